Source: an optimization exercise on an open RTL-to-GDS flow (aim: small area and a short achievable clock period). Production flows keep margins and buffers that such runs may drop. The RTL was checked by simulation tests, not by an equivalence proof against the original design. Runs are listed by start time; runs that overlapped did not see each other's results, and the first one shown may already differ from the original design. Not every run is shown, and edits may drop behaviour that the tests do not exercise. Power figures rest on the tool's default switching activity, not on a simulated workload.

<file path="flow/config.mk">
export PLATFORM = sky130hd
export DESIGN_NAME = harvos_mpu_pair
export DESIGN_NICKNAME = harvos_mpu_pair
export VERILOG_FILES = /design/flow/design.v
export SDC_FILE = /design/flow/constraint.sdc
export NUM_CORES = 4
export LEC_CHECK = 0
export CAP_MARGIN = 20
export CORE_MARGIN = 2
export CORE_UTILIZATION = 40
export PLACE_DENSITY = 0.6
export SETUP_SLACK_MARGIN = 0.25
export SLEW_MARGIN = 20
</file>
<file path="flow/constraint.sdc">
create_clock -name core_clock -period 7.0 [get_ports {clk}]
set_input_delay 1.4000 -clock core_clock [delete_from_list [all_inputs] [get_ports {clk}]]
set_output_delay 1.4000 -clock core_clock [all_outputs]
set_load 0.01 [all_outputs]
</file>
<file path="flow/design.v">
module mpu #(
  parameter integer NREG = 8
) (
  input  wire                          clk,
  input  wire                          rst_n,
  input  wire [31:0]                   smpuctl_q,  
  input  wire                          prog_en,
  input  wire [$clog2(NREG)-1:0]       prog_idx,
  input  wire                          prog_valid,
  input  wire [31:0]                   prog_base,
  input  wire [31:0]                   prog_limit,     
  input  wire                          prog_allow_r,
  input  wire                          prog_allow_w,
  input  wire                          prog_allow_x,
  input  wire                          prog_user_ok,   
  input  wire                          prog_is_ispace,
  input  wire [1:0]                    acc_type,    
  input  wire [1:0]                    cur_priv,    
  input  wire [31:0]                   phys_addr,
  output reg                           allow,
  output reg                           is_ispace_region
);
  localparam [1:0] ACC_FETCH = 2'b00, ACC_LOAD = 2'b01, ACC_STORE = 2'b10;
  localparam [1:0] PRIV_U = 2'b00;
  integer i;
  reg regs_valid[NREG];
  reg [31:0] regs_base[NREG];
  reg [31:0] regs_limit[NREG];
  reg regs_allow_r[NREG];
  reg regs_allow_w[NREG];
  reg regs_allow_x[NREG];
  reg regs_user_ok[NREG];
  reg regs_is_ispace[NREG];
  reg lock_q;
  always @(posedge clk or negedge rst_n) begin
    if (!rst_n) lock_q <= 1'b0; else lock_q <= lock_q | smpuctl_q[0];
  end
  always @(posedge clk or negedge rst_n) begin
    if (!rst_n) begin
      for (i = 0; i < NREG; i++) begin
        regs_valid[i] <= '0; regs_base[i] <= '0; regs_limit[i] <= '0; regs_allow_r[i] <= '0; regs_allow_w[i] <= '0; regs_allow_x[i] <= '0; regs_user_ok[i] <= '0; regs_is_ispace[i] <= '0;
      end
    end else begin
      if (prog_en && !lock_q) begin
        regs_valid[prog_idx] <= prog_valid; regs_base[prog_idx] <= prog_base; regs_limit[prog_idx] <= prog_limit; regs_allow_r[prog_idx] <= prog_allow_r; regs_allow_w[prog_idx] <= prog_allow_w; regs_allow_x[prog_idx] <= prog_allow_x; regs_user_ok[prog_idx] <= prog_user_ok; regs_is_ispace[prog_idx] <= prog_is_ispace;
      end
    end
  end
  reg hit;
  reg allow_r, allow_w, allow_x, user_ok;
  reg region_is_ispace;
  always @* begin
    hit = 1'b0;
    allow_r = 1'b0; allow_w = 1'b0; allow_x = 1'b0; user_ok = 1'b0;
    region_is_ispace = 1'b0;
    for (i = 0; i < NREG; i++) begin
      if (regs_valid[i] && phys_addr >= regs_base[i] && phys_addr <= regs_limit[i]) begin
        hit = 1'b1;
        allow_r = regs_allow_r[i];
        allow_w = regs_allow_w[i];
        allow_x = regs_allow_x[i];
        user_ok = regs_user_ok[i];
        region_is_ispace = regs_is_ispace[i];
      end
    end
    allow = 1'b0;
    is_ispace_region = region_is_ispace;
    if (hit) begin
      case (acc_type)
        ACC_FETCH: allow = allow_x;
        ACC_LOAD:  allow = allow_r;
        ACC_STORE: allow = allow_w;
        default:   allow = 1'b0;
      endcase
      if (cur_priv == PRIV_U && !user_ok) allow = 1'b0;
    end
  end
endmodule
module harvos_mpu_pair (
  input  wire        clk,
  input  wire        rst_n,
  input  wire        smpuctl_lock,
  input  wire        mpu_prog_en,
  input  wire [2:0]  mpu_prog_idx,
  input  wire [31:0] mpu_prog_base,
  input  wire [31:0] mpu_prog_limit,
  input  wire [2:0]  mpu_prog_perm,       
  input  wire        mpu_prog_user_ok,
  input  wire        mpu_prog_is_ispace,
  input  wire [1:0]  cur_priv,
  input  wire [31:0] if_paddr,
  output wire        if_allow,
  output wire        if_is_ispace,
  input  wire [31:0] d_paddr,
  input  wire        d_is_store,
  output wire        d_allow,
  output wire        d_is_ispace
);
  localparam [1:0] ACC_FETCH = 2'b00, ACC_LOAD = 2'b01, ACC_STORE = 2'b10;
  wire [31:0] smpuctl_q = {31'h0, smpuctl_lock};
  mpu #(.NREG(8)) u_mpu_if (
    .clk(clk), .rst_n(rst_n),
    .smpuctl_q      (smpuctl_q),
    .prog_en        (mpu_prog_en),
    .prog_idx       (mpu_prog_idx),
    .prog_valid     (mpu_prog_en),
    .prog_base      (mpu_prog_base),
    .prog_limit     (mpu_prog_limit),
    .prog_allow_r   (mpu_prog_perm[0]),
    .prog_allow_w   (mpu_prog_perm[1]),
    .prog_allow_x   (mpu_prog_perm[2]),
    .prog_user_ok   (mpu_prog_user_ok),
    .prog_is_ispace (mpu_prog_is_ispace),
    .acc_type       (ACC_FETCH),
    .cur_priv       (cur_priv),
    .phys_addr      (if_paddr),
    .allow          (if_allow),
    .is_ispace_region(if_is_ispace)
  );
  mpu #(.NREG(8)) u_mpu_d (
    .clk(clk), .rst_n(rst_n),
    .smpuctl_q      (smpuctl_q),
    .prog_en        (mpu_prog_en),
    .prog_idx       (mpu_prog_idx),
    .prog_valid     (mpu_prog_en),
    .prog_base      (mpu_prog_base),
    .prog_limit     (mpu_prog_limit),
    .prog_allow_r   (mpu_prog_perm[0]),
    .prog_allow_w   (mpu_prog_perm[1]),
    .prog_allow_x   (mpu_prog_perm[2]),
    .prog_user_ok   (mpu_prog_user_ok),
    .prog_is_ispace (mpu_prog_is_ispace),
    .acc_type       (d_is_store ? ACC_STORE : ACC_LOAD),
    .cur_priv       (cur_priv),
    .phys_addr      (d_paddr),
    .allow          (d_allow),
    .is_ispace_region(d_is_ispace)
  );
endmodule
</file>
<file path="flow/run.sh">
#!/bin/bash
# synth_recipe.tcl (not shown) runs the flow's synth.tcl, then flattens the netlist and writes it again
# the make line also repeats each setting of config.mk as NAME=value (left out here)
make -C /OpenROAD-flow-scripts/flow DESIGN_CONFIG=/design/flow/config.mk WORK_HOME=/design/flow/orfs CLKGATE_MAP_FILE= SYNTH_SCRIPT=/design/flow/synth_recipe.tcl finish
</file>
==> results of run 1 <==
==> final cells by class <==
class	count	area, um2	area share (%)
multi-input cells	4259	34100	44.7
flip-flops and latches	1098	27500	36.1
repair buffers	412	4170	5.47
inverters	1033	3880	5.09
clock buffers	186	3600	4.73
well taps	2175	2720	3.57
clock inverters	29	259	0.340
diodes	7	17.5	0.0230
==> per-layer routing <==
layer / part of all wire, % / vias to the layer above / wire (um) / GRT usage (%)
met2: 46 / 1262 / 91300 / 38.5
met3: 5.7 / 317 / 11400 / 3.36
li1: - / 23500 / - / -
met1: 46 / 24700 / 91100 / 33.2
met4: 3.0 / 8 / 5990 / 6.73
met5: 0.024 / - / 48 / 0
==> power by group through the flow <==
stage,Combinational (mW),Clock (mW),Sequential (mW)
after floorplan,1.20,0,6.83
after global placement,2.20,0,6.85
after detailed placement,2.27,0,6.86
after CTS,2.32,6.46,6.75
after global routing,2.61,6.72,6.78
final,2.32,6.35,6.75
==> registers in the layout (all words and copies together) (netlist names) <==
signal	count
u_mpu_if.regs_user_ok	8
u_mpu_if.lock_q	1
u_mpu_d.regs_allow_r	8
u_mpu_d.regs_valid	8
u_mpu_if.regs_allow_x	8
u_mpu_d.regs_base	256
u_mpu_if.regs_limit	256
u_mpu_if.regs_base	256
u_mpu_d.regs_user_ok	8
u_mpu_d.regs_limit	256
u_mpu_d.regs_is_ispace	8
u_mpu_if.regs_is_ispace	8
u_mpu_if.regs_valid	8
u_mpu_d.lock_q	1
u_mpu_d.regs_allow_w	8
==> cells by family after synthesis <==
| family | after synthesis |
|---|---|
| fa+ha+maj | 1024 |
| simple gates | 1242 |
| buf+inv | 1271 |
| mux | 587 |
| compound gates | 1406 |
| flops | 1098 |
==> cells in the final DEF, fill, tap and decap left out, types with 141 or more instances in the layout <==
| cell | count |
|---|---|
| dfrtp_1 | 1098 |
| buf_4 | 204 |
| a21o_1 | 141 |
| mux2_2 | 585 |
| ha_1 | 1023 |
| a21oi_1 | 289 |
| nand4_1 | 165 |
| o21ai_0 | 678 |
| inv_1 | 1031 |
| nand2_1 | 629 |
==> worst paths after layout <==
check	from	end	slack [ns]	cells past startpoint
max in group asynchronous	rst_n	u_mpu_d.regs_limit[3][3]	4.80	3
setup / recovery	if_paddr[7]	if_is_ispace	0.21	16
hold / removal	u_mpu_if.regs_valid[4]	u_mpu_if.regs_valid[4]	0.48	1
hold reg to reg	u_mpu_if.regs_valid[4]	u_mpu_if.regs_valid[4]	0.48	1
min in group asynchronous	rst_n	u_mpu_d.regs_base[0][7]	0.66	1
setup reg to reg	u_mpu_if.lock_q	u_mpu_if.regs_limit[6][0]	4.42	4
==> stage by stage <==
step,utilization (%),worst slack (ns)
2_1_floorplan,-,1.51
3_3_place_gp,44.0,-0.585
3_5_place_dp,44.0,-0.582
4_1_cts,46.6,0.231
5_1_grt,46.7,0.00902
6_report,46.7,0.205
==> cell usage after synthesis (10+ instances only) <==
cell type  instances  area (um2)
a31oi_1           13        81.3
nand2_1          635        2380
o21a_1            42         315
a2111oi_0         20         175
nand2b_1          51         319
o22ai_1           11        68.8
and4_1            14         123
or2_2             19         119
nor3_1            38         190
mux2_2           585        6590
a211o_1           21         184
o31ai_1           13        97.6
o211ai_1          31         233
nor2_1           123         462
nand3_1           67         335
a221o_1           10         100
buf_1             59         221
nand4_1          165        1030
a21o_1           141        1060
o2111ai_1         10        87.6
ha_1            1024       12800
inv_1           1033        3880
clkbuf_1         179         672
a221oi_1          20         175
nor4_1            21         131
dfrtp_1         1098       27500
o21ai_0          679        3400
a21oi_1          292        1460
nor2b_1           50         313
a211oi_1          51         383
and3_1            14        87.6
==> repair_timing <==
action / in CTS / in global routing
setup endpoints to repair: 4 / 4
resized for setup: 81 / 20
setup buffers: 8 / 2
pin swaps: 13 / 12
==> results_dict.tcl, run 1 <==
set metrics [dict create \
    finalNonFillerCells 9199 \
    timing.final.crit_period_ns 6.79 \
    combPwrFrac_pct 15.1 \
    cp.arrival_ns 5.39 \
    synth-simple-area-share_pct 8.91 \
    hold_path_class "flop to flop" \
    p_switching_mw 4.25 \
    num_io_pins 147 \
    synth_area_mm2 0.0658 \
    grt.total_usage_pct 23.8 \
    cts_root_buffer "clkbuf_16" \
    layout-drive-gt1-share_pct 16.2 \
    grt_start_max_net_pins 149 \
    run_status "no timing/DRC/antenna violations" \
    chipWidth_um 410 \
    clk_latency_ns 0.75 \
    slowest_delay_ns 0.55 \
    path_buf_inv 6 \
    hold_buffers 0 \
    ir_worst_vdd_mv 0.219 \
    crit_path_end_kind "output pin" \
    syn_nets 7795 \
    synth_cells 6628 \
    synth-edff-count 0 \
    synthArstFlopShare_pct 100 \
    drc 0 \
    synth_mux_area_share_pct 10.0 \
    path_cells "clkdlybuf4s50_1 > buf_12 > buf_6 > ha_1 > o21ai_0 > a2111oi_2 > o21ai_0 > o211ai_1 > a211oi_2 > o22ai_2 > a21boi_2 > inv_1 > o211a_1 > o31ai_2 > buf_4 > clkdlybuf4s50_1" \
    syn_area_per_cell_um2 9.93 \
    synth_compound_area_share_pct 12.6 \
    worstSetupStartpointType "input pin" \
    nFillCells 15200 \
    gp_congestion 0.903 \
    power_frac_seq_pct 43.8 \
    start_util_pct 40.3 \
    cp.required_ns 5.60 \
    stdcell_area_mm2 0.0762 \
    yosysWarnings 9 \
    dp_cells 8967 \
    power_mw 15.4 \
    die_h_um 410 \
    dpl.hpwl_mm 138 \
    cts_buffer_depth 3 \
    critical_path_class "input pin to output pin" \
    cp_slowest_cell "clkdlybuf4s50_1" \
    final.setup.tns_ns 0 \
    ys_ff_latch 1098 \
    grt_pass1_vias 50200 \
    slew_headroom_pct 25.1 \
    netSwitchingFraction_pct 27.5 \
    cts-htree-levels 3 \
    num_rows 148 \
    finalCritPeriodShare_pct 97.1 \
    ant_nets 0 \
    synth_fa_ha_area_share_pct 19.5 \
    p_int_mw 11.2 \
    setup_viol 0 \
    tightest_slew_ns 1.12 \
    io_buffer_count 146 \
    ys_seq_area_share_pct 41.7 \
    crit_family "compound AO/OA/AOI/OAI gates" \
    p_leak_nw 37.7 \
    fin_nets 8091 \
    synth_top_family_by_area "adder cells" \
    avgViaCountPerCell 5.41 \
    cts.sinks 1098 \
    cts_tree "yes" \
    synth_cell_type_count 72 \
    first_iter_violations 3775 \
    finalHoldViolCount 0 \
    worst-path-max-fanout 12 \
    first_pass_iters 5 \
    clk_pin_slew_ns 0.06 \
    p_per_area_mw_per_mm2 202 \
    fmax_mhz 147 \
    maxCapViolations 0 \
    hold_slack_ns 0.479 \
    rsz0062_at_grt "true" \
    wl_per_cell_um 21.7 \
    vias 49800 \
    wirelength_mm 200 \
    fin_worst_skew_ns 0.0160 \
    clock_power_share_pct 41.2 \
    grt_antenna_before_repair 30 \
    place_area_mm2 0.0718 \
    synthXorXnorAreaFrac_pct 0 \
    die_area_mm2 0.168 \
    synth_flop_cell "dfrtp_1" \
    area_growth_pct 15.7 \
    grt_overflow 0 \
    core_mm2 0.163 \
    grt_pass1_wl_mm 306 \
    drv_slew 0 \
    cts_buffers 120 \
]
==> run 2, diff against run 1 <==
==> flow/design.v (replaced) <==
module mpu #(
  parameter integer NREG = 8
) (
  input  wire                    clk,
  input  wire                    rst_n,
  input  wire                    lock_in,
  input  wire                    prog_en,
  input  wire [$clog2(NREG)-1:0] prog_idx,
  input  wire [31:0]             prog_base,
  input  wire [31:0]             prog_limit,     
  input  wire [2:0]              prog_perm,      
  input  wire                    prog_user_ok,
  input  wire                    prog_is_ispace,
  input  wire [1:0]              cur_priv,       
  input  wire [31:0]             if_addr,
  output wire                    if_allow,
  output wire                    if_is_ispace,
  input  wire [31:0]             d_addr,
  input  wire                    d_is_store,
  output wire                    d_allow,
  output wire                    d_is_ispace
);
  function automatic ge32(input [31:0] a, input [31:0] b);
    reg c;
    integer k;
    begin
      c = 1'b1;
      for (k = 0; k < 32; k = k + 1)
        c = (a[k] & ~b[k]) | (a[k] & c) | (~b[k] & c);
      ge32 = c;
    end
  endfunction
  reg            lock_q;
  reg [NREG-1:0] valid;
  reg [31:0]     base  [NREG];
  reg [31:0]     limit [NREG];
  reg [NREG-1:0] perm_r, perm_w, perm_x, user_ok, is_ispace;
  wire wr = prog_en && !lock_q;
  always @(posedge clk or negedge rst_n) begin
    if (!rst_n) lock_q <= 1'b0; else lock_q <= lock_q | lock_in;
  end
  always @(posedge clk or negedge rst_n) begin
    if (!rst_n) valid <= '0;
    else if (wr) valid[prog_idx] <= 1'b1;
  end
  always @(posedge clk) begin
    if (wr) begin
      base[prog_idx]      <= prog_base;
      limit[prog_idx]     <= prog_limit;
      perm_r[prog_idx]    <= prog_perm[0];
      perm_w[prog_idx]    <= prog_perm[1];
      perm_x[prog_idx]    <= prog_perm[2];
      user_ok[prog_idx]   <= prog_user_ok;
      is_ispace[prog_idx] <= prog_is_ispace;
    end
  end
  wire sup = |cur_priv;
  reg [NREG-1:0] if_hit, d_hit;
  reg [NREG-1:0] if_ok, d_ok;
  integer i;
  always @* begin
    for (i = 0; i < NREG; i = i + 1) begin
      if_hit[i] = valid[i] && ge32(if_addr, base[i]) && ge32(limit[i], if_addr);
      d_hit[i]  = valid[i] && ge32(d_addr, base[i]) && ge32(limit[i], d_addr);
      if_ok[i]  = perm_x[i] && (sup || user_ok[i]);
      d_ok[i]   = (d_is_store ? perm_w[i] : perm_r[i]) && (sup || user_ok[i]);
    end
  end
  reg if_a, if_s, d_a, d_s;
  always @* begin
    if_a = 1'b0; if_s = 1'b0; d_a = 1'b0; d_s = 1'b0;
    for (i = 0; i < NREG; i = i + 1) begin
      if (if_hit[i]) begin if_a = if_ok[i]; if_s = is_ispace[i]; end
      if (d_hit[i])  begin d_a = d_ok[i];   d_s = is_ispace[i]; end
    end
  end
  assign if_allow     = if_a;
  assign if_is_ispace = if_s;
  assign d_allow      = d_a;
  assign d_is_ispace  = d_s;
endmodule
module harvos_mpu_pair (
  input  wire        clk,
  input  wire        rst_n,
  input  wire        smpuctl_lock,
  input  wire        mpu_prog_en,
  input  wire [2:0]  mpu_prog_idx,
  input  wire [31:0] mpu_prog_base,
  input  wire [31:0] mpu_prog_limit,
  input  wire [2:0]  mpu_prog_perm,       
  input  wire        mpu_prog_user_ok,
  input  wire        mpu_prog_is_ispace,
  input  wire [1:0]  cur_priv,
  input  wire [31:0] if_paddr,
  output wire        if_allow,
  output wire        if_is_ispace,
  input  wire [31:0] d_paddr,
  input  wire        d_is_store,
  output wire        d_allow,
  output wire        d_is_ispace
);
  mpu #(.NREG(8)) u_mpu (
    .clk            (clk),
    .rst_n          (rst_n),
    .lock_in        (smpuctl_lock),
    .prog_en        (mpu_prog_en),
    .prog_idx       (mpu_prog_idx),
    .prog_base      (mpu_prog_base),
    .prog_limit     (mpu_prog_limit),
    .prog_perm      (mpu_prog_perm),
    .prog_user_ok   (mpu_prog_user_ok),
    .prog_is_ispace (mpu_prog_is_ispace),
    .cur_priv       (cur_priv),
    .if_addr        (if_paddr),
    .if_allow       (if_allow),
    .if_is_ispace   (if_is_ispace),
    .d_addr         (d_paddr),
    .d_is_store     (d_is_store),
    .d_allow        (d_allow),
    .d_is_ispace    (d_is_ispace)
  );
endmodule
--- a/flow/config.mk
+++ b/flow/config.mk
@@ -5,6 +5,7 @@
 export SDC_FILE = /design/flow/constraint.sdc
 export NUM_CORES = 4
 export LEC_CHECK = 0
+export ABC_AREA = 1
 export CAP_MARGIN = 20
 export CORE_MARGIN = 2
 export CORE_UTILIZATION = 40
==> run 2 against run 1 <==
Net effect: critical endpoint is now d_allow; sequential power decreased by 45%; largest power group unchanged; synthesized cell count decreased by 31%; synthesized area decreased by 47%; combinational power decreased by 59%; clock power decreased by 44%; fmax increased by 4.8%; non-clock buffer count decreased by 80; sequential share of layout area increased by 5.1 points.
==> results_dict.tcl, run 2 <==
set metrics [dict create \
    grt_pass1_wl_mm 172 \
    first_pass_iters 6 \
    regArea_mm2 0.0168 \
    grt.total_usage_pct 24.9 \
    setup_slack_ns 0.516 \
    hold_depth 1 \
    crit_family "simple AND/OR/NAND/NOR gates" \
    finalCritPeriodShare_pct 92.6 \
    finalHoldViolCount 0 \
    syn_area_per_cell_um2 7.62 \
    cts-htree-levels 3 \
    cts_buffers 68 \
    drv_slew 0 \
    synth_flop_cell "edfxtp_1" \
    vias 31200 \
    wl_per_cell_um 19.2 \
    stdcell_area_mm2 0.0408 \
    r2r-start "u_mpu.lock_q" \
    dpl.hpwl_mm 83.2 \
    top_regs "u_mpu.base x256, u_mpu.limit x256" \
    worst-path-max-fanout 6 \
    chipWidth_um 298 \
    slew_headroom_pct 34.9 \
    final_core_util_pct 47.7 \
    crit_path_end_kind "output pin" \
    setup_viol 0 \
    cp_slowest_cell "clkdlybuf4s50_1" \
    reg2reg_to "u_mpu.limit[5][21]" \
    run_status "no timing/DRC/antenna violations" \
    p_leak_nw 20.0 \
    clk_latency_ns 0.61 \
    synth_top_area_cell "edfxtp_1" \
    fmax_mhz 154 \
    tightest_slew_ns 0.974 \
    fin_nets 4904 \
    die_h_um 298 \
    critical_path_class "input pin to output pin" \
    worstSetupStartpointType "input pin" \
    maxCapViolations 0 \
    start_util_pct 40.5 \
    grt_antenna_before_repair 7 \
    place_area_mm2 0.0381 \
    wirelength_mm 114 \
    synth_top_area_share_pct 47.9 \
    p_int_mw 6.10 \
    final.setup.tns_ns 0 \
    synth-edff-count 552 \
    nFillCells 8241 \
    ys_seq_area_share_pct 48.5 \
    yosysWarnings 1 \
    holdPathEnd "u_mpu.lock_q" \
    power_frac_seq_pct 44.8 \
    area_growth_pct 17.8 \
    path_buf_inv 5 \
    gp_congestion 0.907 \
    rsz0062_at_grt "false" \
    p_per_area_mw_per_mm2 202 \
    clk_pin_slew_ns 0.06 \
    grt_overflow 0 \
    reg2reg_slack_ns 3.55 \
    cts.sinks 561 \
    hold_path_class "flop to flop" \
    power_mw 8.23 \
    cts_tree "yes" \
    ant_nets 0 \
    clock_power_share_pct 43.5 \
    yosys-top-cells-count "1416 x inv_1, 1105 x nand2_1, 939 x o22ai_1, 552 x edfxtp_1, 142 x clkbuf_1" \
    hold_slack_ns 0.465 \
    cts_root_buffer "clkbuf_16" \
    dp_slack_ns -0.288 \
    io_buffer_count 146 \
    hold_buffers 0 \
    min_from "u_mpu.lock_q" \
    multi_input_area_mm2 0.0119 \
    timing.final.crit_period_ns 6.48 \
    first_iter_violations 3487 \
    netSwitchingFraction_pct 25.9 \
    synth_most_common_cell "inv_1" \
    grt_start_max_net_pins 65 \
    syn_nets 4692 \
    ir_worst_vdd_mv 0.196 \
    synth.area.top_cells "edfxtp_1 48%, o22ai_1 17%, inv_1 15%" \
    worst_path_most_repeated_cell "nand2_1" \
    slowest_delay_ns 0.64 \
    reg2regPathDepth 7 \
    final_cell_mix "1415 x inv_1, 1026 x nand2_1, 932 x o22ai_1" \
    synthArstFlopShare_pct 1.60 \
    cts_buffer_depth 3 \
    finalNonFillerCells 5955 \
    core_mm2 0.0855 \
    avgViaCountPerCell 5.23 \
    cp.arrival_ns 5.08 \
    die_area_mm2 0.0890 \
    num_rows 107 \
    combPwrFrac_pct 11.7 \
    drc 0 \
    synth_area_mm2 0.0346 \
    grt_pass1_vias 28900 \
    dp_cells 5825 \
    layout-drive-gt1-share_pct 10.2 \
    synth_cells 4546 \
    ys_ff_latch 561 \
    final_common_cell "inv_1" \
    cp.required_ns 5.60 \
    num_io_pins 147 \
    p_switching_mw 2.13 \
    synth_cell_type_count 33 \
    fin_worst_skew_ns 0.0233 \
]
run 2: cells by family (layout without fill, tap and decap cells):
family	after synthesis	after routing	synth area share, %
buffers and inverters	1664	1928	18.4
AND/OR/NAND/NOR	1272	1272	14.0
AO/OA/AOI/OAI	1042	1042	18.8
flip-flops	561	561	48.5
multiplexers	4	4	0.130
adder cells (fa/ha/maj)	3	3	0.108
other	0	1	0
run 2: power groups by stage:
stage | Sequential, mW | Combinational [mW] | Clock, mW
global placement | 3.76 | 0.914 | 0
CTS | 3.69 | 0.928 | 3.62
finish | 3.69 | 0.961 | 3.58
floorplan | 3.76 | 0.521 | 0
global route | 3.69 | 1.05 | 3.75
detailed placement | 3.76 | 0.919 | 0
run 2: worst max-delay path by stage:
| stage | startpoint | to | slack, ns | depth (start not counted) |
|---|---|---|---|---|
| 2_1_floorplan | mpu_prog_en | u_mpu.base[0][0] | 1.12 | 4 |
| 3_3_place_gp | if_paddr[1] | if_allow | -0.27 | 41 |
| 3_5_place_dp | d_paddr[2] | d_allow | -0.29 | 38 |
| 4_1_cts | d_paddr[1] | d_is_ispace | 0.25 | 44 |
| 5_1_grt | if_paddr[1] | if_allow | 0.20 | 41 |
| 6_report | d_paddr[10] | d_allow | 0.52 | 38 |
run 2: final cells by class:
cell class / instances / share of cell area, %
diodes: 1 / 0.00613
clock buffers: 78 / 4.36
clock inverters: 44 / 1.06
inverters: 1473 / 13.6
multi-input cells: 2321 / 29.1
flip-flops and latches: 561 / 41.2
well taps: 1144 / 3.51
repair buffers: 332 / 7.17
repair inverters: 1 / 0.0184
run 2: worst reg2reg max path, delay by kind of cell, from the launching register on:
kind	cells	cell delay [ns]
DFF	1	0.37
and+or+nand+nor	3	1.48
buffers and inverters	4	1.23
run 2: per-layer routing:
| metal | vias to the layer above | wire [um] | track usage [%] |
|---|---|---|---|
| met1 | 14400 | 52900 | 37.3 |
| met2 | 1426 | 47600 | 35.8 |
| met5 | - | 31 | 0 |
| met3 | 155 | 11200 | 5.53 |
| li1 | 15200 | - | - |
| met4 | 6 | 2410 | 6.64 |
run 2: timing repair:
item                       4_1_cts  5_1_grt
gates cloned                     0        1
resized for setup               57      120
setup endpoints to repair        4        4
pin swaps                       28       93
setup buffers                    4        2
==> run 3, diff against run 2 <==
--- a/flow/design.v
+++ b/flow/design.v
@@ -21,13 +21,17 @@
   output wire                    d_is_ispace
 );
   function automatic ge32(input [31:0] a, input [31:0] b);
-    reg c;
-    integer k;
+    reg [31:0] gt, ge;
+    integer w, k;
     begin
-      c = 1'b1;
-      for (k = 0; k < 32; k = k + 1)
-        c = (a[k] & ~b[k]) | (a[k] & c) | (~b[k] & c);
-      ge32 = c;
+      gt = a & ~b;
+      ge = a | ~b;
+      for (w = 1; w < 32; w = w * 2)
+        for (k = 0; k < 32; k = k + 2 * w) begin
+          ge[k] = gt[k + w] | (ge[k + w] & ge[k]);
+          gt[k] = gt[k + w] | (ge[k + w] & gt[k]);
+        end
+      ge32 = ge[0];
     end
   endfunction
   reg            lock_q;
--- a/flow/config.mk
+++ b/flow/config.mk
@@ -10,5 +10,5 @@
 export CORE_MARGIN = 2
 export CORE_UTILIZATION = 40
 export PLACE_DENSITY = 0.6
-export SETUP_SLACK_MARGIN = 0.25
+export SETUP_SLACK_MARGIN = 2.0
 export SLEW_MARGIN = 20
==> run 3 against run 2 <==
Net effect: still clean on timing, DRC and antenna; synthesized cell count increased by 22%; combinational power rose by 66%; clock power increased by 5%; fmax is 28% higher; critical path type unchanged; largest power group is now clock.
==> results_dict.tcl, run 3 <==
set metrics [dict create \
    run_status "no timing/DRC/antenna violations" \
    dp_slack_ns 0.667 \
    chipWidth_um 317 \
    dp_cells 6864 \
    synth_cells 5540 \
    finalHoldViolCount 0 \
    layout-drive-gt1-share_pct 17.4 \
    first_iter_violations 4468 \
    synth_most_common_cell "nand2_1" \
    start_util_pct 40.4 \
    die_h_um 317 \
    cts_buffer_depth 3 \
    core_mm2 0.0969 \
    syn_area_per_cell_um2 7.06 \
    vias 41000 \
    synth_cell_type_count 54 \
    ant_nets 0 \
    fmax_mhz 197 \
    ys_ff_latch 561 \
    grt_start_max_net_pins 65 \
    top_regs "u_mpu.base x256, u_mpu.limit x256" \
    cts-htree-levels 3 \
    syn_nets 5687 \
    wl_per_cell_um 21.7 \
    rsz0062_at_grt "true" \
    drv_slew 0 \
    maxCapViolations 0 \
    hold_buffers 0 \
    synth_flop_cell "edfxtp_1" \
    synthArstFlopShare_pct 1.60 \
    hold_path_class "flop to flop" \
    ir_worst_vdd_mv 0.190 \
    synth.area.top_cells "edfxtp_1 42%, nand2_1 18%, o21ai_0 6.1%" \
    hold_depth 1 \
    worst-path-max-fanout 4 \
    cts.sinks 561 \
    finalNonFillerCells 7223 \
    critical_path_class "input pin to output pin" \
    fin_worst_skew_ns 0.0255 \
    tightest_slew_ns 0.934 \
    reg2regPathDepth 7 \
    die_area_mm2 0.100 \
    cts_tree "yes" \
    drc 0 \
    grt_pass1_vias 37000 \
    area_growth_pct 26.3 \
    final_cell_mix "1719 x nand2_1, 561 x inv_1, 552 x edfxtp_1" \
    power_mw 9.04 \
    synth_area_mm2 0.0391 \
    cp.required_ns 5.60 \
    final_common_cell "nand2_1" \
    reg2reg_slack_ns 3.43 \
    stdcell_area_mm2 0.0494 \
    holdPathEnd "u_mpu.lock_q" \
    fin_nets 6034 \
    timing.final.crit_period_ns 5.07 \
    cts_buffers 73 \
    nFillCells 9175 \
    yosysWarnings 1 \
    p_per_area_mw_per_mm2 183 \
    grt_pass1_wl_mm 223 \
    place_area_mm2 0.0418 \
    clk_latency_ns 0.66 \
    gp_congestion 0.964 \
    slew_headroom_pct 37.6 \
    reg2reg_to "u_mpu.limit[7][20]" \
    crit_path_end_kind "output pin" \
    final_core_util_pct 51.0 \
    setup_viol 0 \
    min_from "u_mpu.lock_q" \
    r2r-start "u_mpu.lock_q" \
    avgViaCountPerCell 5.68 \
    setup_slack_ns 1.93 \
    first_pass_iters 7 \
    finalCritPeriodShare_pct 72.4 \
    ys_seq_area_share_pct 43.0 \
    cts_root_buffer "clkbuf_16" \
    num_io_pins 147 \
    yosys-top-cells-count "1909 x nand2_1, 581 x inv_1, 574 x nor2_1, 552 x edfxtp_1, 476 x o21ai_0" \
    worstSetupStartpointType "input pin" \
    clk_pin_slew_ns 0.05 \
    p_leak_nw 21.5 \
    grt_antenna_before_repair 3 \
    io_buffer_count 146 \
    num_rows 114 \
    final.setup.tns_ns 0 \
    grt_overflow 0 \
    cp.arrival_ns 3.67 \
    hold_slack_ns 0.467 \
    synth-edff-count 552 \
    grt.total_usage_pct 30.0 \
    synth_top_area_cell "edfxtp_1" \
    wirelength_mm 157 \
    synth_top_area_share_pct 42.4 \
    dpl.hpwl_mm 102 \
]
[run 3: final cells by class]
class	instances	area (um2)	area share [%]
Multi-Input combinational cell	4134	20500	41.6
Sequential cell	561	16800	34.0
Timing Repair Buffer	451	5240	10.6
Inverter	647	2790	5.64
Clock buffer	98	2000	4.05
Tap cell	1276	1600	3.23
Clock inverter	34	324	0.656
Timing Repair inverter	19	108	0.218
Antenna cell	3	7.51	0.0152
[run 3: what timing repair did]
action                     4_1_cts  5_1_grt
buffers inserted               141       30
resized for setup              829      472
setup endpoints to repair        4        4
cloned                          38       13
pin swaps                       88      146
[run 3: cells by family after synthesis]
group	share of synthesized area, %
buffers and inverters	9.33
AO/OA/AOI/OAI	19.1
adder cells (fa/ha/maj)	0.179
AND/OR/NAND/NOR	28.3
flip-flops	43.0
multiplexers	0.0576
[run 3: worst max path at each step]
stage | end | from
after detailed placement | if_is_ispace | if_paddr[12]
after floorplan | u_mpu.base[0][0] | mpu_prog_en
after CTS | if_is_ispace | if_paddr[3]
after global placement | if_is_ispace | if_paddr[12]
after global routing | d_allow | d_paddr[17]
final | if_is_ispace | if_paddr[10]
[run 3: per-layer routing]
metal  share of wire (%)  GRT usage (%)  vias to the layer above  routed length (um)
li1                    -              -                    19300                   -
met1                  39           37.8                    19300               60900
met2                  46           49.5                     2008               72800
met3                 8.2           3.57                      418               12800
met4                 6.6           18.2                        0               10300
met5                   0              0                        -                   0
[run 3: power by group]
| part | internal (mW) | switching, mW |
|---|---|---|
| clock | 2.20 | 1.55 |
| sequential | 3.69 | 0.00292 |
| combinational | 0.584 | 1.02 |
[run 3: worst max-delay path: stages]
cell        delay (ns)
buf_6             0.09
clkinvlp_4        0.19
buf_6             0.18
o22ai_2           0.10
nand2_1           0.10
nand2_1           0.06
nand3_1           0.08
nand2_1           0.07
nand3_1           0.07
nand2_1           0.07
nand4_1           0.32
a21oi_2           0.31
nor2_4            0.09
buf_4             0.14
a21oi_2           0.16
a21oi_4           0.09
buf_6             0.12
==> run 4, diff against run 3 <==
--- a/flow/config.mk
+++ b/flow/config.mk
@@ -10,5 +10,5 @@
 export CORE_MARGIN = 2
 export CORE_UTILIZATION = 40
 export PLACE_DENSITY = 0.6
-export SETUP_SLACK_MARGIN = 2.0
+export SETUP_SLACK_MARGIN = 0.25
 export SLEW_MARGIN = 20
==> run 4 against run 3 <==
Net effect: still clean on timing, DRC and antenna; worst hold slack better by 0.00076 ns; synthesized area unchanged; utilization is 5.4 points lower; synthesized cell count stayed put; clock skew about the same; clock-buffer cell count did not move; combinational power fell by 24%; final cell count decreased by 3.1%; wire length is 8.4% lower; global-route usage is 1.9 points lower; sequential share of layout area up 4.0 points; critical path type unchanged.
==> results_dict.tcl, run 4 <==
set metrics [dict create \
    run_status "no timing/DRC/antenna violations" \
    cts_buffers 73 \
    num_rows 114 \
    ys_ff_latch 561 \
    clk_pin_slew_ns 0.05 \
    synth_cells 5540 \
    grt_overflow 0 \
    path_buf_inv 3 \
    start_util_pct 40.4 \
    ctsResizeCount 0 \
    synth_most_common_cell "nand2_1" \
    maxCapViolations 0 \
    synth-edff-count 552 \
    cts-htree-levels 3 \
    area_growth_pct 13.0 \
    final.setup.tns_ns 0 \
    cts.sinks 561 \
    core_mm2 0.0969 \
    hold_buffers 0 \
    cts_buffer_depth 3 \
    grt.total_usage_pct 28.1 \
    fin_nets 5812 \
    io_buffer_count 146 \
    timing.final.crit_period_ns 6.38 \
    ir_worst_vdd_mv 0.183 \
    die_area_mm2 0.100 \
    yosys-top-cells-count "1909 x nand2_1, 581 x inv_1, 574 x nor2_1, 552 x edfxtp_1, 476 x o21ai_0" \
    clk_latency_ns 0.65 \
    first_iter_violations 3858 \
    gp_congestion 0.964 \
    cp_slowest_cell "clkdlybuf4s50_1" \
    slew_headroom_pct 38.4 \
    num_io_pins 147 \
    cp.arrival_ns 4.98 \
    tightest_slew_ns 0.922 \
    hold_path_class "flop to flop" \
    worst-path-max-fanout 14 \
    worst_path_most_repeated_cell "nand2_1" \
    crit_family "buffers and inverters" \
    synth.area.top_cells "edfxtp_1 42%, nand2_1 18%, o21ai_0 6.1%" \
    fin_worst_skew_ns 0.0259 \
    ant_nets 0 \
    final_common_cell "nand2_1" \
    p_leak_nw 19.5 \
    syn_area_per_cell_um2 7.06 \
    path_cells "clkdlybuf4s50_1 > inv_2 > o22ai_1 > o21ai_1 > nand2_1 > nand2_1 > nand2_1 > nand3_1 > nand2_1 > nand4_1 > a21oi_1 > nor2_2 > a21oi_1 > nand2_1 > a21oi_2 > clkdlybuf4s50_1" \
    die_h_um 317 \
    synth_cell_type_count 54 \
    final_cell_mix "1909 x nand2_1, 581 x inv_1, 566 x nor2_1" \
    fmax_mhz 157 \
    syn_nets 5687 \
    crit_path_end_kind "output pin" \
    nFillCells 9596 \
    ys_seq_area_share_pct 43.0 \
    dpl.hpwl_mm 102 \
    grt_pass1_wl_mm 209 \
    worstSetupStartpointType "input pin" \
    avgViaCountPerCell 5.55 \
    slowest_delay_ns 0.89 \
    drc 0 \
    synth_area_mm2 0.0391 \
    synthArstFlopShare_pct 1.60 \
    wirelength_mm 144 \
    wl_per_cell_um 20.5 \
    rsz0062_at_grt "false" \
    critical_path_class "input pin to output pin" \
    finalHoldViolCount 0 \
    yosysWarnings 1 \
    p_per_area_mw_per_mm2 196 \
    synth_flop_cell "edfxtp_1" \
    synth_top_area_cell "edfxtp_1" \
    cp.required_ns 5.60 \
    first_pass_iters 6 \
    grt_start_max_net_pins 65 \
    vias 38900 \
    setup_viol 0 \
    chipWidth_um 317 \
    synth_top_area_share_pct 42.4 \
    post-cts-setup-buffer-count 0 \
    layout-drive-gt1-share_pct 5.33 \
    grt_antenna_before_repair 3 \
    drv_slew 0 \
    place_area_mm2 0.0418 \
    cts_root_buffer "clkbuf_16" \
    top_regs "u_mpu.base x256, u_mpu.limit x256" \
    finalCritPeriodShare_pct 91.2 \
    cts_tree "yes" \
    stdcell_area_mm2 0.0442 \
    grt_pass1_vias 35100 \
]
## run 4: worst register-to-register path: stages (launching register included)
cell	delay (ns)
dfrtp_1	0.37
inv_1	0.05
nand2_1	0.30
inv_1	0.78
nand2_1	0.44
nor2_4	0.16
buf_4	0.46
buf_4	0.59
## run 4: metal layers
metal  GRT usage [%]  vias up  wire length [um]
li1                -    18900                 -
met1            34.8    18000             57200
met2            47.0     1641             67700
met3            3.46      332              9830
met4            16.6        0              8920
met5               0        -                 0
## run 4: cells by family after synthesis
group / share of synthesized area [%]
AND/OR/NAND/NOR: 28.3
AO/OA/AOI/OAI: 19.1
buffers and inverters: 9.33
flip-flops: 43.0
adder cells (fa/ha/maj): 0.179
multiplexers: 0.0576
## run 4: final cells by class
| type | instances | area, um2 | area share (%) |
|---|---|---|---|
| multi-input combinational | 4134 | 18700 | 42.4 |
| sequential | 561 | 16800 | 38.0 |
| inverter | 647 | 2440 | 5.53 |
| timing repair buffer | 248 | 2280 | 5.17 |
| clock buffer | 98 | 2000 | 4.53 |
| tap | 1276 | 1600 | 3.61 |
| clock inverter | 34 | 324 | 0.733 |
| antenna | 3 | 7.51 | 0.0170 |
## run 4: per-stage QoR
step                      hold WS [ns]  utilization [%]  setup WS (ns)  cells  power [mW]
final                            0.468             45.6          0.619   7001        8.64
after global routing             0.486             45.6          0.305   7001        8.92
after CTS                        0.466             45.6          0.651   6996        8.69
after detailed placement         0.454             43.2          0.667   6864        4.96
after global placement           0.451             43.2          0.677   6864        4.95
after floorplan                  0.440                -           1.13   5540        4.47
## run 4: path summary, 6_finish.rpt
check | depth (start not counted) | start | slack, ns | endpoint
max | 16 | if_paddr[12] | 0.62 | if_is_ispace
max in group asynchronous | 1 | rst_n | 5.45 | u_mpu.valid[6]
min | 1 | u_mpu.lock_q | 0.47 | u_mpu.lock_q
min in group asynchronous | 1 | rst_n | 1.14 | u_mpu.valid[7]
min reg2reg | 1 | u_mpu.lock_q | 0.47 | u_mpu.lock_q
max reg2reg | 7 | u_mpu.lock_q | 3.43 | u_mpu.limit[7][20]
## run 4: where the power goes
| group | internal (mW) | total, mW | switching [mW] |
|---|---|---|---|
| Clock | 2.20 | 3.73 | 1.53 |
| Combinational | 0.369 | 1.22 | 0.851 |
| Sequential | 3.69 | 3.69 | 0.00219 |
==> run 5, diff against run 4 <==
--- a/flow/design.v
+++ b/flow/design.v
@@ -21,17 +21,18 @@
   output wire                    d_is_ispace
 );
   function automatic ge32(input [31:0] a, input [31:0] b);
-    reg [31:0] gt, ge;
+    reg [31:0] gt, pp;
     integer w, k;
     begin
       gt = a & ~b;
-      ge = a | ~b;
+      pp = a | ~b;
+      gt[0] = pp[0];
       for (w = 1; w < 32; w = w * 2)
         for (k = 0; k < 32; k = k + 2 * w) begin
-          ge[k] = gt[k + w] | (ge[k + w] & ge[k]);
-          gt[k] = gt[k + w] | (ge[k + w] & gt[k]);
+          gt[k] = gt[k + w] | (pp[k + w] & gt[k]);
+          pp[k] = pp[k + w] & pp[k];
         end
-      ge32 = ge[0];
+      ge32 = gt[0];
     end
   endfunction
   reg            lock_q;
@@ -70,18 +71,28 @@
       d_ok[i]   = (d_is_store ? perm_w[i] : perm_r[i]) && (sup || user_ok[i]);
     end
   end
-  reg if_a, if_s, d_a, d_s;
-  always @* begin
-    if_a = 1'b0; if_s = 1'b0; d_a = 1'b0; d_s = 1'b0;
-    for (i = 0; i < NREG; i = i + 1) begin
-      if (if_hit[i]) begin if_a = if_ok[i]; if_s = is_ispace[i]; end
-      if (d_hit[i])  begin d_a = d_ok[i];   d_s = is_ispace[i]; end
+  function automatic [1:0] pick8(input [7:0] hit, input [7:0] v);
+    reg [7:0] h, x;
+    integer w, k;
+    begin
+      h = hit;
+      x = hit & v;
+      for (w = 1; w < 8; w = w * 2)
+        for (k = 0; k < 8; k = k + 2 * w) begin
+          x[k] = x[k + w] | (~h[k + w] & x[k]);
+          h[k] = h[k + w] | h[k];
+        end
+      pick8 = {h[0], x[0]};
     end
-  end
-  assign if_allow     = if_a;
-  assign if_is_ispace = if_s;
-  assign d_allow      = d_a;
-  assign d_is_ispace  = d_s;
+  endfunction
+  wire [1:0] if_a = pick8(if_hit, if_ok);
+  wire [1:0] if_s = pick8(if_hit, is_ispace);
+  wire [1:0] d_a  = pick8(d_hit, d_ok);
+  wire [1:0] d_s  = pick8(d_hit, is_ispace);
+  assign if_allow     = if_a[0];
+  assign if_is_ispace = if_s[0];
+  assign d_allow      = d_a[0];
+  assign d_is_ispace  = d_s[0];
 endmodule
 module harvos_mpu_pair (
   input  wire        clk,
--- a/flow/config.mk
+++ b/flow/config.mk
@@ -10,5 +10,5 @@
 export CORE_MARGIN = 2
 export CORE_UTILIZATION = 40
 export PLACE_DENSITY = 0.6
-export SETUP_SLACK_MARGIN = 0.25
+export SETUP_SLACK_MARGIN = 2.5
 export SLEW_MARGIN = 20
==> run 5 against run 4 <==
Net effect: sequential share of layout area down 1.1 points; fmax rose by 31%; clock power decreased by 6.4%; wire length grew 1.5%; non-clock buffer count up 196; register-to-register slack better by 0.51 ns; first-iteration DRC count grew 12%; clock skew up 0.0022 ns; largest cell class unchanged; highest routed layer is now met5.
==> results_dict.tcl, run 5 <==
set metrics [dict create \
    cts-htree-levels 3 \
    p_int_mw 6.16 \
    yosys-top-cells-count "1528 x nand2_1, 647 x nor2_1, 579 x inv_1, 552 x edfxtp_1, 444 x o21ai_0" \
    start_util_pct 40.2 \
    wirelength_mm 146 \
    ant_nets 0 \
    worst-path-max-fanout 5 \
    netSwitchingFraction_pct 27.4 \
    ys_ff_latch 561 \
    synth_top_area_share_pct 46.1 \
    grt_overflow 0 \
    cts_buffers 69 \
    multi_input_area_mm2 0.0178 \
    first_iter_violations 4312 \
    maxCapViolations 0 \
    top_regs "u_mpu.base x256, u_mpu.limit x256" \
    power_frac_seq_pct 43.6 \
    synthArstFlopShare_pct 1.60 \
    layout-drive-gt1-share_pct 19.7 \
    first_pass_iters 6 \
    die_area_mm2 0.0924 \
    grt.total_usage_pct 30.7 \
    reg2reg_slack_ns 3.94 \
    p_switching_mw 2.32 \
    fin_worst_skew_ns 0.0281 \
    slew_headroom_pct 21.7 \
    finalHoldViolCount 0 \
    clk_latency_ns 0.62 \
    drv_slew 0 \
    tightest_slew_ns 1.17 \
    rsz0062_at_grt "true" \
    synth_most_common_cell "nand2_1" \
    cts_root_buffer "clkbuf_16" \
    wl_per_cell_um 22.4 \
    cp.required_ns 5.60 \
    p_per_area_mw_per_mm2 186 \
    syn_nets 5079 \
    grt_antenna_before_repair 5 \
    ir_worst_vdd_mv 0.189 \
    yosysWarnings 1 \
    clk_pin_slew_ns 0.05 \
    grt_start_max_net_pins 57 \
    final_cell_mix "1331 x nand2_1, 558 x nor2_1, 552 x edfxtp_1" \
    regArea_mm2 0.0168 \
    grt_pass1_wl_mm 213 \
    hold_buffers 0 \
    dp_cells 6171 \
    syn_area_per_cell_um2 7.30 \
    num_io_pins 147 \
    clock_power_share_pct 41.1 \
    core_mm2 0.0896 \
    die_h_um 304 \
    final.setup.tns_ns 0 \
    area_growth_pct 26.4 \
    power_mw 8.48 \
    synth_cell_type_count 42 \
    combPwrFrac_pct 15.3 \
    finalCritPeriodShare_pct 69.4 \
    io_buffer_count 146 \
    avgViaCountPerCell 5.68 \
    cts_buffer_depth 3 \
    vias 37000 \
    final_common_cell "nand2_1" \
    synth.area.top_cells "edfxtp_1 46%, nand2_1 16%, nor2_1 6.7%" \
    cts_tree "yes" \
    cts.sinks 561 \
    grt_pass1_vias 33900 \
    num_rows 110 \
    synth_flop_cell "edfxtp_1" \
    drc 0 \
    synth_area_mm2 0.0360 \
    synth_cells 4932 \
    setup_viol 0 \
    worstSetupStartpointType "input pin" \
    gp_congestion 1.00 \
    timing.final.crit_period_ns 4.86 \
    fmax_mhz 206 \
    cp.arrival_ns 3.46 \
    nFillCells 8525 \
    critical_path_class "input pin to output pin" \
    synth_top_area_cell "edfxtp_1" \
    hold_path_class "flop to flop" \
    run_status "no timing/DRC/antenna violations" \
    finalNonFillerCells 6515 \
    crit_path_end_kind "output pin" \
    dpl.hpwl_mm 99.6 \
    p_leak_nw 19.2 \
    fin_nets 5431 \
    ys_seq_area_share_pct 46.7 \
    chipWidth_um 304 \
    synth-edff-count 552 \
]
==> run 5: changes by cell type after synthesis, moves of 48 or more <==
cell     before   now
nor2_1      574   647
a31oi_1     167    79
nand3_1     196   313
a21oi_1     267   219
nor3_1       87    23
nand2_1    1909  1528
==> run 5: final timing paths <==
check / startpoint / endpoint / cells after the start
max: if_paddr[5] / if_is_ispace / 20
min reg2reg: u_mpu.lock_q / u_mpu.lock_q / 1
min in group asynchronous: rst_n / u_mpu.valid[3] / 1
max in group asynchronous: rst_n / u_mpu.valid[6] / 1
min: u_mpu.lock_q / u_mpu.lock_q / 1
max reg2reg: u_mpu.lock_q / u_mpu.limit[0][22] / 6
==> run 5: layout make-up <==
class	count	area share, %
inverter	621	5.74
multi-input combinational	3570	39.2
clock inverter	37	0.668
tap	1176	3.23
timing repair inverter	17	0.275
clock buffer	87	4.04
sequential	561	36.9
antenna	2	0.0110
timing repair buffer	444	9.90
==> run 5: power groups by stage <==
stage,logic (mW),registers [mW],clock network (mW)
after floorplan,0.542,3.76,0
after global routing,1.37,3.69,3.65
after detailed placement,0.968,3.76,0
after CTS,1.22,3.69,3.53
final,1.30,3.69,3.49
after global placement,0.962,3.76,0
==> run 5: logic make-up after synthesis <==
kind of cell               after synthesis  synth area share, %
and+or+nand+nor                       2604                 29.2
AOI/OAI and AO/OA                      960                 14.5
DFF                                    561                 46.7
buffers and inverters                  801                 9.49
muxes                                    2               0.0626
adders and majority gates                4                0.139
==> run 5: timing repair <==
action	4_1_cts	5_1_grt
cloned	30	1
endpoints found under the hold margin	0	0
setup buffers	163	24
pin swaps	234	112
endpoints found under the setup margin	4	26
gates resized for setup	1057	153
==> run 5: per-layer routing <==
metal	share of wire (%)	vias to the layer above	track usage (%)	wire length, um
met5	0.12	-	0	176
met1	40	17500	41.0	58000
li1	-	17100	-	-
met3	10	368	5.72	15000
met2	45	2027	48.8	65900
met4	4.7	10	13.4	6850
==> run 5: worst max-delay path, cell delays in order <==
cell and delay (ns):
buf_8 0.08, clkinvlp_4 0.19, buf_4 0.20, nand2_1 0.05, nand3_1 0.16, a21oi_2 0.16
nand2_1 0.07, nand2_1 0.15, nand2_1 0.09, nand2_2 0.10, nand2_1 0.07, nand2_2 0.08
nand3_2 0.09, nand2_4 0.11, inv_2 0.04, nand3_1 0.07, nand2_1 0.06, inv_2 0.07
nand2_4 0.09, buf_6 0.13
==> run 5: stage by stage <==
step	hold WS [ns]	setup WS, ns	instance area [um2]	util (%)
floorplan	0.440	2.10	36000	-
global placement	0.492	0.627	38600	43.1
detailed placement	0.480	0.662	38600	43.1
CTS	0.491	2.21	44800	50.0
global route	0.547	2.06	45500	50.8
finish	0.506	2.14	45500	50.8
==> run 6, diff against run 5 <==
--- a/flow/config.mk
+++ b/flow/config.mk
@@ -10,5 +10,5 @@
 export CORE_MARGIN = 2
 export CORE_UTILIZATION = 40
 export PLACE_DENSITY = 0.6
-export SETUP_SLACK_MARGIN = 2.5
+export SETUP_SLACK_MARGIN = 1.5
 export SLEW_MARGIN = 20
==> run 6 against run 5 <==
Net effect: first-iteration DRC count grew 2.1%; critical path depth is 5 lower; clock power rose by 2%; non-clock buffer count is 153 lower; total power down 1.7%; clock skew fell by 0.015 ns; cell area down 7.5%; critical endpoint is now d_is_ispace; final cell count fell by 2.6%; wire length shrank 4.3%; die area unchanged; synthesized area unchanged.
==> results_dict.tcl, run 6 <==
set metrics [dict create \
    dp_slack_ns 0.650 \
    gp_congestion 0.972 \
    reg2reg_to "u_mpu.base[7][21]" \
    cts_buffers 68 \
    holdPathEnd "u_mpu.lock_q" \
    regArea_mm2 0.0168 \
    cts_tree "yes" \
    p_switching_mw 2.24 \
    ys_seq_area_share_pct 46.7 \
    final_cell_mix "1492 x nand2_1, 613 x nor2_1, 558 x inv_1" \
    synth_cell_type_count 42 \
    fin_nets 5266 \
    synth_top_area_cell "edfxtp_1" \
    clk_pin_slew_ns 0.06 \
    cts_root_buffer "clkbuf_16" \
    core_mm2 0.0896 \
    wirelength_mm 140 \
    min_from "u_mpu.lock_q" \
    multi_input_area_mm2 0.0163 \
    crit_path_end_kind "output pin" \
    critical_path_class "input pin to output pin" \
    p_per_area_mw_per_mm2 198 \
    grt_pass1_wl_mm 203 \
    synth.area.top_cells "edfxtp_1 46%, nand2_1 16%, nor2_1 6.7%" \
    hold_buffers 0 \
    cp.arrival_ns 4.03 \
    syn_nets 5079 \
    synth_cells 4932 \
    synth-edff-count 552 \
    ir_worst_vdd_mv 0.171 \
    combPwrFrac_pct 12.8 \
    reg2reg_slack_ns 3.65 \
    ant_nets 0 \
    dpl.hpwl_mm 99.9 \
    setup_viol 0 \
    layout-drive-gt1-share_pct 9.33 \
    drv_slew 0 \
    io_buffer_count 146 \
    p_int_mw 6.10 \
    yosysWarnings 1 \
    grt_antenna_before_repair 3 \
    first_iter_violations 4403 \
    finalCritPeriodShare_pct 77.5 \
    hold_depth 1 \
    netSwitchingFraction_pct 26.8 \
    run_status "no timing/DRC/antenna violations" \
    yosys-top-cells-count "1528 x nand2_1, 647 x nor2_1, 579 x inv_1, 552 x edfxtp_1, 444 x o21ai_0" \
    chipWidth_um 304 \
    r2r-start "u_mpu.lock_q" \
    fin_worst_skew_ns 0.0131 \
    setup_slack_ns 1.57 \
    die_area_mm2 0.0924 \
    synth_top_area_share_pct 46.1 \
    grt.total_usage_pct 29.5 \
    cts_buffer_depth 3 \
    finalHoldViolCount 0 \
    area_growth_pct 16.9 \
    final_common_cell "nand2_1" \
    hold_path_class "flop to flop" \
    tightest_slew_ns 0.946 \
    num_rows 110 \
    grt_overflow 0 \
    wl_per_cell_um 22.0 \
    slew_headroom_pct 36.8 \
    clock_power_share_pct 42.9 \
    first_pass_iters 6 \
    synthArstFlopShare_pct 1.60 \
    grt_start_max_net_pins 57 \
    p_leak_nw 18.0 \
    cts-htree-levels 3 \
    cp.required_ns 5.60 \
    grt_pass1_vias 32200 \
    power_frac_seq_pct 44.3 \
    worstSetupStartpointType "input pin" \
    synth_flop_cell "edfxtp_1" \
    vias 35600 \
    synth_most_common_cell "nand2_1" \
    top_regs "u_mpu.base x256, u_mpu.limit x256" \
    clk_latency_ns 0.64 \
    final.setup.tns_ns 0 \
    cts.sinks 561 \
    ys_ff_latch 561 \
    fmax_mhz 184 \
    drc 0 \
    worst-path-max-fanout 14 \
    maxCapViolations 0 \
    reg2regPathDepth 6 \
    start_util_pct 40.2 \
    avgViaCountPerCell 5.62 \
    synth_area_mm2 0.0360 \
    power_mw 8.34 \
    nFillCells 8763 \
    syn_area_per_cell_um2 7.30 \
    die_h_um 304 \
    num_io_pins 147 \
    rsz0062_at_grt "true" \
    timing.final.crit_period_ns 5.43 \
]
run 6: cell counts after synthesis:
Identical to the previous run, type by type.
run 6: critical path: stages:
cell and delay, ns:
clkdlybuf4s50_1 0.55, inv_4 0.12, buf_4 0.18, o211ai_1 0.24
nor2_1 0.10, nor2_2 0.24, nand2_1 0.16, a21oi_1 0.15
nand2_1 0.11, nand3_1 0.09, nand2_1 0.06, nor2_1 0.14
nand2_1 0.09, nand2_2 0.11, dlygate4sd2_1 0.28
run 6: power groups by stage:
stage,sequential [mW],combinational [mW],clock [mW]
global placement,3.76,0.967,0
detailed placement,3.76,0.972,0
CTS,3.69,1.01,3.62
floorplan,3.76,0.542,0
global route,3.69,1.15,3.74
finish,3.69,1.07,3.57
run 6: cells by family after synthesis:
logic type,share of synthesized area [%]
AO/OA/AOI/OAI,14.5
adder cells (fa/ha/maj),0.139
buffers and inverters,9.49
flip-flops,46.7
multiplexers,0.0626
AND/OR/NAND/NOR,29.2
run 6: metrics by stage:
stage / hold slack, ns / instances / instance area (um2) / utilization, %
after floorplan: 0.440 / 4932 / 36000 / -
after global placement: 0.455 / 6167 / 38700 / 43.2
after CTS: 0.476 / 6328 / 41500 / 46.3
after detailed placement: 0.462 / 6167 / 38700 / 43.2
after global routing: 0.481 / 6343 / 42100 / 46.9
final: 0.474 / 6345 / 42100 / 46.9
run 6: per-layer routing:
layer	share of wire, %	global-route usage (%)
met5	0.014	0
met4	4.5	12.7
met3	10	4.95
met2	45	46.3
met1	41	40.2
run 6: worst max path at each step:
stage	start	endpoint	slack (ns)	cells after the start
3_3_place_gp	if_paddr[14]	if_is_ispace	0.69	18
6_report	d_paddr[22]	d_is_ispace	1.57	15
2_1_floorplan	mpu_prog_en	u_mpu.base[0][0]	1.12	4
4_1_cts	if_paddr[13]	if_allow	1.46	20
3_5_place_dp	if_paddr[14]	if_allow	0.65	18
5_1_grt	d_paddr[20]	d_is_ispace	1.39	15
run 6: what timing repair did:
action                                  in CTS  in global routing
pin swaps                                    9                 26
setup buffers                               37                 14
endpoints found under the setup margin       4                  4
gates cloned                                 6                  1
gates resized for setup                    124                198
run 6: layout make-up:
cell class              instances  area share [%]
flip-flops and latches        561            39.9
well taps                    1176            3.50
clock inverters                32           0.833
repair buffers                291            6.67
multi-input cells            3570            38.6
repair inverters                6           0.107
inverters                     621            5.94
diodes                          2          0.0119
clock buffers                  86            4.36
==> run 7, diff against run 6 <==
--- a/flow/config.mk
+++ b/flow/config.mk
@@ -9,6 +9,9 @@
 export CAP_MARGIN = 20
 export CORE_MARGIN = 2
 export CORE_UTILIZATION = 40
+export CTS_BUF_LIST = sky130_fd_sc_hd__clkbuf_2 sky130_fd_sc_hd__clkbuf_4 sky130_fd_sc_hd__clkbuf_8
+export CTS_CLUSTER_DIAMETER = 60
+export CTS_CLUSTER_SIZE = 30
 export PLACE_DENSITY = 0.6
-export SETUP_SLACK_MARGIN = 1.5
+export SETUP_SLACK_MARGIN = 2.5
 export SLEW_MARGIN = 20
==> run 7 against run 6 <==
Net effect: still clean; via count is 3.9% higher; register-to-register slack gained 0.28 ns; synthesized cell count unchanged; fmax increased by 12%; wire length is 4.8% higher; clock-buffer cell count is 22 lower; sequential power about the same; final cell count is 2.7% higher; clock skew up 0.021 ns; worst hold slack better by 0.038 ns; synthesized area unchanged; critical path type unchanged; largest cell class is now multi-input gates; largest power group unchanged.
==> results_dict.tcl, run 7 <==
set metrics [dict create \
    reg2reg_slack_ns 3.93 \
    grt_pass1_vias 33700 \
    start_util_pct 40.2 \
    cts_root_buffer "clkbuf_8" \
    io_buffer_count 146 \
    cts_buffers 60 \
    fin_worst_skew_ns 0.0338 \
    synth_most_common_cell "nand2_1" \
    grt.total_usage_pct 30.5 \
    synth-edff-count 552 \
    critical_path_class "input pin to output pin" \
    hold_buffers 0 \
    worst_path_most_repeated_cell "nand2_2" \
    first_iter_violations 4334 \
    slowest_delay_ns 0.20 \
    cts.sinks 561 \
    die_area_mm2 0.0924 \
    dpl.hpwl_mm 99.6 \
    synth_cell_type_count 42 \
    hold_depth 1 \
    grt_start_max_net_pins 57 \
    cts_tree "yes" \
    run_status "no timing/DRC/antenna violations" \
    top_regs "u_mpu.base x256, u_mpu.limit x256" \
    yosys-top-cells-count "1528 x nand2_1, 647 x nor2_1, 579 x inv_1, 552 x edfxtp_1, 444 x o21ai_0" \
    synthArstFlopShare_pct 1.60 \
    tightest_slew_ns 1.16 \
    final.setup.tns_ns 0 \
    core_mm2 0.0896 \
    cp.required_ns 5.60 \
    synth_top_area_cell "edfxtp_1" \
    rsz0062_at_grt "true" \
    synth_cells 4932 \
    synth.area.top_cells "edfxtp_1 46%, nand2_1 16%, nor2_1 6.7%" \
    final_common_cell "nand2_1" \
    avgViaCountPerCell 5.68 \
    die_h_um 304 \
    area_growth_pct 25.8 \
    p_per_area_mw_per_mm2 170 \
    ys_seq_area_share_pct 46.7 \
    reg2regPathDepth 6 \
    vias 37000 \
    finalCritPeriodShare_pct 69.3 \
    power_mw 7.69 \
    cp.arrival_ns 3.45 \
    cts_buffer_depth 3 \
    holdPathEnd "u_mpu.lock_q" \
    maxCapViolations 0 \
    yosysWarnings 1 \
    worst-path-max-fanout 5 \
    hold_path_class "flop to flop" \
    cp_slowest_cell "buf_12" \
    first_pass_iters 6 \
    nFillCells 8524 \
    ir_worst_vdd_mv 0.190 \
    wirelength_mm 146 \
    fmax_mhz 206 \
    timing.final.crit_period_ns 4.85 \
    r2r-start "u_mpu.lock_q" \
    synth_area_mm2 0.0360 \
    p_leak_nw 19.0 \
    grt_pass1_wl_mm 212 \
    gp_congestion 1.00 \
    slew_headroom_pct 22.2 \
    num_rows 110 \
    min_from "u_mpu.lock_q" \
    drv_slew 0 \
    drc 0 \
    num_io_pins 147 \
    worstSetupStartpointType "input pin" \
    clk_pin_slew_ns 0.12 \
    grt_overflow 0 \
    setup_slack_ns 2.15 \
    ant_nets 0 \
    synth_top_area_share_pct 46.1 \
    reg2reg_to "u_mpu.base[6][22]" \
    syn_area_per_cell_um2 7.30 \
    layout-drive-gt1-share_pct 21.7 \
    ys_ff_latch 561 \
    wl_per_cell_um 22.5 \
    path_cells "buf_4 > clkinvlp_4 > buf_12 > nand2_2 > nand3_2 > nor2_1 > nor2_2 > nand2_4 > nand2_1 > nand2_2 > nand2_2 > nand2_4 > nand3_4 > inv_2 > nor2_1 > nor2_1 > nand2_1 > inv_1 > nand2_2 > buf_6" \
    cts-htree-levels 2 \
    final_cell_mix "1297 x nand2_1, 552 x edfxtp_1, 547 x inv_1" \
    synth_flop_cell "edfxtp_1" \
    fin_nets 5430 \
    grt_antenna_before_repair 5 \
    dp_slack_ns 0.662 \
    setup_viol 0 \
    syn_nets 5079 \
    finalHoldViolCount 0 \
    crit_path_end_kind "output pin" \
    clk_latency_ns 0.78 \
    chipWidth_um 304 \
]
==> run 7: cell types whose count changed in the layout (fill, tap and decap cells not counted), moves of 58 or more <==
cell / before / now
nand2_1: 1492 / 1297
nand2_2: 37 / 194
buf_4: 107 / 203
o21ai_0: 419 / 329
nor2_1: 613 / 544
clkbuf_16: 70 / 3
a21oi_1: 200 / 136
clkbuf_8: 2 / 61
nor2_2: 26 / 84
==> run 7: per-layer routing <==
metal,global-route usage [%],vias up,part of all wire (%),wire length (um)
li1,-,17100,-,-
met1,40.7,17600,40,58700
met2,48.5,1964,45,66200
met3,5.70,377,9.9,14500
met4,13.0,6,4.8,7010
met5,0,-,0.023,34
==> run 7: where the power goes <==
part | total [mW] | switching, mW | internal, mW
Combinational | 1.32 | 0.852 | 0.468
Sequential | 3.69 | 0.00405 | 3.68
Clock | 2.69 | 1.60 | 1.09
Total | 7.69 | 2.45 | 5.24
==> run 7: cell type report <==
cell class,count,area (um2),share of cell area (%)
Antenna cell,3,7.51,0.0166
Sequential cell,561,16800,37.1
Timing Repair Buffer,451,4550,10.0
Multi-Input combinational cell,3570,18200,40.1
Tap cell,1176,1470,3.25
Clock buffer,64,862,1.90
Clock inverter,50,642,1.42
Inverter,621,2640,5.82
Timing Repair inverter,18,129,0.285
==> run 7: cell families after synthesis <==
| kind of cell | share of synthesized area [%] |
|---|---|
| AO/OA/AOI/OAI | 14.5 |
| AND/OR/NAND/NOR | 29.2 |
| flip-flops | 46.7 |
| adder cells (fa/ha/maj) | 0.139 |
| multiplexers | 0.0626 |
| buffers and inverters | 9.49 |
==> run 7: how the worst max path moves through the flow <==
stage	slack (ns)	end	cells past startpoint	startpoint
after CTS	2.22	d_allow	17	d_paddr[11]
after global placement	0.63	d_is_ispace	14	d_paddr[26]
after floorplan	2.10	u_mpu.base[2][0]	4	mpu_prog_en
after detailed placement	0.66	d_allow	17	d_paddr[26]
after global routing	2.10	if_is_ispace	20	if_paddr[5]
final	2.15	d_is_ispace	20	d_paddr[7]
==> run 7: stage by stage <==
| step | hold slack [ns] | instances | util, % | instance area (um2) |
|---|---|---|---|---|
| 6_report | 0.513 | 6514 | 50.5 | 45300 |
| 4_1_cts | 0.509 | 6479 | 49.3 | 44100 |
| 3_3_place_gp | 0.492 | 6171 | 43.1 | 38600 |
| 3_5_place_dp | 0.480 | 6171 | 43.1 | 38600 |
| 2_1_floorplan | 0.440 | 4932 | - | 36000 |
| 5_1_grt | 0.565 | 6513 | 50.5 | 45300 |
==> run 7: timing repair <==
item	4_1_cts	5_1_grt
gates cloned	29	4
setup buffers	165	28
endpoints found under the hold margin	0	0
setup endpoints to repair	4	17
pin swaps	240	199
gates resized for setup	1063	295
==> run 7: critical path, delay by kind of cell <==
family                 cells  cell delay, ns
buffers and inverters      6            0.77
AND/OR/NAND/NOR           14            1.28
==> run 8, diff against run 7 <==
==> flow/flow/run.sh (new file) <==
#!/bin/bash
# Own layout flow: the standard layout, with the port buffers that
# global placement inserts made plain buf_2 cells (the resizer may upsize
# them later) instead of the delay-cell buffers ORFS picks by default.
set -euo pipefail
bash standard.sh synth > synth.log 2>&1
bash standard.sh finish "BUFFER_PORTS_ARGS=-buffer_cell sky130_fd_sc_hd__buf_2" > layout.log 2>&1
==> flow/standard.sh (new file) <==
#!/bin/bash
# synth_recipe.tcl (not shown) runs the flow's synth.tcl, then flattens the netlist and writes it again
# the make line also repeats each setting of config.mk as NAME=value (left out here)
make -C /OpenROAD-flow-scripts/flow DESIGN_CONFIG=/design/flow/config.mk WORK_HOME=/design/flow/orfs CLKGATE_MAP_FILE= SYNTH_SCRIPT=/design/flow/synth_recipe.tcl "${@:-finish}"
--- a/flow/config.mk
+++ b/flow/config.mk
@@ -9,9 +9,9 @@
 export CAP_MARGIN = 20
 export CORE_MARGIN = 2
 export CORE_UTILIZATION = 40
-export CTS_BUF_LIST = sky130_fd_sc_hd__clkbuf_2 sky130_fd_sc_hd__clkbuf_4 sky130_fd_sc_hd__clkbuf_8
-export CTS_CLUSTER_DIAMETER = 60
-export CTS_CLUSTER_SIZE = 30
+export CTS_BUF_LIST = sky130_fd_sc_hd__clkbuf_4 sky130_fd_sc_hd__clkbuf_8
+export CTS_CLUSTER_DIAMETER = 50
+export CTS_CLUSTER_SIZE = 20
 export PLACE_DENSITY = 0.6
 export SETUP_SLACK_MARGIN = 2.5
 export SLEW_MARGIN = 20
removed: flow/run.sh
==> run 8 against run 7 <==
Net effect: sequential cell count stayed put; clock-buffer cell count is 17 higher; synthesized area stayed put.
==> results_dict.tcl, run 8 <==
set metrics [dict create \
    cts_root_buffer "clkbuf_8" \
    crit_path_end_kind "output pin" \
    clk_latency_ns 0.74 \
    cp.required_ns 5.60 \
    die_area_mm2 0.0924 \
    grt_overflow 0 \
    syn_area_per_cell_um2 7.30 \
    avgViaCountPerCell 5.60 \
    p_per_area_mw_per_mm2 182 \
    final_core_util_pct 47.0 \
    final_cell_mix "1427 x nand2_1, 584 x nor2_1, 553 x inv_1" \
    io_buffer_count 146 \
    wl_per_cell_um 22.0 \
    path_cells "buf_12 > clkinvlp_4 > buf_4 > clkbuf_16 > o21ai_0 > nor2_1 > nand2_1 > nand2_1 > nand2_2 > nand2_1 > nand2_2 > nand4_1 > nand2_1 > nand3_1 > nand2_1 > inv_1 > nand2_2 > buf_6" \
    core_mm2 0.0896 \
    ant_nets 0 \
    final.setup.tns_ns 0 \
    synth_area_mm2 0.0360 \
    ys_seq_area_share_pct 46.7 \
    finalHoldViolCount 0 \
    run_status "no timing/DRC/antenna violations" \
    clk_pin_slew_ns 0.10 \
    synth_cells 4932 \
    syn_nets 5079 \
    setup_slack_ns 2.12 \
    vias 35600 \
    grt_start_max_net_pins 45 \
    p_leak_nw 17.8 \
    worstSetupStartpointType "input pin" \
    yosys-top-cells-count "1528 x nand2_1, 647 x nor2_1, 579 x inv_1, 552 x edfxtp_1, 444 x o21ai_0" \
    synth_top_area_share_pct 46.1 \
    ys_ff_latch 561 \
    grt_pass1_vias 32400 \
    top_regs "u_mpu.base x256, u_mpu.limit x256" \
    cp_slowest_cell "o21ai_0" \
    synth_flop_cell "edfxtp_1" \
    timing.final.crit_period_ns 4.88 \
    maxCapViolations 0 \
    die_h_um 304 \
    first_pass_iters 6 \
    dp_slack_ns 1.31 \
    drv_slew 0 \
    fin_worst_skew_ns 0.0481 \
    cts_buffers 75 \
    chipWidth_um 304 \
    yosysWarnings 1 \
    drc 0 \
    slew_headroom_pct 29.9 \
    cts.sinks 561 \
    gp_congestion 0.998 \
    num_io_pins 147 \
    tightest_slew_ns 1.05 \
    synth_top_area_cell "edfxtp_1" \
    fin_nets 5253 \
    layout-drive-gt1-share_pct 15.2 \
    first_iter_violations 4092 \
    dp_cells 6091 \
    power_mw 7.66 \
    final_common_cell "nand2_1" \
    critical_path_class "input pin to output pin" \
    finalNonFillerCells 6348 \
    start_util_pct 40.2 \
    hold_path_class "flop to flop" \
    grt_antenna_before_repair 12 \
    cp.arrival_ns 3.48 \
    cts_buffer_depth 3 \
    finalCritPeriodShare_pct 69.8 \
    area_growth_pct 17.1 \
    synth_cell_type_count 42 \
    grt.total_usage_pct 29.3 \
    hold_slack_ns 0.509 \
    slowest_delay_ns 0.19 \
    grt_pass1_wl_mm 202 \
    setup_viol 0 \
    worst_path_most_repeated_cell "nand2_1" \
    synth.area.top_cells "edfxtp_1 46%, nand2_1 16%, nor2_1 6.7%" \
    synthArstFlopShare_pct 1.60 \
    dpl.hpwl_mm 97.2 \
    worst-path-max-fanout 16 \
    num_rows 110 \
    wirelength_mm 139 \
    ir_worst_vdd_mv 0.187 \
    synth-edff-count 552 \
    stdcell_area_mm2 0.0421 \
    nFillCells 8861 \
    rsz0062_at_grt "true" \
    cts_tree "yes" \
    fmax_mhz 205 \
    synth_most_common_cell "nand2_1" \
    cts-htree-levels 3 \
    place_area_mm2 0.0373 \
]
[run 8: worst max-delay path, delay by kind of cell]
kind	cells	cell delay (ns)
AOI/OAI and AO/OA	1	0.19
and+or+nand+nor	11	1.16
buffers and inverters	6	0.71
[run 8: logic make-up after synthesis]
kind of cell             Yosys count  synth area share [%]
AO/OA/AOI/OAI                    960                  14.5
AND/OR/NAND/NOR                 2604                  29.2
flip-flops                       561                  46.7
multiplexers                       2                0.0626
adder cells (fa/ha/maj)            4                 0.139
buffers and inverters            801                  9.49
[run 8: path summary, 6_finish.rpt]
kind	startpoint	cells after the start	slack (ns)	endpoint
worst max-delay path	d_paddr[7]	18	2.12	d_allow
worst min-delay path	u_mpu.lock_q	1	0.51	u_mpu.lock_q
worst max register to register	u_mpu.lock_q	6	4.02	u_mpu.base[7][22]
worst min register to register	u_mpu.lock_q	1	0.51	u_mpu.lock_q
max in group asynchronous	rst_n	1	6.20	u_mpu.valid[2]
min in group asynchronous	rst_n	1	0.53	u_mpu.valid[0]
[run 8: per-layer routing]
layer	share of wire [%]	vias up	track usage [%]
met3	10	302	6.19
li1	-	16700	-
met1	40	16700	39.0
met5	0.062	-	0
met2	45	1819	46.5
met4	4.0	16	11.8
[run 8: power breakdown]
part           switching, mW  total [mW]  internal (mW)
clock network           1.57        2.87           1.30
registers            0.00379        3.69           3.68
logic                  0.760        1.11          0.346
[run 8: cell type report]
| class | count | area (um2) | area share, % |
|---|---|---|---|
| multi-input combinational | 3570 | 16900 | 40.0 |
| sequential | 561 | 16800 | 39.9 |
| antenna | 5 | 12.5 | 0.0297 |
| inverter | 621 | 2650 | 6.29 |
| tap | 1176 | 1470 | 3.49 |
| timing repair buffer | 263 | 2550 | 6.06 |
| clock inverter | 57 | 606 | 1.44 |
| clock buffer | 81 | 1080 | 2.57 |
| timing repair inverter | 14 | 98.8 | 0.235 |
[run 8: what timing repair did]
action | in CTS | in global routing
cloned | 18 | 1
resized for setup | 543 | 122
setup buffers | 90 | 5
hold buffers | 0 | 0
pin swaps | 84 | 36
setup endpoints to repair | 4 | 4
==> run 9, diff against run 8 <==
==> flow/run.sh (new file) <==
#!/bin/bash
# synth_recipe.tcl (not shown) runs the flow's synth.tcl, then flattens the netlist and writes it again
# the make line also repeats each setting of config.mk as NAME=value (left out here)
make -C /OpenROAD-flow-scripts/flow DESIGN_CONFIG=/design/flow/config.mk WORK_HOME=/design/flow/orfs CLKGATE_MAP_FILE= SYNTH_SCRIPT=/design/flow/synth_recipe.tcl finish
--- a/flow/config.mk
+++ b/flow/config.mk
@@ -8,10 +8,10 @@
 export ABC_AREA = 1
 export CAP_MARGIN = 20
 export CORE_MARGIN = 2
-export CORE_UTILIZATION = 40
+export CORE_UTILIZATION = 60
 export CTS_BUF_LIST = sky130_fd_sc_hd__clkbuf_4 sky130_fd_sc_hd__clkbuf_8
 export CTS_CLUSTER_DIAMETER = 50
 export CTS_CLUSTER_SIZE = 20
-export PLACE_DENSITY = 0.6
+export PLACE_DENSITY = 0.75
 export SETUP_SLACK_MARGIN = 2.5
 export SLEW_MARGIN = 20
removed: flow/flow/run.sh
removed: flow/standard.sh
==> run 9 against run 8 <==
Net effect: fmax increased by 1.9%; worst setup slack improved by 0.091 ns; synthesized area unchanged; die area decreased by 33%; clock power about the same; final cell count decreased by 3.9%; utilization increased by 29 points; sequential cell count unchanged; critical path type unchanged.
==> results_dict.tcl, run 9 <==
set metrics [dict create \
    run_status "no timing/DRC/antenna violations" \
    vias 38100 \
    synth_area_mm2 0.0360 \
    grt_pass1_wl_mm 203 \
    yosys-top-cells-count "1528 x nand2_1, 647 x nor2_1, 579 x inv_1, 552 x edfxtp_1, 444 x o21ai_0" \
    cp.required_ns 5.60 \
    syn_nets 5079 \
    core_mm2 0.0591 \
    path_cells "buf_4 > inv_6 > buf_6 > o21ai_1 > inv_1 > nand3_1 > nand2_1 > nand2_1 > nand2_2 > a21oi_4 > nand2_2 > nand3_2 > nand2_2 > nor2_2 > nand2_1 > nand2_2 > buf_6" \
    combPwrFrac_pct 16.7 \
    area_growth_pct 25.1 \
    dp_slack_ns 0.741 \
    drv_slew 0 \
    hold_path_class "flop to flop" \
    setup_viol 0 \
    io_buffer_count 146 \
    drc 0 \
    avgViaCountPerCell 6.25 \
    final_common_cell "nand2_1" \
    yosysWarnings 1 \
    cp_slowest_cell "a21oi_4" \
    num_rows 89 \
    final.setup.tns_ns 0 \
    grt_pass1_vias 33600 \
    final_cell_mix "1349 x nand2_1, 552 x edfxtp_1, 548 x inv_1" \
    tightest_slew_ns 0.922 \
    place_area_mm2 0.0381 \
    synth.area.top_cells "edfxtp_1 46%, nand2_1 16%, nor2_1 6.7%" \
    die_h_um 249 \
    first_pass_iters 13 \
    slew_headroom_pct 38.4 \
    wl_per_cell_um 23.0 \
    crit_path_end_kind "output pin" \
    p_per_area_mw_per_mm2 175 \
    finalCritPeriodShare_pct 68.5 \
    path_buf_inv 5 \
    clk_latency_ns 0.74 \
    gp_congestion 1.05 \
    finalHoldViolCount 0 \
    grt.total_usage_pct 43.5 \
    synth_flop_cell "edfxtp_1" \
    cts-htree-levels 3 \
    synthArstFlopShare_pct 1.60 \
    layout-drive-gt1-share_pct 21.9 \
    ys_seq_area_share_pct 46.7 \
    synth_top_area_share_pct 46.1 \
    fin_nets 5418 \
    num_io_pins 147 \
    p_switching_mw 2.45 \
    rsz0062_at_grt "true" \
    ys_ff_latch 561 \
    timing.final.crit_period_ns 4.79 \
    worstSetupStartpointType "input pin" \
    ir_worst_vdd_mv 0.201 \
    p_leak_nw 19.0 \
    maxCapViolations 0 \
    dpl.hpwl_mm 90.9 \
    hold_buffers 0 \
    power_frac_seq_pct 46.8 \
    cts_tree "yes" \
    start_util_pct 60.9 \
    critical_path_class "input pin to output pin" \
    top_regs "u_mpu.base x256, u_mpu.limit x256" \
    p_int_mw 5.43 \
    slowest_delay_ns 0.25 \
    grt_overflow 0 \
    netSwitchingFraction_pct 31.1 \
    ant_nets 0 \
    grt_start_max_net_pins 65 \
    wirelength_mm 141 \
    cts_root_buffer "clkbuf_8" \
    stdcell_area_mm2 0.0450 \
    cts_buffer_depth 3 \
    cp.arrival_ns 3.39 \
    clock_power_share_pct 36.5 \
    clk_pin_slew_ns 0.09 \
    synth_cells 4932 \
    worst-path-max-fanout 15 \
    synth-edff-count 552 \
    fin_worst_skew_ns 0.0363 \
    cts.sinks 561 \
    fmax_mhz 209 \
    synth_most_common_cell "nand2_1" \
    worst_path_most_repeated_cell "nand2_2" \
    die_area_mm2 0.0620 \
    crit_family "simple AND/OR/NAND/NOR gates" \
    first_iter_violations 6886 \
    grt_antenna_before_repair 2 \
    cts_buffers 71 \
    setup_slack_ns 2.21 \
    synth_top_area_cell "edfxtp_1" \
    synth_cell_type_count 42 \
    syn_area_per_cell_um2 7.30 \
    chipWidth_um 249 \
]
[run 9: cell counts after synthesis]
No cell type changed its count.
[run 9: repair_timing]
action | 4_1_cts | 5_1_grt
endpoints found under the setup margin | 4 | 17
pin swaps | 228 | 171
cloned | 42 | 3
buffers inserted | 143 | 23
gates resized for setup | 1130 | 324
[run 9: power groups by stage]
stage | logic (mW) | clock network, mW | registers [mW]
after floorplan | 0.542 | 0 | 3.76
after global placement | 0.930 | 0 | 3.76
after detailed placement | 0.938 | 0 | 3.76
after CTS | 1.19 | 2.86 | 3.69
after global routing | 1.37 | 2.99 | 3.69
final | 1.32 | 2.88 | 3.69
[run 9: layout make-up]
type,instances,area (um2)
antenna,3,7.51
clock buffer,73,998
clock inverter,56,669
fill,4299,14100
inverter,621,2620
multi-input combinational,3570,18500
sequential,561,16800
tap,773,967
timing repair buffer,419,4320
timing repair inverter,27,181
[run 9: metal layers]
layer	GRT usage, %	vias to the layer above	part of all wire, %
met5	0	-	0.0092
met4	19.4	2	5.4
li1	-	17100	-
met3	12.8	565	16
met1	60.2	17300	36
met2	63.6	3175	42
[run 9: kinds of logic after synthesis]
family,after synthesis,share of synthesized area (%)
AOI/OAI and AO/OA,960,14.5
DFF,561,46.7
and+or+nand+nor,2604,29.2
buffers and inverters,801,9.49
muxes,2,0.0626
adders and majority gates,4,0.139
[run 9: path summary, 6_finish.rpt]
check | from | endpoint | slack [ns] | depth (start not counted)
worst max-delay path | d_paddr[18] | d_is_ispace | 2.21 | 17
worst min-delay path | u_mpu.lock_q | u_mpu.lock_q | 0.48 | 1
worst max register to register | u_mpu.lock_q | u_mpu.limit[5][17] | 4.18 | 6
worst min register to register | u_mpu.lock_q | u_mpu.lock_q | 0.48 | 1
max in group asynchronous | rst_n | u_mpu.lock_q | 5.66 | 1
min in group asynchronous | rst_n | u_mpu.valid[6] | 0.98 | 1
[run 9: worst reg2reg max path, stage by stage (launching register included)]
cell	delay, ns
dfrtp_1	0.38
inv_1	0.05
nand2_1	0.25
inv_1	0.19
nand2_1	0.24
nor2_4	0.71
buf_4	0.60
[run 9: stage by stage]
stage / instances / power, mW / hold WS [ns] / util (%)
2_1_floorplan: 4932 / 4.30 / 0.440 / -
5_1_grt: 6100 / 8.05 / 0.495 / 76.2
3_3_place_gp: 5759 / 4.69 / 0.457 / 64.5
4_1_cts: 6073 / 7.73 / 0.481 / 74.1
6_report: 6103 / 7.88 / 0.478 / 76.2
3_5_place_dp: 5759 / 4.70 / 0.463 / 64.5
==> run 10, diff against run 9 <==
==> flow/flow/run.sh (new file) <==
#!/bin/bash
# Own layout flow: the standard synthesis and layout, with
#  - the port buffers that global placement inserts made plain buf_2 cells
#    (the resizer may upsize them later) instead of ORFS's default pick, a
#    delay cell;
#  - the delay cells and low-power clock inverters kept out of placement,
#    resizing and timing repair, so the resizer uses ordinary buffers and
#    inverters.
set -euo pipefail
bash standard.sh synth > synth.log 2>&1
DU=$(make -s -C "$FLOW_HOME" DESIGN_CONFIG="$PWD/config.mk" WORK_HOME="$PWD/orfs" print-DONT_USE_CELLS | sed 's/^DONT_USE_CELLS: *//')
for c in clkdlybuf4s15_1 clkdlybuf4s15_2 clkdlybuf4s18_1 clkdlybuf4s18_2 clkdlybuf4s25_1 \
         clkdlybuf4s25_2 clkdlybuf4s50_1 clkdlybuf4s50_2 clkinvlp_2 clkinvlp_4 dlygate4sd1_1 \
         dlygate4sd2_1 dlygate4sd3_1 dlymetal6s2s_1 dlymetal6s4s_1 dlymetal6s6s_1; do
  DU="$DU sky130_fd_sc_hd__$c"
done
echo "DONT_USE_CELLS=$DU" > dont_use.log
bash standard.sh finish "BUFFER_PORTS_ARGS=-buffer_cell sky130_fd_sc_hd__buf_2" "DONT_USE_CELLS=$DU" > layout.log 2>&1
==> flow/standard.sh (new file) <==
#!/bin/bash
# synth_recipe.tcl (not shown) runs the flow's synth.tcl, then flattens the netlist and writes it again
# the make line also repeats each setting of config.mk as NAME=value (left out here)
make -C /OpenROAD-flow-scripts/flow DESIGN_CONFIG=/design/flow/config.mk WORK_HOME=/design/flow/orfs CLKGATE_MAP_FILE= SYNTH_SCRIPT=/design/flow/synth_recipe.tcl "${@:-finish}"
--- a/flow/config.mk
+++ b/flow/config.mk
@@ -8,10 +8,10 @@
 export ABC_AREA = 1
 export CAP_MARGIN = 20
 export CORE_MARGIN = 2
-export CORE_UTILIZATION = 60
+export CORE_UTILIZATION = 40
 export CTS_BUF_LIST = sky130_fd_sc_hd__clkbuf_4 sky130_fd_sc_hd__clkbuf_8
 export CTS_CLUSTER_DIAMETER = 50
 export CTS_CLUSTER_SIZE = 20
-export PLACE_DENSITY = 0.75
+export PLACE_DENSITY = 0.6
 export SETUP_SLACK_MARGIN = 2.5
 export SLEW_MARGIN = 20
removed: flow/run.sh
==> run 10 against run 9 <==
Net effect: total power rose by 3.4%; fmax rose by 1.9%; via count fell by 4.7%; critical path depth fell by 1; synthesized area did not move; utilization fell by 26 points; synthesized cell count did not move; first-iteration DRC count fell by 40%; sequential power barely moved.
==> results_dict.tcl, run 10 <==
set metrics [dict create \
    first_pass_iters 6 \
    cp_slowest_cell "a21oi_2" \
    synthArstFlopShare_pct 1.60 \
    power_frac_seq_pct 45.3 \
    grt.total_usage_pct 29.5 \
    worst-path-max-fanout 10 \
    cts-htree-levels 3 \
    first_iter_violations 4106 \
    area_growth_pct 24.5 \
    synth_area_mm2 0.0360 \
    final_core_util_pct 50.0 \
    multi_input_area_mm2 0.0185 \
    cts_buffers 85 \
    slew_headroom_pct 37.4 \
    ant_nets 0 \
    final.setup.tns_ns 0 \
    start_util_pct 40.2 \
    die_h_um 304 \
    final_cell_mix "1329 x nand2_1, 552 x edfxtp_1, 545 x inv_1" \
    synth-edff-count 552 \
    synth_flop_cell "edfxtp_1" \
    core_mm2 0.0896 \
    vias 36300 \
    grt_antenna_before_repair 7 \
    fin_nets 5335 \
    p_switching_mw 2.52 \
    setup_viol 0 \
    p_int_mw 5.62 \
    combPwrFrac_pct 15.1 \
    reg2regPathDepth 6 \
    num_rows 110 \
    gp_congestion 0.996 \
    rsz0062_at_grt "true" \
    finalCritPeriodShare_pct 67.2 \
    nFillCells 8541 \
    yosys-top-cells-count "1528 x nand2_1, 647 x nor2_1, 579 x inv_1, 552 x edfxtp_1, 444 x o21ai_0" \
    synth_cells 4932 \
    syn_area_per_cell_um2 7.30 \
    regArea_mm2 0.0168 \
    chipWidth_um 304 \
    grt_overflow 0 \
    drc 0 \
    reg2reg_slack_ns 3.88 \
    synth_top_area_cell "edfxtp_1" \
    clock_power_share_pct 39.6 \
    ir_worst_vdd_mv 0.151 \
    r2r-start "u_mpu.lock_q" \
    synth.area.top_cells "edfxtp_1 46%, nand2_1 16%, nor2_1 6.7%" \
    slowest_delay_ns 0.35 \
    worst_path_most_repeated_cell "nand2_1" \
    layout-drive-gt1-share_pct 21.2 \
    timing.final.crit_period_ns 4.70 \
    num_io_pins 147 \
    p_per_area_mw_per_mm2 182 \
    cp.required_ns 5.60 \
    grt_pass1_vias 32800 \
    fin_worst_skew_ns 0.0462 \
    yosysWarnings 1 \
    cts_root_buffer "clkbuf_8" \
    cts_tree "yes" \
    ys_seq_area_share_pct 46.7 \
    maxCapViolations 0 \
    path_cells "buf_16 > buf_6 > nand2_1 > o211ai_1 > a21oi_2 > nand2_1 > nand2_1 > a21oi_2 > nand2_1 > nand4_1 > nand2_1 > nand2_1 > nand2_1 > nand2_2 > nand2_4 > buf_6" \
    run_status "no timing/DRC/antenna violations" \
    ys_ff_latch 561 \
    synth_cell_type_count 42 \
    hold_path_class "input pin to async pin" \
    hold_buffers 0 \
    drv_slew 0 \
    top_regs "u_mpu.base x256, u_mpu.limit x256" \
    finalHoldViolCount 0 \
    final_common_cell "nand2_1" \
    synth_top_area_share_pct 46.1 \
    p_leak_nw 18.8 \
    dpl.hpwl_mm 96.8 \
    wirelength_mm 142 \
    wl_per_cell_um 22.1 \
    critical_path_class "input pin to output pin" \
    tightest_slew_ns 0.940 \
    grt_pass1_wl_mm 205 \
    grt_start_max_net_pins 65 \
    avgViaCountPerCell 5.64 \
    cp.arrival_ns 3.30 \
    io_buffer_count 146 \
    netSwitchingFraction_pct 31.0 \
    clk_pin_slew_ns 0.09 \
    syn_nets 5079 \
    die_area_mm2 0.0924 \
    worstSetupStartpointType "input pin" \
    fmax_mhz 213 \
    cts.sinks 561 \
    clk_latency_ns 0.74 \
    crit_path_end_kind "output pin" \
    reg2reg_to "u_mpu.base[0][22]" \
    synth_most_common_cell "nand2_1" \
    cts_buffer_depth 3 \
]
## run 10: metal layers
layer	vias up	track usage, %	part of all wire, %
met5	-	0	0.037
met4	8	12.1	4.4
met3	332	5.55	9.9
met2	1806	47.0	45
met1	17200	39.7	40
li1	17000	-	-
## run 10: how the worst max path moves through the flow
stage	endpoint	cells after the start	startpoint
2_1_floorplan	u_mpu.base[2][0]	4	mpu_prog_en
3_3_place_gp	d_is_ispace	16	d_paddr[29]
3_5_place_dp	if_allow	16	if_paddr[28]
4_1_cts	if_allow	19	if_paddr[31]
5_1_grt	d_allow	18	d_paddr[18]
6_report	if_is_ispace	16	if_paddr[21]
## run 10: cells by family (layout without fill, tap and decap cells)
logic type | count (synthesis) | after routing | synth area share [%]
simple gates | 2604 | 2604 | 29.2
compound gates | 960 | 960 | 14.5
buf+inv | 801 | 1129 | 9.49
flops | 561 | 561 | 46.7
fa+ha+maj | 4 | 4 | 0.139
mux | 2 | 2 | 0.0626
other cells | 0 | 3 | 0
## run 10: area by class of cell
cell class | count | share of cell area, %
antenna | 3 | 0.0168
sequential | 561 | 37.5
tap | 1176 | 3.28
inverter | 621 | 6.67
multi-input combinational | 3570 | 41.2
clock buffer | 87 | 2.64
clock inverter | 72 | 1.78
timing repair inverter | 15 | 0.282
timing repair buffer | 334 | 6.62
## run 10: critical path, delay by kind of cell
kind	cells	cell delay [ns]
simple gates	10	0.95
buf+inv	3	0.37
compound gates	3	0.59
## run 10: what timing repair did
action | 4_1_cts | 5_1_grt
pin swaps | 187 | 222
gates cloned | 10 | 9
resized for setup | 962 | 421
setup buffers | 124 | 45
setup endpoints to repair | 4 | 4
## run 10: power by group through the flow
stage	sequential, mW	combinational, mW	clock (mW)
global placement	3.76	0.877	0
global route	3.69	1.31	3.41
detailed placement	3.76	0.883	0
CTS	3.69	1.11	3.27
floorplan	3.76	0.542	0
finish	3.69	1.23	3.23
## run 10: through the flow
step                      worst slack (ns)  hold slack [ns]  cells  area (um2)  total power, mW
after floorplan                       2.10            0.440   4932       36000             4.30
after global placement                1.34            0.464   6089       37300             4.64
after detailed placement              1.40            0.479   6089       37300             4.64
after CTS                             2.40            0.426   6382       43100             8.07
after global routing                  2.24            0.464   6439       44800             8.40
final                                 2.30            0.465   6439       44800             8.14
==> run 11, diff against run 10 <==
--- a/flow/design.v
+++ b/flow/design.v
@@ -20,19 +20,23 @@
   output wire                    d_allow,
   output wire                    d_is_ispace
 );
+  localparam integer RIP = 10;
   function automatic ge32(input [31:0] a, input [31:0] b);
     reg [31:0] gt, pp;
+    reg c;
     integer w, k;
     begin
       gt = a & ~b;
       pp = a | ~b;
-      gt[0] = pp[0];
-      for (w = 1; w < 32; w = w * 2)
-        for (k = 0; k < 32; k = k + 2 * w) begin
+      c = pp[0];
+      for (k = 1; k < RIP; k = k + 1)
+        c = gt[k] | (pp[k] & c);
+      for (w = 1; w < 32 - RIP; w = w * 2)
+        for (k = RIP; k + w < 32; k = k + 2 * w) begin
           gt[k] = gt[k + w] | (pp[k + w] & gt[k]);
           pp[k] = pp[k + w] & pp[k];
         end
-      ge32 = gt[0];
+      ge32 = gt[RIP] | (pp[RIP] & c);
     end
   endfunction
   reg            lock_q;
==> run 11 against run 10 <==
Net effect: utilization shrank 1.4 points; register-to-register slack got worse by 0.61 ns; die area fell by 2.8%; highest routed layer unchanged; cell area decreased by 5.9%; final cell count is 8.3% lower; via count fell by 4.5%; worst hold slack improved by 0.0083 ns; worst setup slack got worse by 0.31 ns; clock skew fell by 0.0034 ns; sequential share of layout area is 2.3 points higher.
==> results_dict.tcl, run 11 <==
set metrics [dict create \
    final_cell_mix "1092 x nand2_1, 593 x inv_1, 552 x edfxtp_1" \
    synth_flop_cell "edfxtp_1" \
    cp.required_ns 5.60 \
    stdcell_area_mm2 0.0422 \
    synth-edff-count 552 \
    layout-drive-gt1-share_pct 18.0 \
    grt_overflow 0 \
    clock_power_share_pct 39.9 \
    syn_area_per_cell_um2 7.93 \
    power_frac_seq_pct 46.0 \
    avgViaCountPerCell 5.87 \
    power_mw 8.01 \
    top_regs "u_mpu.base x256, u_mpu.limit x256" \
    critical_path_class "input pin to output pin" \
    vias 34700 \
    cp_slowest_cell "a21oi_1" \
    synth_area_mm2 0.0350 \
    synthArstFlopShare_pct 1.60 \
    synth_most_common_cell "nand2_1" \
    cts_buffer_depth 3 \
    final_common_cell "nand2_1" \
    path_cells "buf_16 > buf_1 > o21ai_0 > inv_1 > nand3_1 > o211ai_1 > a21oi_1 > nand2_1 > a21oi_2 > nand2_2 > nand3_1 > nand2_1 > nor2_4 > nand2_2 > nand2_4 > buf_6" \
    combPwrFrac_pct 14.1 \
    nFillCells 8294 \
    fmax_mhz 200 \
    area_growth_pct 20.6 \
    finalCritPeriodShare_pct 71.6 \
    synth_top_area_share_pct 47.4 \
    synth.area.top_cells "edfxtp_1 47%, nand2_1 12%, inv_1 6.6%" \
    p_per_area_mw_per_mm2 190 \
    cp.arrival_ns 3.61 \
    core_mm2 0.0868 \
    grt_start_max_net_pins 49 \
    chipWidth_um 300 \
    p_switching_mw 2.45 \
    cts.sinks 561 \
    grt_antenna_before_repair 14 \
    netSwitchingFraction_pct 30.6 \
    grt_pass1_wl_mm 206 \
    fin_worst_skew_ns 0.0429 \
    timing.final.crit_period_ns 5.01 \
    finalNonFillerCells 5907 \
    die_h_um 300 \
    clk_pin_slew_ns 0.07 \
    dp_cells 5573 \
    first_iter_violations 5330 \
    setup_viol 0 \
    tightest_slew_ns 1.07 \
    worstSetupStartpointType "input pin" \
    die_area_mm2 0.0898 \
    place_area_mm2 0.0364 \
    cts_tree "yes" \
    final.setup.tns_ns 0 \
    p_leak_nw 17.3 \
    synth_cell_type_count 51 \
    cts-htree-levels 3 \
    synth_cells 4411 \
    ant_nets 0 \
    grt.total_usage_pct 31.2 \
    yosysWarnings 1 \
    cts_root_buffer "clkbuf_8" \
    num_rows 108 \
    grt_pass1_vias 31500 \
    run_status "no timing/DRC/antenna violations" \
    gp_congestion 1.02 \
    syn_nets 4558 \
    num_io_pins 147 \
    slew_headroom_pct 28.6 \
    finalHoldViolCount 0 \
    hold_path_class "flop to flop" \
    worst-path-max-fanout 7 \
    ys_ff_latch 561 \
    start_util_pct 40.3 \
    yosys-top-cells-count "1147 x nand2_1, 611 x inv_1, 552 x edfxtp_1, 373 x nand3_1, 321 x o21ai_0" \
    maxCapViolations 0 \
    ir_worst_vdd_mv 0.183 \
    crit_path_end_kind "output pin" \
    drc 0 \
    first_pass_iters 6 \
    wirelength_mm 143 \
    wl_per_cell_um 24.2 \
    drv_slew 0 \
    io_buffer_count 146 \
    clk_latency_ns 0.77 \
    ys_seq_area_share_pct 48.0 \
    synth_top_area_cell "edfxtp_1" \
    hold_buffers 0 \
    fin_nets 4818 \
    p_int_mw 5.56 \
    slowest_delay_ns 0.36 \
    dpl.hpwl_mm 101 \
    rsz0062_at_grt "true" \
    hold_slack_ns 0.473 \
    cts_buffers 85 \
]
-- run 11: cell type report --
cell class	count	area, um2	share of cell area (%)
Antenna cell	9	22.5	0.0534
Clock buffer	94	1260	2.99
Clock inverter	65	716	1.70
Inverter	661	2890	6.85
Multi-Input combinational cell	3018	16300	38.6
Sequential cell	561	16800	39.8
Tap cell	1155	1450	3.43
Timing Repair Buffer	339	2730	6.48
Timing Repair inverter	5	38.8	0.0920
-- run 11: cells by family (layout without fill, tap and decap cells) --
family                   count (synthesis)  after routing  share of synthesized area, %
AO/OA/AOI/OAI                          965            965                          16.5
adder cells (fa/ha/maj)                  4              4                         0.143
buffers and inverters                  832           1164                          10.1
flip-flops                             561            561                          48.0
multiplexers                             2              2                        0.0644
other                                    0              9                             0
AND/OR/NAND/NOR                       2047           2047                          25.1
-- run 11: what timing repair did --
action / in CTS / in global routing
endpoints found under the setup margin: 4 / 4
gates cloned: 8 / 0
buffers inserted: 129 / 29
resized for setup: 640 / 133
pin swaps: 144 / 86
-- run 11: worst paths after layout --
check                           slack, ns                to  cells after the start         start
worst max register to register       3.27  u_mpu.base[5][5]                      6  u_mpu.lock_q
max in group asynchronous            6.24    u_mpu.valid[0]                      1         rst_n
worst max-delay path                 1.99           d_allow                     16   d_paddr[24]
worst min register to register       0.47      u_mpu.lock_q                      1  u_mpu.lock_q
worst min-delay path                 0.47      u_mpu.lock_q                      1  u_mpu.lock_q
min in group asynchronous            0.50    u_mpu.valid[5]                      1         rst_n
-- run 11: power groups by stage --
stage / Combinational (mW) / Clock (mW) / Sequential, mW
5_1_grt: 1.20 / 3.38 / 3.68
3_5_place_dp: 0.884 / 0 / 3.76
4_1_cts: 1.06 / 3.23 / 3.68
6_report: 1.13 / 3.20 / 3.68
3_3_place_gp: 0.879 / 0 / 3.76
2_1_floorplan: 0.526 / 0 / 3.76
-- run 11: through the flow --
step	setup slack, ns	util [%]
6_report	1.99	48.6
5_1_grt	1.86	48.6
4_1_cts	2.10	47.9
3_5_place_dp	0.812	42.0
3_3_place_gp	0.731	41.9
2_1_floorplan	2.11	-
-- run 11: worst max-delay path: cells and delay by family --
kind	cells	cell delay (ns)
and+or+nand+nor	8	0.84
buffers and inverters	4	0.43
AOI/OAI and AO/OA	4	0.94
-- run 11: per-layer routing --
layer / wire [um] / vias up / track usage [%]
li1: - / 15800 / -
met1: 57600 / 16500 / 43.5
met2: 61900 / 2050 / 46.5
met3: 17000 / 325 / 6.97
met4: 6680 / 8 / 13.7
met5: 50 / - / 0
==> run 12, diff against run 11 <==
--- a/flow/design.v
+++ b/flow/design.v
@@ -20,23 +20,19 @@
   output wire                    d_allow,
   output wire                    d_is_ispace
 );
-  localparam integer RIP = 10;
   function automatic ge32(input [31:0] a, input [31:0] b);
     reg [31:0] gt, pp;
-    reg c;
     integer w, k;
     begin
       gt = a & ~b;
       pp = a | ~b;
-      c = pp[0];
-      for (k = 1; k < RIP; k = k + 1)
-        c = gt[k] | (pp[k] & c);
-      for (w = 1; w < 32 - RIP; w = w * 2)
-        for (k = RIP; k + w < 32; k = k + 2 * w) begin
+      gt[0] = pp[0];
+      for (w = 1; w < 32; w = w * 2)
+        for (k = 0; k < 32; k = k + 2 * w) begin
           gt[k] = gt[k + w] | (pp[k + w] & gt[k]);
           pp[k] = pp[k + w] & pp[k];
         end
-      ge32 = gt[RIP] | (pp[RIP] & c);
+      ge32 = gt[0];
     end
   endfunction
   reg            lock_q;
==> flow/flow/run.sh (replaced) <==
#!/bin/bash
# Own layout flow: the standard layout, with the port buffers that
# global placement inserts made plain buf_2 cells (the resizer may upsize
# them later) instead of the delay-cell buffers ORFS picks by default.
set -euo pipefail
bash standard.sh synth > synth.log 2>&1
bash standard.sh finish "BUFFER_PORTS_ARGS=-buffer_cell sky130_fd_sc_hd__buf_2" > layout.log 2>&1
--- a/flow/config.mk
+++ b/flow/config.mk
@@ -13,5 +13,5 @@
 export CTS_CLUSTER_DIAMETER = 50
 export CTS_CLUSTER_SIZE = 20
 export PLACE_DENSITY = 0.6
-export SETUP_SLACK_MARGIN = 2.5
+export SETUP_SLACK_MARGIN = 2.0
 export SLEW_MARGIN = 20
==> run 12 against run 11 <==
Net effect: still clean on timing, DRC and antenna; sequential share of layout area rose by 1.1 points; sequential cell count did not move; final cell count rose by 7.0%; sequential power barely moved; worst hold slack improved by 0.0041 ns; synthesized cell count rose by 12%; register-to-register slack improved by 0.42 ns; critical endpoint is now if_is_ispace.
==> results_dict.tcl, run 12 <==
set metrics [dict create \
    synth_top_area_share_pct 46.1 \
    top_regs "u_mpu.base x256, u_mpu.limit x256" \
    drv_slew 0 \
    r2r-start "u_mpu.lock_q" \
    hold_buffers 0 \
    fin_worst_skew_ns 0.0402 \
    final.setup.tns_ns 0 \
    clk_latency_ns 0.75 \
    cp.required_ns 5.60 \
    first_pass_iters 8 \
    synth_top_family_by_area "simple AND/OR/NAND/NOR gates" \
    wirelength_mm 137 \
    syn_area_per_cell_um2 7.30 \
    nFillCells 8814 \
    p_int_mw 5.42 \
    maxCapViolations 0 \
    die_area_mm2 0.0924 \
    timing.final.crit_period_ns 4.98 \
    crit_path_end "if_is_ispace" \
    cp.arrival_ns 3.58 \
    grt_pass1_vias 31400 \
    wl_per_cell_um 21.7 \
    synthArstFlopShare_pct 1.60 \
    ys_seq_area_share_pct 46.7 \
    synth.area.top_cells "edfxtp_1 46%, nand2_1 16%, nor2_1 6.7%" \
    avgViaCountPerCell 5.58 \
    synth-edff-count 552 \
    p_per_area_mw_per_mm2 191 \
    ir_worst_vdd_mv 0.141 \
    finalCritPeriodShare_pct 71.1 \
    cp_num_cells 14 \
    num_io_pins 147 \
    crit_family "buffers and inverters" \
    cts_root_buffer "clkbuf_8" \
    slew_headroom_pct 23.3 \
    grt_pass1_wl_mm 198 \
    yosys-top-cells-count "1528 x nand2_1, 647 x nor2_1, 579 x inv_1, 552 x edfxtp_1, 444 x o21ai_0" \
    core_mm2 0.0896 \
    clk_pin_slew_ns 0.10 \
    synth_compound_area_share_pct 14.5 \
    rsz0062_at_grt "true" \
    die_h_um 304 \
    crit_path_end_kind "output pin" \
    synth_area_mm2 0.0360 \
    p_leak_nw 17.5 \
    synth_cells 4932 \
    cts_buffer_depth 3 \
    grt.total_usage_pct 28.7 \
    netSwitchingFraction_pct 30.7 \
    clock_power_share_pct 39.9 \
    gp_congestion 1.01 \
    drc 0 \
    p_switching_mw 2.40 \
    first_iter_violations 4024 \
    grt_start_max_net_pins 49 \
    dpl.hpwl_mm 96.5 \
    synth_fa_ha_area_share_pct 0.139 \
    reg2reg_to "u_mpu.base[6][21]" \
    start_util_pct 40.2 \
    synth_top_area_cell "edfxtp_1" \
    cts-htree-levels 3 \
    combPwrFrac_pct 13.0 \
    tightest_slew_ns 1.15 \
    cts.sinks 561 \
    fin_nets 5222 \
    final_common_cell "nand2_1" \
    synth_cell_type_count 42 \
    syn_nets 5079 \
    io_buffer_count 146 \
    setup_viol 0 \
    final_cell_mix "1488 x nand2_1, 605 x nor2_1, 554 x inv_1" \
    fmax_mhz 201 \
    vias 35200 \
    synth_most_common_cell "nand2_1" \
    power_frac_seq_pct 47.1 \
    layout-drive-gt1-share_pct 12.3 \
    ant_nets 0 \
    worst-path-max-fanout 14 \
    num_rows 110 \
    synth_mux_area_share_pct 0.0626 \
    yosysWarnings 1 \
    run_status "no timing/DRC/antenna violations" \
    power_mw 7.83 \
    reg2regPathDepth 7 \
    cp_slowest_cell "o21ai_0" \
    chipWidth_um 304 \
    synth_flop_cell "edfxtp_1" \
    setup_slack_ns 2.02 \
    finalHoldViolCount 0 \
    reg2reg_slack_ns 3.69 \
    place_area_mm2 0.0373 \
    grt_overflow 0 \
    area_growth_pct 14.1 \
    worst_path_most_repeated_cell "nand2_1" \
    grt_antenna_before_repair 9 \
    worstSetupStartpointType "input pin" \
    synthXorXnorAreaFrac_pct 0 \
    cts_buffers 79 \
    critical_path_class "input pin to output pin" \
    slowest_delay_ns 0.30 \
    dp_slack_ns 1.32 \
    path_buf_inv 5 \
    cts_tree "yes" \
    ys_ff_latch 561 \
    path_cells "buf_4 > clkinvlp_4 > buf_12 > o21ai_0 > nor3b_4 > buf_4 > a21oi_2 > nand2_1 > nand3_2 > nand2_1 > nor2_2 > nand2_1 > nand2_4 > buf_2" \
    hold_path_class "input pin to async pin" \
    startpoint "if_paddr[24]" \
    stdcell_area_mm2 0.0411 \
    synth-simple-area-share_pct 29.2 \
]
[run 12: cell count changes after synthesis, sizes merged, moves of 40 or more]
cell    before   now
nand2     1151  1531
a21oi      128   219
nand3      375   318
a211oi      49     6
a31oi       31    79
o21ai      366   470
o22ai      263   156
nor3        65    25
nor2       314   650
[run 12: power groups by stage]
stage	registers (mW)	clock network (mW)	logic [mW]
floorplan	3.76	0	0.542
global placement	3.76	0	0.873
detailed placement	3.76	0	0.881
CTS	3.68	3.16	0.952
global route	3.68	3.30	1.10
finish	3.68	3.12	1.02
[run 12: worst register-to-register path, stage by stage, from the launching register on]
cell     delay [ns]
dfrtp_1        0.38
inv_1          0.05
nand2_1        0.19
inv_1          0.47
nand2_1        0.39
nor2_4         0.15
buf_4          0.48
buf_4          0.73
[run 12: repair_timing]
| action | in CTS | in global routing |
|---|---|---|
| cloned | 14 | 2 |
| pin swaps | 11 | 35 |
| setup buffers | 53 | 13 |
| gates resized for setup | 199 | 204 |
| endpoints found under the setup margin | 4 | 4 |
[run 12: layer usage]
layer	up-vias	part of all wire [%]	track usage, %
li1	16700	-	-
met1	16400	41	38.8
met2	1791	45	45.4
met3	321	10	5.91
met4	12	4.2	11.0
met5	-	0.052	0
[run 12: how the worst min path moves through the flow]
| stage | endpoint | cells past startpoint |
|---|---|---|
| 6_report | u_mpu.valid[4] | 1 |
| 5_1_grt | u_mpu.valid[7] | 1 |
| 4_1_cts | u_mpu.valid[6] | 1 |
| 3_5_place_dp | u_mpu.lock_q | 1 |
| 3_3_place_gp | u_mpu.lock_q | 1 |
| 2_1_floorplan | u_mpu.lock_q | 1 |
[run 12: kinds of logic (layout without fill, tap and decap cells)]
logic type,Yosys count,count (layout)
adder cells (fa/ha/maj),4,4
buffers and inverters,801,1010
AND/OR/NAND/NOR,2604,2604
multiplexers,2,2
other,0,3
flip-flops,561,561
AO/OA/AOI/OAI,960,960
[run 12: per-stage QoR]
step	util, %	hold slack (ns)	std cells
after floorplan	-	0.440	4932
after global placement	41.7	0.454	6088
after detailed placement	41.7	0.461	6088
after CTS	45.0	0.453	6302
after global routing	45.8	0.461	6320
final	45.8	0.477	6320
[run 12: cell type report]
| cell class | instances | area [um2] | share of cell area (%) |
|---|---|---|---|
| Sequential cell | 561 | 16800 | 40.9 |
| Multi-Input combinational cell | 3570 | 16400 | 39.9 |
| Inverter | 621 | 2570 | 6.27 |
| Timing Repair Buffer | 227 | 1830 | 4.45 |
| Tap cell | 1176 | 1470 | 3.58 |
| Clock buffer | 82 | 1120 | 2.72 |
| Clock inverter | 65 | 774 | 1.89 |
| Timing Repair inverter | 15 | 110 | 0.268 |
| Antenna cell | 3 | 7.51 | 0.0183 |
==> run 13, diff against run 12 <==
--- a/flow/design.v
+++ b/flow/design.v
@@ -20,19 +20,23 @@
   output wire                    d_allow,
   output wire                    d_is_ispace
 );
+  localparam integer RIP = 10;
   function automatic ge32(input [31:0] a, input [31:0] b);
     reg [31:0] gt, pp;
+    reg c;
     integer w, k;
     begin
       gt = a & ~b;
       pp = a | ~b;
-      gt[0] = pp[0];
-      for (w = 1; w < 32; w = w * 2)
-        for (k = 0; k < 32; k = k + 2 * w) begin
+      c = pp[0];
+      for (k = 1; k < RIP; k = k + 1)
+        c = gt[k] | (pp[k] & c);
+      for (w = 1; w < 32 - RIP; w = w * 2)
+        for (k = RIP; k + w < 32; k = k + 2 * w) begin
           gt[k] = gt[k + w] | (pp[k + w] & gt[k]);
           pp[k] = pp[k + w] & pp[k];
         end
-      ge32 = gt[0];
+      ge32 = gt[RIP] | (pp[RIP] & c);
     end
   endfunction
   reg            lock_q;
--- a/flow/config.mk
+++ b/flow/config.mk
@@ -13,5 +13,5 @@
 export CTS_CLUSTER_DIAMETER = 50
 export CTS_CLUSTER_SIZE = 20
 export PLACE_DENSITY = 0.6
-export SETUP_SLACK_MARGIN = 2.0
+export SETUP_SLACK_MARGIN = 2.5
 export SLEW_MARGIN = 20
==> run 13 against run 12 <==
Net effect: sequential power barely moved; critical path depth rose by 2; global-route usage rose by 2.2 points; highest routed layer unchanged; cell area rose by 1.1%; fmax fell by 4.0%; combinational power rose by 9.8%; utilization rose by 2.0 points; via count fell by 1.7%; register-to-register slack got worse by 0.38 ns; synthesized cell count fell by 11%.
==> results_dict.tcl, run 13 <==
set metrics [dict create \
    die_h_um 300 \
    final_common_cell "nand2_1" \
    min_from "u_mpu.lock_q" \
    avgViaCountPerCell 5.89 \
    grt_pass1_vias 30800 \
    grt_start_max_net_pins 42 \
    grt_pass1_wl_mm 204 \
    drc 0 \
    syn_nets 4558 \
    syn_area_per_cell_um2 7.93 \
    clk_latency_ns 0.75 \
    p_switching_mw 2.35 \
    yosysWarnings 1 \
    rsz0062_at_grt "true" \
    wirelength_mm 143 \
    synth_area_mm2 0.0350 \
    setup_viol 0 \
    cts-htree-levels 3 \
    synth.area.top_cells "edfxtp_1 47%, nand2_1 12%, inv_1 6.6%" \
    power_mw 7.80 \
    critical_path_class "input pin to output pin" \
    timing.final.crit_period_ns 5.18 \
    final_cell_mix "1114 x nand2_1, 594 x inv_1, 552 x edfxtp_1" \
    combPwrFrac_pct 14.4 \
    hold_buffers 0 \
    p_leak_nw 17.1 \
    cts_buffers 78 \
    finalCritPeriodShare_pct 74.0 \
    layout-drive-gt1-share_pct 17.1 \
    power_frac_seq_pct 47.2 \
    slew_headroom_pct 24.1 \
    wl_per_cell_um 24.4 \
    synth_cell_type_count 51 \
    yosys-top-cells-count "1147 x nand2_1, 611 x inv_1, 552 x edfxtp_1, 373 x nand3_1, 321 x o21ai_0" \
    worstSetupStartpointType "input pin" \
    die_area_mm2 0.0898 \
    ys_seq_area_share_pct 48.0 \
    crit_path_end_kind "output pin" \
    cp.arrival_ns 3.78 \
    grt_overflow 0 \
    chipWidth_um 300 \
    first_iter_violations 4626 \
    fin_worst_skew_ns 0.0313 \
    finalHoldViolCount 0 \
    fmax_mhz 193 \
    synth_top_area_cell "edfxtp_1" \
    top_regs "u_mpu.base x256, u_mpu.limit x256" \
    cts_tree "yes" \
    cts_root_buffer "clkbuf_8" \
    startpoint "if_paddr[16]" \
    run_status "no timing/DRC/antenna violations" \
    core_mm2 0.0868 \
    maxCapViolations 0 \
    p_int_mw 5.44 \
    ant_nets 0 \
    cp.required_ns 5.60 \
    cts_buffer_depth 3 \
    first_pass_iters 6 \
    p_per_area_mw_per_mm2 188 \
    num_io_pins 147 \
    vias 34600 \
    worst-path-max-fanout 17 \
    io_buffer_count 146 \
    ys_ff_latch 561 \
    clock_power_share_pct 38.4 \
    final_core_util_pct 47.9 \
    ir_worst_vdd_mv 0.168 \
    cts.sinks 561 \
    synth-edff-count 552 \
    drv_slew 0 \
    grt_antenna_before_repair 15 \
    netSwitchingFraction_pct 30.2 \
    clk_pin_slew_ns 0.09 \
    tightest_slew_ns 1.14 \
    area_growth_pct 18.8 \
    grt.total_usage_pct 30.9 \
    synthArstFlopShare_pct 1.60 \
    synth_most_common_cell "nand2_1" \
    hold_slack_ns 0.494 \
    synth_flop_cell "edfxtp_1" \
    hold_path_class "flop to flop" \
    gp_congestion 1.01 \
    fin_nets 4800 \
    final.setup.tns_ns 0 \
    start_util_pct 40.3 \
    dpl.hpwl_mm 101 \
    num_rows 108 \
    synth_top_area_share_pct 47.4 \
    synth_cells 4411 \
    r2r-start "u_mpu.lock_q" \
]
-- run 13: cell count changes after synthesis, moves of 26 or more --
cell	before	now
nand4_1	23	49
inv_1	579	611
a21oi_1	219	127
nand2_1	1528	1147
nand3_1	313	373
nor2_1	647	310
o211ai_1	18	56
o22ai_1	156	263
o21ai_0	444	321
a31oi_1	79	31
buf_2	108	77
o221ai_1	0	28
nor3_1	23	59
a211oi_1	6	40
-- run 13: critical path, stage by stage --
cell and delay (ns):
buf_4 0.19, inv_4 0.20, o21ai_1 0.09, nor2_1 0.46, o21ai_1 0.15, nand3_1 0.25
nand2_1 0.08, nand2_1 0.06, a21oi_1 0.08, nand2_1 0.11, nand3_2 0.10, nand2_2 0.12
nor2_1 0.05, a21oi_1 0.15, nand2_2 0.12, buf_6 0.14
-- run 13: cell families (layout without fill, tap and decap cells) --
family / Yosys count / count (layout) / synth area share (%)
flops: 561 / 561 / 48.0
simple gates: 2047 / 2047 / 25.1
mux: 2 / 2 / 0.0644
fa+ha+maj: 4 / 4 / 0.143
other cells: 0 / 10 / 0
compound gates: 965 / 965 / 16.5
buf+inv: 832 / 1137 / 10.1
-- run 13: per-layer routing --
layer / wire [um] / up-vias / share of wire [%] / global-route usage (%)
li1: - / 15700 / - / -
met1: 58300 / 16400 / 41 / 43.9
met2: 61700 / 2148 / 43 / 46.0
met3: 16900 / 329 / 12 / 6.29
met4: 6300 / 10 / 4.4 / 12.5
met5: 64 / - / 0.045 / 0
-- run 13: stage by stage --
step	area, um2	cells	worst slack (ns)
after detailed placement	36500	5575	0.641
after CTS	40800	5837	1.91
final	41500	5881	1.82
after floorplan	35000	4411	2.11
after global placement	36400	5574	0.571
after global routing	41500	5875	1.81
-- run 13: final timing paths --
kind | endpoint | slack (ns) | cells past startpoint
hold reg to reg | u_mpu.lock_q | 0.49 | 1
setup reg to reg | u_mpu.base[7][11] | 3.31 | 7
max in group asynchronous | u_mpu.valid[6] | 6.23 | 1
hold / removal | u_mpu.lock_q | 0.49 | 1
min in group asynchronous | u_mpu.valid[7] | 0.52 | 1
setup / recovery | if_is_ispace | 1.82 | 16
-- run 13: final cells by class --
type / count / area (um2)
Antenna cell: 10 / 25.0
Clock buffer: 82 / 1120
Clock inverter: 61 / 704
Fill cell: 8308 / 45200
Inverter: 661 / 2780
Multi-Input combinational cell: 3018 / 15800
Sequential cell: 561 / 16800
Tap cell: 1155 / 1450
Timing Repair Buffer: 320 / 2750
Timing Repair inverter: 13 / 91.3
-- run 13: timing repair --
item / in CTS / in global routing
pin swaps: 94 / 66
endpoints found under the hold margin: 0 / 0
gates cloned: 11 / 4
endpoints found under the setup margin: 4 / 4
setup buffers: 108 / 30
gates resized for setup: 417 / 129
-- run 13: power groups by stage --
| stage | Sequential [mW] | Clock, mW | Combinational, mW |
|---|---|---|---|
| after global placement | 3.76 | 0 | 0.883 |
| after detailed placement | 3.76 | 0 | 0.888 |
| after CTS | 3.68 | 3.04 | 1.04 |
| after global routing | 3.68 | 3.17 | 1.18 |
| final | 3.68 | 2.99 | 1.12 |
| after floorplan | 3.76 | 0 | 0.526 |
==> run 14, diff against run 13 <==
--- a/flow/design.v
+++ b/flow/design.v
@@ -20,23 +20,19 @@
   output wire                    d_allow,
   output wire                    d_is_ispace
 );
-  localparam integer RIP = 10;
   function automatic ge32(input [31:0] a, input [31:0] b);
     reg [31:0] gt, pp;
-    reg c;
     integer w, k;
     begin
       gt = a & ~b;
       pp = a | ~b;
-      c = pp[0];
-      for (k = 1; k < RIP; k = k + 1)
-        c = gt[k] | (pp[k] & c);
-      for (w = 1; w < 32 - RIP; w = w * 2)
-        for (k = RIP; k + w < 32; k = k + 2 * w) begin
+      gt[0] = pp[0];
+      for (w = 1; w < 32; w = w * 2)
+        for (k = 0; k < 32; k = k + 2 * w) begin
           gt[k] = gt[k + w] | (pp[k + w] & gt[k]);
           pp[k] = pp[k + w] & pp[k];
         end
-      ge32 = gt[RIP] | (pp[RIP] & c);
+      ge32 = gt[0];
     end
   endfunction
   reg            lock_q;
@@ -76,17 +72,15 @@
     end
   end
   function automatic [1:0] pick8(input [7:0] hit, input [7:0] v);
-    reg [7:0] h, x;
-    integer w, k;
+    reg x;
+    reg [7:0] above;
+    integer k;
     begin
-      h = hit;
-      x = hit & v;
-      for (w = 1; w < 8; w = w * 2)
-        for (k = 0; k < 8; k = k + 2 * w) begin
-          x[k] = x[k + w] | (~h[k + w] & x[k]);
-          h[k] = h[k + w] | h[k];
-        end
-      pick8 = {h[0], x[0]};
+      above[7] = 1'b0;
+      for (k = 6; k >= 0; k = k - 1) above[k] = above[k+1] | hit[k+1];
+      x = 1'b0;
+      for (k = 0; k < 8; k = k + 1) x = x | (hit[k] & v[k] & ~above[k]);
+      pick8 = {|hit, x};
     end
   endfunction
   wire [1:0] if_a = pick8(if_hit, if_ok);
--- a/flow/config.mk
+++ b/flow/config.mk
@@ -13,5 +13,5 @@
 export CTS_CLUSTER_DIAMETER = 50
 export CTS_CLUSTER_SIZE = 20
 export PLACE_DENSITY = 0.6
-export SETUP_SLACK_MARGIN = 2.5
+export SETUP_SLACK_MARGIN = 2.0
 export SLEW_MARGIN = 20
==> run 14 against run 13 <==
Net effect: still clean on timing, DRC and antenna; global-route usage shrank 3.0 points; synthesized area grew 1.9%; wire length decreased by 7.7%; sequential power hardly changed; clock-buffer cell count up 3; register-to-register slack is essentially flat; fmax rose by 4.9%; first-iteration DRC count is 10% lower; sequential cell count is the same; final cell count grew 3.1%; critical path type unchanged; critical endpoint is now d_allow; largest power group unchanged.
==> results_dict.tcl, run 14 <==
set metrics [dict create \
    run_status "no timing/DRC/antenna violations" \
    synth_area_mm2 0.0357 \
    timing.final.crit_period_ns 4.94 \
    fmax_mhz 202 \
    vias 34600 \
    synth-simple-area-share_pct 26.6 \
    synth_cell_type_count 50 \
    io_buffer_count 146 \
    synth_flop_cell "edfxtp_1" \
    cts_tree "yes" \
    cp.arrival_ns 3.54 \
    cts-htree-levels 3 \
    drv_slew 0 \
    hold_path_class "flop to flop" \
    cts_buffer_depth 3 \
    slew_headroom_pct 32.1 \
    clock_power_share_pct 39.1 \
    synth_top_family_by_area "simple AND/OR/NAND/NOR gates" \
    dpl.hpwl_mm 92.2 \
    power_frac_seq_pct 47.6 \
    die_area_mm2 0.0915 \
    p_int_mw 5.43 \
    gp_congestion 0.960 \
    worstSetupStartpointType "input pin" \
    dp_cells 5866 \
    finalNonFillerCells 6065 \
    chipWidth_um 303 \
    final_common_cell "nand2_1" \
    ant_nets 0 \
    rsz0062_at_grt "true" \
    first_pass_iters 6 \
    synth_mux_area_share_pct 0.0597 \
    cp.required_ns 5.60 \
    first_iter_violations 4161 \
    cts_root_buffer "clkbuf_8" \
    wl_per_cell_um 21.8 \
    finalHoldViolCount 0 \
    syn_area_per_cell_um2 7.57 \
    clk_latency_ns 0.72 \
    start_util_pct 40.3 \
    synth_cells 4710 \
    finalCritPeriodShare_pct 70.6 \
    crit_path_end_kind "output pin" \
    layout-drive-gt1-share_pct 13.0 \
    synthXorXnorAreaFrac_pct 0 \
    drc 0 \
    cts.sinks 561 \
    num_io_pins 147 \
    critical_path_class "input pin to output pin" \
    synth_compound_area_share_pct 16.5 \
    avgViaCountPerCell 5.71 \
    synth_most_common_cell "nand2_1" \
    p_leak_nw 16.9 \
    num_rows 109 \
    clk_pin_slew_ns 0.08 \
    grt_pass1_vias 30200 \
    die_h_um 303 \
    syn_nets 4857 \
    setup_viol 0 \
    synthArstFlopShare_pct 1.60 \
    core_mm2 0.0884 \
    synth.area.top_cells "edfxtp_1 46%, nand2_1 13%, inv_1 5.9%" \
    combPwrFrac_pct 13.2 \
    maxCapViolations 0 \
    yosys-top-cells-count "1261 x nand2_1, 560 x inv_1, 552 x edfxtp_1, 547 x nor2_1, 404 x o21ai_0" \
    nFillCells 8731 \
    area_growth_pct 14.9 \
    grt.total_usage_pct 27.9 \
    synth_top_area_share_pct 46.5 \
    synth-edff-count 552 \
    final_cell_mix "1213 x nand2_1, 552 x edfxtp_1, 548 x inv_1" \
    synth_top_area_cell "edfxtp_1" \
    ys_seq_area_share_pct 47.1 \
    grt_overflow 0 \
    tightest_slew_ns 1.02 \
    hold_slack_ns 0.479 \
    yosysWarnings 1 \
    worst-path-max-fanout 18 \
    wirelength_mm 132 \
    ys_ff_latch 561 \
    grt_start_max_net_pins 42 \
    synth_fa_ha_area_share_pct 0.140 \
    p_per_area_mw_per_mm2 189 \
    grt_pass1_wl_mm 191 \
    grt_antenna_before_repair 4 \
    top_regs "u_mpu.base x256, u_mpu.limit x256" \
    final.setup.tns_ns 0 \
    netSwitchingFraction_pct 29.9 \
    p_switching_mw 2.31 \
    power_mw 7.74 \
    fin_nets 4983 \
    fin_worst_skew_ns 0.0501 \
    ir_worst_vdd_mv 0.140 \
    cts_buffers 78 \
]
==> run 14: cell count changes in the layout (fill, tap and decap cells not counted), moves of 21 or more <==
| cell | previous run | this run |
|---|---|---|
| nand3_1 | 357 | 325 |
| o221ai_1 | 24 | 3 |
| nand2_1 | 1114 | 1213 |
| a31oi_1 | 30 | 70 |
| o21ai_0 | 269 | 379 |
| nor2_2 | 15 | 42 |
| buf_4 | 153 | 60 |
| inv_1 | 594 | 548 |
| o22ai_1 | 263 | 184 |
| nor2_1 | 287 | 501 |
| a21oi_1 | 96 | 184 |
==> run 14: cell families (layout without fill, tap and decap cells) <==
group / count (synthesis) / after routing
AND/OR/NAND/NOR: 2304 / 2304
flip-flops: 561 / 561
adder cells (fa/ha/maj): 4 / 4
multiplexers: 2 / 2
AO/OA/AOI/OAI: 1043 / 1043
other: 0 / 2
buffers and inverters: 796 / 984
==> run 14: final cells by class <==
cell class | instances | area [um2] | share of cell area, %
inverters | 622 | 2760 | 6.73
flip-flops and latches | 561 | 16800 | 41.0
clock buffers | 85 | 1150 | 2.81
repair buffers | 212 | 1910 | 4.65
diodes | 2 | 5.00 | 0.0122
multi-input cells | 3353 | 16100 | 39.4
repair inverters | 8 | 66.3 | 0.162
well taps | 1165 | 1460 | 3.56
clock inverters | 57 | 677 | 1.65
==> run 14: per-stage QoR <==
step	setup slack [ns]	area [um2]	utilization [%]
2_1_floorplan	1.12	35700	-
3_3_place_gp	1.50	37000	41.9
5_1_grt	1.95	41000	46.4
6_report	2.06	41000	46.4
3_5_place_dp	1.49	37000	41.9
4_1_cts	1.99	39700	44.9
==> run 14: power by group through the flow <==
stage	Clock, mW	Combinational (mW)	Sequential [mW]
after global routing	3.21	1.10	3.68
after CTS	3.08	0.926	3.68
after detailed placement	0	0.872	3.76
after global placement	0	0.867	3.76
final	3.03	1.03	3.68
after floorplan	0	0.535	3.76
==> run 14: critical path, cell delays in order <==
cell and delay, ns:
buf_6 0.17, inv_8 0.17, nor2_1 0.07, a211oi_1 0.27, nand2_1 0.28, nor4_2 0.35, nand2_1 0.14, nand2_1 0.09
nand3_1 0.15, nor2_1 0.13, nand3_1 0.07, nand3_1 0.10, buf_2 0.13
==> run 14: path summary, 6_finish.rpt <==
kind | to | start | slack (ns) | cells past startpoint
min | u_mpu.lock_q | u_mpu.lock_q | 0.48 | 1
max reg2reg | u_mpu.base[3][12] | u_mpu.lock_q | 3.32 | 7
min in group asynchronous | u_mpu.valid[2] | rst_n | 0.57 | 1
max | d_allow | d_paddr[25] | 2.06 | 13
max in group asynchronous | u_mpu.valid[3] | rst_n | 6.11 | 1
min reg2reg | u_mpu.lock_q | u_mpu.lock_q | 0.48 | 1
==> run 14: metal layers <==
metal | vias up | global-route usage (%) | wire [um]
met5 | - | 0 | 13
met4 | 2 | 9.91 | 4590
met2 | 1936 | 41.0 | 55800
met1 | 16200 | 41.4 | 57000
li1 | 16300 | - | -
met3 | 233 | 4.70 | 14800
==> run 14: timing repair <==
action	CTS	global route
pin swaps	7	67
resized for setup	200	312
setup endpoints to repair	4	4
cloned	3	7
hold buffers	0	0
setup buffers	29	15
==> run 15, diff against run 14 <==
--- a/flow/design.v
+++ b/flow/design.v
@@ -72,15 +72,17 @@
     end
   end
   function automatic [1:0] pick8(input [7:0] hit, input [7:0] v);
-    reg x;
-    reg [7:0] above;
-    integer k;
+    reg [7:0] h, x;
+    integer w, k;
     begin
-      above[7] = 1'b0;
-      for (k = 6; k >= 0; k = k - 1) above[k] = above[k+1] | hit[k+1];
-      x = 1'b0;
-      for (k = 0; k < 8; k = k + 1) x = x | (hit[k] & v[k] & ~above[k]);
-      pick8 = {|hit, x};
+      h = hit;
+      x = hit & v;
+      for (w = 1; w < 8; w = w * 2)
+        for (k = 0; k < 8; k = k + 2 * w) begin
+          x[k] = x[k + w] | (~h[k + w] & x[k]);
+          h[k] = h[k + w] | h[k];
+        end
+      pick8 = {h[0], x[0]};
     end
   endfunction
   wire [1:0] if_a = pick8(if_hit, if_ok);
--- a/flow/config.mk
+++ b/flow/config.mk
@@ -9,9 +9,9 @@
 export CAP_MARGIN = 20
 export CORE_MARGIN = 2
 export CORE_UTILIZATION = 40
-export CTS_BUF_LIST = sky130_fd_sc_hd__clkbuf_4 sky130_fd_sc_hd__clkbuf_8
+export CTS_BUF_LIST = sky130_fd_sc_hd__clkbuf_8
 export CTS_CLUSTER_DIAMETER = 50
-export CTS_CLUSTER_SIZE = 20
+export CTS_CLUSTER_SIZE = 24
 export PLACE_DENSITY = 0.6
 export SETUP_SLACK_MARGIN = 2.0
 export SLEW_MARGIN = 20
==> run 15 against run 14 <==
Net effect: still clean; worst hold slack worse by 0.0051 ns; sequential power about the same; combinational power is essentially flat; sequential share of layout area fell by 0.099 points; fmax down 0.74%; largest cell class unchanged.
==> results_dict.tcl, run 15 <==
set metrics [dict create \
    run_status "no timing/DRC/antenna violations" \
    p_per_area_mw_per_mm2 190 \
    synth-edff-count 552 \
    multi_input_area_mm2 0.0164 \
    cts_buffer_depth 3 \
    gp_congestion 1.01 \
    io_buffer_count 146 \
    area_growth_pct 14.1 \
    synth_cell_type_count 42 \
    drc 0 \
    reg2regPathDepth 7 \
    critical_path_class "input pin to output pin" \
    synthArstFlopShare_pct 1.60 \
    maxCapViolations 0 \
    layout-drive-gt1-share_pct 12.3 \
    synth.area.top_cells "edfxtp_1 46%, nand2_1 16%, nor2_1 6.7%" \
    reg2reg_slack_ns 3.69 \
    cts_buffers 79 \
    netSwitchingFraction_pct 30.7 \
    clk_pin_slew_ns 0.10 \
    cp.required_ns 5.60 \
    timing.final.crit_period_ns 4.98 \
    start_util_pct 40.2 \
    first_pass_iters 7 \
    wl_per_cell_um 21.7 \
    ant_nets 0 \
    synth_most_common_cell "nand2_1" \
    finalHoldViolCount 0 \
    num_rows 110 \
    slew_headroom_pct 23.3 \
    cts-htree-levels 3 \
    first_iter_violations 4025 \
    synth_top_area_share_pct 46.1 \
    yosys-top-cells-count "1528 x nand2_1, 647 x nor2_1, 579 x inv_1, 552 x edfxtp_1, 444 x o21ai_0" \
    p_int_mw 5.41 \
    reg2reg_to "u_mpu.base[6][21]" \
    r2r-start "u_mpu.lock_q" \
    p_switching_mw 2.40 \
    core_mm2 0.0896 \
    synth_flop_cell "edfxtp_1" \
    fmax_mhz 201 \
    clock_power_share_pct 39.8 \
    syn_area_per_cell_um2 7.30 \
    stdcell_area_mm2 0.0411 \
    top_regs "u_mpu.base x256, u_mpu.limit x256" \
    crit_path_end_kind "output pin" \
    cts_root_buffer "clkbuf_8" \
    final_common_cell "nand2_1" \
    avgViaCountPerCell 5.58 \
    finalCritPeriodShare_pct 71.1 \
    synth_cells 4932 \
    grt_pass1_wl_mm 198 \
    grt_overflow 0 \
    rsz0062_at_grt "true" \
    hold_buffers 0 \
    dpl.hpwl_mm 96.5 \
    setup_viol 0 \
    cp.arrival_ns 3.58 \
    ys_seq_area_share_pct 46.7 \
    finalNonFillerCells 6321 \
    wirelength_mm 137 \
    fin_worst_skew_ns 0.0394 \
    final.setup.tns_ns 0 \
    grt_pass1_vias 31400 \
    ys_ff_latch 561 \
    slowest_delay_ns 0.30 \
    die_h_um 304 \
    regArea_mm2 0.0168 \
    place_area_mm2 0.0373 \
    syn_nets 5079 \
    power_frac_seq_pct 47.1 \
    power_mw 7.81 \
    yosysWarnings 1 \
    worst_path_most_repeated_cell "nand2_1" \
    synth_area_mm2 0.0360 \
    final_cell_mix "1488 x nand2_1, 605 x nor2_1, 556 x inv_1" \
    grt_antenna_before_repair 9 \
    dp_cells 6088 \
    num_io_pins 147 \
    hold_path_class "input pin to async pin" \
    path_cells "buf_4 > clkinvlp_4 > buf_12 > o21ai_0 > nor3b_4 > buf_4 > a21oi_2 > nand2_1 > nand3_2 > nand2_1 > nor2_2 > nand2_1 > nand2_4 > buf_2" \
    clk_latency_ns 0.74 \
    vias 35300 \
    synth_top_area_cell "edfxtp_1" \
    p_leak_nw 17.5 \
    nFillCells 8813 \
    grt_start_max_net_pins 49 \
    chipWidth_um 304 \
    worst-path-max-fanout 14 \
    die_area_mm2 0.0924 \
    cts_tree "yes" \
    cts.sinks 561 \
    fin_nets 5222 \
    grt.total_usage_pct 28.7 \
    tightest_slew_ns 1.15 \
    drv_slew 0 \
    ir_worst_vdd_mv 0.141 \
    combPwrFrac_pct 13.1 \
    cp_slowest_cell "o21ai_0" \
    worstSetupStartpointType "input pin" \
]
-- run 15: changes by cell type after synthesis, sizes merged, moves of 8 or more --
| cell | delta |
|---|---|
| nand2 | +261 |
| nor2 | +94 |
| nand3 | -34 |
| o22ai | -29 |
| a211oi | -24 |
| o211ai | -21 |
| o2111ai | -17 |
| nor3 | -16 |
| a21oi | +15 |
| a31oi | +9 |
| nand4 | -8 |
-- run 15: worst max-delay path: cells and delay by family --
family	cells	cell delay [ns]
and+or+nand+nor	7	0.73
AOI/OAI and AO/OA	2	0.48
buffers and inverters	5	0.95
-- run 15: per-layer routing --
| metal | global-route usage (%) | vias to the layer above | routed length [um] | part of all wire (%) |
|---|---|---|---|---|
| met5 | 0 | - | 72 | 0.052 |
| met3 | 5.91 | 319 | 14100 | 10 |
| met1 | 38.8 | 16500 | 55800 | 41 |
| li1 | - | 16700 | - | - |
| met2 | 45.4 | 1796 | 61400 | 45 |
| met4 | 11.0 | 12 | 5810 | 4.2 |
-- run 15: kinds of logic (layout without fill, tap and decap cells) --
| kind of cell | Yosys count | count (layout) | share of synthesized area (%) |
|---|---|---|---|
| adders and majority gates | 4 | 4 | 0.139 |
| muxes | 2 | 2 | 0.0626 |
| buffers and inverters | 801 | 1010 | 9.49 |
| other | 0 | 4 | 0 |
| and+or+nand+nor | 2604 | 2604 | 29.2 |
| AOI/OAI and AO/OA | 960 | 960 | 14.5 |
| DFF | 561 | 561 | 46.7 |
-- run 15: area by class of cell --
class	count	share of cell area, %
Sequential cell	561	40.9
Multi-Input combinational cell	3570	39.9
Inverter	621	6.27
Timing Repair Buffer	227	4.45
Tap cell	1176	3.58
Clock buffer	80	2.68
Clock inverter	67	1.90
Timing Repair inverter	15	0.268
Antenna cell	4	0.0244
-- run 15: timing repair --
item / in CTS / in global routing
pin swaps: 11 / 35
setup endpoints to repair: 4 / 4
buffers inserted: 53 / 13
resized for setup: 199 / 204
cloned: 14 / 2
-- run 15: power groups by stage --
| stage | clock [mW] | combinational (mW) | sequential [mW] |
|---|---|---|---|
| after floorplan | 0 | 0.542 | 3.76 |
| after global placement | 0 | 0.873 | 3.76 |
| after detailed placement | 0 | 0.881 | 3.76 |
| after CTS | 3.15 | 0.952 | 3.68 |
| after global routing | 3.29 | 1.10 | 3.68 |
| final | 3.11 | 1.02 | 3.68 |
-- run 15: stage by stage --
step	hold WS, ns	setup slack, ns	util [%]
after floorplan	0.440	1.12	-
after CTS	0.453	1.98	45.0
after global placement	0.454	1.36	41.7
after detailed placement	0.461	1.32	41.7
after global routing	0.461	1.93	45.8
final	0.474	2.02	45.8
-- run 15: worst max-delay path by stage --
stage                       startpoint          endpoint  slack, ns
after floorplan            mpu_prog_en  u_mpu.base[0][0]       1.12
after global placement     d_paddr[29]           d_allow       1.36
after detailed placement   d_paddr[29]           d_allow       1.32
after CTS                  d_paddr[18]           d_allow       1.98
after global routing      if_paddr[24]          if_allow       1.93
final                     if_paddr[24]      if_is_ispace       2.02
==> run 16, diff against run 15 <==
--- a/flow/design.v
+++ b/flow/design.v
@@ -72,17 +72,15 @@
     end
   end
   function automatic [1:0] pick8(input [7:0] hit, input [7:0] v);
-    reg [7:0] h, x;
-    integer w, k;
+    reg x;
+    reg [7:0] above;
+    integer k;
     begin
-      h = hit;
-      x = hit & v;
-      for (w = 1; w < 8; w = w * 2)
-        for (k = 0; k < 8; k = k + 2 * w) begin
-          x[k] = x[k + w] | (~h[k + w] & x[k]);
-          h[k] = h[k + w] | h[k];
-        end
-      pick8 = {h[0], x[0]};
+      above[7] = 1'b0;
+      for (k = 6; k >= 0; k = k - 1) above[k] = above[k+1] | hit[k+1];
+      x = 1'b0;
+      for (k = 0; k < 8; k = k + 1) x = x | (hit[k] & v[k] & ~above[k]);
+      pick8 = {|hit, x};
     end
   endfunction
   wire [1:0] if_a = pick8(if_hit, if_ok);
==> flow/flow/run.sh (replaced) <==
#!/bin/bash
# Own layout flow: the standard synthesis and layout, with
#  - the port buffers that global placement inserts made plain buf_2 cells
#    (the resizer may upsize them later) instead of ORFS's default pick, a
#    delay cell;
#  - the resizer free to swap a cell for any equivalent cell, not only one
#    with the same footprint (MATCH_CELL_FOOTPRINT=0).
set -euo pipefail
bash standard.sh synth > synth.log 2>&1
bash standard.sh finish "BUFFER_PORTS_ARGS=-buffer_cell sky130_fd_sc_hd__buf_2" MATCH_CELL_FOOTPRINT=0 > layout.log 2>&1
--- a/flow/config.mk
+++ b/flow/config.mk
@@ -9,9 +9,9 @@
 export CAP_MARGIN = 20
 export CORE_MARGIN = 2
 export CORE_UTILIZATION = 40
-export CTS_BUF_LIST = sky130_fd_sc_hd__clkbuf_8
+export CTS_BUF_LIST = sky130_fd_sc_hd__clkbuf_4 sky130_fd_sc_hd__clkbuf_8
 export CTS_CLUSTER_DIAMETER = 50
-export CTS_CLUSTER_SIZE = 24
+export CTS_CLUSTER_SIZE = 20
 export PLACE_DENSITY = 0.6
 export SETUP_SLACK_MARGIN = 2.0
 export SLEW_MARGIN = 20
==> run 16 against run 15 <==
Net effect: combinational power about the same; via count down 1.7%; worst setup slack better by 0.014 ns; worst hold slack better by 0.0026 ns; sequential share of layout area about the same.
==> results_dict.tcl, run 16 <==
set metrics [dict create \
    cp.arrival_ns 3.56 \
    cp.required_ns 5.60 \
    fin_nets 4985 \
    drc 0 \
    clk_pin_slew_ns 0.08 \
    synth_area_mm2 0.0357 \
    combPwrFrac_pct 13.3 \
    yosysWarnings 1 \
    gp_congestion 0.960 \
    first_iter_violations 4158 \
    hold_path_class "flop to flop" \
    fmax_mhz 202 \
    path_buf_inv 3 \
    final_core_util_pct 46.5 \
    grt_start_max_net_pins 42 \
    first_pass_iters 6 \
    chipWidth_um 303 \
    cts_root_buffer "clkbuf_8" \
    tightest_slew_ns 1.03 \
    synth_top_area_cell "edfxtp_1" \
    nFillCells 8718 \
    cts_buffers 78 \
    ys_ff_latch 561 \
    syn_nets 4857 \
    synth_top_area_share_pct 46.5 \
    fin_worst_skew_ns 0.0437 \
    synth.area.top_cells "edfxtp_1 46%, nand2_1 13%, inv_1 5.9%" \
    p_int_mw 5.43 \
    vias 34700 \
    critical_path_class "input pin to output pin" \
    start_util_pct 40.3 \
    synth_cells 4710 \
    hold_buffers 0 \
    grt_pass1_vias 30200 \
    reg2regPathDepth 7 \
    finalCritPeriodShare_pct 70.9 \
    timing.final.crit_period_ns 4.96 \
    die_area_mm2 0.0915 \
    crit_family "simple AND/OR/NAND/NOR gates" \
    dp_slack_ns 1.49 \
    cts_tree "yes" \
    area_growth_pct 15.1 \
    slowest_delay_ns 0.45 \
    cp_num_cells 12 \
    run_status "no timing/DRC/antenna violations" \
    rsz0062_at_grt "true" \
    setup_slack_ns 2.04 \
    clock_power_share_pct 39.1 \
    ys_seq_area_share_pct 47.1 \
    ant_nets 0 \
    r2r-start "u_mpu.lock_q" \
    die_h_um 303 \
    finalHoldViolCount 0 \
    setup_viol 0 \
    hold_depth 1 \
    clk_latency_ns 0.71 \
    synth_flop_cell "edfxtp_1" \
    syn_area_per_cell_um2 7.57 \
    final_common_cell "nand2_1" \
    dpl.hpwl_mm 92.2 \
    ir_worst_vdd_mv 0.141 \
    wirelength_mm 132 \
    startpoint "d_paddr[28]" \
    num_io_pins 147 \
    p_switching_mw 2.31 \
    maxCapViolations 0 \
    synthArstFlopShare_pct 1.60 \
    final.setup.tns_ns 0 \
    grt.total_usage_pct 27.9 \
    power_mw 7.74 \
    top_regs "u_mpu.base x256, u_mpu.limit x256" \
    core_mm2 0.0884 \
    finalNonFillerCells 6068 \
    dp_cells 5866 \
    p_leak_nw 17.0 \
    layout-drive-gt1-share_pct 13.0 \
    grt_overflow 0 \
    cts-htree-levels 3 \
    p_per_area_mw_per_mm2 188 \
    wl_per_cell_um 21.8 \
    yosys-top-cells-count "1261 x nand2_1, 560 x inv_1, 552 x edfxtp_1, 547 x nor2_1, 404 x o21ai_0" \
    slew_headroom_pct 31.5 \
    path_cells "buf_6 > clkinv_8 > a211oi_1 > nand2_1 > nor2_1 > nand2_1 > nand2_1 > nand3_1 > nor2_1 > nand3_1 > nand3_1 > buf_2" \
    min_from "u_mpu.lock_q" \
    grt_pass1_wl_mm 191 \
    crit_path_end_kind "output pin" \
    io_buffer_count 146 \
    cp_slowest_cell "a211oi_1" \
    cts.sinks 561 \
    final_cell_mix "1209 x nand2_1, 552 x edfxtp_1, 548 x inv_1" \
    cts_buffer_depth 3 \
    synth_most_common_cell "nand2_1" \
    synth-edff-count 552 \
    netSwitchingFraction_pct 29.8 \
    worstSetupStartpointType "input pin" \
    power_frac_seq_pct 47.6 \
    avgViaCountPerCell 5.72 \
    synth_cell_type_count 50 \
    grt_antenna_before_repair 4 \
    num_rows 109 \
    drv_slew 0 \
    worst-path-max-fanout 18 \
]
==> run 16: changes by cell type after synthesis, sizes merged, moves of 7 or more <==
cell | previous run | this run
nand4 | 23 | 31
o22ai | 156 | 185
nand2 | 1531 | 1270
o21bai | 8 | 15
o2111ai | 0 | 17
a21oi | 219 | 204
nor2 | 650 | 556
clkbuf | 19 | 12
a211oi | 6 | 30
nor3 | 25 | 41
nand3 | 318 | 352
a31oi | 79 | 70
o211ai | 18 | 39
==> run 16: worst register-to-register path, stage by stage, from the launching register on <==
cell and delay [ns]:
dfrtp_1 0.38, inv_1 0.05, nand2_1 0.33, inv_1 0.71, nand2_1 0.43, nor2_4 0.70
buf_16 0.25, buf_4 0.43
==> run 16: final cells by class <==
type                    instances  area (um2)  share of cell area (%)
diodes                          3        7.51                  0.0183
clock buffers                  85        1150                    2.80
clock inverters                57         677                    1.65
inverters                     622        2820                    6.88
multi-input cells            3353       16100                    39.3
flip-flops and latches        561       16800                    40.9
well taps                    1165        1460                    3.55
repair buffers                214        1930                    4.71
repair inverters                8        66.3                   0.162
==> run 16: layer usage <==
metal	vias to the layer above	share of wire [%]	GRT usage (%)	routed length, um
li1	16300	-	-	-
met1	16100	43	41.4	56900
met2	2003	42	40.9	55900
met3	237	11	4.85	14900
met4	2	3.6	9.93	4810
met5	-	0.0091	0	12
==> run 16: cell families (layout without fill, tap and decap cells) <==
family / after synthesis / in the layout / synth area share (%)
AO/OA/AOI/OAI: 1043 / 1043 / 16.5
AND/OR/NAND/NOR: 2304 / 2304 / 26.6
flip-flops: 561 / 561 / 47.1
other: 0 / 3 / 0
multiplexers: 2 / 2 / 0.0597
buffers and inverters: 796 / 986 / 9.53
adder cells (fa/ha/maj): 4 / 4 / 0.140
==> run 16: what timing repair did <==
action	in CTS	in global routing
resized for setup	305	327
pin swaps	9	67
setup buffers	29	17
endpoints found under the hold margin	0	0
gates cloned	3	7
setup endpoints to repair	4	4
==> run 16: through the flow <==
step / hold WS [ns] / instance area, um2
6_report: 0.477 / 41100
5_1_grt: 0.498 / 41000
4_1_cts: 0.482 / 39800
3_5_place_dp: 0.464 / 37000
3_3_place_gp: 0.452 / 37000
2_1_floorplan: 0.440 / 35700
==> run 16: power by group through the flow <==
stage          sequential, mW  combinational [mW]  clock (mW)
2_1_floorplan            3.76               0.535           0
3_3_place_gp             3.76               0.867           0
3_5_place_dp             3.76               0.872           0
4_1_cts                  3.68               0.929        3.08
5_1_grt                  3.68                1.10        3.21
6_report                 3.68                1.03        3.02
==> run 16: path summary, 6_finish.rpt <==
check / to / slack (ns)
worst max-delay path: d_allow / 2.04
worst min-delay path: u_mpu.lock_q / 0.48
worst max register to register: u_mpu.base[3][12] / 3.30
worst min register to register: u_mpu.lock_q / 0.48
max in group asynchronous: u_mpu.valid[3] / 6.13
min in group asynchronous: u_mpu.valid[2] / 0.57
==> run 17, diff against run 16 <==
==> flow/flow/run.sh (replaced) <==
#!/bin/bash
# Own layout flow: the standard synthesis and layout, with
#  - the port buffers that global placement inserts made plain buf_2 cells
#    (the resizer may upsize them later) instead of ORFS's default pick, a
#    delay cell;
#  - power recovery after global routing (RECOVER_POWER), which downsizes
#    gates on paths with slack to spare.
set -euo pipefail
bash standard.sh synth > synth.log 2>&1
bash standard.sh finish "BUFFER_PORTS_ARGS=-buffer_cell sky130_fd_sc_hd__buf_2" RECOVER_POWER=100 > layout.log 2>&1
==> run 17 against run 16 <==
Net effect: the layout now fails its checks (max-capacitance violations, max-slew violations); final cell count barely moved; cell area fell by 0.74%; sequential power is essentially flat; clock-buffer cell count did not move; critical path depth fell by 5; worst setup slack got worse by 0.84 ns; highest routed layer unchanged.
==> results_dict.tcl, run 17 <==
set metrics [dict create \
    run_status "failed layout checks" \
    violations "max-capacitance violations, max-slew violations" \
    cts_root_buffer "clkbuf_8" \
    maxCapViolations 12 \
    top_regs "u_mpu.base x256, u_mpu.limit x256" \
    start_util_pct 40.3 \
    clk_pin_slew_ns 0.08 \
    cts-htree-levels 3 \
    rsz0062_at_grt "true" \
    synth_cells 4710 \
    synth_most_common_cell "nand2_1" \
    die_area_mm2 0.0915 \
    area_growth_pct 14.3 \
    p_leak_nw 16.7 \
    grt_overflow 0 \
    hold_buffers 0 \
    wl_per_cell_um 21.8 \
    gp_congestion 0.960 \
    crit_path_end_kind "flop" \
    final.setup.tns_ns 0 \
    avgViaCountPerCell 5.70 \
    holdPathEnd "u_mpu.lock_q" \
    wl_met1_mm 57.2 \
    cts_buffers 78 \
    dpl.hpwl_mm 92.2 \
    ys_ff_latch 561 \
    tightest_slew_ns 3.10 \
    layout-drive-gt1-share_pct 11.3 \
    synth_cell_type_count 50 \
    final_common_cell "nand2_1" \
    drc 0 \
    synth_top_area_share_pct 46.5 \
    dp_slack_ns 1.49 \
    syn_area_per_cell_um2 7.57 \
    wirelength_mm 132 \
    ir_worst_vdd_mv 0.140 \
    core_mm2 0.0884 \
    min_from "u_mpu.lock_q" \
    syn_nets 4857 \
    cts.sinks 561 \
    synth-edff-count 552 \
    slew_headroom_pct -107 \
    dr_wl_met2_mm 55.8 \
    routed.top_layer "met5" \
    cts_buffer_depth 3 \
    clk_latency_ns 0.72 \
    die_h_um 303 \
    num_rows 109 \
    grt_pass1_vias 30200 \
    p_per_area_mw_per_mm2 190 \
    cts_tree "yes" \
    io_buffer_count 146 \
    finalNonFillerCells 6064 \
    fmax_mhz 172 \
    synth_area_mm2 0.0357 \
    synth_top_area_cell "edfxtp_1" \
    yosys-top-cells-count "1261 x nand2_1, 560 x inv_1, 552 x edfxtp_1, 547 x nor2_1, 404 x o21ai_0" \
    reg2reg_to "u_mpu.limit[7][1]" \
    setup_slack_ns 1.20 \
    first_iter_violations 4145 \
    dp_cells 5866 \
    grt_start_max_net_pins 42 \
    wl_met3_mm 14.8 \
    finalCritPeriodShare_pct 82.9 \
    reg2reg_slack_ns 1.53 \
    reg2regPathDepth 7 \
    num_io_pins 147 \
    drv_slew 316 \
    r2r-start "u_mpu.lock_q" \
    cp.arrival_ns 6.12 \
    yosysWarnings 1 \
    hold_depth 1 \
    cp.required_ns 7.32 \
    finalHoldViolCount 0 \
    fin_nets 4983 \
    setup_viol 0 \
    synth_flop_cell "edfxtp_1" \
    first_pass_iters 6 \
    ant_nets 0 \
    synthArstFlopShare_pct 1.60 \
    fin_worst_skew_ns 0.0531 \
    ys_seq_area_share_pct 47.1 \
    worst-path-max-fanout 29 \
    critical_path_class "input pin to flop" \
    grt.total_usage_pct 27.9 \
    nFillCells 8786 \
    grt_antenna_before_repair 3 \
    synth.area.top_cells "edfxtp_1 46%, nand2_1 13%, inv_1 5.9%" \
    final_cell_mix "1214 x nand2_1, 552 x edfxtp_1, 548 x inv_1" \
    vias 34600 \
    timing.final.crit_period_ns 5.80 \
    hold_path_class "flop to flop" \
    worstSetupStartpointType "input pin" \
    grt_pass1_wl_mm 191 \
    chipWidth_um 303 \
]
[run 17: repair_timing]
action | CTS | global route
cloned | 3 | 7
setup buffers | 29 | 15
setup endpoints to repair | 4 | 4
pin swaps | 7 | 67
gates resized for setup | 200 | 312
[run 17: per-stage QoR]
stage                     hold slack [ns]  util [%]  power (mW)  instance area (um2)
after floorplan                     0.440         -        4.30                35700
after global placement              0.452      41.9        4.63                37000
after detailed placement            0.464      41.9        4.63                37000
after CTS                           0.482      44.9        7.69                39700
after global routing                0.498      46.1        7.99                40700
final                               0.477      46.1        7.73                40700
[run 17: cell families after synthesis]
group	after synthesis	synth area share (%)
buf+inv	796	9.53
mux	2	0.0597
simple gates	2304	26.6
flops	561	47.1
compound gates	1043	16.5
fa+ha+maj	4	0.140
[run 17: routing by layer]
metal,up-vias,GRT usage (%)
met5,-,0
li1,16300,-
met4,2,9.91
met3,219,4.70
met2,2006,41.0
met1,16000,41.4
[run 17: critical path, cell delays in order]
cell,delay [ns]
buf_2,0.07
nand2_1,0.33
inv_1,0.69
nand2_1,0.30
nor2_1,1.08
clkbuf_1,1.23
clkbuf_2,0.96
[run 17: how the worst max path moves through the flow]
stage	slack (ns)	cells past startpoint	startpoint	to
2_1_floorplan	1.12	4	mpu_prog_en	u_mpu.base[0][0]
3_3_place_gp	1.50	18	d_paddr[10]	d_is_ispace
3_5_place_dp	1.49	18	d_paddr[10]	d_is_ispace
4_1_cts	1.99	19	d_paddr[31]	d_is_ispace
5_1_grt	1.03	7	mpu_prog_en	u_mpu.base[3][12]
6_report	1.20	7	mpu_prog_en	u_mpu.limit[7][1]
[run 17: power by group]
part           switching (mW)  leakage (nW)  internal, mW
clock network            1.58         0.929          1.45
registers             0.00346          5.08          3.68
logic                   0.724          10.7         0.294
[run 17: cell type report]
type	count	area (um2)	share of cell area, %
Sequential cell	561	16800	41.2
Timing Repair inverter	8	66.3	0.163
Multi-Input combinational cell	3353	16100	39.5
Timing Repair Buffer	212	1740	4.27
Antenna cell	1	2.50	0.00614
Inverter	622	2750	6.75
Clock buffer	85	1150	2.83
Clock inverter	57	677	1.66
Tap cell	1165	1460	3.58
==> run 18, diff against run 17 <==
==> flow/flow/run.sh (replaced) <==
#!/bin/bash
# Own layout flow: the standard layout, with the port buffers that
# global placement inserts made plain buf_2 cells (the resizer may upsize
# them later) instead of the delay-cell buffers ORFS picks by default.
set -euo pipefail
bash standard.sh synth > synth.log 2>&1
bash standard.sh finish "BUFFER_PORTS_ARGS=-buffer_cell sky130_fd_sc_hd__buf_2" > layout.log 2>&1
--- a/flow/config.mk
+++ b/flow/config.mk
@@ -8,10 +8,10 @@
 export ABC_AREA = 1
 export CAP_MARGIN = 20
 export CORE_MARGIN = 2
-export CORE_UTILIZATION = 40
+export CORE_UTILIZATION = 50
 export CTS_BUF_LIST = sky130_fd_sc_hd__clkbuf_4 sky130_fd_sc_hd__clkbuf_8
 export CTS_CLUSTER_DIAMETER = 50
 export CTS_CLUSTER_SIZE = 20
-export PLACE_DENSITY = 0.6
+export PLACE_DENSITY = 0.7
 export SETUP_SLACK_MARGIN = 2.0
 export SLEW_MARGIN = 20
==> run 18 against run 17 <==
Net effect: the run now finishes clean; utilization increased by 11 points; wire length decreased by 5.4%; largest cell class unchanged; sequential cell count unchanged; total power decreased by 4.7%; sequential share of layout area increased by 0.55 points; combinational power about the same; synthesized cell count unchanged; fmax increased by 17%; final cell count decreased by 3.9%; largest power group unchanged; clock-buffer cell count decreased by 10; worst hold slack improved by 0.0077 ns; non-clock buffer count increased by 4.
==> results_dict.tcl, run 18 <==
set metrics [dict create \
    run_status "no timing/DRC/antenna violations" \
    timing.final.crit_period_ns 4.96 \
    synth_top_area_share_pct 46.5 \
    cts_buffers 70 \
    hold_slack_ns 0.484 \
    area_growth_pct 12.8 \
    top_regs "u_mpu.base x256, u_mpu.limit x256" \
    syn_nets 4857 \
    final_common_cell "nand2_1" \
    clk_latency_ns 0.71 \
    combPwrFrac_pct 13.6 \
    drv_slew 0 \
    yosysWarnings 1 \
    cts_tree "yes" \
    synthArstFlopShare_pct 1.60 \
    nFillCells 6395 \
    critical_path_class "input pin to output pin" \
    chipWidth_um 271 \
    crit_path_end_kind "output pin" \
    hold_path_class "flop to flop" \
    setup_viol 0 \
    wl_per_cell_um 21.5 \
    die_h_um 271 \
    worstSetupStartpointType "input pin" \
    synth_area_mm2 0.0357 \
    ys_ff_latch 561 \
    first_pass_iters 8 \
    grt.total_usage_pct 32.9 \
    synth.area.top_cells "edfxtp_1 46%, nand2_1 13%, inv_1 5.9%" \
    synth_most_common_cell "nand2_1" \
    p_per_area_mw_per_mm2 183 \
    synth_cell_type_count 50 \
    hold_depth 1 \
    finalHoldViolCount 0 \
    reg2regPathDepth 7 \
    grt_pass1_wl_mm 183 \
    num_io_pins 147 \
    gp_congestion 1.00 \
    slew_headroom_pct 30.7 \
    yosys-top-cells-count "1261 x nand2_1, 560 x inv_1, 552 x edfxtp_1, 547 x nor2_1, 404 x o21ai_0" \
    grt_pass1_vias 30100 \
    ir_worst_vdd_mv 0.159 \
    power_frac_seq_pct 50.0 \
    final.setup.tns_ns 0 \
    first_iter_violations 5334 \
    num_rows 97 \
    power_mw 7.37 \
    io_buffer_count 146 \
    core_mm2 0.0703 \
    synth_top_area_cell "edfxtp_1" \
    ant_nets 0 \
    tightest_slew_ns 1.04 \
    die_area_mm2 0.0735 \
    netSwitchingFraction_pct 29.6 \
    avgViaCountPerCell 5.96 \
    cp.required_ns 5.60 \
    ys_seq_area_share_pct 47.1 \
    synth_flop_cell "edfxtp_1" \
    start_util_pct 50.7 \
    worst-path-max-fanout 18 \
    finalCritPeriodShare_pct 70.8 \
    rsz0062_at_grt "false" \
    maxCapViolations 0 \
    p_leak_nw 16.7 \
    fmax_mhz 202 \
    grt_antenna_before_repair 4 \
    synth-edff-count 552 \
    hold_buffers 0 \
    synth_cells 4710 \
    clock_power_share_pct 36.4 \
    syn_area_per_cell_um2 7.57 \
    p_int_mw 5.19 \
    drc 0 \
    cts_buffer_depth 3 \
    fin_worst_skew_ns 0.0337 \
    clk_pin_slew_ns 0.08 \
    cts-htree-levels 3 \
    cts_root_buffer "clkbuf_8" \
    cp.arrival_ns 3.56 \
    grt_start_max_net_pins 57 \
    layout-drive-gt1-share_pct 12.6 \
    p_switching_mw 2.18 \
    grt_overflow 0 \
    vias 34800 \
    dpl.hpwl_mm 86.8 \
    wirelength_mm 125 \
    cts.sinks 561 \
    final_cell_mix "1225 x nand2_1, 552 x edfxtp_1, 548 x inv_1" \
    fin_nets 4976 \
]
## run 18: cell count changes in the layout (fill, tap and decap cells not counted), sizes merged
cell / previous run / this run
clkbuf: 170 / 78
buf: 127 / 213
inv: 629 / 621
clkinvlp: 18 / 22
bufinv: 6 / 4
diode: 1 / 3
## run 18: cell families after synthesis
logic type / Yosys count / synth area share [%]
buffers and inverters: 796 / 9.53
adder cells (fa/ha/maj): 4 / 0.140
AO/OA/AOI/OAI: 1043 / 16.5
flip-flops: 561 / 47.1
AND/OR/NAND/NOR: 2304 / 26.6
multiplexers: 2 / 0.0597
## run 18: worst max-delay path: stages
cell	delay (ns)
buf_4	0.27
inv_6	0.15
a211oi_1	0.37
o21ai_0	0.16
o2111ai_1	0.24
nor2_1	0.10
nand2_1	0.22
nand4_1	0.18
nor2_2	0.13
nor2_2	0.06
nand3_1	0.10
buf_2	0.15
## run 18: worst paths after layout
path | start | end | slack (ns)
setup / recovery | d_paddr[28] | d_is_ispace | 2.04
hold / removal | u_mpu.lock_q | u_mpu.lock_q | 0.48
setup reg to reg | u_mpu.lock_q | u_mpu.limit[7][12] | 3.22
hold reg to reg | u_mpu.lock_q | u_mpu.lock_q | 0.48
max in group asynchronous | rst_n | u_mpu.lock_q | 6.16
min in group asynchronous | rst_n | u_mpu.valid[1] | 0.59
## run 18: final cells by class
cell class,instances,area (um2),share of cell area (%)
Inverter,622,2700,6.71
Timing Repair inverter,5,36.3,0.0902
Clock buffer,75,1020,2.54
Sequential cell,561,16800,41.8
Multi-Input combinational cell,3353,16100,40.1
Timing Repair Buffer,216,1820,4.53
Clock inverter,54,523,1.30
Tap cell,940,1180,2.92
Antenna cell,3,7.51,0.0187
## run 18: layer usage
metal	GRT usage, %	part of all wire (%)	vias to the layer above	routed length (um)
li1	-	-	16300	-
met2	47.3	41	2337	51700
met3	7.80	14	276	17600
met5	0	0.010	-	13
met1	47.9	41	15900	50900
met4	12.4	3.9	2	4920
## run 18: what timing repair did
| item | CTS | global route |
|---|---|---|
| cloned | 4 | 2 |
| endpoints found under the setup margin | 4 | 4 |
| buffers inserted | 39 | 10 |
| endpoints found under the hold margin | 0 | 0 |
| pin swaps | 6 | 52 |
| resized for setup | 164 | 305 |
## run 18: power by group through the flow
| stage | combinational (mW) | sequential, mW | clock [mW] |
|---|---|---|---|
| global route | 1.07 | 3.68 | 2.83 |
| global placement | 0.844 | 3.76 | 0 |
| floorplan | 0.535 | 3.76 | 0 |
| CTS | 0.905 | 3.68 | 2.71 |
| detailed placement | 0.852 | 3.76 | 0 |
| finish | 1.00 | 3.68 | 2.68 |
## run 18: metrics by stage
| step | setup slack [ns] | util (%) | instance area [um2] | cells |
|---|---|---|---|---|
| floorplan | 1.12 | - | 35700 | 4710 |
| CTS | 1.99 | 55.6 | 39100 | 5813 |
| detailed placement | 1.54 | 52.3 | 36700 | 5641 |
| global route | 1.95 | 57.2 | 40200 | 5827 |
| finish | 2.04 | 57.2 | 40200 | 5829 |
| global placement | 1.55 | 52.2 | 36700 | 5639 |
==> run 19, diff against run 18 <==
--- a/flow/config.mk
+++ b/flow/config.mk
@@ -8,10 +8,10 @@
 export ABC_AREA = 1
 export CAP_MARGIN = 20
 export CORE_MARGIN = 2
-export CORE_UTILIZATION = 50
+export CORE_UTILIZATION = 40
 export CTS_BUF_LIST = sky130_fd_sc_hd__clkbuf_4 sky130_fd_sc_hd__clkbuf_8
 export CTS_CLUSTER_DIAMETER = 50
 export CTS_CLUSTER_SIZE = 20
-export PLACE_DENSITY = 0.7
-export SETUP_SLACK_MARGIN = 2.0
+export PLACE_DENSITY = 0.6
+export SETUP_SLACK_MARGIN = 2.3
 export SLEW_MARGIN = 20
==> run 19 against run 18 <==
Net effect: critical path depth up 4; combinational power up about 20%; sequential cell count unchanged; critical endpoint is now if_allow; synthesized cell count unchanged; fmax up 0.61%.
==> results_dict.tcl, run 19 <==
set metrics [dict create \
    run_status "no timing/DRC/antenna violations" \
    finalCritPeriodShare_pct 70.4 \
    grt_antenna_before_repair 5 \
    ys_seq_area_share_pct 47.1 \
    wl_met1_mm 57.5 \
    cp.arrival_ns 3.53 \
    ant_nets 0 \
    syn_nets 4857 \
    drv_slew 0 \
    final_common_cell "nand2_1" \
    clk_latency_ns 0.77 \
    netSwitchingFraction_pct 30.9 \
    setup_viol 0 \
    rsz0062_at_grt "true" \
    cts.sinks 561 \
    yosys-top-cells-count "1261 x nand2_1, 560 x inv_1, 552 x edfxtp_1, 547 x nor2_1, 404 x o21ai_0" \
    synth_top_area_share_pct 46.5 \
    wirelength_mm 137 \
    hold_path_class "flop to flop" \
    layout-drive-gt1-share_pct 19.8 \
    top_regs "u_mpu.base x256, u_mpu.limit x256" \
    nFillCells 8358 \
    p_int_mw 5.49 \
    synth_flop_cell "edfxtp_1" \
    dpl.hpwl_mm 91.3 \
    final_cell_mix "1127 x nand2_1, 552 x edfxtp_1, 548 x inv_1" \
    synth-edff-count 552 \
    tightest_slew_ns 1.11 \
    fin_worst_skew_ns 0.0315 \
    crit_path_end_kind "output pin" \
    num_rows 109 \
    grt_start_max_net_pins 41 \
    chipWidth_um 303 \
    synth_most_common_cell "nand2_1" \
    cts_tree "yes" \
    synth_cells 4710 \
    grt_pass1_vias 30800 \
    crit_family "simple AND/OR/NAND/NOR gates" \
    p_switching_mw 2.46 \
    timing.final.crit_period_ns 4.93 \
    maxCapViolations 0 \
    first_iter_violations 4576 \
    synth_compound_area_share_pct 16.5 \
    dr_wl_met2_mm 58.2 \
    clock_power_share_pct 38.5 \
    multi_input_area_mm2 0.0171 \
    avgViaCountPerCell 5.67 \
    slowest_delay_ns 0.32 \
    synthArstFlopShare_pct 1.60 \
    grt_overflow 0 \
    synth_area_mm2 0.0357 \
    num_io_pins 147 \
    critical_path_class "input pin to output pin" \
    syn_area_per_cell_um2 7.57 \
    path_cells "buf_8 > inv_8 > nand3_1 > o21ai_0 > nor2_1 > nand2_1 > a21oi_1 > nand2_2 > nand3_4 > nand2_4 > nor2_4 > nand3_2 > nor2_2 > nor2_2 > nand3_1 > buf_2" \
    power_mw 7.95 \
    gp_congestion 0.951 \
    combPwrFrac_pct 15.1 \
    grt_pass1_wl_mm 194 \
    p_leak_nw 18.1 \
    wl_met3_mm 15.9 \
    slew_headroom_pct 25.8 \
    final.setup.tns_ns 0 \
    worst-path-max-fanout 17 \
    synth_fa_ha_area_share_pct 0.140 \
    drc 0 \
    yosysWarnings 1 \
    finalHoldViolCount 0 \
    start_util_pct 40.3 \
    path_buf_inv 3 \
    cp_slowest_cell "nor2_1" \
    synth_top_area_cell "edfxtp_1" \
    cp.required_ns 5.60 \
    die_h_um 303 \
    grt.total_usage_pct 28.5 \
    synth_mux_area_share_pct 0.0597 \
    synth-simple-area-share_pct 26.6 \
    p_per_area_mw_per_mm2 181 \
    regArea_mm2 0.0168 \
    area_growth_pct 23.2 \
    clk_pin_slew_ns 0.08 \
    core_mm2 0.0884 \
    ys_ff_latch 561 \
    fmax_mhz 203 \
    die_area_mm2 0.0915 \
    dp_cells 5865 \
    synthXorXnorAreaFrac_pct 0 \
    first_pass_iters 6 \
    wl_per_cell_um 22.1 \
    finalNonFillerCells 6212 \
    power_frac_seq_pct 46.3 \
    cts_buffers 81 \
    io_buffer_count 146 \
    cts_buffer_depth 3 \
    hold_buffers 0 \
    worstSetupStartpointType "input pin" \
    ir_worst_vdd_mv 0.120 \
    routed.top_layer "met4" \
    synth_cell_type_count 50 \
    cts_root_buffer "clkbuf_8" \
    fin_nets 5119 \
    synth_top_family_by_area "simple AND/OR/NAND/NOR gates" \
    cts-htree-levels 3 \
    synth.area.top_cells "edfxtp_1 46%, nand2_1 13%, inv_1 5.9%" \
    vias 35300 \
]
[run 19: cell counts after synthesis]
No cell type changed its count.
[run 19: timing repair]
action                                  in CTS  in global routing
endpoints found under the setup margin       4                  4
gates resized for setup                    618                343
pin swaps                                  108                161
buffers inserted                            97                 58
cloned                                      22                 12
[run 19: cell families after synthesis]
family                     count (synthesis)
AOI/OAI and AO/OA                       1043
adders and majority gates                  4
buffers and inverters                    796
DFF                                      561
muxes                                      2
and+or+nand+nor                         2304
[run 19: path summary, 6_finish.rpt]
path | from | to | slack (ns) | depth (start not counted)
max in group asynchronous | rst_n | u_mpu.valid[3] | 6.17 | 1
worst min register to register | u_mpu.lock_q | u_mpu.lock_q | 0.47 | 1
worst min-delay path | u_mpu.lock_q | u_mpu.lock_q | 0.47 | 1
min in group asynchronous | rst_n | u_mpu.valid[4] | 0.54 | 1
worst max register to register | u_mpu.lock_q | u_mpu.limit[7][6] | 3.79 | 6
worst max-delay path | if_paddr[22] | if_allow | 2.07 | 16
[run 19: worst reg2reg max path: cells and delay by family, from the launching register on]
| kind | cells | cell delay [ns] |
|---|---|---|
| buf+inv | 3 | 0.97 |
| flops | 1 | 0.38 |
| simple gates | 3 | 1.50 |
[run 19: final cells by class]
class,instances,share of cell area [%]
well taps,1165,3.32
multi-input cells,3353,39.0
clock inverters,67,1.68
diodes,6,0.0342
flip-flops and latches,561,38.2
clock buffers,85,2.61
repair inverters,23,0.407
repair buffers,330,7.97
inverters,622,6.72
[run 19: per-layer routing]
layer | vias up | track usage (%)
met5 | - | 0
met3 | 243 | 6.59
met4 | 0 | 10.8
li1 | 16600 | -
met1 | 16400 | 40.6
met2 | 2022 | 42.0
[run 19: stage by stage]
step           utilization [%]  hold WS, ns  instance area, um2  setup WS, ns
2_1_floorplan                -        0.440               35700          2.10
5_1_grt                   49.7        0.483               43900          2.01
6_report                  49.7        0.469               43900          2.07
4_1_cts                   47.6        0.475               42000          2.18
3_3_place_gp              41.9        0.453               37000          1.60
3_5_place_dp              41.9        0.456               37000          1.61
[run 19: power by group through the flow]
stage | registers [mW] | clock network (mW) | logic [mW]
finish | 3.69 | 3.06 | 1.20
global route | 3.69 | 3.24 | 1.27
CTS | 3.68 | 3.10 | 1.06
detailed placement | 3.76 | 0 | 0.866
global placement | 3.76 | 0 | 0.860
floorplan | 3.76 | 0 | 0.535
==> run 20, diff against run 19 <==
--- a/flow/config.mk
+++ b/flow/config.mk
@@ -8,10 +8,10 @@
 export ABC_AREA = 1
 export CAP_MARGIN = 20
 export CORE_MARGIN = 2
-export CORE_UTILIZATION = 40
+export CORE_UTILIZATION = 60
 export CTS_BUF_LIST = sky130_fd_sc_hd__clkbuf_4 sky130_fd_sc_hd__clkbuf_8
 export CTS_CLUSTER_DIAMETER = 50
 export CTS_CLUSTER_SIZE = 20
-export PLACE_DENSITY = 0.6
-export SETUP_SLACK_MARGIN = 2.3
+export PLACE_DENSITY = 0.75
+export SETUP_SLACK_MARGIN = 2.0
 export SLEW_MARGIN = 20
==> run 20 against run 19 <==
Net effect: sequential share of layout area is 4.0 points higher; synthesized area unchanged; die area is 33% lower; global-route usage is 11 points higher; synthesized cell count is the same; critical endpoint is now if_is_ispace; highest routed layer is now met5.
==> results_dict.tcl, run 20 <==
set metrics [dict create \
    yosysWarnings 1 \
    cts_root_buffer "clkbuf_8" \
    path_buf_inv 3 \
    drc 0 \
    num_rows 89 \
    p_per_area_mw_per_mm2 184 \
    maxCapViolations 0 \
    cts_buffer_depth 3 \
    dpl.hpwl_mm 85.1 \
    io_buffer_count 146 \
    gp_congestion 1.03 \
    avgViaCountPerCell 6.20 \
    finalHoldViolCount 0 \
    cts-htree-levels 3 \
    clk_pin_slew_ns 0.09 \
    wirelength_mm 123 \
    cts_tree "yes" \
    fin_worst_skew_ns 0.0420 \
    worst-path-max-fanout 19 \
    ys_ff_latch 561 \
    synth_most_common_cell "nand2_1" \
    synth-edff-count 552 \
    syn_nets 4857 \
    synth.area.top_cells "edfxtp_1 46%, nand2_1 13%, inv_1 5.9%" \
    run_status "no timing/DRC/antenna violations" \
    crit_path_end_kind "output pin" \
    layout-drive-gt1-share_pct 12.2 \
    die_h_um 248 \
    path_cells "buf_4 > clkinv_8 > a211oi_1 > nand2_2 > a21oi_1 > nor2_1 > nand2_1 > nand3_1 > nor2_1 > nand4_1 > nand3_1 > buf_2" \
    hold_path_class "flop to flop" \
    area_growth_pct 11.6 \
    syn_area_per_cell_um2 7.57 \
    fin_nets 4958 \
    ir_worst_vdd_mv 0.181 \
    synth_cells 4710 \
    wl_per_cell_um 21.8 \
    synth_area_mm2 0.0357 \
    fmax_mhz 201 \
    die_area_mm2 0.0614 \
    final.setup.tns_ns 0 \
    synth_top_area_cell "edfxtp_1" \
    cp.required_ns 5.60 \
    synth_flop_cell "edfxtp_1" \
    slew_headroom_pct 21.9 \
    first_iter_violations 5649 \
    ant_nets 0 \
    finalCritPeriodShare_pct 71.1 \
    num_io_pins 147 \
    synthArstFlopShare_pct 1.60 \
    grt_pass1_vias 29800 \
    crit_family "simple AND/OR/NAND/NOR gates" \
    tightest_slew_ns 1.17 \
    cp_slowest_cell "a211oi_1" \
    slowest_delay_ns 0.39 \
    synth_cell_type_count 50 \
    rsz0062_at_grt "true" \
    critical_path_class "input pin to output pin" \
    cts_buffers 68 \
    grt_overflow 0 \
    p_leak_nw 16.6 \
    timing.final.crit_period_ns 4.98 \
    drv_slew 0 \
    final_cell_mix "1228 x nand2_1, 552 x edfxtp_1, 548 x inv_1" \
    grt_pass1_wl_mm 179 \
    core_mm2 0.0589 \
    yosys-top-cells-count "1261 x nand2_1, 560 x inv_1, 552 x edfxtp_1, 547 x nor2_1, 404 x o21ai_0" \
    chipWidth_um 248 \
    top_regs "u_mpu.base x256, u_mpu.limit x256" \
    grt.total_usage_pct 39.1 \
    synth_top_area_share_pct 46.5 \
    vias 35000 \
    power_mw 7.32 \
    first_pass_iters 7 \
    clk_latency_ns 0.70 \
    start_util_pct 60.5 \
    grt_antenna_before_repair 5 \
    worstSetupStartpointType "input pin" \
    ys_seq_area_share_pct 47.1 \
    cts.sinks 561 \
    grt_start_max_net_pins 65 \
    final_common_cell "nand2_1" \
    cp.arrival_ns 3.58 \
    setup_viol 0 \
]
[run 20: cell count changes in the layout (fill, tap and decap cells not counted), sizes merged]
| cell | delta |
|---|---|
| diode | -3 |
| inv | -34 |
| clkbuf | -6 |
| clkinv | -7 |
| clkinvlp | -1 |
| bufbuf | -5 |
| buf | -123 |
[run 20: cell families (layout without fill, tap and decap cells)]
group	count (synthesis)	count (layout)	share of synthesized area, %
and+or+nand+nor	2304	2304	26.6
other	0	3	0
buffers and inverters	796	951	9.53
muxes	2	2	0.0597
adders and majority gates	4	4	0.140
AOI/OAI and AO/OA	1043	1043	16.5
DFF	561	561	47.1
[run 20: metal layers]
| layer | up-vias | wire (um) | share of wire [%] | GRT usage, % |
|---|---|---|---|---|
| met2 | 2595 | 49700 | 40 | 54.2 |
| met1 | 15900 | 48800 | 40 | 57.8 |
| met4 | 8 | 4850 | 3.9 | 13.9 |
| li1 | 16200 | - | - | - |
| met5 | - | 49 | 0.040 | 0 |
| met3 | 260 | 19700 | 16 | 11.6 |
[run 20: area by class of cell]
type,count,area (um2)
multi-input cells,3353,16100
inverters,622,2730
clock inverters,43,444
well taps,773,967
flip-flops and latches,561,16800
fillers,4905,19100
diodes,3,7.51
repair buffers,200,1650
clock buffers,81,1060
repair inverters,5,38.8
[run 20: where the power goes]
part           leakage, nW  internal, mW  switching (mW)
Sequential            5.08          3.68         0.00343
Combinational         10.8         0.285           0.709
Clock                0.762          1.23            1.41
Total                 16.6          5.19            2.12
[run 20: stage by stage]
step,setup WS (ns),hold WS [ns],util (%),area [um2],std cells
after global placement,1.71,0.452,61.9,36400,5466
after detailed placement,1.67,0.507,61.9,36500,5467
after global routing,1.97,0.525,67.6,39800,5638
after CTS,2.00,0.526,65.6,38600,5627
final,2.02,0.527,67.6,39800,5641
after floorplan,1.12,0.440,-,35700,4710
[run 20: timing repair]
item	CTS	global route
pin swaps	5	51
hold buffers	0	0
gates resized for setup	135	348
buffers inserted	32	8
setup endpoints to repair	4	4
cloned	4	2
[run 20: final timing paths]
path	startpoint	slack, ns	cells after the start	to
max	if_paddr[28]	2.02	12	if_is_ispace
min	u_mpu.lock_q	0.53	1	u_mpu.lock_q
max reg2reg	u_mpu.lock_q	3.68	6	u_mpu.limit[2][6]
min reg2reg	u_mpu.lock_q	0.53	1	u_mpu.lock_q
max in group asynchronous	rst_n	6.16	1	u_mpu.valid[7]
min in group asynchronous	rst_n	0.57	1	u_mpu.lock_q
==> run 21, diff against run 20 <==
--- a/flow/config.mk
+++ b/flow/config.mk
@@ -8,10 +8,10 @@
 export ABC_AREA = 1
 export CAP_MARGIN = 20
 export CORE_MARGIN = 2
-export CORE_UTILIZATION = 60
+export CORE_UTILIZATION = 50
 export CTS_BUF_LIST = sky130_fd_sc_hd__clkbuf_4 sky130_fd_sc_hd__clkbuf_8
 export CTS_CLUSTER_DIAMETER = 50
 export CTS_CLUSTER_SIZE = 20
-export PLACE_DENSITY = 0.75
-export SETUP_SLACK_MARGIN = 2.0
+export PLACE_DENSITY = 0.7
+export SETUP_SLACK_MARGIN = 1.8
 export SLEW_MARGIN = 20
==> run 21 against run 20 <==
Net effect: still clean on timing, DRC and antenna; sequential cell count unchanged; worst hold slack worse by 0.041 ns; clock power up 2%; final cell count up 3.0%; die area up 20%; critical endpoint unchanged; largest cell class unchanged.
==> results_dict.tcl, run 21 <==
set metrics [dict create \
    run_status "no timing/DRC/antenna violations" \
    synth_cells 4710 \
    p_per_area_mw_per_mm2 186 \
    cts_buffer_depth 3 \
    core_mm2 0.0703 \
    hold_path_class "flop to flop" \
    final_common_cell "nand2_1" \
    cts_root_buffer "clkbuf_8" \
    drc 0 \
    grt_start_max_net_pins 57 \
    finalHoldViolCount 0 \
    path_cells "clkbuf_4 > inv_4 > o21ai_0 > nor2_1 > nand2_1 > nor2_1 > nand2_1 > nand2_1 > nand2_1 > nand2_1 > nand3_2 > nand2_2 > nor2_1 > nor2_1 > nand3_1 > nor2_1 > nand3_1 > buf_2" \
    yosys-top-cells-count "1261 x nand2_1, 560 x inv_1, 552 x edfxtp_1, 547 x nor2_1, 404 x o21ai_0" \
    multi_input_area_mm2 0.0157 \
    cp.required_ns 5.60 \
    wirelength_mm 124 \
    dp_slack_ns 1.54 \
    grt_antenna_before_repair 5 \
    fmax_mhz 194 \
    finalNonFillerCells 5811 \
    routed.top_layer "met4" \
    syn_nets 4857 \
    critical_path_class "input pin to output pin" \
    dr_wl_met2_mm 51.1 \
    nFillCells 6484 \
    cts_tree "yes" \
    layout-drive-gt1-share_pct 10.3 \
    setup_viol 0 \
    regArea_mm2 0.0168 \
    path_buf_inv 3 \
    chipWidth_um 271 \
    drv_slew 0 \
    tightest_slew_ns 1.03 \
    dp_cells 5641 \
    final_core_util_pct 55.8 \
    first_iter_violations 5300 \
    gp_congestion 1.00 \
    crit_family "simple AND/OR/NAND/NOR gates" \
    final_cell_mix "1250 x nand2_1, 552 x edfxtp_1, 548 x inv_1" \
    synth_area_mm2 0.0357 \
    slew_headroom_pct 31.6 \
    wl_per_cell_um 21.3 \
    synth.area.top_cells "edfxtp_1 46%, nand2_1 13%, inv_1 5.9%" \
    num_rows 97 \
    grt_pass1_wl_mm 182 \
    worstSetupStartpointType "input pin" \
    cts_buffers 70 \
    final.setup.tns_ns 0 \
    area_growth_pct 10.0 \
    cp_slowest_cell "inv_4" \
    io_buffer_count 146 \
    start_util_pct 50.7 \
    p_leak_nw 16.4 \
    top_regs "u_mpu.base x256, u_mpu.limit x256" \
    finalCritPeriodShare_pct 73.6 \
    fin_worst_skew_ns 0.0376 \
    hold_buffers 0 \
    cts.sinks 561 \
    slowest_delay_ns 0.23 \
    cp.arrival_ns 3.75 \
    cts-htree-levels 3 \
    maxCapViolations 0 \
    crit_path_end_kind "output pin" \
    yosysWarnings 1 \
    first_pass_iters 6 \
    grt_overflow 0 \
    die_area_mm2 0.0735 \
    synth-edff-count 552 \
    synth_cell_type_count 50 \
    grt_pass1_vias 29900 \
    avgViaCountPerCell 5.93 \
    rsz0062_at_grt "true" \
    wl_met3_mm 16.7 \
    num_io_pins 147 \
    clk_latency_ns 0.72 \
    vias 34500 \
    wl_met1_mm 51.3 \
    setup_slack_ns 1.85 \
    ys_seq_area_share_pct 47.1 \
    ir_worst_vdd_mv 0.157 \
    synth_most_common_cell "nand2_1" \
    synth_top_area_cell "edfxtp_1" \
    worst-path-max-fanout 18 \
    die_h_um 271 \
    clk_pin_slew_ns 0.08 \
    synth_top_area_share_pct 46.5 \
    grt.total_usage_pct 32.6 \
    power_mw 7.30 \
    synthArstFlopShare_pct 1.60 \
    ant_nets 0 \
    timing.final.crit_period_ns 5.15 \
    syn_area_per_cell_um2 7.57 \
    dpl.hpwl_mm 86.8 \
    synth_flop_cell "edfxtp_1" \
    ys_ff_latch 561 \
    fin_nets 4958 \
]
run 21: cell counts after synthesis:
Identical to the previous run, type by type.
run 21: metrics by stage:
| stage | hold slack, ns | area, um2 |
|---|---|---|
| floorplan | 0.440 | 35700 |
| global placement | 0.456 | 36700 |
| detailed placement | 0.467 | 36700 |
| CTS | 0.485 | 38600 |
| global route | 0.508 | 39200 |
| finish | 0.486 | 39200 |
run 21: repair_timing:
action	4_1_cts	5_1_grt
gates resized for setup	47	214
pin swaps	1	6
setup endpoints to repair	4	4
setup buffers	20	14
cloned	2	1
run 21: worst reg2reg max path, cell delays in order (launching register included):
cell,delay [ns]
dfrtp_1,0.39
inv_1,0.05
nand2_1,0.29
inv_1,0.42
buf_4,0.49
nand2_1,0.36
nor2_4,0.62
buf_4,0.76
run 21: final timing paths:
kind | from | end | slack [ns] | depth (start not counted)
setup / recovery | if_paddr[12] | if_is_ispace | 1.85 | 18
hold / removal | u_mpu.lock_q | u_mpu.lock_q | 0.49 | 1
setup reg to reg | u_mpu.lock_q | u_mpu.limit[7][12] | 3.18 | 7
hold reg to reg | u_mpu.lock_q | u_mpu.lock_q | 0.49 | 1
max in group asynchronous | rst_n | u_mpu.valid[6] | 6.17 | 1
min in group asynchronous | rst_n | u_mpu.valid[1] | 0.58 | 1
run 21: layer usage:
layer | global-route usage (%) | vias to the layer above
met1 | 47.6 | 15900
met3 | 7.70 | 257
met5 | 0 | -
met4 | 12.2 | 0
met2 | 46.9 | 2138
li1 | - | 16200
run 21: power by group:
group          leakage (nW)  switching (mW)  internal (mW)
clock                 0.780            1.46           1.21
combinational          10.6           0.685          0.256
sequential             5.08         0.00300           3.68
total                  16.4            2.15           5.15
run 21: cells by family (layout without fill, tap and decap cells):
logic type      Yosys count  count (layout)  synth area share, %
simple gates           2304            2304                 26.6
fa+ha+maj                 4               4                0.140
buf+inv                 796             954                 9.53
flops                   561             561                 47.1
other cells               0               3                    0
mux                       2               2               0.0597
compound gates         1043            1043                 16.5
run 21: layout make-up:
type                    instances  share of cell area (%)
repair buffers                200                    3.53
flip-flops and latches        561                    42.8
inverters                     622                    6.61
well taps                     940                    3.00
clock buffers                  75                    2.60
clock inverters                54                    1.33
repair inverters                3                  0.0574
multi-input cells            3353                    40.0
diodes                          3                  0.0191
==> run 22, diff against run 21 <==
--- a/flow/config.mk
+++ b/flow/config.mk
@@ -8,10 +8,10 @@
 export ABC_AREA = 1
 export CAP_MARGIN = 20
 export CORE_MARGIN = 2
-export CORE_UTILIZATION = 50
+export CORE_UTILIZATION = 70
 export CTS_BUF_LIST = sky130_fd_sc_hd__clkbuf_4 sky130_fd_sc_hd__clkbuf_8
 export CTS_CLUSTER_DIAMETER = 50
 export CTS_CLUSTER_SIZE = 20
-export PLACE_DENSITY = 0.7
-export SETUP_SLACK_MARGIN = 1.8
+export PLACE_DENSITY = 0.85
+export SETUP_SLACK_MARGIN = 2.0
 export SLEW_MARGIN = 20
==> run 22 against run 21 <==
Net effect: still clean; sequential cell count unchanged; critical path depth decreased by 2; combinational power increased by 7%; sequential share of layout area decreased by 0.21 points; cell area increased by 0.50%; global-route usage increased by 13 points; sequential power about the same; clock power decreased by 9.3%; worst hold slack improved by 0.019 ns; wire length increased by 1.1%; clock-buffer cell count decreased by 21; worst setup slack improved by 0.17 ns.
==> results_dict.tcl, run 22 <==
set metrics [dict create \
    run_status "no timing/DRC/antenna violations" \
    synthArstFlopShare_pct 1.60 \
    synth_cells 4710 \
    path_buf_inv 3 \
    yosysWarnings 1 \
    path_cells "buf_4 > inv_8 > nand2_1 > o21ai_0 > nor2_1 > nand3_2 > nor2_1 > nand2_1 > nand2_4 > nand3_4 > nor3_1 > nand2_1 > nand3_1 > nor2_1 > nand3_1 > buf_2" \
    io_buffer_count 146 \
    power_frac_seq_pct 51.7 \
    reg2reg_slack_ns 3.27 \
    nFillCells 3492 \
    num_io_pins 147 \
    cts_root_buffer "clkbuf_8" \
    grt_pass1_wl_mm 182 \
    syn_nets 4857 \
    tightest_slew_ns 1.21 \
    cts.sinks 561 \
    crit_path_end "d_allow" \
    cts_buffers 54 \
    crit_path_end_kind "output pin" \
    cts_buffer_depth 3 \
    r2r-start "u_mpu.lock_q" \
    die_h_um 230 \
    reg2regPathDepth 7 \
    cp.required_ns 5.60 \
    cp_num_cells 16 \
    critical_path_class "input pin to output pin" \
    start_util_pct 71.1 \
    ir_worst_vdd_mv 0.209 \
    synth_top_area_share_pct 46.5 \
    clock_power_share_pct 34.1 \
    ys_seq_area_share_pct 47.1 \
    yosys-top-cells-count "1261 x nand2_1, 560 x inv_1, 552 x edfxtp_1, 547 x nor2_1, 404 x o21ai_0" \
    drc 0 \
    synth_most_common_cell "nand2_1" \
    cp_slowest_cell "nor2_1" \
    vias 36200 \
    slowest_delay_ns 0.28 \
    hold_buffers 0 \
    finalCritPeriodShare_pct 71.2 \
    p_int_mw 4.98 \
    timing.final.crit_period_ns 4.99 \
    clk_latency_ns 0.75 \
    grt.total_usage_pct 45.5 \
    rsz0062_at_grt "true" \
    avgViaCountPerCell 6.55 \
    wl_per_cell_um 22.6 \
    synth.area.top_cells "edfxtp_1 46%, nand2_1 13%, inv_1 5.9%" \
    p_leak_nw 16.5 \
    synth_cell_type_count 50 \
    clk_pin_slew_ns 0.11 \
    gp_congestion 1.09 \
    final_cell_mix "1232 x nand2_1, 552 x edfxtp_1, 548 x inv_1" \
    fin_worst_skew_ns 0.0420 \
    synth_flop_cell "edfxtp_1" \
    grt_start_max_net_pins 65 \
    area_growth_pct 10.6 \
    ant_nets 0 \
    die_area_mm2 0.0528 \
    dp_slack_ns 1.68 \
    fmax_mhz 201 \
    p_switching_mw 2.15 \
    syn_area_per_cell_um2 7.57 \
    fin_nets 4947 \
    finalHoldViolCount 0 \
    crit_family "simple AND/OR/NAND/NOR gates" \
    maxCapViolations 0 \
    layout-drive-gt1-share_pct 11.5 \
    synth_area_mm2 0.0357 \
    dpl.hpwl_mm 83.6 \
    setup_viol 0 \
    cts_tree "yes" \
    startpoint "d_paddr[29]" \
    top_regs "u_mpu.base x256, u_mpu.limit x256" \
    cp.arrival_ns 3.59 \
    wirelength_mm 125 \
    worst-path-max-fanout 20 \
    combPwrFrac_pct 14.2 \
    synth-edff-count 552 \
    final_core_util_pct 78.6 \
    drv_slew 0 \
    cts-htree-levels 2 \
    grt_antenna_before_repair 8 \
    setup_slack_ns 2.01 \
    grt_overflow 0 \
    synth_top_area_cell "edfxtp_1" \
    hold_path_class "input pin to async pin" \
    first_pass_iters 17 \
    ys_ff_latch 561 \
    p_per_area_mw_per_mm2 181 \
    worstSetupStartpointType "input pin" \
    final_common_cell "nand2_1" \
    slew_headroom_pct 18.8 \
    reg2reg_to "u_mpu.base[7][8]" \
    power_mw 7.13 \
    num_rows 82 \
    grt_pass1_vias 31300 \
    final.setup.tns_ns 0 \
    core_mm2 0.0502 \
    netSwitchingFraction_pct 30.2 \
    chipWidth_um 230 \
    first_iter_violations 7216 \
]
[run 22: cell counts after synthesis]
Identical to the previous run, type by type.
[run 22: per-stage QoR]
stage	cell area (um2)	cells	hold slack [ns]
after floorplan	35700	4710	0.440
after global placement	36300	5366	0.453
after detailed placement	36300	5366	0.489
after CTS	38300	5500	0.500
after global routing	39400	5518	0.518
final	39400	5521	0.505
[run 22: what timing repair did]
action,in CTS,in global routing
endpoints found under the setup margin,4,4
resized for setup,131,300
gates cloned,5,2
buffers inserted,28,14
pin swaps,0,51
[run 22: area by class of cell]
class	count	area, um2	area share [%]
Multi-Input combinational cell	3353	16100	40.8
Timing Repair Buffer	202	1660	4.20
Clock buffer	54	743	1.88
Tap cell	672	841	2.13
Sequential cell	561	16800	42.6
Clock inverter	47	567	1.44
Inverter	622	2690	6.81
Timing Repair inverter	6	43.8	0.111
Antenna cell	4	10.0	0.0254
[run 22: layer usage]
| layer | GRT usage (%) | vias up | share of wire (%) |
|---|---|---|---|
| li1 | - | 16200 | - |
| met1 | 64.0 | 16000 | 35 |
| met2 | 64.5 | 3448 | 41 |
| met3 | 16.2 | 542 | 19 |
| met4 | 18.2 | 10 | 5.5 |
| met5 | 0 | - | 0.054 |
[run 22: worst min-delay path by stage]
| stage | end | slack [ns] | depth (start not counted) |
|---|---|---|---|
| 2_1_floorplan | u_mpu.lock_q | 0.44 | 1 |
| 3_3_place_gp | u_mpu.lock_q | 0.45 | 1 |
| 3_5_place_dp | u_mpu.lock_q | 0.49 | 1 |
| 4_1_cts | u_mpu.lock_q | 0.50 | 1 |
| 5_1_grt | u_mpu.lock_q | 0.52 | 1 |
| 6_report | u_mpu.lock_q | 0.51 | 1 |
[run 22: kinds of logic (layout without fill, tap and decap cells)]
logic type      count (synthesis)  in the layout  share of synthesized area (%)
compound gates               1043           1043                           16.5
simple gates                 2304           2304                           26.6
fa+ha+maj                       4              4                          0.140
flops                         561            561                           47.1
other cells                     0              4                              0
buf+inv                       796            931                           9.53
mux                             2              2                         0.0597
[run 22: power by group through the flow]
stage               clock (mW)  sequential (mW)  combinational [mW]
CTS                       2.42             3.68               0.885
floorplan                    0             3.76               0.535
global placement             0             3.76               0.826
finish                    2.43             3.68                1.01
global route              2.53             3.69                1.06
detailed placement           0             3.76               0.840
==> run 23, diff against run 22 <==
--- a/flow/config.mk
+++ b/flow/config.mk
@@ -8,10 +8,10 @@
 export ABC_AREA = 1
 export CAP_MARGIN = 20
 export CORE_MARGIN = 2
-export CORE_UTILIZATION = 70
+export CORE_UTILIZATION = 65
 export CTS_BUF_LIST = sky130_fd_sc_hd__clkbuf_4 sky130_fd_sc_hd__clkbuf_8
 export CTS_CLUSTER_DIAMETER = 50
 export CTS_CLUSTER_SIZE = 20
-export PLACE_DENSITY = 0.85
+export PLACE_DENSITY = 0.8
 export SETUP_SLACK_MARGIN = 2.0
 export SLEW_MARGIN = 20
==> run 23 against run 22 <==
Net effect: still clean on timing, DRC and antenna; total power fell by 0.96%; clock-buffer cell count rose by 5; final cell count rose by 0.60%; clock power fell by 2%; global-route usage fell by 3.4 points; cell area rose by 0.70%; via count fell by 2.9%; utilization fell by 5.1 points; worst hold slack got worse by 0.027 ns; largest power group unchanged.
==> results_dict.tcl, run 23 <==
set metrics [dict create \
    cts.sinks 561 \
    startpoint "d_paddr[28]" \
    core_mm2 0.0540 \
    grt_pass1_vias 30100 \
    avgViaCountPerCell 6.33 \
    run_status "no timing/DRC/antenna violations" \
    gp_congestion 1.05 \
    io_buffer_count 146 \
    cp.required_ns 5.60 \
    fin_nets 4955 \
    synth_area_mm2 0.0357 \
    ys_seq_area_share_pct 47.1 \
    grt_overflow 0 \
    layout-drive-gt1-share_pct 12.5 \
    top_regs "u_mpu.base x256, u_mpu.limit x256" \
    reg2regPathDepth 6 \
    syn_area_per_cell_um2 7.57 \
    drc 0 \
    finalHoldViolCount 0 \
    final.setup.tns_ns 0 \
    grt_start_max_net_pins 41 \
    clk_pin_slew_ns 0.10 \
    final_common_cell "nand2_1" \
    reg2reg_slack_ns 3.93 \
    synth_top_area_share_pct 46.5 \
    wirelength_mm 123 \
    grt_antenna_before_repair 3 \
    synth_top_area_cell "edfxtp_1" \
    cts_tree "yes" \
    cts-htree-levels 2 \
    cts_buffer_depth 3 \
    cp_num_cells 16 \
    vias 35100 \
    drv_slew 0 \
    cts_buffers 56 \
    synth_flop_cell "edfxtp_1" \
    synthArstFlopShare_pct 1.60 \
    synth_most_common_cell "nand2_1" \
    synth.area.top_cells "edfxtp_1 46%, nand2_1 13%, inv_1 5.9%" \
    ant_nets 0 \
    setup_slack_ns 1.99 \
    p_per_area_mw_per_mm2 178 \
    reg2reg_to "u_mpu.base[1][18]" \
    hold_path_class "flop to flop" \
    ys_ff_latch 561 \
    p_leak_nw 16.6 \
    r2r-start "u_mpu.lock_q" \
    timing.final.crit_period_ns 5.01 \
    rsz0062_at_grt "true" \
    dp_cells 5395 \
    dpl.hpwl_mm 86.3 \
    dp_slack_ns 1.63 \
    regArea_mm2 0.0168 \
    final_cell_mix "1222 x nand2_1, 552 x edfxtp_1, 548 x inv_1" \
    crit_path_end_kind "output pin" \
    slowest_delay_ns 0.31 \
    finalNonFillerCells 5554 \
    cp_slowest_cell "nand4_1" \
    die_area_mm2 0.0567 \
    fmax_mhz 200 \
    critical_path_class "input pin to output pin" \
    hold_buffers 0 \
    cts_root_buffer "clkbuf_8" \
    worst-path-max-fanout 15 \
    wl_per_cell_um 22.2 \
    synth_cells 4710 \
    clk_latency_ns 0.73 \
    path_buf_inv 4 \
    yosys-top-cells-count "1261 x nand2_1, 560 x inv_1, 552 x edfxtp_1, 547 x nor2_1, 404 x o21ai_0" \
    min_from "u_mpu.lock_q" \
    chipWidth_um 238 \
    fin_worst_skew_ns 0.0489 \
    crit_path_end "d_is_ispace" \
    crit_family "simple AND/OR/NAND/NOR gates" \
    tightest_slew_ns 1.08 \
    nFillCells 4274 \
    slew_headroom_pct 27.6 \
    yosysWarnings 1 \
    maxCapViolations 0 \
    path_cells "clkbuf_4 > clkinv_8 > buf_4 > nor2_1 > nor3_2 > nand4_1 > nor3_1 > nand2_1 > nand2_1 > nand3_2 > nor2_1 > nand3_1 > nand3_1 > nor2_1 > nand3_1 > buf_2" \
    cp.arrival_ns 3.61 \
    finalCritPeriodShare_pct 71.5 \
    die_h_um 238 \
    setup_viol 0 \
    synth-edff-count 552 \
    grt_pass1_wl_mm 179 \
    start_util_pct 66.0 \
    syn_nets 4857 \
    num_io_pins 147 \
    first_pass_iters 8 \
    ir_worst_vdd_mv 0.221 \
    multi_input_area_mm2 0.0162 \
    area_growth_pct 11.4 \
    grt.total_usage_pct 42.1 \
    worstSetupStartpointType "input pin" \
    first_iter_violations 5843 \
    num_rows 85 \
    synth_cell_type_count 50 \
]
-- run 23: cell counts after synthesis --
No cell type changed its count.
-- run 23: cells by family (layout without fill, tap and decap cells) --
kind of cell | Yosys count | in the layout | share of synthesized area, %
AND/OR/NAND/NOR | 2304 | 2304 | 26.6
flip-flops | 561 | 561 | 47.1
multiplexers | 2 | 2 | 0.0597
AO/OA/AOI/OAI | 1043 | 1043 | 16.5
buffers and inverters | 796 | 941 | 9.53
other | 0 | 3 | 0
adder cells (fa/ha/maj) | 4 | 4 | 0.140
-- run 23: per-layer routing --
metal,track usage [%],wire length [um],vias to the layer above
met5,0,11,-
met4,15.4,5070,2
met3,15.2,22400,310
met2,57.6,49100,2774
met1,61.4,46600,15800
li1,-,-,16200
-- run 23: power by group --
group          internal [mW]  total, mW  leakage (nW)  switching [mW]
logic                  0.294       1.01          10.8           0.719
clock network          0.922       2.37         0.647            1.44
registers               3.68       3.68          5.08         0.00386
total                   4.90       7.06          16.6            2.17
-- run 23: timing repair --
action	CTS	global route
pin swaps	5	81
endpoints found under the setup margin	4	4
cloned	4	3
setup buffers	28	15
endpoints found under the hold margin	0	0
gates resized for setup	152	354
-- run 23: final cells by class --
class | count | area share (%)
Tap cell | 696 | 2.19
Inverter | 622 | 6.89
Antenna cell | 3 | 0.0189
Multi-Input combinational cell | 3353 | 40.7
Clock inverter | 46 | 1.30
Timing Repair inverter | 5 | 0.0977
Sequential cell | 561 | 42.3
Clock buffer | 59 | 2.00
Timing Repair Buffer | 209 | 4.49
-- run 23: worst reg2reg max path: stages, from the launching register on --
cell,delay [ns]
dfrtp_1,0.38
inv_1,0.05
nand2_1,0.23
inv_1,0.25
nand2_1,0.28
nor2_4,0.89
buf_4,0.60
-- run 23: through the flow --
stage	hold WS, ns	total power [mW]	area [um2]	util (%)
after floorplan	0.440	4.30	35700	-
after global placement	0.449	4.59	36400	67.4
after detailed placement	0.457	4.60	36400	67.4
after CTS	0.480	6.93	38400	71.0
after global routing	0.482	7.24	39700	73.5
final	0.478	7.06	39700	73.5
-- run 23: how the worst min path moves through the flow --
stage	slack, ns	cells after the start	end
2_1_floorplan	0.44	1	u_mpu.lock_q
3_3_place_gp	0.45	1	u_mpu.lock_q
3_5_place_dp	0.46	1	u_mpu.lock_q
4_1_cts	0.48	1	u_mpu.lock_q
5_1_grt	0.48	1	u_mpu.lock_q
6_report	0.48	1	u_mpu.lock_q

port drivers added, routing unchanged:
Ports are ideal in the flow. The routed layouts listed here were re-timed in OpenROAD. Step 1 sets driving cells, clkbuf_16 on the clock port and buf_2 on the other inputs (assumed; they add their load-dependent delay and slew). Step 2, shift: input delay + t, output delay - t, t = (earliest + latest rising clock arrival at the registers) / 2. This alone moves slack from input paths to output paths. Three values: ideal, step 1, step 2; two values: the first two.
run | t (ns) | setup slack, ns | slew at the worst register clock pin (ns) | worst slew at a driven data input, ns | cell pins on the clock port's net
run 1 | 0.813 | 0.205 / 0.176 / 0.176 | 0.07 / 0.07 | 0.18 | 1
run 2 | 0.668 | 0.516 / 0.487 / 0.487 | 0.07 / 0.07 | 0.18 | 1
run 3 | 0.716 | 1.934 / 1.885 / 1.668 | 0.06 / 0.06 | 0.12 | 1
run 4 | 0.712 | 0.619 / 0.586 / 0.586 | 0.06 / 0.06 | 0.12 | 1
run 5 | 0.684 | 2.141 / 2.089 / 2.089 | 0.06 / 0.06 | 0.13 | 1
run 6 | 0.708 | 1.573 / 1.552 / 1.552 | 0.06 / 0.06 | 0.15 | 1
run 7 | 0.837 | 2.148 / 2.117 / 2.117 | 0.12 / 0.12 | 0.15 | 1
run 8 | 0.793 | 2.117 / 2.036 / 2.036 | 0.11 / 0.11 | 0.14 | 1
run 9 | 0.782 | 2.208 / 2.172 / 1.922 | 0.11 / 0.11 | 0.09 | 1
run 10 | 0.808 | 2.298 / 2.205 / 2.205 | 0.09 / 0.09 | 0.17 | 1
run 11 | 0.809 | 1.988 / 1.827 / 1.827 | 0.10 / 0.10 | 0.18 | 1
run 12 | 0.801 | 2.024 / 1.947 / 1.947 | 0.10 / 0.10 | 0.16 | 1
run 13 | 0.793 | 1.817 / 1.789 / 1.789 | 0.10 / 0.10 | 0.14 | 1
run 14 | 0.760 | 2.060 / 1.938 / 1.938 | 0.10 / 0.10 | 0.18 | 1
run 15 | 0.801 | 2.023 / 1.946 / 1.946 | 0.10 / 0.10 | 0.16 | 1
run 16 | 0.760 | 2.038 / 1.947 / 1.947 | 0.10 / 0.10 | 0.17 | 1
run 17 | 0.758 | 1.197 / 1.237 / 0.479 | 0.10 / 0.10 | 0.18 | 1
run 18 | 0.752 | 2.044 / 1.900 / 1.900 | 0.10 / 0.10 | 0.15 | 1
run 19 | 0.804 | 2.074 / 2.021 / 2.021 | 0.10 / 0.10 | 0.18 | 1
run 20 | 0.742 | 2.023 / 1.948 / 1.948 | 0.11 / 0.11 | 0.18 | 1
run 21 | 0.754 | 1.845 / 1.822 / 1.822 | 0.10 / 0.10 | 0.10 | 1
run 22 | 0.793 | 2.014 / 1.956 / 1.956 | 0.12 / 0.12 | 0.16 | 1
run 23 | 0.774 | 1.992 / 1.879 / 1.879 | 0.12 / 0.12 | 0.14 | 1
For run 17, which loses most, drivers alone change the setup slack by +0.040 ns; drivers and shift together by -0.718 ns.
